Background: an optimization exercise with open tools, aiming at small area. Do not read the settings as production practice. RTL that was checked went through simulation tests only; none was proved equivalent to the original. Order is by start time. A run may have started before the one above it ended, and the first run may already hold edits. Not every run is shown, and edits may drop behaviour that the tests do not exercise. No functional check of the RTL was part of runs 6, 13, 14, 18, 19, 24 and 28 to 30.

`design/flow/run.sh`:
```
#!/bin/bash
# synth_recipe.tcl (not shown) runs the flow's synth.tcl, then flattens the netlist and writes it again
# the make line also repeats each setting of config.mk as NAME=value (left out here)
make -C /OpenROAD-flow-scripts/flow DESIGN_CONFIG=/design/flow/config.mk WORK_HOME=/design/flow/orfs CLKGATE_MAP_FILE= SYNTH_SCRIPT=/design/flow/synth_recipe.tcl finish
```
`design/flow/constraint.sdc`:
```
create_clock -name core_clock -period 10.0 [get_ports {clk}]
set_input_delay 2.0000 -clock core_clock [delete_from_list [all_inputs] [get_ports {clk}]]
set_output_delay 2.0000 -clock core_clock [all_outputs]
set_load 0.01 [all_outputs]
```
`design/flow/config.mk`:
```
export PLATFORM = sky130hd
export DESIGN_NAME = lpf_cascade
export DESIGN_NICKNAME = lpf_cascade
export VERILOG_FILES = /design/flow/design.v
export SDC_FILE = /design/flow/constraint.sdc
export NUM_CORES = 4
export LEC_CHECK = 0
export CAP_MARGIN = 20
export CORE_MARGIN = 2
export CORE_UTILIZATION = 40
export PLACE_DENSITY = 0.6
export SLEW_MARGIN = 20
```
`design/flow/design.v`:
```
module Module_LowPassFilter	(	qzt_clk,
					clk_in,
					reset,
					k,
					Vin,
					Vout);
input		qzt_clk;
input		clk_in;
input		reset;
input	[3:0]	k;
input signed	[19:0]	Vin;
output signed	[19:0]	Vout;
reg signed	[19:0]	Vout;
reg signed	[19:0]	Vin_old;
reg		clk_in_old;
always @(posedge qzt_clk) begin
	if(clk_in & !clk_in_old)begin
		Vin_old <= Vin;
		Vout <= ((Vin + Vin_old) >>> (k+1)) + Vout - (Vout >>> k);
	end
	clk_in_old <= clk_in;
	if (reset) begin
		Vin_old <= 0;
		Vout <= 0;
		clk_in_old <= 0;
	end
end
endmodule
module lpf_cascade	(	clk,
				rst,
				sample_clk,
				k,
				vin,
				vout,
				vout_valid);
input		clk;
input		rst;
input		sample_clk;
input	[3:0]	k;
input	[13:0]	vin;
output	[19:0]	vout;
output		vout_valid;
reg		vout_valid;
reg		sample_clk_old;
wire	[19:0]	wb_Va_filtered_1;
wire	[19:0]	wb_Va_filtered_2;
wire	[19:0]	wb_Va_filtered_3;
wire	[19:0]	wb_Va_filtered_4;
wire	[19:0]	wb_Va_filtered_5;
assign vout = wb_Va_filtered_5;
always @(posedge clk) begin
	vout_valid <= sample_clk & !sample_clk_old & !rst;
	sample_clk_old <= sample_clk & !rst;
end
Module_LowPassFilter	LPF_1		(	.qzt_clk(clk),
						.clk_in(sample_clk),
						.reset(rst),
						.k(k),
						.Vin({vin[13:0], 6'b000000}),
						.Vout(wb_Va_filtered_1));
Module_LowPassFilter	LPF_2		(	.qzt_clk(clk),
						.clk_in(sample_clk),
						.reset(rst),
						.k(k),
						.Vin(wb_Va_filtered_1),
						.Vout(wb_Va_filtered_2));
Module_LowPassFilter	LPF_3		(	.qzt_clk(clk),
						.clk_in(sample_clk),
						.reset(rst),
						.k(k),
						.Vin(wb_Va_filtered_2),
						.Vout(wb_Va_filtered_3));
Module_LowPassFilter	LPF_4		(	.qzt_clk(clk),
						.clk_in(sample_clk),
						.reset(rst),
						.k(k),
						.Vin(wb_Va_filtered_3),
						.Vout(wb_Va_filtered_4));
Module_LowPassFilter	LPF_5		(	.qzt_clk(clk),
						.clk_in(sample_clk),
						.reset(rst),
						.k(k),
						.Vin(wb_Va_filtered_4),
						.Vout(wb_Va_filtered_5));
endmodule
```
==> reports/metrics.yaml, run 1 <==
clocking:
  cts.sinks: 197
  clkTransAtPathRegs_ps: 90
  numCtsBuffers: 17
  clockBufferDepth: 2
  tritoncts: "done"
  cts_root_buf: "clkbuf_16"
  hold_buffers: 0
  insertion_delay_ps: 540
  ctsResizeCount: 0
  cts_max_level: 4
  post_cts_buffers: 0
sta:
  whs_ps: 390
  hold_viol: 0
  rsz0062_at_grt: "no"
  skew_ps: 19.9
  setup_viol: 0
  maxSlewHeadroom_pct: 17.8
  fmax_mhz: 118
  maxSlewViolCount: 0
  fin_crit_sh_pct: 84.6
  timing.final.crit_period_ps: 8460
  worst_pin_slew_ps: 1230
  setup-tns-final_ps: 0
worst_setup_path:
  crit_arrival_ps: 8920
  path_buf_inv: 3
  ff2ff_path_depth: 26
  cp-end-kind: "flop"
  critical_path.slowest_cell: "nor2_1"
  cp_cell_sequence: "clkbuf_8 -> ha_2 -> inv_2 -> nor2_1 -> nand3_1 -> o211a_1 -> o221ai_1 -> nor2_1 -> o31ai_1 -> fa_1 -> inv_1 -> ha_1 -> a21o_1 -> a21o_1 -> a2111oi_0 -> nor3_1 -> nor3_1 -> o31ai_1 -> a31oi_1 -> xnor2_1 -> nand2_1 -> a21oi_1"
  required_ps: 10460
  cp_slowest_stage_delay_ps: 800
  crit_type: "input port to flop"
  critical-path-top-delay-family: "compound AO/OA/AOI/OAI gates"
  timing.rr.end: "LPF_2.Vout[18]$_SDFFE_PP0P_"
  r2r_slack_ps: 2990
  cp_max_fo: 104
  r2r-start: "LPF_1.Vout[0]$_SDFFE_PP0P_"
  critPathLaunchType: "input port"
floorplan:
  die-area_um2: 70000
  boundaryPins: 42
  rows: 95
  die-height_um: 264
  core_um2: 67200
  initial_core_util_pct: 40.4
  fp.dieW_um: 264
detailed_routing:
  drtIter0Drc: 2429
  vias_per_cell: 5.93
  wl_per_cell_um: 20.2
  drcViolationCount: 0
  dr.pass1.iters: 6
  ant_nets: 0
  wl_um: 91200
  via_count: 26800
grt:
  grt_pass1_vias: 24500
  grt_usage_pct: 25.8
  grt_overflow_total: 0
  antenna_found_initial: 2
  grt_pass1_wl_um: 142000
  grt_max_degree: 145
run_status:
  status: "complete, no violations"
cells_and_area:
  fillers: 6908
  antennaDiodeCount: 0
  nets: 3952
  areaGrowthSynthToFinish_pct: 6.05
  drive_gt1_share_pct: 6.08
place:
  port_buffers: 41
  dp_hpwl_um: 67500
  routabilityCongestion: 0.936
synthesis:
  synth_edf_count: 0
  ys_ff_latch: 197
  syn_inst: 3763
  syn_avg_cell_area_um2: 7.21
  synthesis.area_um2: 27100
  synth.distinct_cells: 94
  synth_top_flop_cell: "dfxtp_1"
  yosysSeqAreaShare_pct: 14.5
  ys_async_sr_fraction_pct: 0
  ys.warnings.count: 2
  synth_nets: 4074
run:
  drv_cap: 0
hold_path:
  min_to: "vout_valid$_DFF_P_"
  min_path_cells: 1
  hp-start: "sample_clk_old$_DFF_P_"
  min_path_type: "flop to flop"
[metrics by stage]
step                      std cells  utilization [%]  setup WS, ps  instance area (um2)
after floorplan                3763                -          2690                27100
after global placement         4494             41.9          1360                28200
after detailed placement       4495             41.9          1200                28200
after CTS                      4527             42.9          1760                28800
after global routing           4527             42.9          1140                28800
final                          4527             42.9          1540                28800
[state kept, by name, indices dropped and copies added, names as in the netlist]
register          count
LPF_1.Vout           20
LPF_2.Vin_old        20
LPF_2.Vout           20
LPF_3.Vin_old        20
LPF_3.Vout           20
LPF_4.Vin_old        20
LPF_4.Vout           20
LPF_5.Vin_old        20
LPF_5.Vout           20
LPF_1.Vin_old        14
LPF_5.clk_in_old      1
sample_clk_old        1
vout_valid            1
[area by class of cell]
type,instances,area [um2],share of cell area [%]
clock buffers,17,425,1.48
repair buffers,75,677,2.35
clock inverters,15,188,0.652
well taps,873,1090,3.79
inverters,337,1270,4.41
flip-flops and latches,197,3940,13.7
multi-input cells,3013,21200,73.6
[worst register-to-register path: stages (launching register included)]
cell,delay (ps)
dfxtp_1,400
ha_1,230
inv_1,70
fa_1,400
nor2b_1,120
o21ai_0,110
a21oi_1,280
o21a_1,370
o21a_1,330
xor2_1,310
nand2_1,150
a31o_2,310
a221oi_1,350
o211ai_1,220
fa_1,540
inv_1,60
fa_1,400
a21o_1,170
a21o_1,210
a2111oi_0,600
nor3_1,200
nor3_1,330
o31ai_1,170
a31oi_1,230
xnor2_1,140
nand2_1,70
a21oi_1,170
[synth_stat cells (23+ instances only)]
cell type / n / area [um2]
xor2_1: 38 / 333
nor2b_1: 23 / 144
nand3_1: 53 / 265
o211a_1: 24 / 240
nor2_1: 206 / 773
a21o_1: 68 / 510
a21oi_1: 407 / 2040
mux2_2: 36 / 405
xnor2_1: 125 / 1090
dfxtp_1: 197 / 3940
ha_1: 190 / 2380
clkbuf_1: 173 / 649
and3_1: 27 / 169
o211ai_1: 52 / 390
a31oi_1: 51 / 319
mux2i_1: 102 / 1020
nand2b_1: 46 / 288
o21bai_1: 24 / 180
o21ai_0: 193 / 966
nand2_1: 713 / 2680
inv_1: 336 / 1260
buf_1: 39 / 146
nor3_1: 58 / 290
fa_1: 100 / 2000
or3_1: 29 / 181
mux4_2: 56 / 1260
o21a_1: 58 / 435
a211oi_1: 59 / 443
[worst max path at each step]
stage	start	end	slack [ps]	depth (start not counted)
after floorplan	vin[1]	LPF_1.Vout[16]$_SDFFE_PP0P_	2690	24
after global placement	k[0]	LPF_2.Vout[18]$_SDFFE_PP0P_	1360	22
after detailed placement	k[0]	LPF_2.Vout[18]$_SDFFE_PP0P_	1200	22
after CTS	k[0]	LPF_2.Vout[18]$_SDFFE_PP0P_	1760	22
after global routing	k[0]	LPF_2.Vout[18]$_SDFFE_PP0P_	1140	22
final	k[0]	LPF_2.Vout[18]$_SDFFE_PP0P_	1540	22
[layout by cell type, fill, tap and decap left out, types with 9 or more instances in the layout]
cell type / synthesis / routed
and2_1: 19 / 19
xor2_1: 38 / 37
o21bai_1: 24 / 24
clkbuf_16: 0 / 17
or2_2: 13 / 13
o21a_1: 58 / 58
nand3_1: 53 / 53
mux4_2: 56 / 56
o211a_1: 24 / 24
o21ai_0: 193 / 193
a221oi_1: 11 / 11
clkdlybuf4s50_1: 0 / 36
a31oi_1: 51 / 51
nor2b_1: 23 / 22
a21oi_1: 407 / 407
o211ai_1: 52 / 52
a211oi_1: 59 / 59
a21o_1: 68 / 68
nor2_1: 206 / 203
buf_4: 0 / 34
inv_1: 336 / 333
o221ai_1: 12 / 12
nand2b_1: 46 / 45
or3_1: 29 / 29
o31ai_1: 17 / 17
nor3_1: 58 / 57
a211o_1: 19 / 19
mux2_2: 36 / 36
and3_1: 27 / 27
nand2_1: 713 / 713
nand3b_1: 9 / 9
fa_1: 100 / 100
o22ai_1: 14 / 14
ha_1: 190 / 189
dfxtp_1: 197 / 197
xnor2_1: 125 / 122
mux2i_1: 102 / 102
[cell families after synthesis]
| family | Yosys count | synth area share, % |
|---|---|---|
| muxes | 195 | 9.96 |
| adders and majority gates | 290 | 16.1 |
| AOI/OAI and AO/OA | 1133 | 26.8 |
| xor gates and xnor gates | 164 | 5.32 |
| DFF | 197 | 14.5 |
| and+or+nand+nor | 1231 | 19.5 |
| buffers and inverters | 553 | 7.69 |
[per-layer routing]
metal | global-route usage (%) | up-vias | routed length [um]
met4 | 9.14 | 4 | 2870
li1 | - | 12900 | -
met5 | 0 | - | 27
met2 | 39.2 | 978 | 39400
met3 | 5.29 | 171 | 7090
met1 | 36.0 | 12700 | 41900
Power of run 1 is not shown: the default activity estimate is doubtful for this run.
==> inputs of run 2 (changes only) <==
==> design/flow/design.v (replaced) <==
module lpf_stage_sub	(	in,
				w,
				v,
				k,
				d,
				b);
input	[19:0]	in;
input	[19:0]	w;
input	[19:0]	v;
input	[3:0]	k;
output	[20:0]	d;
output		b;
wire	[20:0]	cs;
wire	[19:0]	s;
wire	[20:0]	a;
wire	[20:0]	nv;
wire	[21:0]	cd;
assign cs[0] = 1'b0;
genvar j;
generate
	for (j = 0; j < 20; j = j + 1) begin : g_s
		assign s[j] = in[j] ^ w[j] ^ cs[j];
		assign cs[j+1] = (in[j] & w[j]) | (cs[j] & (in[j] ^ w[j]));
	end
endgenerate
assign a = {s[19], s[19], s[19:1]};
assign nv = ~{v[19], v};
assign cd[0] = 1'b1;
generate
	for (j = 0; j < 21; j = j + 1) begin : g_d
		assign d[j] = a[j] ^ nv[j] ^ cd[j];
		assign cd[j+1] = (a[j] & nv[j]) | (cd[j] & (a[j] ^ nv[j]));
	end
endgenerate
wire	[15:0]	cdk = cd[15:0];
assign b = ~cdk[k];
endmodule
module lpf_stage_acc	(	v,
				d,
				b,
				k,
				vn);
input	[19:0]	v;
input	[20:0]	d;
input		b;
input	[3:0]	k;
output	[19:0]	vn;
wire signed	[20:0]	ds = d;
wire	[20:0]	shf = ds >>> k;
wire	[19:0]	sh = shf[19:0];
wire	[20:0]	c;
assign c[0] = b;
genvar j;
generate
	for (j = 0; j < 20; j = j + 1) begin : g_v
		assign vn[j] = v[j] ^ sh[j] ^ c[j];
		assign c[j+1] = (v[j] & sh[j]) | (c[j] & (v[j] ^ sh[j]));
	end
endgenerate
endmodule
module lpf_cascade	(	clk,
				rst,
				sample_clk,
				k,
				vin,
				vout,
				vout_valid);
input		clk;
input		rst;
input		sample_clk;
input	[3:0]	k;
input	[13:0]	vin;
output	[19:0]	vout;
output		vout_valid;
reg		vout_valid;
reg		sample_clk_old;
reg	[13:0]	vin_h;
reg	[3:0]	k_h;
reg	[2:0]	ph;
reg		clr;
reg		pend;
reg		run;
reg		run2;
reg	[19:0]	V0, V1, V2, V3, V4;
reg	[19:0]	W0, W1, W2, W3, W4;
reg	[20:0]	d_r;
reg		b_r;
wire		sample = sample_clk & !sample_clk_old;
wire		ph4 = (ph == 3'd4);
wire		zero = rst | clr;
wire	[19:0]	in = ph4 ? {vin_h, 6'b000000} : V1;
wire	[20:0]	d;
wire		b;
wire	[19:0]	vn;
lpf_stage_sub	SUB	(	.in(in),
				.w(W0),
				.v(V0),
				.k(k_h),
				.d(d),
				.b(b));
lpf_stage_acc	ACC	(	.v(V4),
				.d(d_r),
				.b(b_r),
				.k(k_h),
				.vn(vn));
assign vout = V3;
always @(posedge clk) begin
	sample_clk_old <= sample_clk & !rst;
	if (sample) begin
		vin_h <= vin;
		k_h <= k;
	end
	if (rst) begin
		ph <= 3'd1;
		clr <= 1'b1;
		pend <= 1'b0;
		run <= 1'b0;
		run2 <= 1'b0;
		vout_valid <= 1'b0;
	end else begin
		ph <= ph4 ? 3'd0 : ph + 3'd1;
		if (ph4)
			clr <= 1'b0;
		if (ph4) begin
			run <= pend | sample;
			pend <= 1'b0;
		end else begin
			pend <= pend | sample;
		end
		run2 <= run;
		vout_valid <= run2 & (ph == 3'd1);
	end
	d_r <= run ? d : 21'd0;
	b_r <= run & b;
	V0 <= V1;
	V1 <= V2;
	V2 <= V3;
	V3 <= zero ? 20'd0 : vn;
	V4 <= V0;
	W0 <= W1;
	W1 <= W2;
	W2 <= W3;
	W3 <= W4;
	W4 <= zero ? 20'd0 : (run ? in : W0);
end
endmodule
==> reports/metrics.yaml, run 2 <==
cells_and_area:
  drive_gt1_share_pct: 19.8
  final_common_cell: "dfxtp_1"
  antennaDiodeCount: 0
  largest-register: "d_r"
  areaGrowthSynthToFinish_pct: 21.8
  nets: 814
  largest_register_ffs: 21
  layout_common_cells: "dfxtp_1 (231), inv_1 (64), fa_2 (41), clkdlybuf4s50_1 (41), and2_1 (40)"
detailed_routing:
  drtIter0Drc: 135
  wl_um: 16900
  drcViolationCount: 0
  vias_per_cell: 4.67
  wl_per_cell_um: 16.5
  dr.pass1.iters: 5
  ant_nets: 0
  via_count: 4796
synthesis:
  synth_nets: 740
  yosysMostFrequentCell: "dfxtp_1"
  yosysSeqAreaShare_pct: 60.0
  synthesis.area_um2: 8610
  synth_top_area_share_pct: 53.7
  ys_ff_latch: 249
  syn_inst: 659
  synthSimpleGateAreaFrac_pct: 7.73
  synth.area.top_cells: "dfxtp_1 (54%), fa_1 (13%), edfxtp_1 (6.3%)"
  synth_top_family_by_area: "adder cells"
  syn_avg_cell_area_um2: 13.1
  ys.warnings.count: 1
  synth_top_flop_cell: "dfxtp_1"
  synth.distinct_cells: 45
  synthMuxAreaShare_pct: 9.14
  synth_xor_area_share_pct: 0.407
  synth_edf_count: 18
  synth_top_area_cell: "dfxtp_1"
  ys_async_sr_fraction_pct: 0
  synth_common_cells: "dfxtp_1 (231), inv_1 (64), fa_1 (56), and2_1 (40), nor2_1 (39)"
  synth_fa_ha_area_share_pct: 13.6
  synth_compound_area_share_pct: 4.77
floorplan:
  initial_core_util_pct: 40.8
  die-area_um2: 22700
  fp.dieW_um: 151
  die-height_um: 151
  boundaryPins: 42
  core_um2: 21100
  rows: 53
grt:
  grt_pass1_wl_um: 27900
  grt_max_degree: 56
  grt_pass1_vias: 5182
  grt_usage_pct: 15.9
  antenna_found_initial: 0
  grt_overflow_total: 0
worst_setup_path:
  required_ps: 10420
  critical_path.slowest_cell: "fa_2"
  crit_top_cell: "fa_2"
  crit_arrival_ps: 10040
  cp_max_fo: 4
  critical-path-top-delay-family: "adder cells"
  critPathLaunchType: "flop"
  path_buf_inv: 4
  cp_slowest_stage_delay_ps: 530
  cp-end-kind: "flop"
  crit_type: "flop to flop"
clocking:
  cts_max_level: 1
  numCtsBuffers: 25
  clkTransAtPathRegs_ps: 60
  cts.sinks: 249
  insertion_delay_ps: 530
  tritoncts: "done"
  clockBufferDepth: 3
  cts_root_buf: "clkbuf_16"
sta:
  worst_pin_slew_ps: 1050
  fin_crit_sh_pct: 96.2
  maxSlewHeadroom_pct: 30.1
  setup_viol: 0
  skew_ps: 9.82
  maxSlewViolCount: 0
  fmax_mhz: 104
  timing.final.crit_period_ps: 9620
  hold_viol: 0
  setup-tns-final_ps: 0
place:
  dp_hpwl_um: 12100
  routabilityCongestion: 0.827
  port_buffers: 41
hold_path:
  min_path_type: "flop to flop"
run:
  drv_cap: 0
run_status:
  status: "complete, no violations"
==> run 2: layer usage <==
metal / share of wire (%) / vias to the layer above / wire length [um] / track usage, %
li1: - / 2307 / - / -
met1: 45 / 2360 / 7690 / 22.0
met2: 48 / 98 / 8090 / 25.7
met3: 4.5 / 31 / 764 / 2.73
met4: 2.1 / 0 / 359 / 4.63
met5: 0 / - / 0 / 0
==> run 2: final cells by class <==
class                           count  area, um2
Inverter                           64        240
Multi-Input combinational cell    316       3200
Tap cell                          275        344
Clock inverter                     16        153
Timing Repair Buffer               77        693
Fill cell                        1863      10600
Sequential cell                   249       5160
Clock buffer                       30        696
==> run 2: worst paths after layout <==
path / from / to / slack [ps] / cells after the start
max: ph[0]$_SDFF_PP1_ / d_r[19]$_SDFF_PN0_ / 380 / 29
min: W1[16]$_DFF_P_ / W0[16]$_DFF_P_ / 320 / 0
max reg2reg: ph[0]$_SDFF_PP1_ / d_r[19]$_SDFF_PN0_ / 380 / 29
min reg2reg: W1[16]$_DFF_P_ / W0[16]$_DFF_P_ / 320 / 0
==> run 2: kinds of logic after synthesis <==
group                      count (synthesis)
buffers and inverters                     94
adders and majority gates                 60
DFF                                      249
and+or+nand+nor                          135
muxes                                     55
xor gates and xnor gates                   4
AOI/OAI and AO/OA                         62
==> run 2: repair_timing <==
action	4_1_cts	5_1_grt
hold buffers	0	0
cloned	0	0
buffers inserted	2	1
hold endpoints to repair	0	0
setup endpoints to repair	4	4
resized for setup	16	14
pin swaps	6	8
==> run 2: metrics by stage <==
step | worst slack, ps | util (%) | cells | cell area, um2 | hold slack, ps
final | 377 | 49.7 | 1027 | 10500 | 323
after detailed placement | -506 | 45.2 | 978 | 9520 | 312
after global placement | -501 | 45.2 | 978 | 9520 | 310
after global routing | -0.262 | 49.7 | 1027 | 10500 | 329
after floorplan | 7.94 | - | 659 | 8670 | 310
after CTS | 9.86 | 49.5 | 1026 | 10400 | 324
Power of run 2 is not shown: the default activity estimate is doubtful for this run.
==> inputs of run 3 (changes only) <==
--- a/design/flow/config.mk
+++ b/design/flow/config.mk
@@ -6,7 +6,9 @@
 export NUM_CORES = 4
 export LEC_CHECK = 0
+export ABC_AREA = 1
 export CAP_MARGIN = 20
 export CORE_MARGIN = 2
 export CORE_UTILIZATION = 40
+export CTS_BUF_LIST = sky130_fd_sc_hd__clkbuf_4
 export PLACE_DENSITY = 0.6
 export SLEW_MARGIN = 20
==> reports/metrics.yaml, run 3 <==
run_status:
  status: "complete, no violations"
worst_setup_path:
  cp_max_fo: 3
  critical_path.slowest_cell: "fa_2"
  critPathLaunchType: "flop"
  cp-end-kind: "flop"
  crit_type: "flop to flop"
  crit_arrival_ps: 10180
  critical-path-top-delay-family: "adder cells"
  cp_slowest_stage_delay_ps: 530
  crit_top_cell: "fa_2"
  required_ps: 10580
  path_buf_inv: 6
cells_and_area:
  nets: 985
  layout_common_cells: "dfxtp_1 (230), nand2_1 (147), inv_1 (133)"
  multi_input_area_um2: 2800
  fillers: 1969
  final_area_um2: 10300
  areaGrowthSynthToFinish_pct: 21.5
  final_common_cell: "dfxtp_1"
  largest-register: "d_r"
  largest_register_ffs: 21
  drive_gt1_share_pct: 18.2
  ff_latch_area_um2: 5170
  fin_cells: 1232
place:
  routabilityCongestion: 0.886
  port_buffers: 41
  dp_hpwl_um: 11300
  dp_cells: 1115
  post_dp_cell_area_um2: 9430
detailed_routing:
  via_count: 5224
  dr.pass1.iters: 4
  ant_nets: 0
  wl_per_cell_um: 13.2
  wl_um: 16200
  vias_per_cell: 4.24
  drcViolationCount: 0
  drtIter0Drc: 202
sta:
  maxSlewViolCount: 0
  whs_ps: 312
  fin_crit_sh_pct: 96.0
  setup_viol: 0
  worst_pin_slew_ps: 845
  timing.final.crit_period_ps: 9600
  fmax_mhz: 104
  skew_ps: 34.5
  maxSlewHeadroom_pct: 43.6
  rsz0062_at_grt: "no"
  hold_viol: 0
clocking:
  clockBufferDepth: 3
  tritoncts: "done"
  hold_buffers: 0
  clkTransAtPathRegs_ps: 70
  cts_root_buf: "clkbuf_4"
  cts_max_level: 2
  numCtsBuffers: 61
  insertion_delay_ps: 660
  cts.sinks: 249
hold_path:
  min_path_type: "flop to flop"
floorplan:
  die-area_um2: 22400
  rows: 53
  initial_core_util_pct: 40.5
  die-height_um: 150
  boundaryPins: 42
  fp.dieW_um: 150
  core_um2: 21000
synthesis:
  yosysSeqAreaShare_pct: 60.8
  syn_inst: 793
  ys_ff_latch: 249
  synth_nets: 874
  synth_top_flop_cell: "dfxtp_1"
  synth.distinct_cells: 28
  ys.warnings.count: 1
  synth.area.top_cells: "dfxtp_1 (54%), fa_1 (13%), nand2_1 (6.5%)"
  synth_edf_count: 18
  synth_top_area_cell: "dfxtp_1"
  ys_async_sr_fraction_pct: 0
  synthesis.area_um2: 8500
  synth_top_area_share_pct: 54.4
  yosysMostFrequentCell: "dfxtp_1"
  syn_avg_cell_area_um2: 10.7
  synth_common_cells: "dfxtp_1 (231), nand2_1 (148), inv_1 (133), fa_1 (56), nor2_1 (48)"
grt:
  grtUsageMet3_pct: 3.66
  grt_usage_pct: 15.4
  antenna_found_initial: 1
  grt_overflow_total: 0
  top_usage_layer: "met2"
  grt_pass1_wl_um: 26600
  grt_max_degree: 60
  grt_pass1_vias: 5421
  met1_usage_pct: 21.2
  use_met2_pct: 23.9
run:
  drv_cap: 0
[run 3: cell count changes after synthesis, sizes merged, moves of 17 or more]
cell    before  now
mux4        17    0
a211oi      19    0
nand2       28  148
o21ai       10   49
o211ai       1   23
and2        41    3
inv         64  134
[run 3: final cells by class]
class                   count  share of cell area, %
multi-input cells         380                   27.1
inverters                 134                   4.87
diodes                      1                 0.0242
clock inverters            29                   1.62
flip-flops and latches    249                   50.1
clock buffers              86                   6.26
well taps                 275                   3.33
repair buffers             78                   6.67
[run 3: per-stage QoR]
| step | utilization (%) | setup TNS, ps | setup slack, ps |
|---|---|---|---|
| 2_1_floorplan | - | 0 | 35.2 |
| 3_3_place_gp | 45.0 | -273 | -174 |
| 3_5_place_dp | 45.0 | -467 | -252 |
| 4_1_cts | 49.0 | -23.3 | -23.3 |
| 5_1_grt | 49.2 | 0 | 0.535 |
| 6_report | 49.2 | 0 | 405 |
[run 3: repair_timing]
item / in CTS / in global routing
endpoints found under the hold margin: 0 / 0
pin swaps: 2 / 8
gates resized for setup: 9 / 16
buffers inserted: 0 / 1
endpoints found under the setup margin: 3 / 4
[run 3: per-layer routing]
metal	routed length (um)	share of wire, %
met3	746	4.6
met2	7280	45
met1	7890	49
met4	295	1.8
met5	0	0
[run 3: final timing paths]
check,start,endpoint,slack [ps],cells past startpoint
setup / recovery,ph[0]$_SDFF_PP1_,d_r[19]$_SDFF_PN0_,400,32
hold / removal,V2[6]$_DFF_P_,V1[6]$_DFF_P_,310,0
setup reg to reg,ph[0]$_SDFF_PP1_,d_r[19]$_SDFF_PN0_,400,32
hold reg to reg,V2[6]$_DFF_P_,V1[6]$_DFF_P_,310,0
[run 3: kinds of logic (layout without fill, tap and decap cells)]
family | Yosys count | after routing | synth area share [%]
DFF | 249 | 249 | 60.8
and+or+nand+nor | 219 | 219 | 10.1
buffers and inverters | 164 | 327 | 7.53
AOI/OAI and AO/OA | 81 | 81 | 5.52
adders and majority gates | 60 | 60 | 13.8
muxes | 16 | 16 | 1.89
xor gates and xnor gates | 4 | 4 | 0.412
other | 0 | 1 | 0
[run 3: worst register-to-register path, delay by kind of cell (launching register included)]
kind,cells,cell delay (ps)
simple gates,4,330
flops,1,330
buf+inv,6,390
fa+ha+maj,22,8480
Power of run 3 is not shown: the default activity estimate is doubtful for this run.
==> inputs of run 4 (changes only) <==
--- a/design/flow/config.mk
+++ b/design/flow/config.mk
@@ -9,6 +9,7 @@
 export CAP_MARGIN = 20
 export CORE_MARGIN = 2
-export CORE_UTILIZATION = 40
-export CTS_BUF_LIST = sky130_fd_sc_hd__clkbuf_4
-export PLACE_DENSITY = 0.6
+export CORE_UTILIZATION = 60
+export CTS_BUF_LIST = sky130_fd_sc_hd__clkbuf_2
+export CTS_CLUSTER_SIZE = 20
+export PLACE_DENSITY = 0.75
 export SLEW_MARGIN = 20
==> reports/metrics.yaml, run 4 <==
run_status:
  status: "complete, no violations"
worst_setup_path:
  path_buf_inv: 6
  cp_slowest_stage_delay_ps: 540
  required_ps: 10750
  crit_type: "flop to flop"
  critical-path-top-delay-family: "adder cells"
  crit_top_cell: "fa_2"
  cp_max_fo: 3
  cp-end-kind: "flop"
  crit_arrival_ps: 10410
  critPathLaunchType: "flop"
  critical_path.slowest_cell: "fa_2"
synthesis:
  synth.distinct_cells: 28
  syn_inst: 793
  ys_ff_latch: 249
  synth_top_area_share_pct: 54.4
  synth_edf_count: 18
  synth_common_cells: "dfxtp_1 (231), nand2_1 (148), inv_1 (133), fa_1 (56), nor2_1 (48)"
  synth_top_flop_cell: "dfxtp_1"
  ys_async_sr_fraction_pct: 0
  yosysMostFrequentCell: "dfxtp_1"
  synth_nets: 874
  yosysSeqAreaShare_pct: 60.8
  syn_avg_cell_area_um2: 10.7
  synthesis.area_um2: 8500
  synth.area.top_cells: "dfxtp_1 (54%), fa_1 (13%), nand2_1 (6.5%)"
  ys.warnings.count: 1
  synth_top_area_cell: "dfxtp_1"
grt:
  grt_overflow_total: 0
  antenna_found_initial: 1
  grt_max_degree: 60
  grt_pass1_vias: 5785
  grt_usage_pct: 24.5
  grt_pass1_wl_um: 28000
clocking:
  clockBufferDepth: 3
  cts_root_buf: "clkbuf_2"
  insertion_delay_ps: 840
  post_cts_buffers: 0
  tritoncts: "done"
  cts_max_level: 2
  hold_buffers: 0
  clkTransAtPathRegs_ps: 110
  numCtsBuffers: 57
  cts.sinks: 249
detailed_routing:
  wl_per_cell_um: 15.4
  drtIter0Drc: 323
  ant_nets: 0
  wl_um: 17200
  via_count: 5360
  vias_per_cell: 4.79
  drcViolationCount: 0
  dr.pass1.iters: 7
place:
  post_dp_cell_area_um2: 9250
  routabilityCongestion: 0.923
  dp_hpwl_um: 12400
  port_buffers: 41
cells_and_area:
  drive_gt1_share_pct: 17.8
  nets: 972
  layout_common_cells: "dfxtp_1 (230), nand2_1 (148), inv_1 (132)"
  largest-register: "d_r"
  largest_register_ffs: 21
  final_area_um2: 9850
  final_common_cell: "dfxtp_1"
  areaGrowthSynthToFinish_pct: 15.9
sta:
  setup-tns-final_ps: 0
  setup_viol: 0
  maxSlewViolCount: 0
  skew_ps: 46.6
  timing.final.crit_period_ps: 9660
  fmax_mhz: 103
  rsz0062_at_grt: "no"
  maxSlewHeadroom_pct: 42.9
  fin_crit_sh_pct: 96.6
  worst_pin_slew_ps: 855
  hold_viol: 0
floorplan:
  initial_core_util_pct: 61.2
  die-height_um: 123
  core_um2: 13900
  rows: 43
  boundaryPins: 42
  die-area_um2: 15100
  fp.dieW_um: 123
run:
  drv_cap: 0
hold_path:
  min_path_type: "flop to flop"
[run 4: cell types whose count changed in the layout (fill, tap and decap cells not counted), sizes merged]
cell	delta
clkbuf	+4
clkinvlp	+1
clkinv	-15
buf	-9
inv	+2
bufinv	-2
[run 4: cells by family (layout without fill, tap and decap cells)]
group | count (synthesis) | count (layout) | share of synthesized area (%)
DFF | 249 | 249 | 60.8
and+or+nand+nor | 219 | 219 | 10.1
buffers and inverters | 164 | 308 | 7.53
AOI/OAI and AO/OA | 81 | 81 | 5.52
adders and majority gates | 60 | 60 | 13.8
muxes | 16 | 16 | 1.89
xor gates and xnor gates | 4 | 4 | 0.412
other | 0 | 1 | 0
[run 4: cell type report]
type                    count  area [um2]
clock inverters            15        65.1
well taps                 180         225
fillers                  1025        4040
multi-input cells         380        2800
repair buffers             69         624
diodes                      1        2.50
flip-flops and latches    249        5170
clock buffers              90         450
inverters                 134         505
[run 4: path summary, 6_finish.rpt]
kind | startpoint | endpoint | slack (ps) | cells after the start
setup / recovery | ph[1]$_SDFF_PP0_ | d_r[19]$_SDFF_PN0_ | 340 | 31
hold / removal | W4[11]$_SDFF_PP0_ | W3[11]$_DFF_P_ | 320 | 0
hold reg to reg | W4[11]$_SDFF_PP0_ | W3[11]$_DFF_P_ | 320 | 0
setup reg to reg | ph[1]$_SDFF_PP0_ | d_r[19]$_SDFF_PN0_ | 340 | 31
[run 4: timing repair]
item	CTS	global route
endpoints found under the setup margin	4	4
pin swaps	4	7
resized for setup	19	9
[run 4: routing by layer]
metal | up-vias | global-route usage [%] | wire length, um
met5 | - | 0 | 0
met4 | 0 | 8.03 | 299
met3 | 31 | 5.72 | 756
met2 | 128 | 39.6 | 8200
met1 | 2558 | 32.8 | 7960
li1 | 2643 | - | -
[run 4: metrics by stage]
| stage | hold slack, ps | utilization (%) | cells | worst slack [ps] |
|---|---|---|---|---|
| 2_1_floorplan | 310 | - | 793 | 35.2 |
| 3_3_place_gp | 310 | 66.6 | 1011 | -111 |
| 3_5_place_dp | 312 | 66.6 | 1012 | -418 |
| 4_1_cts | 307 | 70.7 | 1117 | 30.0 |
| 5_1_grt | 310 | 70.9 | 1118 | 6.47 |
| 6_report | 318 | 70.9 | 1118 | 336 |
Power of run 4 is not shown: the default activity estimate is doubtful for this run.
==> inputs of run 5 (changes only) <==
==> design/flow/flow/run.sh (new file) <==
#!/bin/bash
# Standard ORFS layout with smaller port buffers and a leaner clock tree.
set -euo pipefail
export BUFFER_PORTS_ARGS="-buffer_cell sky130_fd_sc_hd__buf_1"
export CTS_ARGS="-sink_clustering_enable -repair_clock_nets -dont_use_dummy_load -buf_list {sky130_fd_sc_hd__clkbuf_4 sky130_fd_sc_hd__clkbuf_8} -sink_clustering_size 20 -sink_clustering_max_diameter 60"
bash standard.sh > standard.log 2>&1
==> design/flow/standard.sh (new file) <==
#!/bin/bash
# synth_recipe.tcl (not shown) runs the flow's synth.tcl, then flattens the netlist and writes it again
# the make line also repeats each setting of config.mk as NAME=value (left out here)
make -C /OpenROAD-flow-scripts/flow DESIGN_CONFIG=/design/flow/config.mk WORK_HOME=/design/flow/orfs CLKGATE_MAP_FILE= SYNTH_SCRIPT=/design/flow/synth_recipe.tcl "${@:-finish}"
--- a/design/flow/config.mk
+++ b/design/flow/config.mk
@@ -9,7 +9,5 @@
 export CAP_MARGIN = 20
 export CORE_MARGIN = 2
-export CORE_UTILIZATION = 60
-export CTS_BUF_LIST = sky130_fd_sc_hd__clkbuf_2
-export CTS_CLUSTER_SIZE = 20
-export PLACE_DENSITY = 0.75
+export CORE_UTILIZATION = 40
+export PLACE_DENSITY = 0.6
 export SLEW_MARGIN = 20
removed: design/flow/run.sh
==> reports/metrics.yaml, run 5 <==
synthesis:
  yosysMostFrequentCell: "dfxtp_1"
  syn_inst: 793
  synth_nets: 874
  ys_async_sr_fraction_pct: 0
  synth_edf_count: 18
  ys_ff_latch: 249
  synth_common_cells: "dfxtp_1 (231), nand2_1 (148), inv_1 (133), fa_1 (56), nor2_1 (48)"
  yosysSeqAreaShare_pct: 60.8
  synth_top_flop_cell: "dfxtp_1"
  synthesis.area_um2: 8500
  synth.area.top_cells: "dfxtp_1 (54%), fa_1 (13%), nand2_1 (6.5%)"
  synth_top_area_cell: "dfxtp_1"
  synth_top_area_share_pct: 54.4
  ys.warnings.count: 1
  synth.distinct_cells: 28
  syn_avg_cell_area_um2: 10.7
cells_and_area:
  drive_gt1_share_pct: 12.0
  final_common_cell: "dfxtp_1"
  areaGrowthSynthToFinish_pct: 11.8
  nets: 942
  largest_register_ffs: 21
  antennaDiodeCount: 0
  layout_common_cells: "dfxtp_1 (229), nand2_1 (147), inv_1 (132)"
  largest-register: "d_r"
  fillers: 1989
floorplan:
  core_um2: 21000
  boundaryPins: 42
  initial_core_util_pct: 40.5
  die-height_um: 150
  fp.dieW_um: 150
  die-area_um2: 22400
  rows: 53
sta:
  worst_pin_slew_ps: 897
  setup_viol: 0
  fmax_mhz: 104
  maxSlewHeadroom_pct: 40.1
  maxSlewViolCount: 0
  skew_ps: 56.6
  whs_ps: 307
  hold_viol: 0
  timing.final.crit_period_ps: 9630
  fin_crit_sh_pct: 96.3
  rsz0062_at_grt: "no"
  worst_slack_ps: 367
detailed_routing:
  via_count: 4959
  wl_per_cell_um: 14.0
  wl_um: 15900
  dr.pass1.iters: 6
  drtIter0Drc: 225
  ant_nets: 0
  vias_per_cell: 4.37
  drcViolationCount: 0
grt:
  grt_usage_pct: 15.1
  grt_pass1_vias: 5102
  grt_pass1_wl_um: 26100
  grt_overflow_total: 0
  antenna_found_initial: 0
  grt_max_degree: 59
run_status:
  status: "complete, no violations"
worst_setup_path:
  timing.rr.end: "d_r[19]$_SDFF_PN0_"
  cp_max_fo: 3
  crit_arrival_ps: 10110
  crit_type: "flop to flop"
  crit_top_cell: "fa_2"
  required_ps: 10470
  ff2ff_path_depth: 32
  r2r_slack_ps: 370
  r2r-start: "ph[0]$_SDFF_PP1_"
  cp_slowest_stage_delay_ps: 540
  cp-end-kind: "flop"
  critical_path.slowest_cell: "fa_2"
  critPathLaunchType: "flop"
place:
  dp_hpwl_um: 11800
  port_buffers: 41
  routabilityCongestion: 0.890
  place_ws_ps: -304
hold_path:
  hp-start: "W4[2]$_SDFF_PP0_"
  min_to: "W3[2]$_DFF_P_"
  min_path_cells: 0
  min_path_type: "flop to flop"
clocking:
  tritoncts: "done"
  clkTransAtPathRegs_ps: 120
  numCtsBuffers: 18
  cts_root_buf: "clkbuf_8"
  hold_buffers: 0
  clockBufferDepth: 3
  cts.sinks: 249
  insertion_delay_ps: 520
  cts_max_level: 1
run:
  drv_cap: 0
[run 5: logic make-up (layout without fill, tap and decap cells)]
logic type / after synthesis / in the layout / share of synthesized area, %
flip-flops: 249 / 249 / 60.8
AND/OR/NAND/NOR: 219 / 219 / 10.1
buffers and inverters: 164 / 230 / 7.53
AO/OA/AOI/OAI: 81 / 81 / 5.52
adder cells (fa/ha/maj): 60 / 60 / 13.8
multiplexers: 16 / 16 / 1.89
XOR/XNOR: 4 / 4 / 0.412
[run 5: routing by layer]
layer | share of wire, % | global-route usage [%]
met2 | 45 | 23.9
met4 | 2.4 | 4.62
met1 | 49 | 21.3
met3 | 4.1 | 2.41
met5 | 0 | 0
[run 5: critical path: cells and delay by family (launching register included)]
family	cells	cell delay, ps
fa+ha+maj	22	8560
buf+inv	6	380
flops	1	340
simple gates	4	330
[run 5: how the worst max path moves through the flow]
stage	startpoint	end	slack (ps)	depth (start not counted)
2_1_floorplan	ph[0]$_SDFF_PP1_	d_r[19]$_SDFF_PN0_	40	32
3_3_place_gp	ph[0]$_SDFF_PP1_	d_r[19]$_SDFF_PN0_	-160	30
3_5_place_dp	ph[1]$_SDFF_PP0_	d_r[19]$_SDFF_PN0_	-300	32
4_1_cts	k_h[0]$_DFFE_PP_	V3[19]$_SDFF_PP0_	10	32
5_1_grt	ph[0]$_SDFF_PP1_	d_r[19]$_SDFF_PN0_	6	32
6_report	ph[0]$_SDFF_PP1_	d_r[19]$_SDFF_PN0_	370	32
[run 5: repair_timing]
item	CTS	global route
setup buffers	0	1
pin swaps	2	6
endpoints found under the setup margin	3	4
gates resized for setup	12	19
[run 5: area by class of cell]
class / instances / area (um2) / area share (%)
flip-flops and latches: 249 / 5170 / 54.4
multi-input cells: 380 / 2800 / 29.5
inverters: 134 / 503 / 5.29
repair buffers: 78 / 435 / 4.58
well taps: 275 / 344 / 3.62
clock buffers: 18 / 248 / 2.61
[run 5: metrics by stage]
stage	instances	instance area, um2	utilization (%)	TNS (ps)
6_report	1134	9500	45.3	0
5_1_grt	1134	9500	45.3	0
4_1_cts	1133	9450	45.1	0
3_5_place_dp	1115	9170	43.8	-597
3_3_place_gp	1115	9170	43.8	-234
2_1_floorplan	793	8540	-	0
Power of run 5 is not shown: the default activity estimate is doubtful for this run.
==> inputs of run 6 (changes only) <==
==> design/flow/design.v (replaced) <==
module lpf_add_s	(	x,
			y,
			s);
input	[19:0]	x;
input	[19:0]	y;
output	[19:1]	s;
wire	[20:1]	c;
assign c[1] = x[0] | y[0];
genvar j;
generate
	for (j = 1; j < 20; j = j + 1) begin : g_s
		assign s[j] = x[j] ^ y[j] ^ c[j];
		assign c[j+1] = (x[j] & y[j]) | (c[j] & (x[j] ^ y[j]));
	end
endgenerate
endmodule
module lpf_add_d	(	x,
			y,
			s);
input	[20:0]	x;
input	[20:0]	y;
output	[20:0]	s;
wire	[21:0]	c;
assign c[0] = 1'b0;
genvar j;
generate
	for (j = 0; j < 21; j = j + 1) begin : g_d
		assign s[j] = x[j] ^ y[j] ^ c[j];
		assign c[j+1] = (x[j] & y[j]) | (c[j] & (x[j] ^ y[j]));
	end
endgenerate
endmodule
module lpf_add_v	(	x,
			y,
			s);
input	[19:0]	x;
input	[19:0]	y;
output	[19:0]	s;
wire	[20:0]	c;
assign c[0] = 1'b0;
genvar j;
generate
	for (j = 0; j < 20; j = j + 1) begin : g_v
		assign s[j] = x[j] ^ y[j] ^ c[j];
		assign c[j+1] = (x[j] & y[j]) | (c[j] & (x[j] ^ y[j]));
	end
endgenerate
endmodule
module lpf_cascade	(	clk,
				rst,
				sample_clk,
				k,
				vin,
				vout,
				vout_valid);
input		clk;
input		rst;
input		sample_clk;
input	[3:0]	k;
input	[13:0]	vin;
output	[19:0]	vout;
output		vout_valid;
reg		vout_valid;
reg		sample_clk_old;
reg	[13:0]	vin_h;
reg	[3:0]	k_h;
reg	[2:0]	ph;
reg	[1:0]	clr_n;
reg		pend;
reg		run;
reg		run2;
reg	[19:0]	V0, V1, V2, V3, V4;
reg	[19:0]	W0, W1, W2, W3, W4;
reg	[20:0]	d_r;
wire		sample = sample_clk & !sample_clk_old;
wire		ph4 = (ph == 3'd4);
wire		clr = (clr_n != 2'd0);
wire	[19:0]	in_n = ~((ph4 & !clr) ? {vin_h, 6'b000000} : V1);
wire	[14:0]	keep;
wire	[20:0]	vm;
wire	[19:1]	s_n;
wire	[20:0]	d_n;
wire signed	[20:0]	d_s = d_r;
wire	[20:0]	sh = d_s >>> k_h;
wire	[19:0]	vn;
genvar j;
generate
	for (j = 0; j < 15; j = j + 1) begin : g_m
		assign keep[j] = (k_h <= j);
	end
endgenerate
assign vm = {V0[19], V0[19:15], V0[14:0] & keep};
lpf_add_s	ADD_S	(	.x(in_n),
				.y(W0),
				.s(s_n));
lpf_add_d	ADD_D	(	.x({s_n[19], s_n[19], s_n[19:1]}),
				.y(vm),
				.s(d_n));
lpf_add_v	ADD_V	(	.x(V4),
				.y(sh[19:0]),
				.s(vn));
assign vout = V3;
always @(posedge clk) begin
	sample_clk_old <= sample_clk & !rst;
	if (sample) begin
		vin_h <= vin;
		k_h <= k;
	end
	if (rst) begin
		ph <= 3'd3;
		clr_n <= 2'd2;
		pend <= 1'b0;
		run <= 1'b0;
		run2 <= 1'b0;
		vout_valid <= 1'b0;
	end else begin
		ph <= ph4 ? 3'd0 : ph + 3'd1;
		if (ph4) begin
			if (clr)
				clr_n <= clr_n - 2'd1;
			run <= (pend | sample) & (clr_n[1] == 1'b0);
			pend <= (pend | sample) & clr_n[1];
		end else begin
			pend <= pend | sample;
		end
		run2 <= run;
		vout_valid <= run2 & (ph == 3'd1);
	end
	d_r <= ~(d_n | {21{!run}});
	V0 <= V1;
	V1 <= V2;
	V2 <= V3;
	V3 <= (rst | clr) ? 20'd0 : vn;
	V4 <= V0;
	W0 <= W1;
	W1 <= W2;
	W2 <= W3;
	W3 <= W4;
	W4 <= (run | clr) ? in_n : W0;
end
endmodule
--- a/design/flow/flow/run.sh
+++ b/design/flow/flow/run.sh
@@ -1,4 +1,6 @@
 #!/bin/bash
-# Standard ORFS layout with smaller port buffers and a leaner clock tree.
+# Standard ORFS layout (standard.sh) with a single small buffer on
+# each port and a clock tree built from small clock buffers without dummy
+# loads. Each tool's output goes to standard.log.
 set -euo pipefail
 export BUFFER_PORTS_ARGS="-buffer_cell sky130_fd_sc_hd__buf_1"
--- a/design/flow/config.mk
+++ b/design/flow/config.mk
@@ -6,5 +6,5 @@
 export NUM_CORES = 4
 export LEC_CHECK = 0
-export ABC_AREA = 1
+export ABC_AREA = 0
 export CAP_MARGIN = 20
 export CORE_MARGIN = 2
@@ -12,2 +12,4 @@
 export PLACE_DENSITY = 0.6
 export SLEW_MARGIN = 20
+export SYNTH_HIERARCHICAL = 1
+export SYNTH_MINIMUM_KEEP_SIZE = 0
==> reports/metrics.yaml, run 6 <==
run:
  drv_cap: 0
sta:
  worst_slack_ps: 278
  skew_ps: 64.2
  fin_crit_sh_pct: 97.2
  maxSlewHeadroom_pct: 40.0
  maxSlewViolCount: 0
  rsz0062_at_grt: "no"
  fmax_mhz: 103
  setup_viol: 0
  worst_pin_slew_ps: 896
  setup-tns-final_ps: 0
  timing.final.crit_period_ps: 9720
  hold_viol: 0
run_status:
  status: "complete, no violations"
synthesis:
  synth_top_flop_cell: "dfxtp_1"
  synth_common_cells: "dfxtp_1 (231), fa_1 (55), mux2_2 (28), nor2b_1 (28), mux2i_1 (26)"
  syn_inst: 584
  synth_nets: 666
  ys_ff_latch: 249
  syn_avg_cell_area_um2: 14.6
  synth_top_area_share_pct: 54.2
  yosysMostFrequentCell: "dfxtp_1"
  synth_edf_count: 18
  yosysSeqAreaShare_pct: 60.5
  synth.area.top_cells: "dfxtp_1 (54%), fa_1 (13%), edfxtp_1 (6.3%)"
  ys_async_sr_fraction_pct: 0
  synth.distinct_cells: 41
  synth_top_area_cell: "dfxtp_1"
  ys.warnings.count: 7
  synthesis.area_um2: 8540
place:
  dp_cells: 888
  post_dp_cell_area_um2: 9040
  dp_hpwl_um: 10800
  port_buffers: 41
  routabilityCongestion: 0.855
  place_ws_ps: -49.1
worst_setup_path:
  crit_arrival_ps: 10150
  cp-end-kind: "flop"
  required_ps: 10420
  cp_max_fo: 5
  critPathLaunchType: "flop"
  crit_type: "flop to flop"
cells_and_area:
  final_area_um2: 9340
  largest_register_ffs: 21
  nets: 719
  drive_gt1_share_pct: 17.0
  largest-register: "d_r"
  layout_common_cells: "dfxtp_1 (230), buf_1 (41), fa_1 (38)"
  antennaDiodeCount: 0
  fin_cells: 910
  areaGrowthSynthToFinish_pct: 9.35
  final_common_cell: "dfxtp_1"
detailed_routing:
  drtIter0Drc: 149
  dr.pass1.iters: 4
  vias_per_cell: 4.67
  wl_um: 15100
  wl_per_cell_um: 16.6
  drcViolationCount: 0
  ant_nets: 0
  via_count: 4246
grt:
  grt_pass1_wl_um: 24600
  met1_usage_pct: 19.5
  grt_max_degree: 27
  grtUsageMet3_pct: 2.48
  use_met2_pct: 22.9
  grt_pass1_vias: 4521
  grt_usage_pct: 14.0
  grt_overflow_total: 0
  antenna_found_initial: 0
  top_usage_layer: "met2"
floorplan:
  die-area_um2: 22500
  die-height_um: 150
  boundaryPins: 42
  rows: 53
  fp.dieW_um: 150
  initial_core_util_pct: 40.7
  core_um2: 21000
clocking:
  numCtsBuffers: 18
  cts_max_level: 1
  cts.sinks: 249
  tritoncts: "done"
  cts_root_buf: "clkbuf_8"
  clockBufferDepth: 3
  insertion_delay_ps: 520
  clkTransAtPathRegs_ps: 110
hold_path:
  min_path_type: "flop to flop"
==> run 6: cell count changes after synthesis, moves of 18 or more <==
cell      before  now
nand2_1      148   24
o211ai_1      23    1
mux2_2         0   28
inv_1        133    5
o21ai_1       20    0
mux4_2         0   18
nor2_1        48   22
nor2b_1        0   28
and2_1         2   23
==> run 6: through the flow <==
stage          utilization, %  hold slack, ps
2_1_floorplan               -             310
3_3_place_gp             43.1             310
3_5_place_dp             43.1             312
4_1_cts                  44.3             297
5_1_grt                  44.5             289
6_report                 44.5             289
==> run 6: cells by family (layout without fill, tap and decap cells) <==
logic type               count (synthesis)  count (layout)  share of synthesized area (%)
flip-flops                             249             249                           60.5
AND/OR/NAND/NOR                        115             115                           7.02
multiplexers                            76              76                           12.5
adder cells (fa/ha/maj)                 61              61                           13.8
AO/OA/AOI/OAI                           47              47                           3.46
buffers and inverters                   32              83                           1.85
XOR/XNOR                                 4               4                          0.938
==> run 6: final cells by class <==
type	instances	area (um2)
well taps	275	344
repair buffers	60	297
flip-flops and latches	249	5170
multi-input cells	303	3260
inverters	5	18.8
clock buffers	18	248
fillers	1938	11600
==> run 6: metal layers <==
metal	wire, um	up-vias
li1	-	2058
met1	7150	2107
met2	7110	59
met3	487	22
met4	307	0
met5	0	-
==> run 6: worst paths after layout <==
kind / startpoint / to / slack, ps / cells after the start
setup reg to reg: k_h[0]$_DFFE_PP_ / V3[19]$_SDFF_PP0_ / 280 / 26
hold reg to reg: V2[4]$_DFF_P_ / V1[4]$_DFF_P_ / 290 / 0
hold / removal: V2[4]$_DFF_P_ / V1[4]$_DFF_P_ / 290 / 0
setup / recovery: k_h[0]$_DFFE_PP_ / V3[19]$_SDFF_PP0_ / 280 / 26
==> run 6: modules after synthesis (local to each module, per instance) <==
module / flip-flops and latches / copies in the design
lpf_add_d: 0 / 1
lpf_add_s: 0 / 1
lpf_cascade: 249 / 1
lpf_add_v: 0 / 1
==> run 6: timing repair <==
item	CTS	global route
resized for setup	1	6
hold buffers	0	0
endpoints found under the setup margin	1	2
setup buffers	0	4
==> run 6: critical path, stage by stage (launching register included) <==
cell and delay, ps:
edfxtp_1 460, buf_4 150, mux4_2 550, mux2_2 310, nand2_1 70, o21ai_0 150
ha_1 250, fa_1 400, fa_1 400, fa_1 400, fa_1 390, fa_1 390
fa_1 410, fa_1 390, fa_1 400, fa_1 410, fa_1 380, fa_1 410
fa_1 390, fa_1 380, fa_1 390, fa_1 410, fa_1 420, fa_1 400
fa_1 400, xor3_1 360, and2_1 150
Power of run 6 is not shown: the default activity estimate is doubtful for this run.
==> inputs of run 7 (changes only) <==
==> design/flow/design.v (replaced) <==
module lpf_stage_sub	(	in_n,
				w_n,
				v,
				k,
				d_n);
input	[19:0]	in_n;
input	[19:0]	w_n;
input	[19:0]	v;
input	[3:0]	k;
output	[20:0]	d_n;
wire	[20:0]	cs;
wire	[19:0]	s_n;
wire	[20:0]	a_n;
wire	[14:0]	keep;
wire	[20:0]	vm;
wire	[21:0]	ce;
assign cs[0] = 1'b1;
genvar j;
generate
	for (j = 0; j < 20; j = j + 1) begin : g_s
		assign s_n[j] = in_n[j] ^ w_n[j] ^ cs[j];
		assign cs[j+1] = (in_n[j] & w_n[j]) | (cs[j] & (in_n[j] ^ w_n[j]));
	end
	for (j = 0; j < 15; j = j + 1) begin : g_m
		assign keep[j] = (k <= j);
	end
endgenerate
assign a_n = {s_n[19], s_n[19], s_n[19:1]};
assign vm = {v[19], v[19:15], v[14:0] & keep};
assign ce[0] = 1'b0;
generate
	for (j = 0; j < 21; j = j + 1) begin : g_d
		assign d_n[j] = a_n[j] ^ vm[j] ^ ce[j];
		assign ce[j+1] = (a_n[j] & vm[j]) | (ce[j] & (a_n[j] ^ vm[j]));
	end
endgenerate
endmodule
module lpf_stage_acc	(	v,
				d,
				k,
				vn);
input	[19:0]	v;
input	[20:0]	d;
input	[3:0]	k;
output	[19:0]	vn;
wire signed	[20:0]	ds = d;
wire	[20:0]	shf = ds >>> k;
wire	[19:0]	sh = shf[19:0];
wire	[20:0]	c;
assign c[0] = 1'b0;
genvar j;
generate
	for (j = 0; j < 20; j = j + 1) begin : g_v
		assign vn[j] = v[j] ^ sh[j] ^ c[j];
		assign c[j+1] = (v[j] & sh[j]) | (c[j] & (v[j] ^ sh[j]));
	end
endgenerate
endmodule
module lpf_cascade	(	clk,
				rst,
				sample_clk,
				k,
				vin,
				vout,
				vout_valid);
input		clk;
input		rst;
input		sample_clk;
input	[3:0]	k;
input	[13:0]	vin;
output	[19:0]	vout;
output		vout_valid;
reg		vout_valid;
reg		sample_clk_old;
reg	[13:0]	vin_h;
reg	[3:0]	k_h;
reg	[2:0]	ph;
reg	[1:0]	clr_n;
reg		pend;
reg		run;
reg		run2;
reg	[19:0]	V0, V1, V2, V3, V4;
reg	[19:0]	W0, W1, W2, W3, W4;
reg	[20:0]	d_r;
wire		sample = sample_clk & !sample_clk_old;
wire		ph4 = (ph == 3'd4);
wire		clr = (clr_n != 2'd0);
wire	[19:0]	in_n = ~((ph4 & !clr) ? {vin_h, 6'b000000} : V1);
wire	[20:0]	d_n;
wire	[19:0]	vn;
lpf_stage_sub	SUB	(	.in_n(in_n),
				.w_n(W0),
				.v(V0),
				.k(k_h),
				.d_n(d_n));
lpf_stage_acc	ACC	(	.v(V4),
				.d(d_r),
				.k(k_h),
				.vn(vn));
assign vout = V3;
always @(posedge clk) begin
	sample_clk_old <= sample_clk & !rst;
	if (sample) begin
		vin_h <= vin;
		k_h <= k;
	end
	if (rst) begin
		ph <= 3'd3;
		clr_n <= 2'd2;
		pend <= 1'b0;
		run <= 1'b0;
		run2 <= 1'b0;
		vout_valid <= 1'b0;
	end else begin
		ph <= ph4 ? 3'd0 : ph + 3'd1;
		if (ph4) begin
			if (clr)
				clr_n <= clr_n - 2'd1;
			run <= (pend | sample) & (clr_n[1] == 1'b0);
			pend <= (pend | sample) & clr_n[1];
		end else begin
			pend <= pend | sample;
		end
		run2 <= run;
		vout_valid <= run2 & (ph == 3'd1);
	end
	d_r <= ~(d_n | {21{!run}});
	V0 <= V1;
	V1 <= V2;
	V2 <= V3;
	V3 <= (rst | clr) ? 20'd0 : vn;
	V4 <= V0;
	W0 <= W1;
	W1 <= W2;
	W2 <= W3;
	W3 <= W4;
	W4 <= (run | clr) ? in_n : W0;
end
endmodule
--- a/design/flow/config.mk
+++ b/design/flow/config.mk
@@ -6,5 +6,5 @@
 export NUM_CORES = 4
 export LEC_CHECK = 0
-export ABC_AREA = 0
+export ABC_AREA = 1
 export CAP_MARGIN = 20
 export CORE_MARGIN = 2
@@ -12,4 +12,2 @@
 export PLACE_DENSITY = 0.6
 export SLEW_MARGIN = 20
-export SYNTH_HIERARCHICAL = 1
-export SYNTH_MINIMUM_KEEP_SIZE = 0
==> reports/metrics.yaml, run 7 <==
grt:
  grt_max_degree: 25
  antenna_found_initial: 0
  grt_overflow_total: 0
  grt_pass1_wl_um: 25300
  grt_usage_pct: 14.7
  grt_pass1_vias: 4827
cells_and_area:
  drive_gt1_share_pct: 7.38
  largest-register: "d_r"
  fin_cells: 1074
  final_area_um2: 9140
  nets: 884
  antennaDiodeCount: 0
  layout_common_cells: "dfxtp_1 (230), nand2_1 (170), inv_1 (75)"
  areaGrowthSynthToFinish_pct: 8.00
  final_common_cell: "dfxtp_1"
  largest_register_ffs: 21
worst_setup_path:
  required_ps: 10460
  cp_slowest_stage_delay_ps: 500
  critPathLaunch: "ph[0]$_SDFF_PP1_"
  crit_arrival_ps: 10010
  r2r_slack_ps: 450
  timing.rr.end: "d_r[19]$_DFF_P_"
  r2r-start: "ph[0]$_SDFF_PP1_"
  crit_path_end: "d_r[19]$_DFF_P_"
  cp_max_fo: 13
  critPathLaunchType: "flop"
  critical_path.slowest_cell: "fa_1"
  crit_top_cell: "fa_1"
  ff2ff_path_depth: 34
  cp-end-kind: "flop"
  crit_type: "flop to flop"
synthesis:
  synth_top_area_share_pct: 54.7
  ys_ff_latch: 249
  syn_inst: 751
  ys.warnings.count: 1
  synth_top_area_cell: "dfxtp_1"
  synth.area.top_cells: "dfxtp_1 (55%), fa_1 (13%), nand2_1 (7.5%)"
  yosysMostFrequentCell: "dfxtp_1"
  yosysSeqAreaShare_pct: 61.1
  ys_async_sr_fraction_pct: 0
  synth.distinct_cells: 41
  synthesis.area_um2: 8460
  synth_nets: 834
  syn_avg_cell_area_um2: 11.3
  synth_common_cells: "dfxtp_1 (231), nand2_1 (170), inv_1 (75), fa_1 (56), nor2_1 (54)"
  synth_top_flop_cell: "dfxtp_1"
  synth_edf_count: 18
sta:
  fmax_mhz: 105
  setup_viol: 0
  timing.final.crit_period_ps: 9550
  setup-tns-final_ps: 0
  hold_viol: 0
  rsz0062_at_grt: "no"
  maxSlewViolCount: 0
  skew_ps: 88.2
  worst_pin_slew_ps: 908
  maxSlewHeadroom_pct: 39.4
  fin_crit_sh_pct: 95.5
floorplan:
  rows: 53
  die-height_um: 149
  die-area_um2: 22300
  core_um2: 20900
  initial_core_util_pct: 40.5
  fp.dieW_um: 149
  boundaryPins: 42
run:
  drv_cap: 0
place:
  dp_cells: 1055
  port_buffers: 41
  routabilityCongestion: 0.844
  post_dp_cell_area_um2: 8860
  dp_hpwl_um: 10800
detailed_routing:
  drcViolationCount: 0
  wl_um: 15500
  drtIter0Drc: 229
  ant_nets: 0
  wl_per_cell_um: 14.4
  vias_per_cell: 4.50
  via_count: 4834
  dr.pass1.iters: 5
clocking:
  cts_root_buf: "clkbuf_8"
  insertion_delay_ps: 540
  clkTransAtPathRegs_ps: 100
  clockBufferDepth: 3
  cts_max_level: 1
  numCtsBuffers: 19
  cts.sinks: 249
  tritoncts: "done"
run_status:
  status: "complete, no violations"
hold_path:
  min_path_type: "flop to flop"
==> run 7: cell count changes after synthesis, moves of 6 or more <==
cell	change
o21ai_1	+14
mux2_2	-28
o21ai_2	+12
inv_1	+70
and3_1	-6
clkbuf_1	-15
and2_1	-22
nand3_1	+15
nor2b_1	-28
mux4_2	-18
inv_2	+6
nor2_1	+32
mux2i_1	-13
nand2_1	+146
==> run 7: how the worst min path moves through the flow <==
stage / endpoint / depth (start not counted) / from
final: W0[9]$_DFF_P_ / 0 / W1[9]$_DFF_P_
after floorplan: V1[0]$_DFF_P_ / 0 / V2[0]$_DFF_P_
after CTS: W0[9]$_DFF_P_ / 0 / W1[9]$_DFF_P_
after detailed placement: V1[15]$_DFF_P_ / 0 / V2[15]$_DFF_P_
after global routing: W0[9]$_DFF_P_ / 0 / W1[9]$_DFF_P_
after global placement: W0[8]$_DFF_P_ / 0 / W1[8]$_DFF_P_
==> run 7: critical path, delay by kind of cell (launching register included) <==
kind | cells | cell delay (ps)
buffers and inverters | 7 | 490
DFF | 1 | 360
and+or+nand+nor | 5 | 410
adders and majority gates | 22 | 8220
==> run 7: timing repair <==
item | CTS | global route
hold buffers | 0 | 0
buffers inserted | 0 | 0
endpoints found under the setup margin | 0 | 2
resized for setup | 0 | 6
==> run 7: kinds of logic (layout without fill, tap and decap cells) <==
kind of cell,count (synthesis),count (layout),share of synthesized area (%)
compound gates,68,68,5.10
xor+xnor,4,4,0.503
fa+ha+maj,62,62,14.1
buf+inv,104,152,5.71
flops,249,249,61.1
mux,13,13,1.54
simple gates,251,251,12.0
==> run 7: cell type report <==
| class | instances | area, um2 |
|---|---|---|
| fillers | 2028 | 11800 |
| clock buffers | 19 | 262 |
| multi-input cells | 398 | 2820 |
| flip-flops and latches | 249 | 5170 |
| repair buffers | 50 | 221 |
| inverters | 83 | 324 |
| well taps | 275 | 344 |
==> run 7: layer usage <==
metal  vias up  GRT usage (%)  share of wire (%)
met5         -              0                  0
met4         0           4.52                3.3
met3        35           2.62                4.8
met2       120           22.9                 44
met1      2280           20.9                 48
li1       2399              -                  -
==> run 7: stage by stage <==
step                setup WS, ps  hold slack [ps]  utilization (%)
CTS                         65.4              261             43.7
global route                12.9              260             43.7
global placement             137              310             42.4
floorplan                    743              310                -
detailed placement          83.3              312             42.4
finish                       452              255             43.7
Power of run 7 is not shown: the default activity estimate is doubtful for this run.
==> inputs of run 8 (changes only) <==
==> design/flow/flow/run.sh (replaced) <==
#!/bin/bash
# Standard ORFS layout (standard.sh) with a single small buffer on
# each port and a clock tree built from small clock buffers without dummy
# loads. Each tool's output goes to standard.log.
set -euo pipefail
export BUFFER_PORTS_ARGS="-buffer_cell sky130_fd_sc_hd__buf_1"
export CTS_ARGS="-sink_clustering_enable -repair_clock_nets -dont_use_dummy_load -buf_list {sky130_fd_sc_hd__clkbuf_16} -sink_clustering_size 30 -sink_clustering_max_diameter 80"
bash standard.sh > standard.log 2>&1
==> reports/metrics.yaml, run 8 <==
run_status:
  status: "complete, no violations"
detailed_routing:
  ant_nets: 0
  wl_per_cell_um: 14.4
  drcViolationCount: 0
  via_count: 4783
  dr.pass1.iters: 5
  vias_per_cell: 4.48
  drtIter0Drc: 246
  wl_um: 15400
sta:
  skew_ps: 67.2
  timing.final.crit_period_ps: 9540
  whs_ps: 273
  hold_viol: 0
  setup_viol: 0
  worst_pin_slew_ps: 885
  worst_slack_ps: 457
  setup-tns-final_ps: 0
  fmax_mhz: 105
  maxSlewHeadroom_pct: 40.9
  rsz0062_at_grt: "no"
  maxSlewViolCount: 0
  fin_crit_sh_pct: 95.4
clocking:
  cts.sinks: 249
  insertion_delay_ps: 500
  numCtsBuffers: 13
  post_cts_buffers: 0
  ctsResizeCount: 0
  clockBufferDepth: 3
  cts_root_buf: "clkbuf_16"
  tritoncts: "done"
  cts_max_level: 1
  hold_buffers: 0
  clkTransAtPathRegs_ps: 110
hold_path:
  min_path_type: "flop to flop"
  min_path_cells: 0
  min_to: "W2[14]$_DFF_P_"
  hp-start: "W3[14]$_DFF_P_"
floorplan:
  rows: 53
  die-area_um2: 22300
  boundaryPins: 42
  die-height_um: 149
  core_um2: 20900
  initial_core_util_pct: 40.5
  fp.dieW_um: 149
grt:
  grt_pass1_wl_um: 25200
  grt_pass1_vias: 4774
  antenna_found_initial: 0
  grt_usage_pct: 14.6
  grt_overflow_total: 0
  grt_max_degree: 31
worst_setup_path:
  ff2ff_path_depth: 34
  crit_top_cell: "fa_1"
  cp-end-kind: "flop"
  cp_slowest_stage_delay_ps: 500
  critPathLaunchType: "flop"
  critical_path.slowest_cell: "fa_1"
  path_buf_inv: 7
  cp_max_fo: 13
  crit_arrival_ps: 10000
  r2r_slack_ps: 460
  critical-path-top-delay-family: "adder cells"
  crit_type: "flop to flop"
  r2r-start: "ph[0]$_SDFF_PP1_"
  required_ps: 10450
  timing.rr.end: "d_r[19]$_DFF_P_"
place:
  routabilityCongestion: 0.844
  post_dp_cell_area_um2: 8860
  port_buffers: 41
  place_ws_ps: 83.3
  dp_hpwl_um: 10800
cells_and_area:
  antennaDiodeCount: 0
  final_common_cell: "dfxtp_1"
  largest_register_ffs: 21
  final_area_um2: 9200
  nets: 878
  largest-register: "d_r"
  drive_gt1_share_pct: 6.56
  layout_common_cells: "dfxtp_1 (231), nand2_1 (170), inv_1 (75)"
  areaGrowthSynthToFinish_pct: 8.74
synthesis:
  ys.warnings.count: 1
  ys_ff_latch: 249
  synth_edf_count: 18
  synthesis.area_um2: 8460
  synth_top_area_cell: "dfxtp_1"
  syn_inst: 751
  synth.distinct_cells: 41
  synth_nets: 834
  syn_avg_cell_area_um2: 11.3
  synth_common_cells: "dfxtp_1 (231), nand2_1 (170), inv_1 (75), fa_1 (56), nor2_1 (54)"
  yosysMostFrequentCell: "dfxtp_1"
  ys_async_sr_fraction_pct: 0
  synth_top_flop_cell: "dfxtp_1"
  synth.area.top_cells: "dfxtp_1 (55%), fa_1 (13%), nand2_1 (7.5%)"
  synth_top_area_share_pct: 54.7
  yosysSeqAreaShare_pct: 61.1
run:
  drv_cap: 0
==> run 8: cell counts after synthesis <==
Identical to the previous run, type by type.
==> run 8: kinds of logic after synthesis <==
kind of cell | after synthesis | synth area share, %
simple gates | 251 | 12.0
flops | 249 | 61.1
buf+inv | 104 | 5.71
compound gates | 68 | 5.10
fa+ha+maj | 62 | 14.1
mux | 13 | 1.54
xor+xnor | 4 | 0.503
==> run 8: area by class of cell <==
class / count / area (um2)
clock buffers: 13 / 325
flip-flops and latches: 249 / 5160
inverters: 83 / 324
multi-input cells: 398 / 2820
fillers: 2002 / 11700
repair buffers: 50 / 221
well taps: 275 / 344
==> run 8: worst max-delay path by stage <==
stage | from | endpoint | slack (ps) | cells after the start
5_1_grt | ph[0]$_SDFF_PP1_ | d_r[19]$_DFF_P_ | 30 | 34
3_3_place_gp | ph[0]$_SDFF_PP1_ | d_r[19]$_DFF_P_ | 140 | 34
3_5_place_dp | ph[0]$_SDFF_PP1_ | d_r[19]$_DFF_P_ | 80 | 34
2_1_floorplan | ph[0]$_SDFF_PP1_ | d_r[19]$_DFF_P_ | 740 | 35
4_1_cts | ph[0]$_SDFF_PP1_ | d_r[19]$_DFF_P_ | 120 | 34
6_report | ph[0]$_SDFF_PP1_ | d_r[19]$_DFF_P_ | 460 | 34
==> run 8: routing by layer <==
layer  part of all wire (%)  vias to the layer above  GRT usage [%]
li1                       -                     2386              -
met1                     48                     2266           20.7
met2                     45                      104           23.1
met3                    3.9                       27           2.35
met4                    2.9                        0           4.52
met5                      0                        -              0
==> run 8: worst reg2reg max path, delay by kind of cell, from the launching register on <==
family / cells / cell delay, ps
fa+ha+maj: 22 / 8270
buf+inv: 7 / 500
flops: 1 / 370
simple gates: 5 / 420
==> run 8: through the flow <==
stage          util [%]  instances
6_report           44.0       1068
5_1_grt            44.0       1068
4_1_cts            44.0       1068
3_5_place_dp       42.4       1055
3_3_place_gp       42.4       1055
2_1_floorplan         -        751
Power of run 8 is not shown: the default activity estimate is doubtful for this run.
==> inputs of run 9 (changes only) <==
==> design/flow/flow/run.sh (replaced) <==
#!/bin/bash
# Standard ORFS layout (standard.sh) with a single small buffer on
# each port and a clock tree built from small clock buffers without dummy
# loads. Each tool's output goes to standard.log.
set -euo pipefail
export BUFFER_PORTS_ARGS="-buffer_cell sky130_fd_sc_hd__buf_1"
export CTS_ARGS="-sink_clustering_enable -repair_clock_nets -dont_use_dummy_load -buf_list {sky130_fd_sc_hd__clkbuf_4} -sink_clustering_size 12 -sink_clustering_max_diameter 50"
bash standard.sh > standard.log 2>&1
==> reports/metrics.yaml, run 9 <==
run_status:
  status: "complete, no violations"
synthesis:
  synth_top_area_cell: "dfxtp_1"
  ys.warnings.count: 1
  synthesis.area_um2: 8460
  synth_top_flop_cell: "dfxtp_1"
  synth_edf_count: 18
  syn_avg_cell_area_um2: 11.3
  yosysSeqAreaShare_pct: 61.1
  synth_common_cells: "dfxtp_1 (231), nand2_1 (170), inv_1 (75), fa_1 (56), nor2_1 (54)"
  ys_async_sr_fraction_pct: 0
  synth_top_area_share_pct: 54.7
  synth.area.top_cells: "dfxtp_1 (55%), fa_1 (13%), nand2_1 (7.5%)"
  synth.distinct_cells: 41
  yosysMostFrequentCell: "dfxtp_1"
  syn_inst: 751
  synth_nets: 834
  ys_ff_latch: 249
worst_setup_path:
  required_ps: 10650
  cp_max_fo: 13
  critPathLaunchType: "flop"
  cp_slowest_stage_delay_ps: 500
  r2r-start: "clr_n[0]$_SDFFE_PP0P_"
  critical_path.slowest_cell: "fa_1"
  crit_top_cell: "fa_1"
  critPathLaunch: "clr_n[0]$_SDFFE_PP0P_"
  cp-end-kind: "flop"
  crit_arrival_ps: 10220
  crit_type: "flop to flop"
grt:
  grt_usage_pct: 14.8
  grt_max_degree: 25
  grt_pass1_wl_um: 25600
  grt_overflow_total: 0
  antenna_found_initial: 1
  grt_pass1_vias: 4913
detailed_routing:
  ant_nets: 0
  wl_um: 15600
  drtIter0Drc: 203
  drcViolationCount: 0
  dr.pass1.iters: 5
  wl_per_cell_um: 14.4
  vias_per_cell: 4.50
  via_count: 4881
sta:
  setup-tns-final_ps: 0
  maxSlewHeadroom_pct: 38.3
  worst_pin_slew_ps: 924
  rsz0062_at_grt: "no"
  setup_viol: 0
  timing.final.crit_period_ps: 9580
  whs_ps: 276
  maxSlewViolCount: 0
  skew_ps: 102
  fmax_mhz: 104
  fin_crit_sh_pct: 95.8
  worst_slack_ps: 423
  hold_viol: 0
cells_and_area:
  largest-register: "d_r"
  final_area_um2: 9090
  areaGrowthSynthToFinish_pct: 7.42
  nets: 893
  final_common_cell: "dfxtp_1"
  layout_common_cells: "dfxtp_1 (230), nand2_1 (170), inv_1 (75)"
  largest_register_ffs: 21
  drive_gt1_share_pct: 8.29
clocking:
  tritoncts: "done"
  clockBufferDepth: 3
  clkTransAtPathRegs_ps: 120
  hold_buffers: 0
  numCtsBuffers: 27
  cts_root_buf: "clkbuf_4"
  insertion_delay_ps: 690
  cts_max_level: 1
  cts.sinks: 249
place:
  port_buffers: 41
  post_dp_cell_area_um2: 8860
  routabilityCongestion: 0.844
  place_ws_ps: 83.3
  dp_hpwl_um: 10800
hold_path:
  min_path_type: "flop to flop"
  hp-start: "W3[0]$_DFF_P_"
floorplan:
  boundaryPins: 42
  rows: 53
  die-area_um2: 22300
  core_um2: 20900
  die-height_um: 149
  initial_core_util_pct: 40.5
  fp.dieW_um: 149
run:
  drv_cap: 0
==> run 9: cell counts after synthesis <==
Identical to the previous run, type by type.
==> run 9: area by class of cell <==
class	count	area (um2)
inverter	83	324
fill	2028	11800
multi-input combinational	398	2820
tap	275	344
antenna	2	5.00
sequential	249	5170
clock buffer	27	203
timing repair buffer	51	229
==> run 9: final timing paths <==
| path | cells after the start | to | slack [ps] |
|---|---|---|---|
| max reg2reg | 34 | d_r[19]$_DFF_P_ | 420 |
| min | 0 | W2[0]$_DFF_P_ | 280 |
| min reg2reg | 0 | W2[0]$_DFF_P_ | 280 |
| max | 34 | d_r[19]$_DFF_P_ | 420 |
==> run 9: what timing repair did <==
item	4_1_cts	5_1_grt
buffers inserted	0	1
resized for setup	0	5
setup endpoints to repair	0	2
==> run 9: metrics by stage <==
step                      std cells  utilization [%]
after floorplan                 751                -
after global placement         1055             42.4
after detailed placement       1055             42.4
after CTS                      1082             43.4
after global routing           1085             43.5
final                          1085             43.5
==> run 9: kinds of logic after synthesis <==
kind of cell	count (synthesis)	synth area share, %
AND/OR/NAND/NOR	251	12.0
adder cells (fa/ha/maj)	62	14.1
AO/OA/AOI/OAI	68	5.10
flip-flops	249	61.1
XOR/XNOR	4	0.503
buffers and inverters	104	5.71
multiplexers	13	1.54
==> run 9: critical path: cells and delay by family (launching register included) <==
family                     cells  cell delay, ps
adders and majority gates     22            8250
buffers and inverters          8             600
DFF                            1             370
and+or+nand+nor                4             290
==> run 9: metal layers <==
layer	vias to the layer above	wire (um)	GRT usage [%]
li1	2425	-	-
met4	0	542	5.52
met3	33	780	2.59
met5	-	0	0
met2	135	6820	23.1
met1	2288	7440	20.8
Power of run 9 is not shown: the default activity estimate is doubtful for this run.
==> inputs of run 10 (changes only) <==
==> design/flow/flow/run.sh (replaced) <==
#!/bin/bash
# Standard ORFS layout (standard.sh) with a single small buffer on
# each port and a clock tree built from small clock buffers without dummy
# loads. Each tool's output goes to standard.log.
set -euo pipefail
export BUFFER_PORTS_ARGS="-buffer_cell sky130_fd_sc_hd__buf_1"
export CTS_ARGS="-sink_clustering_enable -repair_clock_nets -dont_use_dummy_load -buf_list {sky130_fd_sc_hd__clkbuf_4 sky130_fd_sc_hd__clkbuf_8} -sink_clustering_size 20 -sink_clustering_max_diameter 60"
bash standard.sh > standard.log 2>&1
--- a/design/flow/config.mk
+++ b/design/flow/config.mk
@@ -9,5 +9,5 @@
 export CAP_MARGIN = 20
 export CORE_MARGIN = 2
-export CORE_UTILIZATION = 40
-export PLACE_DENSITY = 0.6
+export CORE_UTILIZATION = 65
+export PLACE_DENSITY = 0.8
 export SLEW_MARGIN = 20
==> reports/metrics.yaml, run 10 <==
run_status:
  status: "complete, no violations"
worst_setup_path:
  crit_type: "flop to flop"
  critPathLaunchType: "flop"
  required_ps: 10480
  crit_arrival_ps: 9970
  cp_slowest_stage_delay_ps: 500
  critical_path.slowest_cell: "fa_1"
  cp-end-kind: "flop"
  crit_top_cell: "fa_1"
  ff2ff_path_depth: 34
  cp_max_fo: 13
cells_and_area:
  ff_latch_area_um2: 5170
  layout_common_cells: "dfxtp_1 (228), nand2_1 (170), inv_1 (75)"
  drive_gt1_share_pct: 7.29
  areaGrowthSynthToFinish_pct: 6.08
  final_common_cell: "dfxtp_1"
  antennaDiodeCount: 0
  fillers: 952
  largest_register_ffs: 21
  multi_input_area_um2: 2820
  largest-register: "d_r"
  nets: 881
floorplan:
  die-height_um: 118
  boundaryPins: 42
  die-area_um2: 13900
  core_um2: 12700
  rows: 41
  initial_core_util_pct: 66.8
  fp.dieW_um: 118
place:
  routabilityCongestion: 0.952
  port_buffers: 41
  dp_hpwl_um: 11200
  place_ws_ps: 294
grt:
  grt_max_degree: 25
  grt_usage_pct: 23.0
  grt_overflow_total: 0
  grt_pass1_vias: 5086
  grt_pass1_wl_um: 25300
  antenna_found_initial: 0
sta:
  fmax_mhz: 105
  worst_pin_slew_ps: 798
  fin_crit_sh_pct: 94.9
  timing.final.crit_period_ps: 9490
  hold_viol: 0
  maxSlewViolCount: 0
  setup-tns-final_ps: 0
  setup_viol: 0
  skew_ps: 55.8
  maxSlewHeadroom_pct: 46.8
  rsz0062_at_grt: "no"
  worst_slack_ps: 512
detailed_routing:
  drcViolationCount: 0
  dr.pass1.iters: 5
  wl_per_cell_um: 15.6
  drtIter0Drc: 278
  vias_per_cell: 5.08
  ant_nets: 0
  wl_um: 15100
  via_count: 4914
hold_path:
  min_path_type: "flop to flop"
  min_path_cells: 0
clocking:
  cts.sinks: 249
  clockBufferDepth: 3
  cts_root_buf: "clkbuf_8"
  numCtsBuffers: 16
  clkTransAtPathRegs_ps: 120
  cts_max_level: 1
  tritoncts: "done"
  insertion_delay_ps: 530
synthesis:
  yosysMostFrequentCell: "dfxtp_1"
  syn_avg_cell_area_um2: 11.3
  synth_nets: 834
  ys_ff_latch: 249
  ys_async_sr_fraction_pct: 0
  synth_top_flop_cell: "dfxtp_1"
  synth_top_area_share_pct: 54.7
  synth_top_area_cell: "dfxtp_1"
  synth.area.top_cells: "dfxtp_1 (55%), fa_1 (13%), nand2_1 (7.5%)"
  synth.distinct_cells: 41
  synth_edf_count: 18
  ys.warnings.count: 1
  synth_common_cells: "dfxtp_1 (231), nand2_1 (170), inv_1 (75), fa_1 (56), nor2_1 (54)"
  syn_inst: 751
  synthesis.area_um2: 8460
  yosysSeqAreaShare_pct: 61.1
run:
  drv_cap: 0
run 10: cell counts after synthesis:
No cell type changed its count.
run 10: per-layer routing:
metal / vias up / wire length (um) / global-route usage (%)
li1: 2385 / - / -
met1: 2342 / 6530 / 30.8
met2: 149 / 7280 / 38.4
met3: 38 / 822 / 3.54
met4: 0 / 506 / 7.53
met5: - / 0 / 0
run 10: cells by family after synthesis:
logic type / synth area share (%)
compound gates: 5.10
xor+xnor: 0.503
fa+ha+maj: 14.1
buf+inv: 5.71
flops: 61.1
mux: 1.54
simple gates: 12.0
run 10: per-stage QoR:
step	instance area [um2]	utilization, %	cells	hold WS, ps
3_5_place_dp	8700	68.7	948	312
4_1_cts	8920	70.4	964	315
6_report	8970	70.8	968	310
3_3_place_gp	8700	68.7	948	310
5_1_grt	8970	70.8	968	335
2_1_floorplan	8460	-	751	310
run 10: final cells by class:
class / count / area share, %
Sequential cell: 249 / 57.6
Multi-Input combinational cell: 398 / 31.5
Inverter: 83 / 3.61
Timing Repair Buffer: 50 / 2.47
Clock buffer: 16 / 2.45
Tap cell: 172 / 2.40
run 10: path summary, 6_finish.rpt:
| path | start | to | slack (ps) |
|---|---|---|---|
| max | clr_n[0]$_SDFFE_PP0P_ | d_r[19]$_DFF_P_ | 510 |
| min | V2[6]$_DFF_P_ | V1[6]$_DFF_P_ | 310 |
| max reg2reg | clr_n[0]$_SDFFE_PP0P_ | d_r[19]$_DFF_P_ | 510 |
| min reg2reg | V2[6]$_DFF_P_ | V1[6]$_DFF_P_ | 310 |
run 10: critical path: cells and delay by family (launching register included):
kind | cells | cell delay (ps)
flip-flops | 1 | 360
AND/OR/NAND/NOR | 4 | 290
adder cells (fa/ha/maj) | 22 | 8160
buffers and inverters | 8 | 610
run 10: timing repair:
item	4_1_cts	5_1_grt
setup endpoints to repair	0	3
gates resized for setup	0	8
hold buffers	0	0
setup buffers	0	4
Power of run 10 is not shown: the default activity estimate is doubtful for this run.
==> inputs of run 11 (changes only) <==
==> design/flow/flow/run.sh (replaced) <==
#!/bin/bash
# Standard ORFS layout (standard.sh) with a single small buffer on
# each port and a clock tree built from small clock buffers without dummy
# loads. Each tool's output goes to standard.log.
set -euo pipefail
export BUFFER_PORTS_ARGS="-buffer_cell sky130_fd_sc_hd__buf_1"
export CTS_ARGS="-sink_clustering_enable -repair_clock_nets -dont_use_dummy_load -buf_list {sky130_fd_sc_hd__clkbuf_4} -sink_clustering_size 10 -sink_clustering_max_diameter 40"
bash standard.sh > standard.log 2>&1
==> reports/metrics.yaml, run 11 <==
floorplan:
  fp.dieW_um: 118
  die-area_um2: 13900
  boundaryPins: 42
  core_um2: 12700
  initial_core_util_pct: 66.8
  rows: 41
  die-height_um: 118
sta:
  maxSlewViolCount: 0
  rsz0062_at_grt: "no"
  setup_viol: 0
  worst_pin_slew_ps: 809
  timing.final.crit_period_ps: 9550
  hold_viol: 0
  maxSlewHeadroom_pct: 46.0
  fin_crit_sh_pct: 95.5
  fmax_mhz: 105
  skew_ps: 74.8
  setup-tns-final_ps: 0
cells_and_area:
  nets: 895
  antennaDiodeCount: 0
  largest_register_ffs: 21
  areaGrowthSynthToFinish_pct: 6.12
  final_common_cell: "dfxtp_1"
  largest-register: "d_r"
  layout_common_cells: "dfxtp_1 (229), nand2_1 (170), inv_1 (75)"
  drive_gt1_share_pct: 8.77
detailed_routing:
  via_count: 4983
  dr.pass1.iters: 5
  ant_nets: 0
  drcViolationCount: 0
  vias_per_cell: 5.07
  drtIter0Drc: 306
  wl_per_cell_um: 15.5
  wl_um: 15300
synthesis:
  yosysSeqAreaShare_pct: 61.1
  synth_top_area_share_pct: 54.7
  synth.area.top_cells: "dfxtp_1 (55%), fa_1 (13%), nand2_1 (7.5%)"
  synth_nets: 834
  synth_common_cells: "dfxtp_1 (231), nand2_1 (170), inv_1 (75), fa_1 (56), nor2_1 (54)"
  synthesis.area_um2: 8460
  yosysMostFrequentCell: "dfxtp_1"
  ys_ff_latch: 249
  ys_async_sr_fraction_pct: 0
  synth_top_area_cell: "dfxtp_1"
  syn_avg_cell_area_um2: 11.3
  ys.warnings.count: 1
  synth_edf_count: 18
  synth_top_flop_cell: "dfxtp_1"
  syn_inst: 751
  synth.distinct_cells: 41
worst_setup_path:
  critPathLaunchType: "flop"
  cp_slowest_stage_delay_ps: 500
  crit_top_cell: "fa_1"
  cp-end-kind: "flop"
  cp_max_fo: 13
  required_ps: 10600
  crit_arrival_ps: 10150
  critical_path.slowest_cell: "fa_1"
  r2r_slack_ps: 450
  crit_type: "flop to flop"
clocking:
  clockBufferDepth: 3
  clkTransAtPathRegs_ps: 100
  cts_max_level: 1
  cts_root_buf: "clkbuf_4"
  cts.sinks: 249
  numCtsBuffers: 30
  insertion_delay_ps: 660
  tritoncts: "done"
place:
  dp_hpwl_um: 11200
  routabilityCongestion: 0.952
  port_buffers: 41
grt:
  grt_max_degree: 25
  grt_pass1_vias: 5222
  grt_pass1_wl_um: 25700
  antenna_found_initial: 0
  grt_usage_pct: 23.3
  grt_overflow_total: 0
run:
  drv_cap: 0
hold_path:
  min_path_type: "flop to flop"
run_status:
  status: "complete, no violations"
run 11: cell types whose count changed in the layout (fill, tap and decap cells not counted), sizes merged:
cell	delta
clkbuf	+14
run 11: stage by stage:
step                      instance area, um2  std cells  util [%]  hold WS [ps]  worst slack, ps
after floorplan                         8460        751         -           310              743
after global routing                    8980        982      70.9           309             17.0
final                                   8980        982      70.9           303              453
after detailed placement                8700        948      68.7           312              294
after CTS                               8930        978      70.5           297              234
after global placement                  8700        948      68.7           310              548
run 11: cells by family after synthesis:
logic type	after synthesis	share of synthesized area (%)
xor gates and xnor gates	4	0.503
buffers and inverters	104	5.71
adders and majority gates	62	14.1
and+or+nand+nor	251	12.0
AOI/OAI and AO/OA	68	5.10
muxes	13	1.54
DFF	249	61.1
run 11: what timing repair did:
action,4_1_cts,5_1_grt
buffers inserted,0,4
hold buffers,0,0
endpoints found under the setup margin,0,3
gates resized for setup,0,7
run 11: routing by layer:
| layer | up-vias | wire [um] | track usage, % |
|---|---|---|---|
| met5 | - | 0 | 0 |
| li1 | 2424 | - | - |
| met2 | 151 | 7480 | 38.3 |
| met3 | 41 | 846 | 4.65 |
| met4 | 0 | 391 | 7.76 |
| met1 | 2367 | 6550 | 31.2 |
run 11: worst paths after layout:
path                endpoint              from  depth (start not counted)
min           W3[11]$_DFF_P_    W4[11]$_DFF_P_                          0
max reg2reg  d_r[19]$_DFF_P_  ph[0]$_SDFF_PP1_                         34
min reg2reg   W3[11]$_DFF_P_    W4[11]$_DFF_P_                          0
max          d_r[19]$_DFF_P_  ph[0]$_SDFF_PP1_                         34
run 11: cell type report:
type,instances,area [um2]
clock buffers,30,225
flip-flops and latches,249,5170
fillers,966,3690
repair buffers,50,221
well taps,172,215
multi-input cells,398,2820
inverters,83,324
run 11: worst max-delay path: cells and delay by family (launching register included):
family / cells / cell delay (ps)
fa+ha+maj: 22 / 8200
buf+inv: 7 / 490
simple gates: 5 / 420
flops: 1 / 370
Power of run 11 is not shown: the default activity estimate is doubtful for this run.
==> inputs of run 12 (changes only) <==
--- a/design/flow/design.v
+++ b/design/flow/design.v
@@ -101,8 +101,10 @@
 always @(posedge clk) begin
 	sample_clk_old <= sample_clk & !rst;
-	if (sample) begin
+	if (sample)
 		vin_h <= vin;
+	if (rst)
+		k_h <= 4'd0;
+	else if (sample)
 		k_h <= k;
-	end
 	if (rst) begin
 		ph <= 3'd3;
==> reports/metrics.yaml, run 12 <==
run_status:
  status: "complete, no violations"
worst_setup_path:
  crit_top_cell: "fa_1"
  timing.rr.end: "d_r[19]$_DFF_P_"
  critPathLaunchType: "flop"
  ff2ff_path_depth: 34
  required_ps: 10620
  r2r-start: "clr_n[1]$_SDFFE_PP1P_"
  cp-end-kind: "flop"
  crit_type: "flop to flop"
  crit_arrival_ps: 10230
  r2r_slack_ps: 390
  cp_slowest_stage_delay_ps: 500
  cp_max_fo: 13
  critical_path.slowest_cell: "fa_1"
clocking:
  clkTransAtPathRegs_ps: 110
  cts_max_level: 1
  post_cts_buffers: 0
  cts_root_buf: "clkbuf_4"
  clockBufferDepth: 3
  tritoncts: "done"
  insertion_delay_ps: 670
  hold_buffers: 0
  cts.sinks: 249
  numCtsBuffers: 31
  ctsResizeCount: 0
hold_path:
  hp-start: "W3[12]$_DFF_P_"
  min_path_cells: 0
  min_to: "W2[12]$_DFF_P_"
  min_path_type: "flop to flop"
run:
  drv_cap: 0
sta:
  fmax_mhz: 104
  timing.final.crit_period_ps: 9610
  maxSlewHeadroom_pct: 48.8
  setup-tns-final_ps: 0
  maxSlewViolCount: 0
  rsz0062_at_grt: "no"
  skew_ps: 83.2
  worst_pin_slew_ps: 767
  whs_ps: 307
  hold_viol: 0
  setup_viol: 0
  fin_crit_sh_pct: 96.1
cells_and_area:
  layout_common_cells: "dfxtp_1 (235), nand2_1 (170), inv_1 (76)"
  fillers: 959
  areaGrowthSynthToFinish_pct: 5.77
  final_area_um2: 8970
  drive_gt1_share_pct: 8.31
  nets: 903
  largest_register_ffs: 21
  final_common_cell: "dfxtp_1"
  multi_input_area_um2: 2870
  ff_latch_area_um2: 5120
  largest-register: "d_r"
  fin_cells: 990
  antennaDiodeCount: 0
synthesis:
  ys.warnings.count: 1
  synth_edf_count: 14
  ys_ff_latch: 249
  synth_nets: 844
  synth.area.top_cells: "dfxtp_1 (55%), fa_1 (13%), nand2_1 (7.5%)"
  synth_top_flop_cell: "dfxtp_1"
  synth_common_cells: "dfxtp_1 (235), nand2_1 (170), inv_1 (76), fa_1 (56), nor2_1 (54)"
  syn_avg_cell_area_um2: 11.1
  synthesis.area_um2: 8480
  yosysMostFrequentCell: "dfxtp_1"
  synth_top_area_cell: "dfxtp_1"
  ys_async_sr_fraction_pct: 0
  synth.distinct_cells: 43
  syn_inst: 761
  synth_top_area_share_pct: 55.5
  yosysSeqAreaShare_pct: 60.4
floorplan:
  initial_core_util_pct: 66.9
  core_um2: 12700
  die-height_um: 118
  die-area_um2: 14000
  boundaryPins: 42
  rows: 41
  fp.dieW_um: 118
place:
  dp_cells: 959
  dp_hpwl_um: 11500
  port_buffers: 41
  post_dp_cell_area_um2: 8730
  routabilityCongestion: 0.927
grt:
  grt_usage_pct: 23.9
  grt_pass1_vias: 5377
  grt_overflow_total: 0
  antenna_found_initial: 0
  grt_pass1_wl_um: 26400
  grt_max_degree: 25
detailed_routing:
  wl_um: 15700
  ant_nets: 0
  via_count: 4980
  dr.pass1.iters: 4
  drcViolationCount: 0
  drtIter0Drc: 225
  wl_per_cell_um: 15.8
  vias_per_cell: 5.03
[run 12: changes by cell type after synthesis, sizes merged]
cell,delta
a21oi,+3
and3,+1
buf,+1
dfxtp,+4
edfxtp,-4
inv,+1
o21ai,+4
[run 12: logic make-up (layout without fill, tap and decap cells)]
kind of cell,Yosys count,count (layout),synth area share [%]
buf+inv,106,163,5.81
fa+ha+maj,62,62,14.1
mux,13,13,1.53
flops,249,249,60.4
compound gates,75,75,5.62
simple gates,252,252,12.0
xor+xnor,4,4,0.502
[run 12: final cells by class]
type	count	share of cell area, %
Tap cell	172	2.40
Timing Repair Buffer	48	2.30
Clock buffer	31	2.59
Sequential cell	249	57.1
Multi-Input combinational cell	406	31.9
Inverter	84	3.63
[run 12: worst max-delay path, delay by kind of cell, from the launching register on]
kind	cells	cell delay [ps]
adders and majority gates	22	8250
buffers and inverters	8	640
DFF	1	410
and+or+nand+nor	4	300
[run 12: how the worst max path moves through the flow]
stage	slack, ps	from	depth (start not counted)	to
2_1_floorplan	740	ph[0]$_SDFF_PP1_	35	d_r[19]$_DFF_P_
3_3_place_gp	520	k_h[2]$_SDFFE_PP0P_	30	V3[19]$_SDFF_PP0_
3_5_place_dp	290	clr_n[1]$_SDFFE_PP1P_	34	d_r[19]$_DFF_P_
4_1_cts	280	clr_n[1]$_SDFFE_PP1P_	34	d_r[19]$_DFF_P_
5_1_grt	30	k_h[2]$_SDFFE_PP0P_	30	V3[19]$_SDFF_PP0_
6_report	390	clr_n[1]$_SDFFE_PP1P_	34	d_r[19]$_DFF_P_
[run 12: metal layers]
| layer | part of all wire [%] | global-route usage, % | wire length (um) |
|---|---|---|---|
| met1 | 42 | 30.9 | 6620 |
| met2 | 51 | 41.0 | 7930 |
| met3 | 4.9 | 4.49 | 764 |
| met4 | 2.4 | 7.08 | 371 |
| met5 | 0 | 0 | 0 |
[run 12: metrics by stage]
| step | setup slack, ps | utilization, % |
|---|---|---|
| floorplan | 743 | - |
| global placement | 517 | 68.9 |
| detailed placement | 289 | 68.9 |
| CTS | 278 | 70.8 |
| global route | 28.5 | 70.8 |
| finish | 388 | 70.8 |
Power of run 12 is not shown: the default activity estimate is doubtful for this run.
==> inputs of run 13 (changes only) <==
--- a/design/flow/design.v
+++ b/design/flow/design.v
@@ -1,24 +1,24 @@
-module lpf_stage_sub	(	in_n,
-				w_n,
+module lpf_stage_sub	(	in,
+				w,
 				v,
 				k,
-				d_n);
-input	[19:0]	in_n;
-input	[19:0]	w_n;
+				d);
+input	[19:0]	in;
+input	[19:0]	w;
 input	[19:0]	v;
 input	[3:0]	k;
-output	[20:0]	d_n;
+output	[20:0]	d;
 wire	[20:0]	cs;
-wire	[19:0]	s_n;
-wire	[20:0]	a_n;
+wire	[19:0]	s;
+wire	[20:0]	a;
 wire	[14:0]	keep;
-wire	[20:0]	vm;
-wire	[21:0]	ce;
-assign cs[0] = 1'b1;
+wire	[20:0]	nvm;
+wire	[21:0]	cd;
+assign cs[0] = 1'b0;
 genvar j;
 generate
 	for (j = 0; j < 20; j = j + 1) begin : g_s
-		assign s_n[j] = in_n[j] ^ w_n[j] ^ cs[j];
-		assign cs[j+1] = (in_n[j] & w_n[j]) | (cs[j] & (in_n[j] ^ w_n[j]));
+		assign s[j] = in[j] ^ w[j] ^ cs[j];
+		assign cs[j+1] = (in[j] & w[j]) | (cs[j] & (in[j] ^ w[j]));
 	end
 	for (j = 0; j < 15; j = j + 1) begin : g_m
@@ -26,11 +26,11 @@
 	end
 endgenerate
-assign a_n = {s_n[19], s_n[19], s_n[19:1]};
-assign vm = {v[19], v[19:15], v[14:0] & keep};
-assign ce[0] = 1'b0;
+assign a = {s[19], s[19], s[19:1]};
+assign nvm = ~{v[19], v[19:15], v[14:0] & keep};
+assign cd[0] = 1'b1;
 generate
 	for (j = 0; j < 21; j = j + 1) begin : g_d
-		assign d_n[j] = a_n[j] ^ vm[j] ^ ce[j];
-		assign ce[j+1] = (a_n[j] & vm[j]) | (ce[j] & (a_n[j] ^ vm[j]));
+		assign d[j] = a[j] ^ nvm[j] ^ cd[j];
+		assign cd[j+1] = (a[j] & nvm[j]) | (cd[j] & (a[j] ^ nvm[j]));
 	end
 endgenerate
@@ -86,12 +86,12 @@
 wire		ph4 = (ph == 3'd4);
 wire		clr = (clr_n != 2'd0);
-wire	[19:0]	in_n = ~((ph4 & !clr) ? {vin_h, 6'b000000} : V1);
-wire	[20:0]	d_n;
+wire	[19:0]	in = (ph4 & !clr) ? {vin_h, 6'b000000} : V1;
+wire	[20:0]	d;
 wire	[19:0]	vn;
-lpf_stage_sub	SUB	(	.in_n(in_n),
-				.w_n(W0),
+lpf_stage_sub	SUB	(	.in(in),
+				.w(W0),
 				.v(V0),
 				.k(k_h),
-				.d_n(d_n));
+				.d(d));
 lpf_stage_acc	ACC	(	.v(V4),
 				.d(d_r),
@@ -127,5 +127,5 @@
 		vout_valid <= run2 & (ph == 3'd1);
 	end
-	d_r <= ~(d_n | {21{!run}});
+	d_r <= d & {21{run}};
 	V0 <= V1;
 	V1 <= V2;
@@ -137,5 +137,5 @@
 	W2 <= W3;
 	W3 <= W4;
-	W4 <= (run | clr) ? in_n : W0;
+	W4 <= (run | clr) ? in : W0;
 end
 endmodule
==> reports/metrics.yaml, run 13 <==
clocking:
  post_cts_buffers: 0
  cts_max_level: 1
  insertion_delay_ps: 660
  clockBufferDepth: 3
  clkTransAtPathRegs_ps: 110
  cts_root_buf: "clkbuf_4"
  hold_buffers: 0
  cts.sinks: 249
  ctsResizeCount: 0
  numCtsBuffers: 29
  tritoncts: "done"
sta:
  fin_crit_sh_pct: 95.4
  fmax_mhz: 105
  rsz0062_at_grt: "no"
  maxSlewHeadroom_pct: 49.3
  setup_viol: 0
  maxSlewViolCount: 0
  worst_slack_ps: 461
  setup-tns-final_ps: 0
  timing.final.crit_period_ps: 9540
  hold_viol: 0
  skew_ps: 99.0
  worst_pin_slew_ps: 760
detailed_routing:
  via_count: 5016
  wl_per_cell_um: 16.0
  dr.pass1.iters: 5
  vias_per_cell: 5.08
  wl_um: 15800
  drtIter0Drc: 301
  ant_nets: 0
  drcViolationCount: 0
synthesis:
  ys_ff_latch: 249
  syn_inst: 760
  synth_common_cells: "dfxtp_1 (235), nand2_1 (167), inv_1 (73), fa_1 (55), nor2_1 (48)"
  ys.warnings.count: 1
  synth_top_area_share_pct: 55.8
  ys_async_sr_fraction_pct: 0
  synth.distinct_cells: 40
  synth_top_area_cell: "dfxtp_1"
  synth.area.top_cells: "dfxtp_1 (56%), fa_1 (13%), nand2_1 (7.4%)"
  syn_avg_cell_area_um2: 11.1
  yosysMostFrequentCell: "dfxtp_1"
  yosysSeqAreaShare_pct: 60.8
  synth_nets: 842
  synthesis.area_um2: 8430
  synth_edf_count: 14
  synth_top_flop_cell: "dfxtp_1"
worst_setup_path:
  crit_top_cell: "fa_1"
  cp-end-kind: "flop"
  cp_max_fo: 17
  r2r-start: "ph[0]$_SDFF_PP1_"
  crit_path_end: "d_r[19]$_DFF_P_"
  cp_slowest_stage_delay_ps: 510
  timing.rr.end: "d_r[19]$_DFF_P_"
  ff2ff_path_depth: 32
  critPathLaunchType: "flop"
  crit_type: "flop to flop"
  critical-path-top-delay-family: "adder cells"
  cp_num_cells: 32
  critical_path.slowest_cell: "fa_1"
  path_buf_inv: 6
  crit_arrival_ps: 10140
  critPathLaunch: "ph[0]$_SDFF_PP1_"
  r2r_slack_ps: 460
  required_ps: 10600
cells_and_area:
  drive_gt1_share_pct: 9.57
  areaGrowthSynthToFinish_pct: 5.91
  largest_register_ffs: 21
  layout_common_cells: "dfxtp_1 (235), nand2_1 (167), inv_1 (73)"
  final_area_um2: 8930
  largest-register: "d_r"
  antennaDiodeCount: 0
  nets: 899
  final_common_cell: "dfxtp_1"
  fin_cells: 987
floorplan:
  core_um2: 12600
  die-area_um2: 13900
  fp.dieW_um: 118
  rows: 41
  boundaryPins: 42
  initial_core_util_pct: 66.8
  die-height_um: 118
grt:
  grt_pass1_vias: 5297
  grt_pass1_wl_um: 26200
  antenna_found_initial: 0
  grt_overflow_total: 0
  grt_usage_pct: 24.0
  grt_max_degree: 24
place:
  place_ws_ps: 452
  dp_hpwl_um: 11800
  dp_cells: 958
  post_dp_cell_area_um2: 8710
  routabilityCongestion: 0.878
  port_buffers: 41
run:
  drv_cap: 0
run_status:
  status: "complete, no violations"
hold_path:
  min_path_type: "flop to flop"
[run 13: cell types whose count changed after synthesis, moves of 3 or more]
cell	change
o211ai_1	+5
nand2_1	-3
o21ai_1	-4
nand2_2	+5
inv_1	-3
mux2i_1	-8
o21ai_0	+6
a31oi_1	+4
nand3_2	+3
o21ai_2	+5
nor2_1	-6
clkbuf_1	+4
[run 13: layer usage]
metal / GRT usage (%) / wire length [um]
met4: 6.70 / 302
met5: 0 / 0
met2: 40.4 / 7580
met1: 32.3 / 7160
met3: 3.88 / 748
[run 13: area by class of cell]
type | instances | area, um2
clock buffers | 29 | 218
inverters | 83 | 319
repair buffers | 49 | 214
well taps | 172 | 215
multi-input cells | 405 | 2840
flip-flops and latches | 249 | 5120
fillers | 971 | 3690
[run 13: logic make-up (layout without fill, tap and decap cells)]
kind of cell | after synthesis | in the layout | synth area share (%)
buffers and inverters | 106 | 161 | 5.55
AO/OA/AOI/OAI | 86 | 86 | 6.50
flip-flops | 249 | 249 | 60.8
multiplexers | 5 | 5 | 0.594
XOR/XNOR | 4 | 4 | 0.416
AND/OR/NAND/NOR | 249 | 249 | 12.2
adder cells (fa/ha/maj) | 61 | 61 | 14.0
[run 13: worst min-delay path by stage]
stage | startpoint | to | cells past startpoint
after floorplan | V2[0]$_DFF_P_ | V1[0]$_DFF_P_ | 0
after global placement | W2[14]$_DFF_P_ | W1[14]$_DFF_P_ | 0
after detailed placement | W4[16]$_DFF_P_ | W3[16]$_DFF_P_ | 0
after CTS | V2[10]$_DFF_P_ | V1[10]$_DFF_P_ | 0
after global routing | V2[10]$_DFF_P_ | V1[10]$_DFF_P_ | 0
final | V2[10]$_DFF_P_ | V1[10]$_DFF_P_ | 0
[run 13: stage by stage]
| step | hold slack, ps | util, % |
|---|---|---|
| after floorplan | 310 | - |
| after global placement | 310 | 69.0 |
| after detailed placement | 312 | 69.0 |
| after CTS | 304 | 70.8 |
| after global routing | 309 | 70.8 |
| final | 299 | 70.8 |
[run 13: worst register-to-register path: cells and delay by family, from the launching register on]
kind                     cells  cell delay [ps]
adder cells (fa/ha/maj)     22             8100
AND/OR/NAND/NOR              4              370
buffers and inverters        6              610
flip-flops                   1              390
Power of run 13 is not shown: the default activity estimate is doubtful for this run.
==> inputs of run 14 (changes only) <==
--- a/design/flow/config.mk
+++ b/design/flow/config.mk
@@ -6,5 +6,5 @@
 export NUM_CORES = 4
 export LEC_CHECK = 0
-export ABC_AREA = 1
+export ABC_AREA = 0
 export CAP_MARGIN = 20
 export CORE_MARGIN = 2
==> reports/metrics.yaml, run 14 <==
run:
  drv_cap: 0
cells_and_area:
  largest_register_ffs: 21
  areaGrowthSynthToFinish_pct: 6.57
  layout_common_cells: "dfxtp_1 (234), nor2_1 (55), fa_1 (55)"
  drive_gt1_share_pct: 10.2
  final_common_cell: "dfxtp_1"
  fin_util_pct: 71.3
  fin_cells: 870
  fillers: 911
  antennaDiodeCount: 0
  nets: 782
  largest-register: "d_r"
clocking:
  hold_buffers: 0
  clockBufferDepth: 3
  insertion_delay_ps: 690
  cts.sinks: 249
  clkTransAtPathRegs_ps: 100
  numCtsBuffers: 31
  tritoncts: "done"
  cts_max_level: 1
  cts_root_buf: "clkbuf_4"
floorplan:
  initial_core_util_pct: 66.9
  rows: 41
  core_um2: 12700
  boundaryPins: 42
  die-area_um2: 14000
  die-height_um: 118
  fp.dieW_um: 118
sta:
  skew_ps: 91.8
  hold_viol: 0
  rsz0062_at_grt: "no"
  setup_viol: 0
  maxSlewHeadroom_pct: 29.5
  fmax_mhz: 106
  maxSlewViolCount: 0
  worst_slack_ps: 535
  timing.final.crit_period_ps: 9460
  worst_pin_slew_ps: 1060
  fin_crit_sh_pct: 94.6
  setup-tns-final_ps: 0
detailed_routing:
  wl_per_cell_um: 18.0
  drcViolationCount: 0
  via_count: 4696
  vias_per_cell: 5.40
  drtIter0Drc: 351
  wl_um: 15700
  ant_nets: 0
  dr.pass1.iters: 4
run_status:
  status: "complete, no violations"
place:
  dp_hpwl_um: 11300
  dp_cells: 839
  routabilityCongestion: 0.977
  place_ws_ps: 379
  port_buffers: 41
synthesis:
  synth_nets: 724
  synth.distinct_cells: 43
  yosysMostFrequentCell: "dfxtp_1"
  syn_avg_cell_area_um2: 13.2
  synth.area.top_cells: "dfxtp_1 (55%), fa_1 (13%), edfxtp_1 (5.0%)"
  ys.warnings.count: 1
  ys_ff_latch: 249
  yosysSeqAreaShare_pct: 60.4
  synth_top_flop_cell: "dfxtp_1"
  synthesis.area_um2: 8480
  syn_inst: 642
  synth_common_cells: "dfxtp_1 (235), fa_1 (55), nor2_1 (55), and2_1 (41), mux2i_1 (33)"
  synth_top_area_cell: "dfxtp_1"
  synth_top_area_share_pct: 55.5
  ys_async_sr_fraction_pct: 0
  synth_edf_count: 14
worst_setup_path:
  required_ps: 10560
  ff2ff_path_depth: 26
  critPathLaunchType: "flop"
  crit_arrival_ps: 10020
  crit_type: "flop to flop"
  cp_slowest_stage_delay_ps: 580
  critical_path.slowest_cell: "mux4_1"
  crit_top_cell: "fa_1"
  cp-end-kind: "flop"
  cp_max_fo: 14
grt:
  grt_pass1_vias: 4904
  grt_pass1_wl_um: 25600
  grt_overflow_total: 0
  grt_usage_pct: 23.4
  grt_max_degree: 26
  antenna_found_initial: 0
hold_path:
  min_path_type: "flop to flop"
  min_path_cells: 0
==> run 14: cell type report <==
| type | count | area (um2) | share of cell area, % |
|---|---|---|---|
| clock buffers | 31 | 233 | 2.58 |
| repair buffers | 53 | 244 | 2.70 |
| well taps | 172 | 215 | 2.38 |
| multi-input cells | 343 | 3140 | 34.7 |
| flip-flops and latches | 249 | 5130 | 56.7 |
| inverters | 22 | 82.6 | 0.914 |
==> run 14: per-stage QoR <==
stage,hold WS [ps],area [um2]
finish,302,9040
floorplan,310,8480
global route,292,9040
detailed placement,312,8800
global placement,310,8800
CTS,284,9030
==> run 14: cell families after synthesis <==
family	count (synthesis)	share of synthesized area [%]
simple gates	161	9.28
fa+ha+maj	61	13.9
xor+xnor	5	0.517
buf+inv	50	2.61
flops	249	60.4
mux	63	9.43
compound gates	53	3.85
==> run 14: final timing paths <==
check	from	to	slack, ps
hold reg to reg	W2[4]$_DFF_P_	W1[4]$_DFF_P_	300
setup / recovery	k_h[1]$_SDFFE_PP0P_	V3[19]$_SDFF_PP0_	540
setup reg to reg	k_h[1]$_SDFFE_PP0P_	V3[19]$_SDFF_PP0_	540
hold / removal	W2[4]$_DFF_P_	W1[4]$_DFF_P_	300
==> run 14: worst max-delay path, delay by kind of cell (launching register included) <==
family          cells  cell delay, ps
mux                 2             890
fa+ha+maj          18            7160
flops               1             380
simple gates        1             150
xor+xnor            2             310
compound gates      1             160
buf+inv             2             300
==> run 14: repair_timing <==
action | 4_1_cts | 5_1_grt
setup buffers | 0 | 0
endpoints found under the setup margin | 0 | 1
gates resized for setup | 0 | 1
==> run 14: layer usage <==
metal	routed length [um]	vias up	global-route usage (%)
li1	-	2205	-
met1	7330	2317	34.4
met2	7270	146	36.6
met3	787	28	3.67
met4	302	0	6.17
met5	0	-	0
Power of run 14 is not shown: the default activity estimate is doubtful for this run.
==> inputs of run 15 (changes only) <==
--- a/design/flow/design.v
+++ b/design/flow/design.v
@@ -79,5 +79,4 @@
 reg		pend;
 reg		run;
-reg		run2;
 reg	[19:0]	V0, V1, V2, V3, V4;
 reg	[19:0]	W0, W1, W2, W3, W4;
@@ -112,5 +111,4 @@
 		pend <= 1'b0;
 		run <= 1'b0;
-		run2 <= 1'b0;
 		vout_valid <= 1'b0;
 	end else begin
@@ -124,6 +122,5 @@
 			pend <= pend | sample;
 		end
-		run2 <= run;
-		vout_valid <= run2 & (ph == 3'd1);
+		vout_valid <= run & (ph == 3'd1);
 	end
 	d_r <= d & {21{run}};
--- a/design/flow/config.mk
+++ b/design/flow/config.mk
@@ -6,5 +6,5 @@
 export NUM_CORES = 4
 export LEC_CHECK = 0
-export ABC_AREA = 0
+export ABC_AREA = 1
 export CAP_MARGIN = 20
 export CORE_MARGIN = 2
==> reports/metrics.yaml, run 15 <==
run_status:
  status: "complete, no violations"
detailed_routing:
  wl_met2_um: 7900
  dr.pass1.iters: 5
  routed.top_layer: "met4"
  vias_per_cell: 5.13
  wl_per_cell_um: 16.4
  wl_met3_um: 624
  via_count: 5056
  drtIter0Drc: 239
  drcViolationCount: 0
  drt-met1-wl_um: 7050
  ant_nets: 0
  wl_um: 16200
sta:
  whs_ps: 313
  rsz0062_at_grt: "no"
  setup_viol: 0
  worst_pin_slew_ps: 828
  fin_crit_sh_pct: 94.6
  fmax_mhz: 106
  timing.final.crit_period_ps: 9460
  hold_viol: 0
  maxSlewHeadroom_pct: 44.7
  setup-tns-final_ps: 0
  maxSlewViolCount: 0
  skew_ps: 51.0
place:
  dp_hpwl_um: 11700
  port_buffers: 41
  routabilityCongestion: 0.896
  post_dp_cell_area_um2: 8590
cells_and_area:
  antennaDiodeCount: 0
  layout_common_cells: "dfxtp_1 (234), nand2_1 (168), inv_1 (75)"
  largest_register_ffs: 21
  drive_gt1_share_pct: 6.03
  fillers: 961
  nets: 897
  final_area_um2: 8810
  largest-register: "d_r"
  final_common_cell: "dfxtp_1"
  fin_util_pct: 70.4
  areaGrowthSynthToFinish_pct: 6.91
synthesis:
  ys_async_sr_fraction_pct: 0
  synth_common_cells: "dfxtp_1 (234), nand2_1 (168), inv_1 (75), fa_1 (55), nor2_1 (47)"
  synth_top_area_cell: "dfxtp_1"
  synth_nets: 835
  syn_inst: 753
  synth_top_area_share_pct: 56.8
  yosysMostFrequentCell: "dfxtp_1"
  syn_avg_cell_area_um2: 10.9
  synth_edf_count: 14
  synth.distinct_cells: 34
  yosysSeqAreaShare_pct: 61.9
  synthesis.area_um2: 8240
  synth.area.top_cells: "dfxtp_1 (57%), fa_1 (13%), nand2_1 (7.7%)"
  ys_ff_latch: 248
  synth_top_flop_cell: "dfxtp_1"
  ys.warnings.count: 1
grt:
  grt_usage_pct: 24.9
  antenna_found_initial: 0
  grt_max_degree: 24
  grt_pass1_wl_um: 25400
  grt_overflow_total: 0
  grt_pass1_vias: 5192
floorplan:
  rows: 41
  die-height_um: 117
  boundaryPins: 42
  initial_core_util_pct: 65.8
  die-area_um2: 13600
  core_um2: 12500
  fp.dieW_um: 117
clocking:
  cts_root_buf: "clkbuf_4"
  tritoncts: "done"
  cts.sinks: 248
  numCtsBuffers: 30
  ctsResizeCount: 0
  clockBufferDepth: 3
  hold_buffers: 0
  clkTransAtPathRegs_ps: 100
  post_cts_buffers: 0
  cts_max_level: 1
  insertion_delay_ps: 640
run:
  drv_cap: 0
worst_setup_path:
  cp-end-kind: "flop"
  crit_top_cell: "fa_1"
  critPathLaunchType: "flop"
  critical_path.slowest_cell: "fa_1"
  required_ps: 10550
  cp_slowest_stage_delay_ps: 460
  cp_max_fo: 23
  crit_arrival_ps: 10010
  crit_type: "flop to flop"
hold_path:
  min_path_type: "flop to flop"
-- run 15: worst max-delay path: cells and delay by family (launching register included) --
kind	cells	cell delay, ps
DFF	1	360
AOI/OAI and AO/OA	2	320
and+or+nand+nor	6	560
xor gates and xnor gates	1	230
buffers and inverters	3	420
adders and majority gates	19	7480
-- run 15: cells by family (layout without fill, tap and decap cells) --
| kind of cell | Yosys count | in the layout | synth area share [%] |
|---|---|---|---|
| fa+ha+maj | 61 | 61 | 14.3 |
| xor+xnor | 4 | 4 | 0.425 |
| compound gates | 88 | 88 | 5.95 |
| mux | 6 | 6 | 0.729 |
| simple gates | 243 | 243 | 11.6 |
| buf+inv | 103 | 163 | 5.04 |
| flops | 248 | 248 | 61.9 |
-- run 15: metrics by stage --
| stage | cells | setup WS [ps] |
|---|---|---|
| final | 985 | 536 |
| after global routing | 985 | 182 |
| after CTS | 985 | 474 |
| after detailed placement | 955 | 491 |
| after global placement | 955 | 555 |
| after floorplan | 753 | 1050 |
-- run 15: metal layers --
metal,track usage (%),vias up
met2,42.2,146
li1,-,2457
met1,31.8,2403
met3,4.72,50
met5,0,-
met4,9.88,0
-- run 15: cell type report --
type	instances	area [um2]	area share, %
repair buffers	53	244	2.77
flip-flops and latches	248	5100	57.9
multi-input cells	402	2720	30.9
inverters	80	300	3.41
well taps	172	215	2.44
clock buffers	30	225	2.56
-- run 15: worst paths after layout --
kind,start,endpoint,slack [ps],cells after the start
max,k_h[0]$_SDFFE_PP0P_,V3[19]$_SDFF_PP0_,540,31
min,W3[19]$_DFF_P_,W2[19]$_DFF_P_,310,0
max reg2reg,k_h[0]$_SDFFE_PP0P_,V3[19]$_SDFF_PP0_,540,31
min reg2reg,W3[19]$_DFF_P_,W2[19]$_DFF_P_,310,0
Power of run 15 is not shown: the default activity estimate is doubtful for this run.
==> inputs of run 16 (changes only) <==
==> design/flow/flow/run.sh (replaced) <==
#!/bin/bash
# The standard layout (standard.sh) with three changes:
#  - synthesis uses ORFS's own scripts unchanged except ABC's area script,
#    which maps for area only (amap) instead of map with buffering and
#    sizing for delay; registers are mapped exactly as the standard
#    synthesis maps them (dfflibmap runs before ABC);
#  - each port gets a single buf_1 buffer;
#  - the clock tree is built from clkbuf_4 cells without dummy loads.
# Each tool's output goes to its own log file in this folder.
set -euo pipefail
rm -rf scripts_local
cp -r "$FLOW_HOME/scripts" scripts_local
printf 'strash\\ndch -f\\namap\\ntopo\\n' > scripts_local/abc_area.script
SCRIPTS_DIR="$PWD/scripts_local" bash standard.sh synth > synth.log 2>&1
export BUFFER_PORTS_ARGS="-buffer_cell sky130_fd_sc_hd__buf_1"
export CTS_ARGS="-sink_clustering_enable -repair_clock_nets -dont_use_dummy_load -buf_list {sky130_fd_sc_hd__clkbuf_4} -sink_clustering_size 10 -sink_clustering_max_diameter 40"
bash standard.sh > standard.log 2>&1
==> reports/metrics.yaml, run 16 <==
run_status:
  status: "stopped before the end"
  lastStage: "synthesis"
  first-error: "ERROR: ABC script did not complete successfully"
synthesis:
  ys.warnings.count: 1
==> inputs of run 17 (changes only) <==
--- a/design/flow/flow/run.sh
+++ b/design/flow/flow/run.sh
@@ -11,5 +11,5 @@
 rm -rf scripts_local
 cp -r "$FLOW_HOME/scripts" scripts_local
-printf 'strash\\ndch -f\\namap\\ntopo\\n' > scripts_local/abc_area.script
+printf 'strash\ndch -f\namap\ntopo\n' > scripts_local/abc_area.script
 SCRIPTS_DIR="$PWD/scripts_local" bash standard.sh synth > synth.log 2>&1
 export BUFFER_PORTS_ARGS="-buffer_cell sky130_fd_sc_hd__buf_1"
==> reports/metrics.yaml, run 17 <==
detailed_routing:
  wl_per_cell_um: 19.1
  drtIter0Drc: 224
  ant_nets: 0
  dr.pass1.iters: 4
  wl_um: 15500
  via_count: 4547
  vias_per_cell: 5.60
  drcViolationCount: 0
run_status:
  status: "complete, no violations"
sta:
  maxSlewHeadroom_pct: 36.9
  setup_viol: 0
  maxSlewViolCount: 0
  fin_crit_sh_pct: 96.2
  worst_pin_slew_ps: 944
  fmax_mhz: 104
  skew_ps: 70.1
  timing.final.crit_period_ps: 9620
  setup-tns-final_ps: 0
  hold_viol: 0
worst_setup_path:
  crit_type: "flop to flop"
  crit_top_cell: "fa_1"
  critPathLaunchType: "flop"
  cp_max_fo: 14
  required_ps: 10520
  cp-end-kind: "flop"
  crit_arrival_ps: 10150
  critical_path.slowest_cell: "fa_1"
  cp_slowest_stage_delay_ps: 470
clocking:
  cts.sinks: 248
  insertion_delay_ps: 650
  cts_max_level: 1
  tritoncts: "done"
  clockBufferDepth: 3
  cts_root_buf: "clkbuf_4"
  hold_buffers: 0
  clkTransAtPathRegs_ps: 100
  numCtsBuffers: 30
cells_and_area:
  nets: 749
  ff_latch_area_um2: 5100
  areaGrowthSynthToFinish_pct: 9.07
  antennaDiodeCount: 0
  largest-register: "d_r"
  multi_input_area_um2: 2650
  largest_register_ffs: 21
  drive_gt1_share_pct: 7.82
  fin_cells: 812
  layout_common_cells: "dfxtp_1 (234), fa_1 (55), o22a_1 (46)"
  final_common_cell: "dfxtp_1"
  fin_util_pct: 71.9
  fillers: 817
grt:
  grt_pass1_vias: 4864
  grt_usage_pct: 25.3
  grt_pass1_wl_um: 25100
  grt_max_degree: 25
  grt_overflow_total: 0
  antenna_found_initial: 0
synthesis:
  yosysMostFrequentCell: "dfxtp_1"
  ys_async_sr_fraction_pct: 0
  synth_nets: 662
  synth_edf_count: 14
  synth_top_area_cell: "dfxtp_1"
  synth_common_cells: "dfxtp_1 (234), fa_1 (55), o22a_1 (46), nor2b_1 (38), nor2_1 (36)"
  ys_ff_latch: 248
  syn_avg_cell_area_um2: 13.5
  ys.warnings.count: 1
  syn_inst: 580
  synth.area.top_cells: "dfxtp_1 (60%), fa_1 (14%), edfxtp_1 (5.4%)"
  synthesis.area_um2: 7850
  yosysSeqAreaShare_pct: 65.0
  synth_top_flop_cell: "dfxtp_1"
  synth.distinct_cells: 26
  synth_top_area_share_pct: 59.7
floorplan:
  die-area_um2: 13000
  core_um2: 11900
  rows: 40
  fp.dieW_um: 114
  die-height_um: 114
  boundaryPins: 42
  initial_core_util_pct: 65.9
place:
  routabilityCongestion: 0.868
  dp_hpwl_um: 11200
  dp_cells: 781
  port_buffers: 41
hold_path:
  min_path_type: "flop to flop"
run:
  drv_cap: 0
==> run 17: worst max-delay path, delay by kind of cell, from the launching register on <==
kind	cells	cell delay (ps)
buf+inv	3	370
flops	1	420
fa+ha+maj	18	7310
simple gates	1	60
compound gates	6	1330
==> run 17: cells by family (layout without fill, tap and decap cells) <==
logic type               Yosys count  count (layout)  synth area share [%]
adder cells (fa/ha/maj)           61              61                  15.0
AND/OR/NAND/NOR                  103             103                  6.41
flip-flops                       248             248                  65.0
AO/OA/AOI/OAI                    134             134                  12.0
buffers and inverters             34             119                  1.63
==> run 17: through the flow <==
| stage | cell area (um2) | setup WS (ps) | hold slack, ps |
|---|---|---|---|
| floorplan | 7850 | 75.7 | 310 |
| global placement | 8290 | 1.44 | 310 |
| detailed placement | 8290 | -8.46 | 312 |
| CTS | 8510 | 145 | 286 |
| global route | 8560 | -0.507 | 280 |
| finish | 8560 | 375 | 282 |
==> run 17: path summary, 6_finish.rpt <==
check        cells after the start  slack (ps)           endpoint                start
min                              0         280      W0[5]$_DFF_P_        W1[5]$_DFF_P_
max reg2reg                     28         380  V3[19]$_SDFF_PP0_  k_h[0]$_SDFFE_PP0P_
min reg2reg                      0         280      W0[5]$_DFF_P_        W1[5]$_DFF_P_
max                             28         380  V3[19]$_SDFF_PP0_  k_h[0]$_SDFFE_PP0P_
==> run 17: what timing repair did <==
| item | in CTS | in global routing |
|---|---|---|
| pin swaps | 0 | 1 |
| setup buffers | 0 | 1 |
| endpoints found under the setup margin | 1 | 4 |
| resized for setup | 1 | 12 |
==> run 17: cell type report <==
| class | instances | share of cell area [%] |
|---|---|---|
| Clock buffer | 30 | 2.63 |
| Inverter | 34 | 1.56 |
| Multi-Input combinational cell | 298 | 30.9 |
| Sequential cell | 248 | 59.6 |
| Tap cell | 147 | 2.15 |
| Timing Repair Buffer | 55 | 3.16 |
==> run 17: per-layer routing <==
metal	global-route usage (%)	wire (um)	vias up	share of wire (%)
met5	0	0	-	0
met2	40.8	7340	131	47
met1	35.6	7160	2227	46
met3	5.79	869	15	5.6
li1	-	-	2174	-
met4	5.37	174	0	1.1
Power of run 17 is not shown: the default activity estimate is doubtful for this run.
==> inputs of run 18 (changes only) <==
--- a/design/flow/design.v
+++ b/design/flow/design.v
@@ -71,5 +71,4 @@
 output	[19:0]	vout;
 output		vout_valid;
-reg		vout_valid;
 reg		sample_clk_old;
 reg	[13:0]	vin_h;
@@ -98,4 +97,5 @@
 				.vn(vn));
 assign vout = V3;
+assign vout_valid = run & (ph == 3'd2);
 always @(posedge clk) begin
 	sample_clk_old <= sample_clk & !rst;
@@ -111,5 +111,4 @@
 		pend <= 1'b0;
 		run <= 1'b0;
-		vout_valid <= 1'b0;
 	end else begin
 		ph <= ph4 ? 3'd0 : ph + 3'd1;
@@ -122,5 +121,4 @@
 			pend <= pend | sample;
 		end
-		vout_valid <= run & (ph == 3'd1);
 	end
 	d_r <= d & {21{run}};
==> reports/metrics.yaml, run 18 <==
worst_setup_path:
  crit_arrival_ps: 10130
  critical_path.slowest_cell: "fa_1"
  critPathLaunchType: "flop"
  required_ps: 10500
  cp_max_fo: 4
  ff2ff_path_depth: 30
  crit_type: "flop to flop"
  crit_top_cell: "fa_1"
  cp_slowest_stage_delay_ps: 460
  cp-end-kind: "flop"
synthesis:
  yosysMostFrequentCell: "dfxtp_1"
  syn_inst: 579
  synth_top_area_share_pct: 59.6
  ys.warnings.count: 1
  synth_top_flop_cell: "dfxtp_1"
  syn_avg_cell_area_um2: 13.5
  synth_top_family_by_area: "adder cells"
  ys_async_sr_fraction_pct: 0
  yosysSeqAreaShare_pct: 64.9
  synth.distinct_cells: 26
  synth_common_cells: "dfxtp_1 (233), fa_1 (55), o22a_1 (46), nor2b_1 (38), nor2_1 (37)"
  synthMuxAreaShare_pct: 0
  ys_ff_latch: 247
  synthesis.area_um2: 7830
  synth.area.top_cells: "dfxtp_1 (60%), fa_1 (14%), edfxtp_1 (5.4%)"
  synth_fa_ha_area_share_pct: 15.0
  synthSimpleGateAreaFrac_pct: 6.41
  synth_edf_count: 14
  synth_nets: 661
  synth_xor_area_share_pct: 0
  synth_top_area_cell: "dfxtp_1"
  synth_compound_area_share_pct: 12.0
sta:
  fmax_mhz: 104
  worst_slack_ps: 372
  skew_ps: 47.9
  hold_viol: 0
  maxSlewHeadroom_pct: 32.8
  fin_crit_sh_pct: 96.3
  worst_pin_slew_ps: 1010
  timing.final.crit_period_ps: 9630
  setup_viol: 0
  maxSlewViolCount: 0
place:
  post_dp_cell_area_um2: 8270
  dp_cells: 780
  routabilityCongestion: 0.955
  dp_hpwl_um: 11300
  place_ws_ps: 151
  port_buffers: 41
clocking:
  hold_buffers: 0
  clockBufferDepth: 3
  cts.sinks: 247
  cts_max_level: 2
  insertion_delay_ps: 600
  tritoncts: "done"
  cts_root_buf: "clkbuf_4"
  numCtsBuffers: 34
  clkTransAtPathRegs_ps: 100
cells_and_area:
  multi_input_area_um2: 2640
  antennaDiodeCount: 0
  ff_latch_area_um2: 5090
  nets: 755
  layout_common_cells: "dfxtp_1 (232), fa_1 (55), o22a_1 (46)"
  largest_register_ffs: 21
  areaGrowthSynthToFinish_pct: 9.52
  final_common_cell: "dfxtp_1"
  fin_cells: 818
  drive_gt1_share_pct: 8.49
  final_area_um2: 8580
  fillers: 832
  largest-register: "d_r"
grt:
  grt_pass1_vias: 4838
  antenna_found_initial: 0
  grt_max_degree: 25
  grt_pass1_wl_um: 25200
  grt_usage_pct: 26.0
  grt_overflow_total: 0
floorplan:
  core_um2: 11900
  boundaryPins: 42
  rows: 40
  die-height_um: 114
  initial_core_util_pct: 66.0
  die-area_um2: 12900
  fp.dieW_um: 114
detailed_routing:
  ant_nets: 0
  via_count: 4583
  drtIter0Drc: 292
  vias_per_cell: 5.60
  drcViolationCount: 0
  wl_per_cell_um: 19.6
  wl_um: 16000
  dr.pass1.iters: 5
hold_path:
  min_path_type: "flop to flop"
  min_path_cells: 0
run:
  drv_cap: 0
run_status:
  status: "complete, no violations"
run 18: final timing paths:
path	start	endpoint	slack, ps
setup reg to reg	k_h[0]$_SDFFE_PP0P_	V3[19]$_SDFF_PP0_	370
setup / recovery	k_h[0]$_SDFFE_PP0P_	V3[19]$_SDFF_PP0_	370
hold / removal	W3[19]$_DFF_P_	W2[19]$_DFF_P_	270
hold reg to reg	W3[19]$_DFF_P_	W2[19]$_DFF_P_	270
run 18: final cells by class:
class	instances	area share (%)
flip-flops and latches	247	59.3
multi-input cells	298	30.8
repair buffers	57	3.24
clock buffers	34	2.98
well taps	147	2.14
inverters	34	1.53
repair inverters	1	0.0584
run 18: timing repair:
action | in CTS | in global routing
setup endpoints to repair | 0 | 4
buffers inserted | 0 | 3
gates resized for setup | 0 | 9
run 18: critical path, delay by kind of cell (launching register included):
family / cells / cell delay, ps
buffers and inverters: 3 / 360
adder cells (fa/ha/maj): 19 / 7510
AND/OR/NAND/NOR: 2 / 150
flip-flops: 1 / 400
AO/OA/AOI/OAI: 6 / 1100
run 18: logic make-up (layout without fill, tap and decap cells):
| kind of cell | Yosys count | after routing |
|---|---|---|
| flops | 247 | 247 |
| compound gates | 134 | 134 |
| simple gates | 103 | 103 |
| fa+ha+maj | 61 | 61 |
| buf+inv | 34 | 126 |
run 18: through the flow:
stage	TNS (ps)	util (%)	hold WS, ps
finish	0	72.3	266
global route	-6.14	72.3	262
CTS	0	71.8	263
detailed placement	0	69.7	313
global placement	0	69.7	310
floorplan	0	-	310
run 18: layer usage:
| layer | track usage (%) | part of all wire (%) |
|---|---|---|
| met3 | 5.37 | 5.7 |
| met5 | 0 | 0 |
| met4 | 8.94 | 1.8 |
| met2 | 41.1 | 47 |
| met1 | 36.6 | 45 |
Power of run 18 is not shown: the default activity estimate is doubtful for this run.
==> inputs of run 19 (changes only) <==
--- a/design/flow/config.mk
+++ b/design/flow/config.mk
@@ -7,7 +7,7 @@
 export LEC_CHECK = 0
 export ABC_AREA = 1
-export CAP_MARGIN = 20
+export CAP_MARGIN = 5
 export CORE_MARGIN = 2
 export CORE_UTILIZATION = 65
 export PLACE_DENSITY = 0.8
-export SLEW_MARGIN = 20
+export SLEW_MARGIN = 5
==> reports/metrics.yaml, run 19 <==
run_status:
  status: "complete, no violations"
detailed_routing:
  wl_um: 16000
  vias_per_cell: 5.60
  drtIter0Drc: 292
  dr.pass1.iters: 5
  drcViolationCount: 0
  via_count: 4583
  ant_nets: 0
  wl_per_cell_um: 19.6
synthesis:
  ys_ff_latch: 247
  synth_top_area_share_pct: 59.6
  syn_avg_cell_area_um2: 13.5
  synth.distinct_cells: 26
  synth.area.top_cells: "dfxtp_1 (60%), fa_1 (14%), edfxtp_1 (5.4%)"
  synth_common_cells: "dfxtp_1 (233), fa_1 (55), o22a_1 (46), nor2b_1 (38), nor2_1 (37)"
  syn_inst: 579
  synth_nets: 661
  ys.warnings.count: 1
  synth_top_area_cell: "dfxtp_1"
  synthesis.area_um2: 7830
  ys_async_sr_fraction_pct: 0
  synth_edf_count: 14
  synth_top_flop_cell: "dfxtp_1"
  yosysSeqAreaShare_pct: 64.9
  yosysMostFrequentCell: "dfxtp_1"
sta:
  skew_ps: 47.9
  setup_viol: 0
  maxSlewViolCount: 0
  hold_viol: 0
  fmax_mhz: 104
  maxSlewHeadroom_pct: 32.8
  timing.final.crit_period_ps: 9630
  worst_pin_slew_ps: 1010
  fin_crit_sh_pct: 96.3
floorplan:
  boundaryPins: 42
  rows: 40
  core_um2: 11900
  die-height_um: 114
  fp.dieW_um: 114
  initial_core_util_pct: 66.0
  die-area_um2: 12900
place:
  dp_hpwl_um: 11300
  routabilityCongestion: 0.955
  port_buffers: 41
  dp_cells: 780
cells_and_area:
  fin_cells: 818
  largest_register_ffs: 21
  layout_common_cells: "dfxtp_1 (232), fa_1 (55), o22a_1 (46)"
  nets: 755
  final_common_cell: "dfxtp_1"
  drive_gt1_share_pct: 8.49
  antennaDiodeCount: 0
  fillers: 832
  largest-register: "d_r"
  areaGrowthSynthToFinish_pct: 9.52
  fin_util_pct: 72.3
clocking:
  insertion_delay_ps: 600
  tritoncts: "done"
  cts_max_level: 2
  clkTransAtPathRegs_ps: 100
  hold_buffers: 0
  clockBufferDepth: 3
  cts_root_buf: "clkbuf_4"
  numCtsBuffers: 34
  cts.sinks: 247
worst_setup_path:
  critical-path-top-delay-family: "adder cells"
  critPathLaunchType: "flop"
  crit_type: "flop to flop"
  required_ps: 10500
  cp_slowest_stage_delay_ps: 460
  critical_path.slowest_cell: "fa_1"
  path_buf_inv: 3
  crit_arrival_ps: 10130
  cp_max_fo: 4
  cp-end-kind: "flop"
  crit_top_cell: "fa_1"
run:
  drv_cap: 0
grt:
  grt_overflow_total: 0
  grt_usage_pct: 26.0
  grt_pass1_vias: 4838
  grt_max_degree: 25
  antenna_found_initial: 0
  grt_pass1_wl_um: 25200
hold_path:
  min_path_type: "flop to flop"
## run 19: cell counts after synthesis
No cell type changed its count.
## run 19: per-layer routing
layer	routed length (um)	part of all wire, %	up-vias	GRT usage (%)
li1	-	-	2176	-
met1	7270	45	2228	36.6
met2	7540	47	150	41.1
met3	910	5.7	29	5.37
met4	292	1.8	0	8.94
met5	0	0	-	0
## run 19: cell type report
class                           instances  area (um2)  area share (%)
Timing Repair Buffer                   57         278            3.24
Inverter                               34         131            1.53
Sequential cell                       247        5090            59.3
Clock buffer                           34         255            2.98
Timing Repair inverter                  1        5.00          0.0584
Multi-Input combinational cell        298        2640            30.8
Tap cell                              147         184            2.14
## run 19: logic make-up (layout without fill, tap and decap cells)
logic type      after synthesis  in the layout  share of synthesized area [%]
flops                       247            247                           64.9
simple gates                103            103                           6.41
fa+ha+maj                    61             61                           15.0
buf+inv                      34            126                           1.63
compound gates              134            134                           12.0
## run 19: per-stage QoR
stage / TNS, ps / setup slack, ps / hold slack [ps] / instance area (um2)
floorplan: 0 / 77.0 / 310 / 7830
CTS: 0 / 76.9 / 263 / 8520
global placement: 0 / 156 / 310 / 8270
finish: 0 / 372 / 266 / 8580
global route: -6.14 / -6.14 / 262 / 8580
detailed placement: 0 / 151 / 313 / 8270
## run 19: final timing paths
path                                     endpoint  cells past startpoint                 from  slack (ps)
worst max-delay path            V3[19]$_SDFF_PP0_                     30  k_h[0]$_SDFFE_PP0P_         370
worst min-delay path               W2[19]$_DFF_P_                      0       W3[19]$_DFF_P_         270
worst max register to register  V3[19]$_SDFF_PP0_                     30  k_h[0]$_SDFFE_PP0P_         370
worst min register to register     W2[19]$_DFF_P_                      0       W3[19]$_DFF_P_         270
## run 19: timing repair
item / 4_1_cts / 5_1_grt
hold endpoints to repair: 0 / 0
setup endpoints to repair: 0 / 4
setup buffers: 0 / 3
resized for setup: 0 / 9
Power of run 19 is not shown: the default activity estimate is doubtful for this run.
==> inputs of run 20 (changes only) <==
--- a/design/flow/design.v
+++ b/design/flow/design.v
@@ -71,4 +71,5 @@
 output	[19:0]	vout;
 output		vout_valid;
+reg		vout_valid;
 reg		sample_clk_old;
 reg	[13:0]	vin_h;
@@ -97,5 +98,4 @@
 				.vn(vn));
 assign vout = V3;
-assign vout_valid = run & (ph == 3'd2);
 always @(posedge clk) begin
 	sample_clk_old <= sample_clk & !rst;
@@ -111,4 +111,5 @@
 		pend <= 1'b0;
 		run <= 1'b0;
+		vout_valid <= 1'b0;
 	end else begin
 		ph <= ph4 ? 3'd0 : ph + 3'd1;
@@ -121,4 +122,5 @@
 			pend <= pend | sample;
 		end
+		vout_valid <= run & (ph == 3'd1);
 	end
 	d_r <= d & {21{run}};
--- a/design/flow/flow/run.sh
+++ b/design/flow/flow/run.sh
@@ -14,4 +14,4 @@
 SCRIPTS_DIR="$PWD/scripts_local" bash standard.sh synth > synth.log 2>&1
 export BUFFER_PORTS_ARGS="-buffer_cell sky130_fd_sc_hd__buf_1"
-export CTS_ARGS="-sink_clustering_enable -repair_clock_nets -dont_use_dummy_load -buf_list {sky130_fd_sc_hd__clkbuf_4} -sink_clustering_size 10 -sink_clustering_max_diameter 40"
+export CTS_ARGS="-sink_clustering_enable -repair_clock_nets -dont_use_dummy_load -buf_list {sky130_fd_sc_hd__clkbuf_8} -sink_clustering_size 20 -sink_clustering_max_diameter 45"
 bash standard.sh > standard.log 2>&1
--- a/design/flow/config.mk
+++ b/design/flow/config.mk
@@ -7,7 +7,7 @@
 export LEC_CHECK = 0
 export ABC_AREA = 1
-export CAP_MARGIN = 5
+export CAP_MARGIN = 20
 export CORE_MARGIN = 2
 export CORE_UTILIZATION = 65
 export PLACE_DENSITY = 0.8
-export SLEW_MARGIN = 5
+export SLEW_MARGIN = 20
==> reports/metrics.yaml, run 20 <==
worst_setup_path:
  critPathLaunchType: "flop"
  crit_arrival_ps: 10040
  required_ps: 10390
  cp-end-kind: "flop"
  critPathLaunch: "k_h[0]$_SDFFE_PP0P_"
  critical_path.slowest_cell: "fa_1"
  ff2ff_path_depth: 28
  timing.rr.end: "V3[19]$_SDFF_PP0_"
  r2r-start: "k_h[0]$_SDFFE_PP0P_"
  r2r_slack_ps: 350
  cp_slowest_stage_delay_ps: 460
  crit_top_cell: "fa_1"
  crit_type: "flop to flop"
  cp_max_fo: 14
  crit_path_end: "V3[19]$_SDFF_PP0_"
cells_and_area:
  antennaDiodeCount: 0
  largest-register: "d_r"
  fin_util_pct: 72.1
  largest_register_ffs: 21
  final_common_cell: "dfxtp_1"
  layout_common_cells: "dfxtp_1 (234), fa_1 (55), o22a_1 (46)"
  drive_gt1_share_pct: 6.12
  areaGrowthSynthToFinish_pct: 9.40
  nets: 738
run:
  drv_cap: 0
floorplan:
  die-height_um: 114
  rows: 40
  boundaryPins: 42
  core_um2: 11900
  die-area_um2: 13000
  initial_core_util_pct: 65.9
  fp.dieW_um: 114
clocking:
  cts.sinks: 248
  cts_max_level: 1
  tritoncts: "done"
  clkTransAtPathRegs_ps: 110
  insertion_delay_ps: 530
  numCtsBuffers: 19
  clockBufferDepth: 3
  cts_root_buf: "clkbuf_8"
grt:
  grt_usage_pct: 25.2
  grt_overflow_total: 0
  grt_pass1_vias: 4773
  grt_pass1_wl_um: 25000
  grt_max_degree: 25
  antenna_found_initial: 0
sta:
  fmax_mhz: 104
  fin_crit_sh_pct: 96.5
  skew_ps: 74.1
  setup_viol: 0
  hold_viol: 0
  maxSlewHeadroom_pct: 37.0
  maxSlewViolCount: 0
  rsz0062_at_grt: "yes"
  timing.final.crit_period_ps: 9650
  worst_pin_slew_ps: 943
synthesis:
  syn_avg_cell_area_um2: 13.5
  synth_edf_count: 14
  yosysSeqAreaShare_pct: 65.0
  ys.warnings.count: 1
  synth_top_flop_cell: "dfxtp_1"
  yosysMostFrequentCell: "dfxtp_1"
  synth.distinct_cells: 26
  synth_top_area_cell: "dfxtp_1"
  synthesis.area_um2: 7850
  synth_nets: 662
  ys_async_sr_fraction_pct: 0
  ys_ff_latch: 248
  synth_top_area_share_pct: 59.7
  synth.area.top_cells: "dfxtp_1 (60%), fa_1 (14%), edfxtp_1 (5.4%)"
  synth_common_cells: "dfxtp_1 (234), fa_1 (55), o22a_1 (46), nor2b_1 (38), nor2_1 (36)"
  syn_inst: 580
detailed_routing:
  ant_nets: 0
  wl_um: 15500
  dr.pass1.iters: 4
  vias_per_cell: 5.57
  via_count: 4464
  wl_per_cell_um: 19.4
  drcViolationCount: 0
  drtIter0Drc: 253
place:
  dp_hpwl_um: 11200
  port_buffers: 41
  routabilityCongestion: 0.868
run_status:
  status: "complete, no violations"
hold_path:
  min_path_type: "flop to flop"
  min_path_cells: 0
==> run 20: changes by cell type in the layout (fill, tap and decap cells not counted), moves of 2 or more <==
cell	change
clkbuf_4	-34
clkbuf_8	+19
clkinv_1	-2
dfxtp_1	+2
buf_4	-3
==> run 20: worst min path at each step <==
stage / startpoint / endpoint / slack (ps)
floorplan: V2[0]$_DFF_P_ / V1[0]$_DFF_P_ / 310
global placement: W2[5]$_DFF_P_ / W1[5]$_DFF_P_ / 310
detailed placement: W2[17]$_DFF_P_ / W1[17]$_DFF_P_ / 310
CTS: W1[5]$_DFF_P_ / W0[5]$_DFF_P_ / 280
global route: W1[5]$_DFF_P_ / W0[5]$_DFF_P_ / 270
finish: W1[5]$_DFF_P_ / W0[5]$_DFF_P_ / 270
==> run 20: cells by family (layout without fill, tap and decap cells) <==
group | after synthesis | in the layout | synth area share [%]
flip-flops | 248 | 248 | 65.0
AO/OA/AOI/OAI | 134 | 134 | 12.0
buffers and inverters | 34 | 108 | 1.63
adder cells (fa/ha/maj) | 61 | 61 | 15.0
AND/OR/NAND/NOR | 103 | 103 | 6.41
==> run 20: stage by stage <==
stage	instances	instance area, um2	setup TNS (ps)	hold WS [ps]	setup WS [ps]
after floorplan	580	7850	0	310	75.7
after global placement	781	8290	0	310	1.44
after detailed placement	781	8290	-8.46	312	-8.46
after CTS	800	8550	0	275	110
after global routing	801	8590	-19.5	270	-19.5
final	801	8590	0	270	353
==> run 20: critical path, delay by kind of cell, from the launching register on <==
family          cells  cell delay (ps)
fa+ha+maj          18             7320
flops               1              420
compound gates      6             1330
simple gates        1               60
buf+inv             3              370
==> run 20: per-layer routing <==
| metal | track usage, % | share of wire (%) | wire length [um] | vias to the layer above |
|---|---|---|---|---|
| met5 | 0 | 0 | 0 | - |
| met4 | 6.26 | 2.1 | 319 | 0 |
| met3 | 4.73 | 5.8 | 909 | 25 |
| met2 | 40.1 | 47 | 7280 | 119 |
| met1 | 36.3 | 45 | 7040 | 2179 |
| li1 | - | - | - | 2141 |
==> run 20: area by class of cell <==
type | instances | area (um2)
repair buffers | 55 | 267
flip-flops and latches | 248 | 5100
well taps | 147 | 184
inverters | 34 | 134
multi-input cells | 298 | 2640
clock buffers | 19 | 262
fillers | 799 | 3320
==> run 20: what timing repair did <==
action	in CTS	in global routing
setup endpoints to repair	1	4
pin swaps	0	1
resized for setup	1	10
setup buffers	0	1
hold buffers	0	0
gates cloned	0	0
Power of run 20 is not shown: the default activity estimate is doubtful for this run.
==> inputs of run 21 (changes only) <==
--- a/design/flow/flow/run.sh
+++ b/design/flow/flow/run.sh
@@ -14,4 +14,4 @@
 SCRIPTS_DIR="$PWD/scripts_local" bash standard.sh synth > synth.log 2>&1
 export BUFFER_PORTS_ARGS="-buffer_cell sky130_fd_sc_hd__buf_1"
-export CTS_ARGS="-sink_clustering_enable -repair_clock_nets -dont_use_dummy_load -buf_list {sky130_fd_sc_hd__clkbuf_8} -sink_clustering_size 20 -sink_clustering_max_diameter 45"
+export CTS_ARGS="-sink_clustering_enable -repair_clock_nets -dont_use_dummy_load -buf_list {sky130_fd_sc_hd__clkbuf_16} -sink_clustering_size 40 -sink_clustering_max_diameter 60"
 bash standard.sh > standard.log 2>&1
==> reports/metrics.yaml, run 21 <==
run_status:
  status: "complete, no violations"
detailed_routing:
  dr.pass1.iters: 4
  wl_um: 15500
  vias_per_cell: 5.60
  wl_per_cell_um: 19.5
  via_count: 4466
  ant_nets: 0
  drtIter0Drc: 250
  drcViolationCount: 0
synthesis:
  ys_async_sr_fraction_pct: 0
  synth_top_area_cell: "dfxtp_1"
  synth.distinct_cells: 26
  synth.area.top_cells: "dfxtp_1 (60%), fa_1 (14%), edfxtp_1 (5.4%)"
  synth_edf_count: 14
  syn_inst: 580
  ys_ff_latch: 248
  synthSimpleGateAreaFrac_pct: 6.41
  yosysMostFrequentCell: "dfxtp_1"
  synth_nets: 662
  synthesis.area_um2: 7850
  synth_top_family_by_area: "adder cells"
  synth_common_cells: "dfxtp_1 (234), fa_1 (55), o22a_1 (46), nor2b_1 (38), nor2_1 (36)"
  ys.warnings.count: 1
  synthMuxAreaShare_pct: 0
  yosysSeqAreaShare_pct: 65.0
  synth_top_flop_cell: "dfxtp_1"
  synth_top_area_share_pct: 59.7
  synth_xor_area_share_pct: 0
  synth_compound_area_share_pct: 12.0
  syn_avg_cell_area_um2: 13.5
  synth_fa_ha_area_share_pct: 15.0
cells_and_area:
  nets: 734
  final_common_cell: "dfxtp_1"
  antennaDiodeCount: 0
  drive_gt1_share_pct: 5.85
  areaGrowthSynthToFinish_pct: 10.5
  largest_register_ffs: 21
  largest-register: "d_r"
  layout_common_cells: "dfxtp_1 (234), fa_1 (55), o22a_1 (46)"
sta:
  worst_pin_slew_ps: 952
  fmax_mhz: 104
  skew_ps: 44.3
  fin_crit_sh_pct: 96.6
  maxSlewHeadroom_pct: 36.4
  hold_viol: 0
  maxSlewViolCount: 0
  timing.final.crit_period_ps: 9660
  whs_ps: 315
  worst_slack_ps: 343
  setup_viol: 0
  rsz0062_at_grt: "no"
place:
  place_ws_ps: -8.46
  port_buffers: 41
  dp_hpwl_um: 11200
  routabilityCongestion: 0.868
worst_setup_path:
  crit_arrival_ps: 10010
  critPathLaunchType: "flop"
  critical_path.slowest_cell: "fa_1"
  required_ps: 10350
  cp_slowest_stage_delay_ps: 460
  critical-path-top-delay-family: "adder cells"
  crit_type: "flop to flop"
  cp_max_fo: 14
  cp-end-kind: "flop"
  path_buf_inv: 3
  crit_top_cell: "fa_1"
hold_path:
  min_path_type: "flop to flop"
grt:
  antenna_found_initial: 0
  grt_overflow_total: 0
  grt_pass1_vias: 4727
  grt_usage_pct: 25.2
  grt_max_degree: 33
  grt_pass1_wl_um: 25000
floorplan:
  rows: 40
  core_um2: 11900
  initial_core_util_pct: 65.9
  fp.dieW_um: 114
  die-area_um2: 13000
  boundaryPins: 42
  die-height_um: 114
clocking:
  numCtsBuffers: 13
  cts.sinks: 248
  cts_max_level: 1
  tritoncts: "done"
  clockBufferDepth: 3
  insertion_delay_ps: 480
  hold_buffers: 0
  clkTransAtPathRegs_ps: 100
  cts_root_buf: "clkbuf_16"
run:
  drv_cap: 0
==> run 21: cell counts after synthesis <==
Identical to the previous run, type by type.
==> run 21: kinds of logic (layout without fill, tap and decap cells) <==
group                    Yosys count  count (layout)
flip-flops                       248             248
AO/OA/AOI/OAI                    134             134
AND/OR/NAND/NOR                  103             103
adder cells (fa/ha/maj)           61              61
buffers and inverters             34             104
==> run 21: path summary, 6_finish.rpt <==
path                  startpoint                end  slack (ps)  cells after the start
max          k_h[0]$_SDFFE_PP0P_  V3[19]$_SDFF_PP0_         340                     28
max reg2reg  k_h[0]$_SDFFE_PP0P_  V3[19]$_SDFF_PP0_         340                     28
min reg2reg        W2[0]$_DFF_P_      W1[0]$_DFF_P_         310                      0
min                W2[0]$_DFF_P_      W1[0]$_DFF_P_         310                      0
==> run 21: worst register-to-register path: cells and delay by family, from the launching register on <==
family                     cells  cell delay [ps]
adders and majority gates     18             7320
and+or+nand+nor                1               60
AOI/OAI and AO/OA              6             1350
DFF                            1              420
buffers and inverters          3              380
==> run 21: final cells by class <==
class | instances | area, um2
Clock buffer | 13 | 325
Fill cell | 794 | 3230
Multi-Input combinational cell | 298 | 2650
Timing Repair Buffer | 57 | 285
Tap cell | 147 | 184
Sequential cell | 248 | 5100
Inverter | 34 | 134
==> run 21: per-layer routing <==
metal  share of wire [%]  routed length [um]  vias up  global-route usage, %
met5                   0                   0        -                      0
li1                    -                   -     2142                      -
met2                  46                7220      103                   40.2
met1                  47                7350     2198                   36.6
met3                 4.1                 635       23                   3.93
met4                 2.1                 332        0                   6.99
==> run 21: through the flow <==
stage	setup TNS, ps	area (um2)	cells	util [%]
final	0	8680	797	72.9
after global routing	0	8680	797	72.9
after CTS	0	8610	794	72.3
after detailed placement	-8.46	8290	781	69.6
after global placement	0	8290	781	69.6
after floorplan	0	7850	580	-
==> run 21: timing repair <==
action,in CTS,in global routing
pin swaps,0,3
setup buffers,0,3
resized for setup,1,13
endpoints found under the setup margin,1,4
Power of run 21 is not shown: the default activity estimate is doubtful for this run.
==> inputs of run 22 (changes only) <==
--- a/design/flow/flow/run.sh
+++ b/design/flow/flow/run.sh
@@ -14,4 +14,4 @@
 SCRIPTS_DIR="$PWD/scripts_local" bash standard.sh synth > synth.log 2>&1
 export BUFFER_PORTS_ARGS="-buffer_cell sky130_fd_sc_hd__buf_1"
-export CTS_ARGS="-sink_clustering_enable -repair_clock_nets -dont_use_dummy_load -buf_list {sky130_fd_sc_hd__clkbuf_16} -sink_clustering_size 40 -sink_clustering_max_diameter 60"
+export CTS_ARGS="-sink_clustering_enable -repair_clock_nets -dont_use_dummy_load -buf_list {sky130_fd_sc_hd__clkbuf_4} -sink_clustering_size 10 -sink_clustering_max_diameter 40"
 bash standard.sh > standard.log 2>&1
--- a/design/flow/config.mk
+++ b/design/flow/config.mk
@@ -10,4 +10,5 @@
 export CORE_MARGIN = 2
 export CORE_UTILIZATION = 65
+export GPL_TIMING_DRIVEN = 0
 export PLACE_DENSITY = 0.8
 export SLEW_MARGIN = 20
==> reports/metrics.yaml, run 22 <==
worst_setup_path:
  critPathLaunch: "ph[1]$_SDFF_PP1_"
  cp_max_fo: 17
  crit_top_cell: "fa_1"
  critPathLaunchType: "flop"
  critical_path.slowest_cell: "fa_1"
  r2r-start: "ph[1]$_SDFF_PP1_"
  crit_arrival_ps: 10170
  cp-end-kind: "flop"
  crit_type: "flop to flop"
  cp_slowest_stage_delay_ps: 460
  required_ps: 10510
clocking:
  cts_root_buf: "clkbuf_4"
  numCtsBuffers: 29
  cts_max_level: 1
  tritoncts: "done"
  cts.sinks: 248
  clockBufferDepth: 3
  hold_buffers: 0
  insertion_delay_ps: 640
  clkTransAtPathRegs_ps: 100
synthesis:
  synth_top_area_cell: "dfxtp_1"
  syn_inst: 580
  synth_top_area_share_pct: 59.7
  synth_top_flop_cell: "dfxtp_1"
  synth_edf_count: 14
  synthSimpleGateAreaFrac_pct: 6.41
  ys_ff_latch: 248
  synthMuxAreaShare_pct: 0
  ys.warnings.count: 1
  synth_compound_area_share_pct: 12.0
  ys_async_sr_fraction_pct: 0
  synth_common_cells: "dfxtp_1 (234), fa_1 (55), o22a_1 (46), nor2b_1 (38), nor2_1 (36)"
  synthesis.area_um2: 7850
  synth.distinct_cells: 26
  yosysSeqAreaShare_pct: 65.0
  synth_fa_ha_area_share_pct: 15.0
  synth_xor_area_share_pct: 0
  syn_avg_cell_area_um2: 13.5
  synth_nets: 662
  yosysMostFrequentCell: "dfxtp_1"
  synth_top_family_by_area: "adder cells"
  synth.area.top_cells: "dfxtp_1 (60%), fa_1 (14%), edfxtp_1 (5.4%)"
floorplan:
  rows: 40
  boundaryPins: 42
  core_um2: 11900
  initial_core_util_pct: 65.9
  die-height_um: 114
  fp.dieW_um: 114
  die-area_um2: 13000
grt:
  grt_usage_pct: 24.9
  grt_pass1_vias: 4953
  grt_overflow_total: 0
  antenna_found_initial: 0
  grt_max_degree: 27
  grt_pass1_wl_um: 25000
place:
  routabilityCongestion: 0.888
  port_buffers: 41
  dp_cells: 771
  place_ws_ps: -794
  dp_hpwl_um: 10400
sta:
  worst_pin_slew_ps: 872
  setup_viol: 0
  hold_viol: 0
  rsz0062_at_grt: "no"
  fmax_mhz: 103
  maxSlewHeadroom_pct: 41.7
  timing.final.crit_period_ps: 9660
  fin_crit_sh_pct: 96.6
  skew_ps: 30.2
  worst_slack_ps: 335
  whs_ps: 323
  maxSlewViolCount: 0
detailed_routing:
  wl_met2_um: 7130
  dr.pass1.iters: 5
  drcViolationCount: 0
  ant_nets: 0
  wl_per_cell_um: 19.1
  vias_per_cell: 5.71
  wl_met3_um: 716
  via_count: 4586
  drt-met1-wl_um: 7030
  routed.top_layer: "met4"
  wl_um: 15300
  drtIter0Drc: 264
cells_and_area:
  fin_util_pct: 71.8
  fillers: 819
  drive_gt1_share_pct: 8.69
  layout_common_cells: "dfxtp_1 (229), fa_1 (52), o22a_1 (46)"
  antennaDiodeCount: 0
  final_common_cell: "dfxtp_1"
  largest-register: "d_r"
  areaGrowthSynthToFinish_pct: 8.99
  nets: 740
  largest_register_ffs: 21
  fin_cells: 803
run_status:
  status: "complete, no violations"
hold_path:
  min_path_type: "flop to flop"
  hp-start: "V2[10]$_DFF_P_"
run:
  drv_cap: 0
[run 22: cell counts after synthesis]
Identical to the previous run, type by type.
[run 22: cells by family (layout without fill, tap and decap cells)]
logic type               count (synthesis)  in the layout
AO/OA/AOI/OAI                          134            134
adder cells (fa/ha/maj)                 61             61
buffers and inverters                   34            110
flip-flops                             248            248
AND/OR/NAND/NOR                        103            103
[run 22: metrics by stage]
step           cell area, um2  setup TNS (ps)
2_1_floorplan            7850               0
3_3_place_gp             8190           -9270
3_5_place_dp             8240           -3490
4_1_cts                  8490               0
5_1_grt                  8560               0
6_report                 8560               0
[run 22: layout make-up]
| class | instances | area (um2) | area share (%) |
|---|---|---|---|
| multi-input cells | 298 | 2660 | 31.1 |
| well taps | 147 | 184 | 2.15 |
| inverters | 34 | 158 | 1.84 |
| flip-flops and latches | 248 | 5120 | 59.8 |
| repair buffers | 47 | 223 | 2.60 |
| clock buffers | 29 | 218 | 2.54 |
[run 22: path summary, 6_finish.rpt]
| path | to | slack (ps) | cells after the start |
|---|---|---|---|
| worst max-delay path | d_r[19]$_DFF_P_ | 340 | 32 |
| worst max register to register | d_r[19]$_DFF_P_ | 340 | 32 |
| worst min register to register | V1[10]$_DFF_P_ | 320 | 0 |
| worst min-delay path | V1[10]$_DFF_P_ | 320 | 0 |
[run 22: metal layers]
metal,global-route usage [%],vias to the layer above
li1,-,2161
met1,34.5,2260
met2,39.5,127
met3,5.21,38
met4,8.94,0
met5,0,-
[run 22: repair_timing]
action	in CTS	in global routing
resized for setup	13	19
setup buffers	1	2
endpoints found under the setup margin	7	5
pin swaps	1	1
[run 22: worst max-delay path: cells and delay by family (launching register included)]
family / cells / cell delay [ps]
flip-flops: 1 / 360
buffers and inverters: 6 / 580
adder cells (fa/ha/maj): 22 / 8150
AND/OR/NAND/NOR: 4 / 440
Power of run 22 is not shown: the default activity estimate is doubtful for this run.
==> inputs of run 23 (changes only) <==
--- a/design/flow/config.mk
+++ b/design/flow/config.mk
@@ -9,6 +9,7 @@
 export CAP_MARGIN = 20
 export CORE_MARGIN = 2
-export CORE_UTILIZATION = 65
+export CORE_UTILIZATION = 55
+export GPL_ROUTABILITY_DRIVEN = 0
 export GPL_TIMING_DRIVEN = 0
-export PLACE_DENSITY = 0.8
+export PLACE_DENSITY = 0.7
 export SLEW_MARGIN = 20
==> reports/metrics.yaml, run 23 <==
worst_setup_path:
  r2r_slack_ps: 360
  cp_max_fo: 7
  cp-end-kind: "flop"
  crit_type: "flop to flop"
  timing.rr.end: "d_r[19]$_DFF_P_"
  ff2ff_path_depth: 33
  crit_path_end: "d_r[19]$_DFF_P_"
  required_ps: 10500
  critical-path-top-delay-family: "adder cells"
  critical_path.slowest_cell: "fa_1"
  crit_arrival_ps: 10140
  crit_top_cell: "fa_1"
  critPathLaunchType: "flop"
  cp_num_cells: 33
  path_buf_inv: 8
  cp_slowest_stage_delay_ps: 420
  critPathLaunch: "clr_n[0]$_SDFFE_PP0P_"
  r2r-start: "clr_n[0]$_SDFFE_PP0P_"
grt:
  grt_pass1_vias: 4679
  met1_usage_pct: 27.5
  grt_max_degree: 27
  grt_usage_pct: 19.9
  antenna_found_initial: 1
  grt_overflow_total: 0
  top_usage_layer: "met2"
  grtUsageMet3_pct: 3.78
  use_met2_pct: 31.8
  grt_pass1_wl_um: 23500
synthesis:
  yosysMostFrequentCell: "dfxtp_1"
  synth_top_area_share_pct: 59.7
  synth_nets: 662
  synth.distinct_cells: 26
  synthesis.area_um2: 7850
  yosysSeqAreaShare_pct: 65.0
  synth.area.top_cells: "dfxtp_1 (60%), fa_1 (14%), edfxtp_1 (5.4%)"
  ys.warnings.count: 1
  syn_inst: 580
  synth_common_cells: "dfxtp_1 (234), fa_1 (55), o22a_1 (46), nor2b_1 (38), nor2_1 (36)"
  ys_async_sr_fraction_pct: 0
  synth_top_area_cell: "dfxtp_1"
  ys_ff_latch: 248
  synth_top_flop_cell: "dfxtp_1"
  synth_edf_count: 14
  syn_avg_cell_area_um2: 13.5
sta:
  timing.final.crit_period_ps: 9640
  fmax_mhz: 104
  worst_pin_slew_ps: 882
  maxSlewViolCount: 0
  skew_ps: 22.6
  setup_viol: 0
  hold_viol: 0
  maxSlewHeadroom_pct: 41.1
  fin_crit_sh_pct: 96.4
clocking:
  cts_root_buf: "clkbuf_4"
  clkTransAtPathRegs_ps: 100
  numCtsBuffers: 29
  cts_max_level: 1
  hold_buffers: 0
  cts.sinks: 248
  insertion_delay_ps: 630
  tritoncts: "done"
  clockBufferDepth: 3
detailed_routing:
  dr.pass1.iters: 7
  drcViolationCount: 0
  via_count: 4541
  wl_um: 14300
  ant_nets: 0
  wl_per_cell_um: 17.1
  drtIter0Drc: 243
  vias_per_cell: 5.41
floorplan:
  fp.dieW_um: 123
  core_um2: 13900
  initial_core_util_pct: 56.4
  rows: 43
  boundaryPins: 42
  die-area_um2: 15200
  die-height_um: 123
cells_and_area:
  areaGrowthSynthToFinish_pct: 9.23
  drive_gt1_share_pct: 7.76
  final_common_cell: "dfxtp_1"
  layout_common_cells: "dfxtp_1 (231), fa_1 (55), o22a_1 (46)"
  largest_register_ffs: 21
  largest-register: "d_r"
  fin_util_pct: 61.6
  nets: 741
place:
  dp_hpwl_um: 9810
  port_buffers: 41
run:
  drv_cap: 0
hold_path:
  min_path_type: "flop to flop"
run_status:
  status: "complete, no violations"
==> run 23: cell counts after synthesis <==
Identical to the previous run, type by type.
==> run 23: kinds of logic after synthesis <==
group | share of synthesized area [%]
flops | 65.0
fa+ha+maj | 15.0
compound gates | 12.0
buf+inv | 1.63
simple gates | 6.41
==> run 23: routing by layer <==
layer / vias up / wire, um / share of wire, %
met4: 0 / 336 / 2.3
met3: 36 / 754 / 5.3
met2: 148 / 6610 / 46
li1: 2156 / - / -
met5: - / 0 / 0
met1: 2201 / 6610 / 46
==> run 23: layout make-up <==
type,instances,area (um2)
fillers,1106,5360
diodes,2,5.00
multi-input cells,298,2650
repair buffers,48,229
flip-flops and latches,248,5110
well taps,180,225
clock buffers,29,218
inverters,34,144
==> run 23: worst min path at each step <==
stage / start / to / slack (ps) / cells past startpoint
final: W1[8]$_DFF_P_ / W0[8]$_DFF_P_ / 320 / 0
after CTS: W1[5]$_DFF_P_ / W0[5]$_DFF_P_ / 330 / 0
after detailed placement: V2[8]$_DFF_P_ / V1[8]$_DFF_P_ / 310 / 0
after global placement: W1[10]$_DFF_P_ / W0[10]$_DFF_P_ / 310 / 0
after floorplan: V2[0]$_DFF_P_ / V1[0]$_DFF_P_ / 310 / 0
after global routing: W1[8]$_DFF_P_ / W0[8]$_DFF_P_ / 330 / 0
==> run 23: metrics by stage <==
stage	TNS [ps]	cell area (um2)	setup slack [ps]	instances	hold slack [ps]
6_report	0	8580	360	839	320
4_1_cts	-52.3	8520	-52.3	833	326
2_1_floorplan	0	7850	75.7	580	310
3_3_place_gp	-8830	8230	-1820	801	310
5_1_grt	-12.3	8570	-12.3	838	330
3_5_place_dp	-2910	8280	-729	804	312
==> run 23: repair_timing <==
action	4_1_cts	5_1_grt
pin swaps	0	1
gates resized for setup	9	10
buffers inserted	0	4
setup endpoints to repair	7	5
Power of run 23 is not shown: the default activity estimate is doubtful for this run.
==> inputs of run 24 (changes only) <==
--- a/design/flow/design.v
+++ b/design/flow/design.v
@@ -71,5 +71,4 @@
 output	[19:0]	vout;
 output		vout_valid;
-reg		vout_valid;
 reg		sample_clk_old;
 reg	[13:0]	vin_h;
@@ -98,4 +97,5 @@
 				.vn(vn));
 assign vout = V3;
+assign vout_valid = run & (ph == 3'd2);
 always @(posedge clk) begin
 	sample_clk_old <= sample_clk & !rst;
@@ -111,5 +111,4 @@
 		pend <= 1'b0;
 		run <= 1'b0;
-		vout_valid <= 1'b0;
 	end else begin
 		ph <= ph4 ? 3'd0 : ph + 3'd1;
@@ -122,5 +121,4 @@
 			pend <= pend | sample;
 		end
-		vout_valid <= run & (ph == 3'd1);
 	end
 	d_r <= d & {21{run}};
==> reports/metrics.yaml, run 24 <==
run_status:
  status: "complete, no violations"
floorplan:
  fp.dieW_um: 123
  initial_core_util_pct: 56.4
  core_um2: 13900
  die-area_um2: 15200
  die-height_um: 123
  boundaryPins: 42
  rows: 43
synthesis:
  ys_ff_latch: 247
  yosysSeqAreaShare_pct: 64.9
  syn_inst: 579
  syn_avg_cell_area_um2: 13.5
  synth_top_area_cell: "dfxtp_1"
  synth_nets: 661
  synth.distinct_cells: 26
  synth_top_flop_cell: "dfxtp_1"
  synthesis.area_um2: 7830
  synth_top_area_share_pct: 59.6
  ys_async_sr_fraction_pct: 0
  synth_common_cells: "dfxtp_1 (233), fa_1 (55), o22a_1 (46), nor2b_1 (38), nor2_1 (37)"
  ys.warnings.count: 1
  synth_edf_count: 14
  synth.area.top_cells: "dfxtp_1 (60%), fa_1 (14%), edfxtp_1 (5.4%)"
  yosysMostFrequentCell: "dfxtp_1"
cells_and_area:
  largest_register_ffs: 21
  areaGrowthSynthToFinish_pct: 9.63
  nets: 745
  largest-register: "d_r"
  drive_gt1_share_pct: 8.77
  layout_common_cells: "dfxtp_1 (230), fa_1 (54), o22a_1 (46)"
  fin_util_pct: 61.9
  final_common_cell: "dfxtp_1"
  antennaDiodeCount: 0
detailed_routing:
  vias_per_cell: 5.42
  drtIter0Drc: 257
  drcViolationCount: 0
  wl_um: 14200
  via_count: 4562
  wl_per_cell_um: 16.9
  dr.pass1.iters: 5
  ant_nets: 0
sta:
  setup_viol: 0
  maxSlewViolCount: 0
  setup-tns-final_ps: 0
  whs_ps: 301
  skew_ps: 54.0
  fmax_mhz: 104
  maxSlewHeadroom_pct: 43.8
  fin_crit_sh_pct: 96.3
  timing.final.crit_period_ps: 9630
  worst_pin_slew_ps: 841
  hold_viol: 0
clocking:
  cts_root_buf: "clkbuf_4"
  hold_buffers: 0
  clockBufferDepth: 3
  cts_max_level: 2
  insertion_delay_ps: 620
  cts.sinks: 247
  numCtsBuffers: 34
  tritoncts: "done"
  clkTransAtPathRegs_ps: 90
worst_setup_path:
  r2r-start: "ph[1]$_SDFF_PP1_"
  timing.rr.end: "d_r[19]$_DFF_P_"
  cp-end-kind: "flop"
  crit_top_cell: "fa_1"
  cp_slowest_stage_delay_ps: 420
  critPathLaunchType: "flop"
  crit_arrival_ps: 10110
  critical_path.slowest_cell: "fa_1"
  required_ps: 10480
  crit_path_end: "d_r[19]$_DFF_P_"
  crit_type: "flop to flop"
  critPathLaunch: "ph[1]$_SDFF_PP1_"
  ff2ff_path_depth: 33
  cp_max_fo: 8
  r2r_slack_ps: 370
grt:
  grt_usage_pct: 20.1
  grt_pass1_vias: 4590
  grt_overflow_total: 0
  antenna_found_initial: 0
  grt_max_degree: 27
  grt_pass1_wl_um: 23300
place:
  port_buffers: 41
  dp_hpwl_um: 9700
run:
  drv_cap: 0
hold_path:
  min_path_type: "flop to flop"
[run 24: worst max-delay path: cells and delay by family (launching register included)]
kind	cells	cell delay, ps
AND/OR/NAND/NOR	4	700
adder cells (fa/ha/maj)	22	7900
buffers and inverters	7	550
flip-flops	1	350
[run 24: logic make-up after synthesis]
logic type               count (synthesis)  synth area share, %
adder cells (fa/ha/maj)                 61                 15.0
AND/OR/NAND/NOR                        103                 6.41
flip-flops                             247                 64.9
buffers and inverters                   34                 1.63
AO/OA/AOI/OAI                          134                 12.0
[run 24: cell type report]
class	instances	area, um2
fill	1072	5300
sequential	247	5090
multi-input combinational	298	2650
clock buffer	34	255
timing repair buffer	48	225
tap	180	225
inverter	34	141
[run 24: worst min-delay path by stage]
stage | startpoint | to | slack [ps] | cells past startpoint
after global routing | W4[4]$_DFF_P_ | W3[4]$_DFF_P_ | 290 | 0
after detailed placement | W2[8]$_DFF_P_ | W1[8]$_DFF_P_ | 310 | 0
after CTS | W4[4]$_DFF_P_ | W3[4]$_DFF_P_ | 300 | 0
final | W4[4]$_DFF_P_ | W3[4]$_DFF_P_ | 300 | 0
after floorplan | V2[0]$_DFF_P_ | V1[0]$_DFF_P_ | 310 | 0
after global placement | W2[10]$_DFF_P_ | W1[10]$_DFF_P_ | 310 | 0
[run 24: what timing repair did]
action / CTS / global route
setup buffers: 0 / 4
pin swaps: 0 / 1
endpoints found under the setup margin: 6 / 5
resized for setup: 9 / 11
[run 24: metal layers]
layer	wire, um	GRT usage [%]	vias up	part of all wire [%]
met3	921	5.07	34	6.5
met1	6490	28.0	2207	46
met2	6500	31.1	161	46
met5	0	0	-	0
met4	320	6.68	0	2.2
li1	-	-	2160	-
[run 24: per-stage QoR]
step | std cells | cell area, um2 | setup WS [ps]
global placement | 800 | 8210 | -1810
global route | 841 | 8590 | -21.8
detailed placement | 803 | 8260 | -705
floorplan | 579 | 7830 | 77.0
CTS | 837 | 8530 | 14.6
finish | 841 | 8590 | 369
Power of run 24 is not shown: the default activity estimate is doubtful for this run.
==> inputs of run 25 (changes only) <==
--- a/design/flow/design.v
+++ b/design/flow/design.v
@@ -39,12 +39,14 @@
 				d,
 				k,
+				en,
 				vn);
 input	[19:0]	v;
 input	[20:0]	d;
 input	[3:0]	k;
+input		en;
 output	[19:0]	vn;
 wire signed	[20:0]	ds = d;
 wire	[20:0]	shf = ds >>> k;
-wire	[19:0]	sh = shf[19:0];
+wire	[19:0]	sh = shf[19:0] & {20{en}};
 wire	[20:0]	c;
 assign c[0] = 1'b0;
@@ -78,11 +80,14 @@
 reg		pend;
 reg		run;
+reg		run2;
 reg	[19:0]	V0, V1, V2, V3, V4;
 reg	[19:0]	W0, W1, W2, W3, W4;
-reg	[20:0]	d_r;
+reg		d20;
 wire		sample = sample_clk & !sample_clk_old;
 wire		ph4 = (ph == 3'd4);
 wire		clr = (clr_n != 2'd0);
-wire	[19:0]	in = (ph4 & !clr) ? {vin_h, 6'b000000} : V1;
+wire	[19:0]	x = {vin_h, 6'b000000};
+wire	[19:0]	in = ph4 ? x : V1;
+wire	[19:0]	in2 = (run2 & (ph == 3'd0)) ? x : V0;
 wire	[20:0]	d;
 wire	[19:0]	vn;
@@ -93,6 +98,7 @@
 				.d(d));
 lpf_stage_acc	ACC	(	.v(V4),
-				.d(d_r),
+				.d({d20, W4}),
 				.k(k_h),
+				.en(run2),
 				.vn(vn));
 assign vout = V3;
@@ -100,15 +106,14 @@
 always @(posedge clk) begin
 	sample_clk_old <= sample_clk & !rst;
-	if (sample)
+	if (sample) begin
 		vin_h <= vin;
-	if (rst)
-		k_h <= 4'd0;
-	else if (sample)
 		k_h <= k;
+	end
 	if (rst) begin
-		ph <= 3'd3;
+		ph <= 3'd2;
 		clr_n <= 2'd2;
 		pend <= 1'b0;
 		run <= 1'b0;
+		run2 <= 1'b0;
 	end else begin
 		ph <= ph4 ? 3'd0 : ph + 3'd1;
@@ -121,6 +126,7 @@
 			pend <= pend | sample;
 		end
+		run2 <= run;
 	end
-	d_r <= d & {21{run}};
+	d20 <= d[20];
 	V0 <= V1;
 	V1 <= V2;
@@ -131,6 +137,6 @@
 	W1 <= W2;
 	W2 <= W3;
-	W3 <= W4;
-	W4 <= (run | clr) ? in : W0;
+	W3 <= (run2 | clr) ? in2 : W4;
+	W4 <= run ? d[19:0] : W0;
 end
 endmodule
==> reports/metrics.yaml, run 25 <==
run:
  drv_cap: 0
detailed_routing:
  via_count: 5020
  vias_per_cell: 5.53
  wl_um: 16000
  wl_per_cell_um: 17.6
  drtIter0Drc: 332
  dr.pass1.iters: 7
  ant_nets: 0
  drcViolationCount: 0
hold_path:
  min_path_type: "flop to flop"
cells_and_area:
  fillers: 1111
  drive_gt1_share_pct: 7.29
  final_common_cell: "dfxtp_1"
  antennaDiodeCount: 0
  nets: 811
  fin_cells: 907
  final_area_um2: 8560
  multi_input_area_um2: 2910
  areaGrowthSynthToFinish_pct: 9.55
  ff_latch_area_um2: 4750
  layout_common_cells: "dfxtp_1 (209), nor2_1 (76), fa_1 (55)"
grt:
  grt_pass1_vias: 5102
  grt_overflow_total: 0
  grt_usage_pct: 22.2
  grt_max_degree: 36
  antenna_found_initial: 0
  grt_pass1_wl_um: 25800
synthesis:
  yosysMostFrequentCell: "dfxtp_1"
  ys_ff_latch: 228
  ys_async_sr_fraction_pct: 0
  synth.area.top_cells: "dfxtp_1 (54%), fa_1 (14%), edfxtp_1 (6.9%)"
  syn_avg_cell_area_um2: 12.1
  ys.warnings.count: 1
  synth.distinct_cells: 27
  synth_nets: 726
  synth_common_cells: "dfxtp_1 (210), nor2_1 (78), fa_1 (55), clkinv_1 (49), o22ai_1 (40)"
  syn_inst: 644
  synth_top_area_cell: "dfxtp_1"
  synth_edf_count: 18
  synth_top_flop_cell: "dfxtp_1"
  yosysSeqAreaShare_pct: 60.7
  synthesis.area_um2: 7810
  synth_top_area_share_pct: 53.8
place:
  place_ws_ps: -1440
  dp_hpwl_um: 10600
  dp_cells: 867
  port_buffers: 41
  post_dp_cell_area_um2: 8220
sta:
  maxSlewViolCount: 0
  timing.final.crit_period_ps: 9580
  hold_viol: 0
  fmax_mhz: 104
  fin_crit_sh_pct: 95.8
  maxSlewHeadroom_pct: 34.3
  skew_ps: 86.6
  worst_pin_slew_ps: 983
  rsz0062_at_grt: "no"
  setup_viol: 0
  worst_slack_ps: 423
worst_setup_path:
  critPathLaunchType: "flop"
  critical_path.slowest_cell: "fa_1"
  crit_top_cell: "fa_1"
  required_ps: 10520
  cp_max_fo: 9
  cp_slowest_stage_delay_ps: 500
  cp-end-kind: "flop"
  crit_type: "flop to flop"
  crit_arrival_ps: 10100
clocking:
  clockBufferDepth: 3
  cts_max_level: 1
  cts.sinks: 228
  cts_root_buf: "clkbuf_4"
  clkTransAtPathRegs_ps: 100
  tritoncts: "done"
  insertion_delay_ps: 670
  hold_buffers: 0
  numCtsBuffers: 29
floorplan:
  die-height_um: 123
  core_um2: 13900
  rows: 43
  fp.dieW_um: 123
  die-area_um2: 15200
  boundaryPins: 42
  initial_core_util_pct: 56.3
run_status:
  status: "complete, no violations"
-- run 25: cell count changes after synthesis, sizes merged, moves of 5 or more --
cell,before,now
o22ai,27,40
clkinv,34,49
nand2,19,35
o22a,46,22
or3,2,8
o21a,0,11
nor2,37,78
nor2b,38,26
a31oi,0,15
dfxtp,233,210
and3,0,5
o21ai,23,6
a21oi,18,26
a32o,1,6
-- run 25: path summary, 6_finish.rpt --
kind / from / endpoint / slack (ps) / cells after the start
worst max-delay path: ph[0]$_SDFF_PP0_ / W4[19]$_DFF_P_ / 420 / 32
worst min-delay path: W3[18]$_DFF_P_ / W2[18]$_DFF_P_ / 280 / 0
worst max register to register: ph[0]$_SDFF_PP0_ / W4[19]$_DFF_P_ / 420 / 32
worst min register to register: W3[18]$_DFF_P_ / W2[18]$_DFF_P_ / 280 / 0
-- run 25: cell type report --
type,count,area share [%]
inverter,49,2.33
sequential,228,55.5
clock buffer,29,2.54
multi-input combinational,368,34.0
tap,180,2.63
timing repair buffer,53,3.07
-- run 25: layer usage --
layer	part of all wire [%]	track usage, %	vias up
met2	48	36.5	182
met1	43	29.1	2405
met5	0	0	-
met3	5.7	4.47	52
li1	-	-	2381
met4	3.4	7.95	0
-- run 25: logic make-up after synthesis --
kind of cell	after synthesis	share of synthesized area, %
adders and majority gates	61	15.1
DFF	228	60.7
AOI/OAI and AO/OA	143	12.5
and+or+nand+nor	163	9.36
buffers and inverters	49	2.36
-- run 25: per-stage QoR --
step | setup TNS (ps) | hold slack, ps | utilization (%)
floorplan | 0 | 310 | -
global placement | -6200 | 310 | 59.0
detailed placement | -7010 | 312 | 59.2
CTS | 0 | 286 | 61.2
global route | 0 | 299 | 61.6
finish | 0 | 280 | 61.6
-- run 25: critical path, delay by kind of cell (launching register included) --
family,cells,cell delay [ps]
fa+ha+maj,22,8030
simple gates,2,250
buf+inv,7,630
flops,1,340
compound gates,1,160
-- run 25: what timing repair did --
item / CTS / global route
resized for setup: 6 / 7
setup buffers: 4 / 5
endpoints found under the setup margin: 9 / 4
pin swaps: 1 / 1
cloned: 1 / 0
Power of run 25 is not shown: the default activity estimate is doubtful for this run.
==> inputs of run 26 (changes only) <==
--- a/design/flow/config.mk
+++ b/design/flow/config.mk
@@ -9,7 +9,7 @@
 export CAP_MARGIN = 20
 export CORE_MARGIN = 2
-export CORE_UTILIZATION = 55
+export CORE_UTILIZATION = 65
 export GPL_ROUTABILITY_DRIVEN = 0
 export GPL_TIMING_DRIVEN = 0
-export PLACE_DENSITY = 0.7
+export PLACE_DENSITY = 0.8
 export SLEW_MARGIN = 20
==> reports/metrics.yaml, run 26 <==
place:
  dp_hpwl_um: 10500
  port_buffers: 41
floorplan:
  initial_core_util_pct: 65.8
  die-area_um2: 12900
  fp.dieW_um: 114
  die-height_um: 114
  core_um2: 11900
  rows: 40
  boundaryPins: 42
synthesis:
  synth_compound_area_share_pct: 12.5
  synth_nets: 726
  synth_xor_area_share_pct: 0
  ys.warnings.count: 1
  yosysSeqAreaShare_pct: 60.7
  synth_common_cells: "dfxtp_1 (210), nor2_1 (78), fa_1 (55), clkinv_1 (49), o22ai_1 (40)"
  synth_fa_ha_area_share_pct: 15.1
  synth_edf_count: 18
  synthesis.area_um2: 7810
  synth.area.top_cells: "dfxtp_1 (54%), fa_1 (14%), edfxtp_1 (6.9%)"
  synth_top_area_share_pct: 53.8
  synth_top_family_by_area: "adder cells"
  yosysMostFrequentCell: "dfxtp_1"
  synth.distinct_cells: 27
  ys_async_sr_fraction_pct: 0
  syn_inst: 644
  synth_top_area_cell: "dfxtp_1"
  synth_top_flop_cell: "dfxtp_1"
  syn_avg_cell_area_um2: 12.1
  synthSimpleGateAreaFrac_pct: 9.36
  synthMuxAreaShare_pct: 0
  ys_ff_latch: 228
sta:
  skew_ps: 37.4
  hold_viol: 0
  fmax_mhz: 103
  fin_crit_sh_pct: 97.0
  setup-tns-final_ps: 0
  worst_pin_slew_ps: 870
  rsz0062_at_grt: "no"
  maxSlewHeadroom_pct: 41.9
  timing.final.crit_period_ps: 9700
  setup_viol: 0
  maxSlewViolCount: 0
clocking:
  cts_max_level: 1
  insertion_delay_ps: 640
  cts_root_buf: "clkbuf_4"
  cts.sinks: 228
  hold_buffers: 0
  clkTransAtPathRegs_ps: 100
  tritoncts: "done"
  numCtsBuffers: 27
  clockBufferDepth: 3
worst_setup_path:
  crit_type: "flop to flop"
  cp_max_fo: 9
  required_ps: 10530
  critical_path.slowest_cell: "fa_1"
  crit_arrival_ps: 10230
  crit_top_cell: "fa_1"
  critPathLaunchType: "flop"
  cp_slowest_stage_delay_ps: 510
  cp-end-kind: "flop"
detailed_routing:
  vias_per_cell: 5.84
  drtIter0Drc: 491
  wl_um: 16100
  ant_nets: 0
  dr.pass1.iters: 5
  via_count: 5087
  drcViolationCount: 0
  wl_per_cell_um: 18.4
grt:
  grtUsageMet3_pct: 5.21
  grt_overflow_total: 0
  met1_usage_pct: 33.8
  use_met2_pct: 42.2
  grt_max_degree: 36
  antenna_found_initial: 0
  grt_pass1_vias: 5257
  grt_pass1_wl_um: 26000
  grt_usage_pct: 25.5
  top_usage_layer: "met2"
run:
  drv_cap: 0
cells_and_area:
  drive_gt1_share_pct: 6.91
  areaGrowthSynthToFinish_pct: 8.80
  final_common_cell: "dfxtp_1"
  antennaDiodeCount: 0
  nets: 808
  layout_common_cells: "dfxtp_1 (209), nor2_1 (76), fa_1 (55)"
run_status:
  status: "complete, no violations"
hold_path:
  min_path_type: "flop to flop"
run 26: cell counts after synthesis:
Identical to the previous run, type by type.
run 26: worst max-delay path, delay by kind of cell, from the launching register on:
kind / cells / cell delay (ps)
AO/OA/AOI/OAI: 1 / 160
adder cells (fa/ha/maj): 22 / 8050
buffers and inverters: 7 / 730
flip-flops: 1 / 330
AND/OR/NAND/NOR: 2 / 330
run 26: cell type report:
type / instances / area (um2)
repair buffers: 52 / 251
fillers: 854 / 3360
well taps: 147 / 184
inverters: 49 / 199
flip-flops and latches: 228 / 4750
clock buffers: 27 / 203
multi-input cells: 368 / 2910
run 26: repair_timing:
item / in CTS / in global routing
gates resized for setup: 6 / 7
setup buffers: 4 / 5
endpoints found under the hold margin: 0 / 0
setup endpoints to repair: 9 / 3
pin swaps: 1 / 0
gates cloned: 1 / 0
run 26: metal layers:
layer | up-vias | share of wire (%) | routed length (um)
met5 | - | 0 | 0
met4 | 0 | 3.7 | 593
met3 | 56 | 6.7 | 1080
met2 | 215 | 48 | 7720
met1 | 2440 | 42 | 6670
li1 | 2376 | - | -
run 26: final timing paths:
| path | cells after the start | from | slack (ps) | end |
|---|---|---|---|---|
| min | 0 | V2[12]$_DFF_P_ | 310 | V1[12]$_DFF_P_ |
| max | 32 | ph[0]$_SDFF_PP0_ | 300 | W4[19]$_DFF_P_ |
| max reg2reg | 32 | ph[0]$_SDFF_PP0_ | 300 | W4[19]$_DFF_P_ |
| min reg2reg | 0 | V2[12]$_DFF_P_ | 310 | V1[12]$_DFF_P_ |
run 26: logic make-up after synthesis:
| group | count (synthesis) |
|---|---|
| flip-flops | 228 |
| adder cells (fa/ha/maj) | 61 |
| AND/OR/NAND/NOR | 163 |
| AO/OA/AOI/OAI | 143 |
| buffers and inverters | 49 |
run 26: metrics by stage:
step	utilization [%]	instance area, um2	setup WS, ps	hold slack (ps)	instances
global route	71.6	8500	20.0	314	871
detailed placement	69.0	8180	-1530	312	834
finish	71.6	8500	301	312	871
floorplan	-	7810	250	310	644
CTS	71.1	8430	104	312	866
global placement	68.7	8150	-1210	309	832
Power of run 26 is not shown: the default activity estimate is doubtful for this run.
==> inputs of run 27 (changes only) <==
--- a/design/flow/flow/run.sh
+++ b/design/flow/flow/run.sh
@@ -11,5 +11,5 @@
 rm -rf scripts_local
 cp -r "$FLOW_HOME/scripts" scripts_local
-printf 'strash\ndch -f\namap\ntopo\n' > scripts_local/abc_area.script
+printf 'strash\ndch\namap -F 4 -A 8\ntopo\n' > scripts_local/abc_area.script
 SCRIPTS_DIR="$PWD/scripts_local" bash standard.sh synth > synth.log 2>&1
 export BUFFER_PORTS_ARGS="-buffer_cell sky130_fd_sc_hd__buf_1"
==> reports/metrics.yaml, run 27 <==
synthesis:
  ys_ff_latch: 228
  synth.distinct_cells: 25
  syn_avg_cell_area_um2: 12.4
  ys_async_sr_fraction_pct: 0
  synth_edf_count: 18
  synth_common_cells: "dfxtp_1 (210), o22ai_1 (67), fa_1 (55), clkinv_1 (53), nor2_1 (46)"
  yosysMostFrequentCell: "dfxtp_1"
  synth.area.top_cells: "dfxtp_1 (55%), fa_1 (14%), edfxtp_1 (7.0%)"
  yosysSeqAreaShare_pct: 61.6
  ys.warnings.count: 1
  synth_top_area_cell: "dfxtp_1"
  synth_nets: 704
  synthesis.area_um2: 7700
  syn_inst: 622
  synth_top_flop_cell: "dfxtp_1"
  synth_top_area_share_pct: 54.6
worst_setup_path:
  r2r_slack_ps: 340
  crit_arrival_ps: 10190
  r2r-start: "k_h[0]$_DFFE_PP_"
  crit_top_cell: "fa_1"
  critical_path.slowest_cell: "edfxtp_1"
  cp-end-kind: "flop"
  crit_type: "flop to flop"
  critPathLaunchType: "flop"
  ff2ff_path_depth: 28
  cp_max_fo: 10
  cp_slowest_stage_delay_ps: 540
  required_ps: 10530
  timing.rr.end: "V3[19]$_SDFF_PP0_"
floorplan:
  die-height_um: 113
  core_um2: 11500
  boundaryPins: 42
  fp.dieW_um: 113
  die-area_um2: 12700
  rows: 39
  initial_core_util_pct: 67.1
cells_and_area:
  fin_cells: 851
  drive_gt1_share_pct: 8.19
  final_common_cell: "dfxtp_1"
  nets: 792
  layout_common_cells: "dfxtp_1 (210), o22ai_1 (66), fa_1 (55)"
  antennaDiodeCount: 0
  areaGrowthSynthToFinish_pct: 9.33
  fillers: 785
place:
  port_buffers: 41
  place_ws_ps: -1370
  dp_hpwl_um: 10500
  dp_cells: 808
clocking:
  numCtsBuffers: 28
  insertion_delay_ps: 630
  cts.sinks: 228
  cts_max_level: 1
  clockBufferDepth: 3
  cts_root_buf: "clkbuf_4"
  tritoncts: "done"
  clkTransAtPathRegs_ps: 100
detailed_routing:
  drtIter0Drc: 715
  drcViolationCount: 0
  via_count: 5050
  ant_nets: 0
  wl_per_cell_um: 18.5
  vias_per_cell: 5.93
  dr.pass1.iters: 7
  wl_um: 15800
hold_path:
  min_path_cells: 0
  hp-start: "V2[13]$_DFF_P_"
  min_path_type: "flop to flop"
  min_to: "V1[13]$_DFF_P_"
sta:
  fin_crit_sh_pct: 96.6
  setup-tns-final_ps: 0
  hold_viol: 0
  maxSlewHeadroom_pct: 34.4
  timing.final.crit_period_ps: 9660
  skew_ps: 34.0
  worst_slack_ps: 341
  fmax_mhz: 104
  worst_pin_slew_ps: 978
  setup_viol: 0
  rsz0062_at_grt: "no"
  maxSlewViolCount: 0
grt:
  grt_pass1_vias: 5225
  grt_max_degree: 37
  antenna_found_initial: 0
  grt_usage_pct: 25.5
  grt_overflow_total: 0
  grt_pass1_wl_um: 25600
run:
  drv_cap: 0
run_status:
  status: "complete, no violations"
-- run 27: how the worst max path moves through the flow --
stage,cells past startpoint,slack [ps],endpoint,startpoint
after floorplan,33,250,W4[19]$_DFF_P_,ph[0]$_SDFF_PP0_
after global placement,33,-1170,W4[19]$_DFF_P_,ph[0]$_SDFF_PP0_
after detailed placement,33,-1370,W4[19]$_DFF_P_,ph[0]$_SDFF_PP0_
after CTS,29,50,V3[19]$_SDFF_PP0_,k_h[0]$_DFFE_PP_
after global routing,29,10,V3[19]$_SDFF_PP0_,k_h[0]$_DFFE_PP_
final,28,340,V3[19]$_SDFF_PP0_,k_h[0]$_DFFE_PP_
-- run 27: routing by layer --
layer	part of all wire, %	vias to the layer above	track usage (%)
met4	4.1	0	9.19
met1	41	2386	33.9
met2	47	255	42.8
met3	7.4	64	4.28
li1	-	2345	-
met5	0	-	0
-- run 27: through the flow --
step / util [%] / instance area (um2) / hold WS (ps)
final: 73.4 / 8410 / 313
after global routing: 73.4 / 8410 / 329
after CTS: 72.4 / 8300 / 320
after detailed placement: 70.3 / 8060 / 312
after global placement: 70.0 / 8030 / 310
after floorplan: - / 7700 / 310
-- run 27: kinds of logic after synthesis --
logic type | synth area share [%]
compound gates | 13.7
fa+ha+maj | 15.3
buf+inv | 2.58
flops | 61.6
simple gates | 6.75
-- run 27: worst max-delay path, delay by kind of cell (launching register included) --
family / cells / cell delay, ps
buffers and inverters: 1 / 260
AOI/OAI and AO/OA: 5 / 1080
adders and majority gates: 19 / 7420
and+or+nand+nor: 3 / 260
DFF: 1 / 540
-- run 27: what timing repair did --
action,CTS,global route
buffers inserted,2,11
resized for setup,5,9
endpoints found under the setup margin,8,4
pin swaps,1,0
gates cloned,1,1
hold buffers,0,0
-- run 27: area by class of cell --
type / count / area (um2) / area share, %
clock buffers: 28 / 210 / 2.50
inverters: 53 / 218 / 2.59
multi-input cells: 342 / 2790 / 33.1
flip-flops and latches: 228 / 4740 / 56.4
well taps: 143 / 179 / 2.13
repair buffers: 56 / 270 / 3.21
repair inverters: 1 / 5.00 / 0.0595
Power of run 27 is not shown: the default activity estimate is doubtful for this run.
==> inputs of run 28 (changes only) <==
==> design/flow/design.v (replaced) <==
module lpf_stage_sub	(	in_n,
				w_n,
				v,
				k,
				d_n);
input	[19:0]	in_n;
input	[19:0]	w_n;
input	[19:0]	v;
input	[3:0]	k;
output	[20:0]	d_n;
wire	[20:1]	cs;
wire	[19:1]	s_n;
wire	[20:0]	a_n;
wire	[14:0]	keep;
wire	[20:0]	vm;
wire	[21:0]	ce;
assign cs[1] = in_n[0] | w_n[0];
genvar j;
generate
	for (j = 1; j < 20; j = j + 1) begin : g_s
		assign s_n[j] = in_n[j] ^ w_n[j] ^ cs[j];
		assign cs[j+1] = (in_n[j] & w_n[j]) | (cs[j] & (in_n[j] ^ w_n[j]));
	end
	for (j = 0; j < 15; j = j + 1) begin : g_m
		assign keep[j] = (k <= j);
	end
endgenerate
assign a_n = {s_n[19], s_n[19], s_n[19:1]};
assign vm = {v[19], v[19:15], v[14:0] & keep};
assign ce[0] = 1'b0;
generate
	for (j = 0; j < 21; j = j + 1) begin : g_d
		assign d_n[j] = a_n[j] ^ vm[j] ^ ce[j];
		assign ce[j+1] = (a_n[j] & vm[j]) | (ce[j] & (a_n[j] ^ vm[j]));
	end
endgenerate
endmodule
module lpf_stage_acc	(	v,
				d_n,
				k,
				en,
				vn);
input	[19:0]	v;
input	[20:0]	d_n;
input	[3:0]	k;
input		en;
output	[19:0]	vn;
wire signed	[20:0]	ds_n = d_n;
wire	[20:0]	shf_n = ds_n >>> k;
wire	[19:0]	sh = ~(shf_n[19:0] | {20{!en}});
wire	[20:0]	c;
assign c[0] = 1'b0;
genvar j;
generate
	for (j = 0; j < 20; j = j + 1) begin : g_v
		assign vn[j] = v[j] ^ sh[j] ^ c[j];
		assign c[j+1] = (v[j] & sh[j]) | (c[j] & (v[j] ^ sh[j]));
	end
endgenerate
endmodule
module lpf_cascade	(	clk,
				rst,
				sample_clk,
				k,
				vin,
				vout,
				vout_valid);
input		clk;
input		rst;
input		sample_clk;
input	[3:0]	k;
input	[13:0]	vin;
output	[19:0]	vout;
output		vout_valid;
reg		sample_clk_old;
reg	[13:0]	vin_h;
reg	[3:0]	k_h;
reg	[2:0]	ph;
reg	[1:0]	clr_n;
reg		pend;
reg		run;
reg		run2;
reg	[19:0]	V0, V1, V2, V3, V4;
reg	[19:0]	W0, W1, W2, W3, W4;
reg		d20_n;
wire		sample = sample_clk & !sample_clk_old;
wire		ph4 = (ph == 3'd4);
wire		clr = (clr_n != 2'd0);
wire	[19:0]	x = {vin_h, 6'b000000};
wire	[19:0]	in_n = ~(ph4 ? x : V1);
wire	[19:0]	in2_n = ~((run2 & (ph == 3'd0)) ? x : V0);
wire	[20:0]	d_n;
wire	[19:0]	vn;
lpf_stage_sub	SUB	(	.in_n(in_n),
				.w_n(W0),
				.v(V0),
				.k(k_h),
				.d_n(d_n));
lpf_stage_acc	ACC	(	.v(V4),
				.d_n({d20_n, W4}),
				.k(k_h),
				.en(run2),
				.vn(vn));
assign vout = V3;
assign vout_valid = run & (ph == 3'd2);
always @(posedge clk) begin
	sample_clk_old <= sample_clk & !rst;
	if (sample) begin
		vin_h <= vin;
		k_h <= k;
	end
	if (rst) begin
		ph <= 3'd2;
		clr_n <= 2'd2;
		pend <= 1'b0;
		run <= 1'b0;
		run2 <= 1'b0;
	end else begin
		ph <= ph4 ? 3'd0 : ph + 3'd1;
		if (ph4) begin
			if (clr)
				clr_n <= clr_n - 2'd1;
			run <= (pend | sample) & (clr_n[1] == 1'b0);
			pend <= (pend | sample) & clr_n[1];
		end else begin
			pend <= pend | sample;
		end
		run2 <= run;
	end
	d20_n <= d_n[20];
	V0 <= V1;
	V1 <= V2;
	V2 <= V3;
	V3 <= (rst | clr) ? 20'd0 : vn;
	V4 <= V0;
	W0 <= W1;
	W1 <= W2;
	W2 <= W3;
	W3 <= (run2 | clr) ? in2_n : W4;
	W4 <= run ? d_n[19:0] : W0;
end
endmodule
==> reports/metrics.yaml, run 28 <==
clocking:
  clockBufferDepth: 3
  cts.sinks: 228
  tritoncts: "done"
  hold_buffers: 0
  cts_max_level: 1
  cts_root_buf: "clkbuf_4"
  insertion_delay_ps: 640
  numCtsBuffers: 27
  clkTransAtPathRegs_ps: 110
grt:
  grt_pass1_vias: 5320
  antenna_found_initial: 0
  grt_pass1_wl_um: 26000
  grt_overflow_total: 0
  grt_max_degree: 28
  grt_usage_pct: 25.7
floorplan:
  core_um2: 11500
  die-height_um: 113
  boundaryPins: 42
  rows: 39
  fp.dieW_um: 113
  initial_core_util_pct: 66.9
  die-area_um2: 12700
detailed_routing:
  vias_per_cell: 6.00
  ant_nets: 0
  wl_um: 15800
  drtIter0Drc: 410
  via_count: 4972
  drcViolationCount: 0
  dr.pass1.iters: 17
  wl_per_cell_um: 19.1
synthesis:
  synth_common_cells: "dfxtp_1 (210), fa_1 (56), clkinv_1 (54), o22ai_1 (53), nor2_1 (42)"
  yosysSeqAreaShare_pct: 61.5
  synth.distinct_cells: 24
  synth_top_area_share_pct: 54.5
  ys.warnings.count: 1
  ys_async_sr_fraction_pct: 0
  synth_nets: 684
  syn_avg_cell_area_um2: 12.8
  ys_ff_latch: 228
  yosysMostFrequentCell: "dfxtp_1"
  synth_top_flop_cell: "dfxtp_1"
  syn_inst: 601
  synth_top_area_cell: "dfxtp_1"
  synth_edf_count: 18
  synth.area.top_cells: "dfxtp_1 (55%), fa_1 (15%), edfxtp_1 (7.0%)"
  synthesis.area_um2: 7710
sta:
  hold_viol: 0
  maxSlewViolCount: 0
  maxSlewHeadroom_pct: 41.0
  worst_slack_ps: 325
  setup-tns-final_ps: 0
  worst_pin_slew_ps: 880
  skew_ps: 34.9
  fin_crit_sh_pct: 96.7
  rsz0062_at_grt: "no"
  timing.final.crit_period_ps: 9670
  fmax_mhz: 103
  setup_viol: 0
worst_setup_path:
  required_ps: 10480
  critPathLaunchType: "flop"
  cp_max_fo: 9
  r2r_slack_ps: 330
  critical_path.slowest_cell: "fa_1"
  critical-path-top-delay-family: "adder cells"
  cp_slowest_stage_delay_ps: 500
  cp-end-kind: "flop"
  path_buf_inv: 7
  crit_arrival_ps: 10160
  crit_top_cell: "fa_1"
  crit_type: "flop to flop"
cells_and_area:
  drive_gt1_share_pct: 8.89
  nets: 771
  final_area_um2: 8440
  layout_common_cells: "dfxtp_1 (208), o22ai_1 (53), fa_1 (53)"
  areaGrowthSynthToFinish_pct: 9.50
  final_common_cell: "dfxtp_1"
  antennaDiodeCount: 0
  fin_util_pct: 73.3
place:
  port_buffers: 41
  post_dp_cell_area_um2: 8070
  dp_hpwl_um: 10800
  place_ws_ps: -629
run_status:
  status: "complete, no violations"
hold_path:
  min_path_type: "flop to flop"
run:
  drv_cap: 0
-- run 28: cell types whose count changed after synthesis, moves of 9 or more --
cell	previous run	this run
o22a_1	8	19
o21ai_0	38	14
a22o_1	1	20
o21a_1	4	14
a22oi_1	10	0
o221ai_1	1	10
o22ai_1	67	53
-- run 28: metal layers --
| metal | up-vias | global-route usage [%] | wire length, um |
|---|---|---|---|
| li1 | 2272 | - | - |
| met1 | 2438 | 33.9 | 6540 |
| met2 | 211 | 43.3 | 7700 |
| met3 | 51 | 4.50 | 1030 |
| met4 | 0 | 9.76 | 565 |
| met5 | - | 0 | 0 |
-- run 28: cell families after synthesis --
| logic type | after synthesis | share of synthesized area [%] |
|---|---|---|
| AOI/OAI and AO/OA | 157 | 14.6 |
| DFF | 228 | 61.5 |
| buffers and inverters | 54 | 2.63 |
| and+or+nand+nor | 100 | 5.71 |
| adders and majority gates | 62 | 15.5 |
-- run 28: final timing paths --
path / depth (start not counted) / to / startpoint
worst max-delay path: 33 / W4[19]$_DFF_P_ / ph[0]$_SDFF_PP0_
worst min register to register: 0 / V1[11]$_DFF_P_ / V2[11]$_DFF_P_
worst min-delay path: 0 / V1[11]$_DFF_P_ / V2[11]$_DFF_P_
worst max register to register: 33 / W4[19]$_DFF_P_ / ph[0]$_SDFF_PP0_
-- run 28: per-stage QoR --
stage	instances	hold WS (ps)
2_1_floorplan	601	310
3_3_place_gp	785	310
3_5_place_dp	787	312
4_1_cts	817	334
5_1_grt	829	334
6_report	829	319
-- run 28: layout make-up --
class | count | area [um2]
Sequential cell | 228 | 4750
Fill cell | 807 | 3080
Multi-Input combinational cell | 319 | 2800
Timing Repair Buffer | 57 | 294
Inverter | 54 | 216
Clock buffer | 27 | 203
Tap cell | 143 | 179
Timing Repair inverter | 1 | 5.00
-- run 28: timing repair --
item | CTS | global route
endpoints found under the setup margin | 5 | 4
resized for setup | 7 | 11
setup buffers | 2 | 12
cloned | 1 | 0
pin swaps | 0 | 1
Power of run 28 is not shown: the default activity estimate is doubtful for this run.
==> inputs of run 29 (changes only) <==
--- a/design/flow/flow/run.sh
+++ b/design/flow/flow/run.sh
@@ -11,5 +11,5 @@
 rm -rf scripts_local
 cp -r "$FLOW_HOME/scripts" scripts_local
-printf 'strash\ndch\namap -F 4 -A 8\ntopo\n' > scripts_local/abc_area.script
+printf 'strash\ndch -f\namap\ntopo\n' > scripts_local/abc_area.script
 SCRIPTS_DIR="$PWD/scripts_local" bash standard.sh synth > synth.log 2>&1
 export BUFFER_PORTS_ARGS="-buffer_cell sky130_fd_sc_hd__buf_1"
--- a/design/flow/config.mk
+++ b/design/flow/config.mk
@@ -9,7 +9,7 @@
 export CAP_MARGIN = 20
 export CORE_MARGIN = 2
-export CORE_UTILIZATION = 65
+export CORE_UTILIZATION = 55
 export GPL_ROUTABILITY_DRIVEN = 0
 export GPL_TIMING_DRIVEN = 0
-export PLACE_DENSITY = 0.8
+export PLACE_DENSITY = 0.7
 export SLEW_MARGIN = 20
==> reports/metrics.yaml, run 29 <==
synthesis:
  synth_top_area_share_pct: 54.6
  syn_avg_cell_area_um2: 12.6
  ys_ff_latch: 228
  syn_inst: 611
  ys.warnings.count: 1
  synth_common_cells: "dfxtp_1 (210), nor2_1 (65), o22ai_1 (57), fa_1 (56), clkinv_1 (51)"
  yosysSeqAreaShare_pct: 61.6
  synth_top_flop_cell: "dfxtp_1"
  synth.distinct_cells: 25
  synthesis.area_um2: 7700
  synth_nets: 694
  ys_async_sr_fraction_pct: 0
  yosysMostFrequentCell: "dfxtp_1"
  synth_top_area_cell: "dfxtp_1"
  synth_edf_count: 18
  synth.area.top_cells: "dfxtp_1 (55%), fa_1 (15%), edfxtp_1 (7.0%)"
clocking:
  tritoncts: "done"
  cts.sinks: 228
  clkTransAtPathRegs_ps: 110
  cts_root_buf: "clkbuf_4"
  insertion_delay_ps: 660
  clockBufferDepth: 3
  numCtsBuffers: 29
  cts_max_level: 1
  hold_buffers: 0
detailed_routing:
  ant_nets: 0
  vias_per_cell: 5.73
  via_count: 5018
  dr.pass1.iters: 6
  wl_per_cell_um: 18.8
  drcViolationCount: 0
  drtIter0Drc: 577
  wl_um: 16400
worst_setup_path:
  critPathLaunchType: "flop"
  crit_arrival_ps: 10280
  cp_max_fo: 15
  cp-end-kind: "flop"
  required_ps: 10500
  crit_type: "flop to flop"
run_status:
  status: "complete, no violations"
grt:
  grt_max_degree: 29
  grt_pass1_vias: 5021
  grt_overflow_total: 0
  grt_pass1_wl_um: 26000
  grt_usage_pct: 22.6
  antenna_found_initial: 1
floorplan:
  rows: 43
  die-height_um: 122
  core_um2: 13800
  initial_core_util_pct: 55.9
  fp.dieW_um: 122
  die-area_um2: 15000
  boundaryPins: 42
sta:
  worst_slack_ps: 216
  fin_crit_sh_pct: 97.8
  worst_pin_slew_ps: 929
  maxSlewViolCount: 0
  timing.final.crit_period_ps: 9780
  fmax_mhz: 102
  hold_viol: 0
  skew_ps: 52.1
  maxSlewHeadroom_pct: 37.9
  rsz0062_at_grt: "no"
  setup_viol: 0
cells_and_area:
  nets: 780
  layout_common_cells: "dfxtp_1 (207), nor2_1 (63), o22ai_1 (57)"
  fillers: 1153
  drive_gt1_share_pct: 8.49
  final_common_cell: "dfxtp_1"
  fin_util_pct: 61.5
  areaGrowthSynthToFinish_pct: 9.91
place:
  dp_hpwl_um: 10800
  port_buffers: 41
  place_ws_ps: -450
hold_path:
  min_path_type: "flop to flop"
run:
  drv_cap: 0
[run 29: cell families after synthesis]
kind of cell / count (synthesis) / synth area share [%]
AOI/OAI and AO/OA: 148 / 13.5
adders and majority gates: 62 / 15.5
buffers and inverters: 51 / 2.49
DFF: 228 / 61.6
and+or+nand+nor: 122 / 6.89
[run 29: final cells by class]
type / count / area, um2 / area share, %
clock buffers: 29 / 218 / 2.57
diodes: 1 / 2.50 / 0.0296
flip-flops and latches: 228 / 4750 / 56.1
well taps: 180 / 225 / 2.66
inverters: 51 / 209 / 2.47
repair buffers: 52 / 254 / 3.00
multi-input cells: 332 / 2790 / 33.0
repair inverters: 3 / 15.0 / 0.177
[run 29: metal layers]
metal  vias up  global-route usage (%)  routed length (um)
met1      2459                    30.5                7010
li1       2297                       -                   -
met3        49                    3.76                 983
met5         -                       0                   0
met2       213                    37.0                7980
met4         0                    8.26                 468
[run 29: final timing paths]
check | start | slack (ps) | end | cells after the start
max | k_h[1]$_DFFE_PP_ | 220 | V3[19]$_SDFF_PP0_ | 26
min | W2[7]$_DFF_P_ | 290 | W1[7]$_DFF_P_ | 0
max reg2reg | k_h[1]$_DFFE_PP_ | 220 | V3[19]$_SDFF_PP0_ | 26
min reg2reg | W2[7]$_DFF_P_ | 290 | W1[7]$_DFF_P_ | 0
[run 29: stage by stage]
step	hold slack [ps]	instance area (um2)	cells	setup TNS (ps)
final	285	8460	876	0
after global routing	270	8460	876	0
after CTS	288	8360	864	0
after detailed placement	312	8120	835	-832
after global placement	310	8080	832	-3620
after floorplan	310	7700	611	0
[run 29: critical path: stages, from the launching register on]
cell	delay, ps
edfxtp_1	690
nor2_1	620
a222oi_1	190
o22ai_1	200
nor3_1	80
ha_1	200
fa_1	400
fa_1	410
fa_1	400
fa_1	390
fa_1	390
fa_1	390
fa_1	420
fa_1	390
fa_1	390
fa_1	380
fa_1	400
fa_1	390
fa_1	400
fa_1	430
fa_1	400
fa_1	380
fa_1	390
fa_1	390
a21oi_1	180
nor2_1	60
a211oi_1	310
[run 29: repair_timing]
action	4_1_cts	5_1_grt
hold endpoints to repair	0	0
pin swaps	0	0
endpoints found under the setup margin	4	4
gates cloned	0	3
buffers inserted	0	8
resized for setup	6	8
Power of run 29 is not shown: the default activity estimate is doubtful for this run.
==> inputs of run 30 (changes only) <==
--- a/design/flow/flow/run.sh
+++ b/design/flow/flow/run.sh
@@ -11,5 +11,5 @@
 rm -rf scripts_local
 cp -r "$FLOW_HOME/scripts" scripts_local
-printf 'strash\ndch -f\namap\ntopo\n' > scripts_local/abc_area.script
+printf 'strash\ndch\namap -F 4 -A 8\ntopo\n' > scripts_local/abc_area.script
 SCRIPTS_DIR="$PWD/scripts_local" bash standard.sh synth > synth.log 2>&1
 export BUFFER_PORTS_ARGS="-buffer_cell sky130_fd_sc_hd__buf_1"
==> reports/metrics.yaml, run 30 <==
detailed_routing:
  ant_nets: 0
  wl_um: 16500
  dr.pass1.iters: 5
  drtIter0Drc: 289
  via_count: 5016
  vias_per_cell: 5.78
  wl_per_cell_um: 19.1
  drcViolationCount: 0
grt:
  antenna_found_initial: 0
  grt_overflow_total: 0
  grt_max_degree: 28
  grt_pass1_vias: 5164
  grt_usage_pct: 23.1
  grt_pass1_wl_um: 26400
worst_setup_path:
  required_ps: 10530
  cp-end-kind: "flop"
  critPathLaunch: "ph[0]$_SDFF_PP0_"
  r2r-start: "ph[0]$_SDFF_PP0_"
  crit_type: "flop to flop"
  critical_path.slowest_cell: "fa_1"
  crit_path_end: "W4[19]$_DFF_P_"
  critPathLaunchType: "flop"
  timing.rr.end: "W4[19]$_DFF_P_"
  cp_slowest_stage_delay_ps: 490
  cp_max_fo: 8
  crit_arrival_ps: 10230
  r2r_slack_ps: 300
  ff2ff_path_depth: 33
  crit_top_cell: "fa_1"
clocking:
  clockBufferDepth: 3
  insertion_delay_ps: 660
  numCtsBuffers: 29
  cts.sinks: 228
  cts_max_level: 1
  tritoncts: "done"
  cts_root_buf: "clkbuf_4"
  clkTransAtPathRegs_ps: 100
run:
  drv_cap: 0
synthesis:
  syn_avg_cell_area_um2: 12.8
  synth_top_flop_cell: "dfxtp_1"
  ys_async_sr_fraction_pct: 0
  ys_ff_latch: 228
  synth_edf_count: 18
  synthesis.area_um2: 7710
  synth_nets: 684
  synth_top_area_share_pct: 54.5
  syn_inst: 601
  yosysSeqAreaShare_pct: 61.5
  synth_top_area_cell: "dfxtp_1"
  synth_common_cells: "dfxtp_1 (210), fa_1 (56), clkinv_1 (54), o22ai_1 (53), nor2_1 (42)"
  ys.warnings.count: 1
  synth.distinct_cells: 24
  synth.area.top_cells: "dfxtp_1 (55%), fa_1 (15%), edfxtp_1 (7.0%)"
  yosysMostFrequentCell: "dfxtp_1"
sta:
  setup_viol: 0
  maxSlewHeadroom_pct: 39.7
  fmax_mhz: 103
  maxSlewViolCount: 0
  worst_pin_slew_ps: 903
  fin_crit_sh_pct: 97.0
  hold_viol: 0
  skew_ps: 69.7
  worst_slack_ps: 301
  setup-tns-final_ps: 0
  timing.final.crit_period_ps: 9700
run_status:
  status: "complete, no violations"
floorplan:
  boundaryPins: 42
  fp.dieW_um: 122
  rows: 43
  initial_core_util_pct: 56.0
  die-area_um2: 15000
  core_um2: 13800
  die-height_um: 122
place:
  port_buffers: 41
  place_ws_ps: -583
  dp_hpwl_um: 11100
cells_and_area:
  areaGrowthSynthToFinish_pct: 10.1
  antennaDiodeCount: 0
  fillers: 1151
  final_common_cell: "dfxtp_1"
  nets: 773
  layout_common_cells: "dfxtp_1 (208), o22ai_1 (53), fa_1 (53)"
  drive_gt1_share_pct: 9.16
hold_path:
  min_path_type: "flop to flop"
  min_path_cells: 0
run 30: cell types whose count changed after synthesis, moves of 6 or more:
cell,delta
a21oi_1,-6
a22o_1,+20
nand2_1,+6
nor2_1,-23
o21a_1,+12
o22a_1,-23
run 30: kinds of logic (layout without fill, tap and decap cells):
logic type,count (synthesis),after routing,synth area share [%]
compound gates,157,157,14.6
fa+ha+maj,62,62,15.5
buf+inv,54,141,2.63
flops,228,228,61.5
simple gates,100,100,5.71
run 30: layout make-up:
class                   instances  area [um2]  area share [%]
repair inverters                1        5.00          0.0590
multi-input cells             319        2800            32.9
clock buffers                  29         218            2.56
repair buffers                 57         282            3.32
flip-flops and latches        228        4750            55.9
inverters                      54         216            2.55
well taps                     180         225            2.65
run 30: worst min path at each step:
stage	startpoint	to	slack [ps]
after CTS	W1[19]$_DFF_P_	W0[19]$_DFF_P_	280
after global placement	W2[15]$_DFF_P_	W1[15]$_DFF_P_	310
after global routing	W1[19]$_DFF_P_	W0[19]$_DFF_P_	290
after floorplan	V2[0]$_DFF_P_	V1[0]$_DFF_P_	310
final	W1[19]$_DFF_P_	W0[19]$_DFF_P_	280
after detailed placement	V2[18]$_DFF_P_	V1[18]$_DFF_P_	310
run 30: stage by stage:
stage | hold WS (ps) | instance area [um2] | std cells | utilization [%]
after CTS | 283 | 8380 | 856 | 60.8
final | 284 | 8490 | 868 | 61.6
after detailed placement | 312 | 8120 | 824 | 59.0
after global routing | 288 | 8490 | 868 | 61.6
after global placement | 310 | 8090 | 822 | 58.7
after floorplan | 310 | 7710 | 601 | -
run 30: critical path, delay by kind of cell (launching register included):
kind                       cells  cell delay, ps
adders and majority gates     22            8300
buffers and inverters          7             570
AOI/OAI and AO/OA              1              60
and+or+nand+nor                3             260
DFF                            1             350
run 30: what timing repair did:
action / CTS / global route
setup buffers: 2 / 12
endpoints found under the setup margin: 5 / 4
cloned: 1 / 0
gates resized for setup: 8 / 9
pin swaps: 0 / 1
hold buffers: 0 / 0
run 30: per-layer routing:
metal	GRT usage, %	vias up	wire [um]	share of wire (%)
li1	-	2281	-	-
met5	0	-	0	0
met4	9.27	0	544	3.3
met1	29.9	2475	6890	42
met2	38.1	212	8020	48
met3	4.69	48	1090	6.6
Power of run 30 is not shown: the default activity estimate is doubtful for this run.
==> inputs of run 31 (changes only) <==
==> design/flow/design.v: back to that of run 25 <==
==> reports/metrics.yaml, run 31 <==
sta:
  setup_viol: 0
  worst_slack_ps: 376
  worst_pin_slew_ps: 994
  fmax_mhz: 104
  timing.final.crit_period_ps: 9620
  maxSlewViolCount: 0
  hold_viol: 0
  rsz0062_at_grt: "no"
  maxSlewHeadroom_pct: 33.3
  fin_crit_sh_pct: 96.2
  skew_ps: 44.6
  whs_ps: 304
synthesis:
  synth_top_family_by_area: "adder cells"
  synth_compound_area_share_pct: 13.7
  synth_xor_area_share_pct: 0
  synth_top_flop_cell: "dfxtp_1"
  yosysMostFrequentCell: "dfxtp_1"
  yosysSeqAreaShare_pct: 61.6
  synth_top_area_share_pct: 54.6
  synthesis.area_um2: 7700
  synth.distinct_cells: 25
  synth.area.top_cells: "dfxtp_1 (55%), fa_1 (14%), edfxtp_1 (7.0%)"
  synth_fa_ha_area_share_pct: 15.3
  syn_inst: 622
  synth_top_area_cell: "dfxtp_1"
  syn_avg_cell_area_um2: 12.4
  synth_nets: 704
  ys_async_sr_fraction_pct: 0
  ys.warnings.count: 1
  synthMuxAreaShare_pct: 0
  synth_common_cells: "dfxtp_1 (210), o22ai_1 (67), fa_1 (55), clkinv_1 (53), nor2_1 (46)"
  synth_edf_count: 18
  ys_ff_latch: 228
  synthSimpleGateAreaFrac_pct: 6.75
cells_and_area:
  final_common_cell: "dfxtp_1"
  areaGrowthSynthToFinish_pct: 9.72
  drive_gt1_share_pct: 7.65
  final_area_um2: 8440
  layout_common_cells: "dfxtp_1 (210), o22ai_1 (66), fa_1 (55)"
  nets: 790
floorplan:
  boundaryPins: 42
  initial_core_util_pct: 55.9
  rows: 43
  core_um2: 13800
  die-area_um2: 15000
  die-height_um: 122
  fp.dieW_um: 122
run_status:
  status: "complete, no violations"
detailed_routing:
  drcViolationCount: 0
  dr.pass1.iters: 9
  wl_per_cell_um: 17.8
  wl_um: 15800
  via_count: 4982
  drtIter0Drc: 394
  vias_per_cell: 5.62
  ant_nets: 0
clocking:
  tritoncts: "done"
  cts.sinks: 228
  clkTransAtPathRegs_ps: 100
  hold_buffers: 0
  numCtsBuffers: 28
  cts_max_level: 1
  cts_root_buf: "clkbuf_4"
  insertion_delay_ps: 650
  clockBufferDepth: 3
worst_setup_path:
  crit_type: "flop to flop"
  crit_arrival_ps: 10120
  crit_top_cell: "fa_1"
  critical_path.slowest_cell: "fa_1"
  cp_max_fo: 19
  critPathLaunchType: "flop"
  cp-end-kind: "flop"
  cp_slowest_stage_delay_ps: 490
  required_ps: 10490
place:
  port_buffers: 41
  place_ws_ps: -1410
  post_dp_cell_area_um2: 8100
  dp_hpwl_um: 10500
run:
  drv_cap: 0
hold_path:
  min_path_type: "flop to flop"
grt:
  grt_usage_pct: 21.8
  grt_pass1_wl_um: 25400
  grt_max_degree: 37
  grt_pass1_vias: 5149
  grt_overflow_total: 0
  antenna_found_initial: 1
-- run 31: cells by family (layout without fill, tap and decap cells) --
family                     count (synthesis)  after routing
DFF                                      228            228
other                                      0              1
and+or+nand+nor                          116            117
adders and majority gates                 61             61
buffers and inverters                     53            136
AOI/OAI and AO/OA                        164            164
-- run 31: worst paths after layout --
kind	startpoint	to	slack, ps	depth (start not counted)
worst max-delay path	ph[0]$_SDFF_PP0_	W4[19]$_DFF_P_	380	33
worst min-delay path	W2[13]$_DFF_P_	W1[13]$_DFF_P_	300	0
worst max register to register	ph[0]$_SDFF_PP0_	W4[19]$_DFF_P_	380	33
worst min register to register	W2[13]$_DFF_P_	W1[13]$_DFF_P_	300	0
-- run 31: what timing repair did --
| action | in CTS | in global routing |
|---|---|---|
| pin swaps | 1 | 0 |
| setup buffers | 2 | 9 |
| gates resized for setup | 5 | 8 |
| gates cloned | 1 | 1 |
| setup endpoints to repair | 8 | 4 |
-- run 31: through the flow --
stage               TNS, ps  util [%]  std cells
global placement      -4990      58.6        843
detailed placement    -5820      58.8        845
CTS                       0      60.6        876
finish                    0      61.3        887
global route              0      61.3        887
floorplan                 0         -        622
-- run 31: area by class of cell --
class                           count  area [um2]
Timing Repair inverter              1        5.00
Tap cell                          180         225
Timing Repair Buffer               54         259
Multi-Input combinational cell    342        2780
Clock buffer                       28         210
Fill cell                        1136        5330
Antenna cell                        1        2.50
Inverter                           53         218
Sequential cell                   228        4740
-- run 31: per-layer routing --
metal	vias to the layer above	share of wire (%)	wire [um]	GRT usage [%]
li1	2341	-	-	-
met1	2411	44	6880	29.7
met2	186	48	7520	36.2
met3	44	6.2	976	3.44
met4	0	2.4	376	6.97
met5	-	0	0	0
-- run 31: worst max-delay path, delay by kind of cell, from the launching register on --
family,cells,cell delay [ps]
AOI/OAI and AO/OA,1,90
adders and majority gates,22,8040
buffers and inverters,7,560
DFF,1,350
and+or+nand+nor,3,460
Power of run 31 is not shown: the default activity estimate is doubtful for this run.
==> inputs of run 32 (changes only) <==
--- a/design/flow/design.v
+++ b/design/flow/design.v
@@ -76,5 +76,5 @@
 reg	[13:0]	vin_h;
 reg	[3:0]	k_h;
-reg	[2:0]	ph;
+reg	[4:0]	ph;
 reg	[1:0]	clr_n;
 reg		pend;
@@ -85,9 +85,9 @@
 reg		d20;
 wire		sample = sample_clk & !sample_clk_old;
-wire		ph4 = (ph == 3'd4);
+wire		ph4 = ph[4];
 wire		clr = (clr_n != 2'd0);
 wire	[19:0]	x = {vin_h, 6'b000000};
 wire	[19:0]	in = ph4 ? x : V1;
-wire	[19:0]	in2 = (run2 & (ph == 3'd0)) ? x : V0;
+wire	[19:0]	in2 = (run2 & ph[0]) ? x : V0;
 wire	[20:0]	d;
 wire	[19:0]	vn;
@@ -103,5 +103,5 @@
 				.vn(vn));
 assign vout = V3;
-assign vout_valid = run & (ph == 3'd2);
+assign vout_valid = run & ph[2];
 always @(posedge clk) begin
 	sample_clk_old <= sample_clk & !rst;
@@ -111,5 +111,5 @@
 	end
 	if (rst) begin
-		ph <= 3'd2;
+		ph <= 5'b00100;
 		clr_n <= 2'd2;
 		pend <= 1'b0;
@@ -117,5 +117,5 @@
 		run2 <= 1'b0;
 	end else begin
-		ph <= ph4 ? 3'd0 : ph + 3'd1;
+		ph <= {ph[3:0], ph[4]};
 		if (ph4) begin
 			if (clr)
==> reports/metrics.yaml, run 32 <==
run:
  drv_cap: 0
sta:
  worst_pin_slew_ps: 962
  maxSlewHeadroom_pct: 35.5
  maxSlewViolCount: 0
  whs_ps: 303
  fmax_mhz: 104
  rsz0062_at_grt: "yes"
  setup_viol: 0
  setup-tns-final_ps: 0
  fin_crit_sh_pct: 96.2
  hold_viol: 0
  skew_ps: 48.5
  timing.final.crit_period_ps: 9620
detailed_routing:
  wl_um: 15400
  wl_per_cell_um: 17.5
  drcViolationCount: 0
  drt-met1-wl_um: 6970
  ant_nets: 0
  wl_met3_um: 826
  wl_met2_um: 7330
  vias_per_cell: 5.57
  routed.top_layer: "met4"
  drtIter0Drc: 450
  dr.pass1.iters: 5
  via_count: 4899
synthesis:
  synth_top_area_cell: "dfxtp_1"
  yosysMostFrequentCell: "dfxtp_1"
  synth_top_area_share_pct: 54.8
  synth.distinct_cells: 27
  syn_avg_cell_area_um2: 12.3
  synth_top_flop_cell: "dfxtp_1"
  synthesis.area_um2: 7740
  ys.warnings.count: 1
  yosysSeqAreaShare_pct: 61.8
  synth_nets: 706
  synth_edf_count: 18
  synth_common_cells: "dfxtp_1 (212), clkinv_1 (59), fa_1 (55), nor2_1 (47)"
  ys_async_sr_fraction_pct: 0
  ys_ff_latch: 230
  synth.area.top_cells: "dfxtp_1 (55%), fa_1 (14%), edfxtp_1 (7.0%)"
  syn_inst: 627
cells_and_area:
  antennaDiodeCount: 0
  layout_common_cells: "dfxtp_1 (211), clkinv_1 (55), fa_1 (55)"
  nets: 781
  ff_latch_area_um2: 4790
  final_common_cell: "dfxtp_1"
  drive_gt1_share_pct: 5.86
  fin_cells: 880
  areaGrowthSynthToFinish_pct: 8.42
  multi_input_area_um2: 2750
  fillers: 1111
  final_area_um2: 8390
place:
  port_buffers: 41
  post_dp_cell_area_um2: 8130
  dp_hpwl_um: 10700
  dp_cells: 849
clocking:
  clkTransAtPathRegs_ps: 100
  cts_root_buf: "clkbuf_4"
  tritoncts: "done"
  numCtsBuffers: 29
  hold_buffers: 0
  cts_max_level: 1
  cts.sinks: 230
  insertion_delay_ps: 650
  clockBufferDepth: 3
floorplan:
  core_um2: 13800
  die-area_um2: 15000
  die-height_um: 123
  fp.dieW_um: 123
  rows: 43
  initial_core_util_pct: 56.0
  boundaryPins: 42
run_status:
  status: "complete, no violations"
hold_path:
  min_path_type: "flop to flop"
grt:
  grt_pass1_vias: 5036
  grt_usage_pct: 21.7
  grt_overflow_total: 0
  grt_max_degree: 37
  grt_pass1_wl_um: 25300
  antenna_found_initial: 0
worst_setup_path:
  cp_max_fo: 21
  crit_top_cell: "fa_1"
  crit_arrival_ps: 10160
  critical_path.slowest_cell: "edfxtp_1"
  critPathLaunchType: "flop"
  critical-path-top-delay-family: "adder cells"
  crit_type: "flop to flop"
  cp_slowest_stage_delay_ps: 460
  path_buf_inv: 3
  cp-end-kind: "flop"
  required_ps: 10550
-- run 32: cell count changes after synthesis, sizes merged, moves of 3 or more --
cell,change
ha,-3
o21ai,+5
a21oi,+4
a221o,+3
o22ai,-24
clkinv,+6
a22o,+12
-- run 32: layout make-up --
class	instances	share of cell area (%)
Sequential cell	230	57.1
Multi-Input combinational cell	338	32.7
Inverter	59	2.77
Tap cell	180	2.68
Clock buffer	29	2.59
Timing Repair Buffer	44	2.15
-- run 32: cells by family (layout without fill, tap and decap cells) --
logic type	after synthesis	after routing	synth area share [%]
simple gates	119	119	6.86
buf+inv	59	132	2.86
fa+ha+maj	58	58	14.7
flops	230	230	61.8
compound gates	161	161	13.7
-- run 32: worst register-to-register path, delay by kind of cell (launching register included) --
| family | cells | cell delay, ps |
|---|---|---|
| simple gates | 3 | 180 |
| buf+inv | 3 | 420 |
| fa+ha+maj | 19 | 7130 |
| compound gates | 6 | 1320 |
| flops | 1 | 460 |
-- run 32: per-layer routing --
metal  track usage (%)  vias to the layer above
met4              5.53                        0
met1              30.6                     2388
met3              4.23                       29
li1                  -                     2315
met5                 0                        -
met2              34.8                      167
-- run 32: what timing repair did --
action | 4_1_cts | 5_1_grt
buffers inserted | 1 | 1
endpoints found under the setup margin | 6 | 3
gates resized for setup | 5 | 5
endpoints found under the hold margin | 0 | 0
-- run 32: worst paths after layout --
| kind | from | endpoint | slack (ps) | depth (start not counted) |
|---|---|---|---|---|
| max | k_h[0]$_DFFE_PP_ | V3[19]$_SDFF_PP0_ | 380 | 31 |
| min | W1[2]$_DFF_P_ | W0[2]$_DFF_P_ | 300 | 0 |
| max reg2reg | k_h[0]$_DFFE_PP_ | V3[19]$_SDFF_PP0_ | 380 | 31 |
| min reg2reg | W1[2]$_DFF_P_ | W0[2]$_DFF_P_ | 300 | 0 |
-- run 32: per-stage QoR --
| step | setup slack [ps] | util, % |
|---|---|---|
| 6_report | 384 | 60.7 |
| 5_1_grt | -23.3 | 60.7 |
| 4_1_cts | 89.6 | 60.5 |
| 3_5_place_dp | -914 | 58.8 |
| 3_3_place_gp | -806 | 58.7 |
| 2_1_floorplan | 578 | - |
Power of run 32 is not shown: the default activity estimate is doubtful for this run.
==> inputs of run 33 (changes only) <==
==> design/flow/design.v (replaced) <==
module lpf_stage_sub	(	in_n,
				w_n,
				v,
				k,
				d_n);
input	[19:0]	in_n;
input	[19:0]	w_n;
input	[19:0]	v;
input	[3:0]	k;
output	[20:0]	d_n;
wire	[19:1]	s_n;
wire	[14:0]	keep;
wire	[20:0]	vm;
genvar j;
generate
	for (j = 0; j < 15; j = j + 1) begin : g_m
		assign keep[j] = (k <= j);
	end
endgenerate
assign vm = {v[19], v[19:15], v[14:0] & keep};
lpf_add_s	ADD_S	(	.x(in_n),
				.y(w_n),
				.s(s_n));
lpf_add_d	ADD_D	(	.x({s_n[19], s_n[19], s_n[19:1]}),
				.y(vm),
				.s(d_n));
endmodule
module lpf_stage_acc	(	v,
				d_n,
				k,
				en,
				vn);
input	[19:0]	v;
input	[20:0]	d_n;
input	[3:0]	k;
input		en;
output	[19:0]	vn;
wire signed	[20:0]	ds_n = d_n;
wire	[20:0]	shf_n = ds_n >>> k;
wire	[19:0]	sh = ~(shf_n[19:0] | {20{!en}});
lpf_add_v	ADD_V	(	.x(v),
				.y(sh),
				.s(vn));
endmodule
module lpf_add_s	(	x,
			y,
			s);
input	[19:0]	x;
input	[19:0]	y;
output	[19:1]	s;
wire	[20:1]	c;
assign c[1] = x[0] | y[0];
genvar j;
generate
	for (j = 1; j < 20; j = j + 1) begin : g_s
		assign s[j] = x[j] ^ y[j] ^ c[j];
		assign c[j+1] = (x[j] & y[j]) | (c[j] & (x[j] ^ y[j]));
	end
endgenerate
endmodule
module lpf_add_d	(	x,
			y,
			s);
input	[20:0]	x;
input	[20:0]	y;
output	[20:0]	s;
wire	[21:0]	c;
assign c[0] = 1'b0;
genvar j;
generate
	for (j = 0; j < 21; j = j + 1) begin : g_d
		assign s[j] = x[j] ^ y[j] ^ c[j];
		assign c[j+1] = (x[j] & y[j]) | (c[j] & (x[j] ^ y[j]));
	end
endgenerate
endmodule
module lpf_add_v	(	x,
			y,
			s);
input	[19:0]	x;
input	[19:0]	y;
output	[19:0]	s;
wire	[20:0]	c;
assign c[0] = 1'b0;
genvar j;
generate
	for (j = 0; j < 20; j = j + 1) begin : g_v
		assign s[j] = x[j] ^ y[j] ^ c[j];
		assign c[j+1] = (x[j] & y[j]) | (c[j] & (x[j] ^ y[j]));
	end
endgenerate
endmodule
module lpf_cascade	(	clk,
				rst,
				sample_clk,
				k,
				vin,
				vout,
				vout_valid);
input		clk;
input		rst;
input		sample_clk;
input	[3:0]	k;
input	[13:0]	vin;
output	[19:0]	vout;
output		vout_valid;
reg		sample_clk_old;
reg	[13:0]	vin_h;
reg	[3:0]	k_h;
reg	[4:0]	ph;
reg	[1:0]	clr_n;
reg		pend;
reg		run;
reg		run2;
reg	[19:0]	V0, V1, V2, V3, V4;
reg	[19:0]	W0, W1, W2, W3, W4;
reg		d20_n;
wire		sample = sample_clk & !sample_clk_old;
wire		ph4 = ph[4];
wire		clr = (clr_n != 2'd0);
wire	[19:0]	x = {vin_h, 6'b000000};
wire	[19:0]	in_n = ~(ph4 ? x : V1);
wire	[19:0]	in2_n = ~((run2 & ph[0]) ? x : V0);
wire	[20:0]	d_n;
wire	[19:0]	vn;
lpf_stage_sub	SUB	(	.in_n(in_n),
				.w_n(W0),
				.v(V0),
				.k(k_h),
				.d_n(d_n));
lpf_stage_acc	ACC	(	.v(V4),
				.d_n({d20_n, W4}),
				.k(k_h),
				.en(run2),
				.vn(vn));
assign vout = V3;
assign vout_valid = run & ph[2];
always @(posedge clk) begin
	sample_clk_old <= sample_clk & !rst;
	if (sample) begin
		vin_h <= vin;
		k_h <= k;
	end
	if (rst) begin
		ph <= 5'b00100;
		clr_n <= 2'd2;
		pend <= 1'b0;
		run <= 1'b0;
		run2 <= 1'b0;
	end else begin
		ph <= {ph[3:0], ph[4]};
		if (ph4) begin
			if (clr)
				clr_n <= clr_n - 2'd1;
			run <= (pend | sample) & (clr_n[1] == 1'b0);
			pend <= (pend | sample) & clr_n[1];
		end else begin
			pend <= pend | sample;
		end
		run2 <= run;
	end
	d20_n <= d_n[20];
	V0 <= V1;
	V1 <= V2;
	V2 <= V3;
	V3 <= (rst | clr) ? 20'd0 : vn;
	V4 <= V0;
	W0 <= W1;
	W1 <= W2;
	W2 <= W3;
	W3 <= (run2 | clr) ? in2_n : W4;
	W4 <= run ? d_n[19:0] : W0;
end
endmodule
--- a/design/flow/config.mk
+++ b/design/flow/config.mk
@@ -14,2 +14,4 @@
 export PLACE_DENSITY = 0.7
 export SLEW_MARGIN = 20
+export SYNTH_HIERARCHICAL = 1
+export SYNTH_MINIMUM_KEEP_SIZE = 0
==> reports/metrics.yaml, run 33 <==
run_status:
  status: "complete, no violations"
sta:
  fin_crit_sh_pct: 98.2
  maxSlewHeadroom_pct: 36.3
  worst_pin_slew_ps: 953
  timing.final.crit_period_ps: 9820
  hold_viol: 0
  setup_viol: 0
  maxSlewViolCount: 0
  rsz0062_at_grt: "no"
  skew_ps: 57.0
  fmax_mhz: 102
worst_setup_path:
  required_ps: 10540
  crit_top_cell: "fa_1"
  critical_path.slowest_cell: "fa_1"
  critPathLaunchType: "flop"
  crit_type: "flop to flop"
  path_buf_inv: 1
  crit_arrival_ps: 10360
  critical-path-top-delay-family: "adder cells"
  cp_slowest_stage_delay_ps: 520
  cp-end-kind: "flop"
  cp_max_fo: 23
detailed_routing:
  wl_per_cell_um: 19.6
  dr.pass1.iters: 5
  drcViolationCount: 0
  ant_nets: 0
  via_count: 4795
  vias_per_cell: 5.92
  wl_um: 15900
  drtIter0Drc: 333
clocking:
  cts_max_level: 1
  cts.sinks: 230
  hold_buffers: 0
  clockBufferDepth: 3
  numCtsBuffers: 28
  insertion_delay_ps: 640
  cts_root_buf: "clkbuf_4"
  clkTransAtPathRegs_ps: 100
  tritoncts: "done"
cells_and_area:
  ff_latch_area_um2: 4790
  nets: 711
  multi_input_area_um2: 2750
  final_area_um2: 8300
  areaGrowthSynthToFinish_pct: 8.97
  final_common_cell: "dfxtp_1"
  antennaDiodeCount: 0
  drive_gt1_share_pct: 6.98
  fillers: 1114
  layout_common_cells: "dfxtp_1 (211), o22ai_1 (59), fa_1 (54)"
synthesis:
  synth_top_flop_cell: "dfxtp_1"
  synth_top_area_share_pct: 55.7
  synth_common_cells: "dfxtp_1 (212), o22ai_1 (59), fa_1 (55), a22o_1 (34), clkinv_1 (26)"
  synthesis.area_um2: 7620
  yosysMostFrequentCell: "dfxtp_1"
  ys_ff_latch: 230
  synth.distinct_cells: 26
  syn_avg_cell_area_um2: 13.8
  synth_nets: 632
  ys.warnings.count: 7
  synth_top_area_cell: "dfxtp_1"
  ys_async_sr_fraction_pct: 0
  yosysSeqAreaShare_pct: 62.8
  syn_inst: 553
  synth.area.top_cells: "dfxtp_1 (56%), fa_1 (14%), edfxtp_1 (7.1%)"
  synth_edf_count: 18
hold_path:
  min_path_type: "flop to flop"
floorplan:
  die-area_um2: 14800
  boundaryPins: 42
  core_um2: 13700
  fp.dieW_um: 122
  initial_core_util_pct: 55.5
  rows: 43
  die-height_um: 122
place:
  dp_hpwl_um: 10500
  post_dp_cell_area_um2: 8020
  port_buffers: 41
run:
  drv_cap: 0
grt:
  grt_pass1_vias: 4820
  grt_usage_pct: 21.9
  antenna_found_initial: 0
  grt_overflow_total: 0
  grt_max_degree: 27
  grt_pass1_wl_um: 25000
## run 33: cell types whose count changed in the layout (fill, tap and decap cells not counted), sizes merged, moves of 5 or more
cell / delta
o221a: +5
a22oi: -7
a21oi: -6
nor2: -24
a22o: +21
o22ai: +16
o21ai: -36
o221ai: +8
o22a: +10
a222oi: -5
nand2: -22
clkinv: -35
o21a: +11
## run 33: path summary, 6_finish.rpt
| kind | cells past startpoint | endpoint | slack [ps] | startpoint |
|---|---|---|---|---|
| max | 25 | W4[19]$_DFF_P_ | 180 | ph[4]$_SDFF_PP0_ |
| min | 0 | W0[19]$_DFF_P_ | 300 | W1[19]$_DFF_P_ |
| max reg2reg | 25 | W4[19]$_DFF_P_ | 180 | ph[4]$_SDFF_PP0_ |
| min reg2reg | 0 | W0[19]$_DFF_P_ | 300 | W1[19]$_DFF_P_ |
## run 33: modules after synthesis, one instance, submodules excluded
module         times used  cell area [um2]
lpf_stage_acc           1              651
lpf_add_s               1              384
lpf_add_v               1              390
lpf_stage_sub           1              153
lpf_cascade             1             5630
lpf_add_d               1              410
## run 33: logic make-up (layout without fill, tap and decap cells)
family	Yosys count	in the layout	synth area share [%]
buffers and inverters	26	103	1.28
AOI/OAI and AO/OA	171	171	16.6
and+or+nand+nor	67	67	4.27
xor gates and xnor gates	1	1	0.115
DFF	230	230	62.8
adders and majority gates	58	58	14.9
## run 33: timing repair
item                                    CTS  global route
buffers inserted                          0             6
gates resized for setup                   3             7
cloned                                    0             1
endpoints found under the setup margin    5             4
## run 33: layout make-up
| class | count | area share (%) |
|---|---|---|
| repair inverters | 1 | 0.0603 |
| well taps | 180 | 2.71 |
| inverters | 26 | 1.37 |
| repair buffers | 48 | 2.53 |
| flip-flops and latches | 230 | 57.7 |
| clock buffers | 28 | 2.53 |
| multi-input cells | 297 | 33.1 |
## run 33: metal layers
metal	share of wire, %	global-route usage [%]	vias to the layer above	wire length (um)
met5	0	0	-	0
met4	2.9	6.68	0	461
met2	45	34.2	245	7200
met1	44	31.2	2325	6930
met3	8.1	4.73	49	1280
li1	-	-	2176	-
## run 33: stage by stage
stage                     std cells  worst slack (ps)  hold WS (ps)  util (%)  TNS (ps)
after global placement          774              -643           310      58.3     -1540
after global routing            810              26.3           302      60.5         0
after CTS                       803              2.68           293      60.0         0
after detailed placement        775              -656           312      58.4     -1970
final                           810               178           300      60.5         0
after floorplan                 553               478           310         -         0
## run 33: worst reg2reg max path, cell delays in order, from the launching register on
cell     delay (ps)
dfxtp_4         440
inv_8           190
nand2_1          70
or2_0           210
fa_1            380
fa_1            390
fa_1            400
fa_1            390
fa_1            400
fa_1            450
fa_1            520
fa_1            480
fa_1            430
fa_1            410
fa_1            390
fa_1            390
fa_1            380
fa_1            380
fa_1            380
fa_1            400
fa_1            390
fa_1            400
fa_1            410
fa_1            400
fa_1            440
a22o_1          230
Power of run 33 is not shown: the default activity estimate is doubtful for this run.
==> inputs of run 34 (changes only) <==
--- a/design/flow/design.v
+++ b/design/flow/design.v
@@ -27,18 +27,17 @@
 endmodule
 module lpf_stage_acc	(	v,
-				d_n,
+				d,
 				k,
 				en,
 				vn);
 input	[19:0]	v;
-input	[20:0]	d_n;
+input	[20:0]	d;
 input	[3:0]	k;
 input		en;
 output	[19:0]	vn;
-wire signed	[20:0]	ds_n = d_n;
-wire	[20:0]	shf_n = ds_n >>> k;
-wire	[19:0]	sh = ~(shf_n[19:0] | {20{!en}});
+wire signed	[20:0]	ds = d;
+wire	[20:0]	shf = ds >>> k;
 lpf_add_v	ADD_V	(	.x(v),
-				.y(sh),
+				.y(shf[19:0] & {20{en}}),
 				.s(vn));
 endmodule
@@ -115,5 +114,5 @@
 reg	[19:0]	V0, V1, V2, V3, V4;
 reg	[19:0]	W0, W1, W2, W3, W4;
-reg		d20_n;
+reg		d20;
 wire		sample = sample_clk & !sample_clk_old;
 wire		ph4 = ph[4];
@@ -130,5 +129,5 @@
 				.d_n(d_n));
 lpf_stage_acc	ACC	(	.v(V4),
-				.d_n({d20_n, W4}),
+				.d({d20, W4}),
 				.k(k_h),
 				.en(run2),
@@ -160,5 +159,5 @@
 		run2 <= run;
 	end
-	d20_n <= d_n[20];
+	d20 <= !d_n[20];
 	V0 <= V1;
 	V1 <= V2;
@@ -169,6 +168,6 @@
 	W1 <= W2;
 	W2 <= W3;
-	W3 <= (run2 | clr) ? in2_n : W4;
-	W4 <= run ? d_n[19:0] : W0;
+	W3 <= ~((run2 | clr) ? ~in2_n : W4);
+	W4 <= ~(run ? d_n[19:0] : W0);
 end
 endmodule
==> reports/metrics.yaml, run 34 <==
cells_and_area:
  drive_gt1_share_pct: 7.29
  areaGrowthSynthToFinish_pct: 9.36
  fillers: 1096
  layout_common_cells: "dfxtp_1 (211), o22ai_1 (78), fa_1 (54)"
  fin_cells: 822
  final_area_um2: 8290
  nets: 726
  final_common_cell: "dfxtp_1"
synthesis:
  synth.area.top_cells: "dfxtp_1 (56%), fa_1 (15%), edfxtp_1 (7.1%)"
  synth.distinct_cells: 24
  syn_inst: 565
  synthesis.area_um2: 7580
  synth_top_flop_cell: "dfxtp_1"
  synth_top_area_cell: "dfxtp_1"
  ys.warnings.count: 7
  synth_top_area_share_pct: 56.0
  synth_nets: 644
  synth_edf_count: 18
  yosysSeqAreaShare_pct: 63.1
  ys_async_sr_fraction_pct: 0
  yosysMostFrequentCell: "dfxtp_1"
  synth_common_cells: "dfxtp_1 (212), o22ai_1 (78), fa_1 (55), nor2_1 (39), nor2b_1 (25)"
  ys_ff_latch: 230
  syn_avg_cell_area_um2: 13.4
clocking:
  clockBufferDepth: 3
  hold_buffers: 0
  clkTransAtPathRegs_ps: 90
  cts_root_buf: "clkbuf_4"
  cts.sinks: 230
  cts_max_level: 1
  numCtsBuffers: 29
  insertion_delay_ps: 640
  tritoncts: "done"
sta:
  maxSlewViolCount: 0
  fmax_mhz: 102
  whs_ps: 317
  setup_viol: 0
  rsz0062_at_grt: "no"
  timing.final.crit_period_ps: 9810
  skew_ps: 38.8
  hold_viol: 0
  maxSlewHeadroom_pct: 36.8
  fin_crit_sh_pct: 98.1
  worst_pin_slew_ps: 946
worst_setup_path:
  crit_arrival_ps: 10310
  cp-end-kind: "flop"
  r2r-start: "ph[4]$_SDFF_PP0_"
  critical-path-top-delay-family: "adder cells"
  crit_top_cell: "fa_1"
  critPathLaunchType: "flop"
  cp_max_fo: 12
  crit_type: "flop to flop"
  critPathLaunch: "ph[4]$_SDFF_PP0_"
  required_ps: 10500
  critical_path.slowest_cell: "fa_2"
  path_buf_inv: 2
  cp_slowest_stage_delay_ps: 470
detailed_routing:
  vias_per_cell: 5.84
  ant_nets: 0
  dr.pass1.iters: 5
  drtIter0Drc: 362
  wl_per_cell_um: 19.5
  drcViolationCount: 0
  via_count: 4800
  wl_um: 16000
floorplan:
  rows: 42
  boundaryPins: 42
  die-height_um: 121
  fp.dieW_um: 121
  core_um2: 13300
  initial_core_util_pct: 56.8
  die-area_um2: 14700
hold_path:
  min_path_type: "flop to flop"
  hp-start: "W2[1]$_DFF_P_"
grt:
  antenna_found_initial: 1
  grt_overflow_total: 0
  grt_pass1_vias: 5073
  grt_usage_pct: 23.0
  grt_pass1_wl_um: 26300
  grt_max_degree: 25
run:
  drv_cap: 0
place:
  dp_hpwl_um: 10500
  dp_cells: 783
  post_dp_cell_area_um2: 7970
  port_buffers: 41
run_status:
  status: "complete, no violations"
==> run 34: what timing repair did <==
item,4_1_cts,5_1_grt
buffers inserted,1,7
endpoints found under the setup margin,6,4
gates resized for setup,6,3
gates cloned,0,1
==> run 34: per-stage QoR <==
stage,TNS [ps],utilization [%],setup slack (ps)
after floorplan,0,-,548
after global placement,-1790,59.6,-596
after detailed placement,-2810,59.7,-929
after CTS,0,61.5,30.9
after global routing,0,62.1,3.97
final,0,62.1,189
==> run 34: cells by family after synthesis <==
kind of cell | Yosys count | synth area share (%)
adders and majority gates | 58 | 15.0
buffers and inverters | 22 | 1.09
AOI/OAI and AO/OA | 168 | 15.5
and+or+nand+nor | 87 | 5.28
DFF | 230 | 63.1
==> run 34: layer usage <==
metal	share of wire, %	track usage, %	vias to the layer above	wire length, um
met5	0	0	-	0
met4	2.4	7.90	0	388
li1	-	-	2208	-
met2	47	36.7	210	7590
met1	44	31.6	2341	7020
met3	6.4	4.61	41	1020
==> run 34: worst reg2reg max path: stages (launching register included) <==
cell      delay (ps)
dfxtp_4          420
clkinv_8         110
nand2_1           70
or2_0            210
fa_1             400
fa_1             420
fa_2             470
fa_1             460
fa_1             410
fa_1             400
fa_1             410
fa_1             400
fa_1             420
fa_1             400
fa_1             390
fa_1             390
fa_1             390
fa_1             400
fa_1             420
fa_1             390
fa_1             400
fa_1             420
fa_1             410
fa_1             410
fa_1             410
a21oi_1          180
clkinv_1          90
==> run 34: Yosys stat by module, one instance, submodules excluded <==
module         cells inside  flops+latches
lpf_add_d                24              0
lpf_add_s                23              0
lpf_cascade             355            230
lpf_stage_acc           110              0
lpf_stage_sub            30              0
lpf_add_v                23              0
==> run 34: area by class of cell <==
class                           count  area, um2  share of cell area, %
Clock buffer                       29        218                   2.63
Timing Repair inverter              1       8.76                  0.106
Multi-Input combinational cell    313       2720                   32.9
Tap cell                          176        220                   2.66
Sequential cell                   230       4790                   57.8
Antenna cell                        1       2.50                 0.0302
Timing Repair Buffer               50        225                   2.72
Inverter                           22        101                   1.22
==> run 34: worst paths after layout <==
kind	to	slack, ps	cells after the start
max	d20$_DFF_P_	190	26
min	W1[1]$_DFF_P_	320	0
max reg2reg	d20$_DFF_P_	190	26
min reg2reg	W1[1]$_DFF_P_	320	0
Power of run 34 is not shown: the default activity estimate is doubtful for this run.
==> inputs of run 35 (changes only) <==
--- a/design/flow/config.mk
+++ b/design/flow/config.mk
@@ -9,8 +9,8 @@
 export CAP_MARGIN = 20
 export CORE_MARGIN = 2
-export CORE_UTILIZATION = 55
+export CORE_UTILIZATION = 65
 export GPL_ROUTABILITY_DRIVEN = 0
 export GPL_TIMING_DRIVEN = 0
-export PLACE_DENSITY = 0.7
+export PLACE_DENSITY = 0.8
 export SLEW_MARGIN = 20
 export SYNTH_HIERARCHICAL = 1
==> reports/metrics.yaml, run 35 <==
sta:
  setup_viol: 0
  fin_crit_sh_pct: 97.2
  fmax_mhz: 103
  skew_ps: 52.3
  maxSlewHeadroom_pct: 36.8
  maxSlewViolCount: 0
  timing.final.crit_period_ps: 9720
  rsz0062_at_grt: "no"
  worst_pin_slew_ps: 946
  whs_ps: 307
  hold_viol: 0
synthesis:
  synthesis.area_um2: 7580
  yosysMostFrequentCell: "dfxtp_1"
  synth_nets: 644
  ys_ff_latch: 230
  syn_avg_cell_area_um2: 13.4
  ys_async_sr_fraction_pct: 0
  synth_top_area_share_pct: 56.0
  ys.warnings.count: 7
  synth_top_flop_cell: "dfxtp_1"
  synth_common_cells: "dfxtp_1 (212), o22ai_1 (78), fa_1 (55), nor2_1 (39), nor2b_1 (25)"
  syn_inst: 565
  synth_top_area_cell: "dfxtp_1"
  yosysSeqAreaShare_pct: 63.1
  synth.area.top_cells: "dfxtp_1 (56%), fa_1 (15%), edfxtp_1 (7.1%)"
  synth.distinct_cells: 24
  synth_edf_count: 18
cells_and_area:
  ff_latch_area_um2: 4790
  antennaDiodeCount: 0
  final_area_um2: 8200
  nets: 721
  areaGrowthSynthToFinish_pct: 8.24
  layout_common_cells: "dfxtp_1 (211), o22ai_1 (78), fa_1 (55)"
  fin_cells: 783
  fillers: 815
  final_common_cell: "dfxtp_1"
  fin_util_pct: 71.8
  drive_gt1_share_pct: 6.41
  multi_input_area_um2: 2720
worst_setup_path:
  cp_max_fo: 23
  timing.rr.end: "d20$_DFF_P_"
  crit_arrival_ps: 10250
  critPathLaunchType: "flop"
  required_ps: 10520
  ff2ff_path_depth: 26
  cp-end-kind: "flop"
  r2r_slack_ps: 280
  crit_path_end: "d20$_DFF_P_"
  crit_type: "flop to flop"
  critPathLaunch: "ph[4]$_SDFF_PP0_"
  r2r-start: "ph[4]$_SDFF_PP0_"
clocking:
  clockBufferDepth: 3
  numCtsBuffers: 27
  tritoncts: "done"
  cts_max_level: 1
  hold_buffers: 0
  clkTransAtPathRegs_ps: 110
  insertion_delay_ps: 620
  cts.sinks: 230
  cts_root_buf: "clkbuf_4"
grt:
  use_met2_pct: 40.4
  grt_overflow_total: 0
  antenna_found_initial: 0
  grt_usage_pct: 25.5
  top_usage_layer: "met2"
  grtUsageMet3_pct: 5.33
  grt_max_degree: 25
  grt_pass1_vias: 5061
  grt_pass1_wl_um: 25300
  met1_usage_pct: 35.5
detailed_routing:
  drcViolationCount: 0
  wl_per_cell_um: 20.0
  via_count: 4788
  vias_per_cell: 6.11
  drtIter0Drc: 507
  ant_nets: 0
  wl_um: 15600
  dr.pass1.iters: 8
floorplan:
  initial_core_util_pct: 66.4
  boundaryPins: 42
  fp.dieW_um: 112
  die-area_um2: 12500
  rows: 39
  die-height_um: 112
  core_um2: 11400
run:
  drv_cap: 0
place:
  post_dp_cell_area_um2: 7930
  port_buffers: 41
  dp_hpwl_um: 10500
  dp_cells: 750
hold_path:
  hp-start: "W3[2]$_DFF_P_"
  min_path_type: "flop to flop"
run_status:
  status: "complete, no violations"
[run 35: cell counts after synthesis]
No cell type changed its count.
[run 35: worst min-delay path by stage]
stage | slack [ps] | end | depth (start not counted)
floorplan | 310 | V1[0]$_DFF_P_ | 0
global placement | 310 | W2[12]$_DFF_P_ | 0
detailed placement | 310 | W0[6]$_DFF_P_ | 0
CTS | 310 | W2[2]$_DFF_P_ | 0
global route | 300 | W2[2]$_DFF_P_ | 0
finish | 310 | W2[2]$_DFF_P_ | 0
[run 35: logic make-up after synthesis]
| family | Yosys count | synth area share (%) |
|---|---|---|
| adder cells (fa/ha/maj) | 58 | 15.0 |
| AO/OA/AOI/OAI | 168 | 15.5 |
| flip-flops | 230 | 63.1 |
| AND/OR/NAND/NOR | 87 | 5.28 |
| buffers and inverters | 22 | 1.09 |
[run 35: final cells by class]
class	count	share of cell area, %
Sequential cell	230	58.4
Multi-Input combinational cell	313	33.2
Timing Repair Buffer	48	2.56
Clock buffer	27	2.47
Tap cell	143	2.18
Inverter	22	1.24
[run 35: routing by layer]
layer,wire [um],part of all wire (%),vias up
met2,7350,47,242
li1,-,-,2199
met1,6640,42,2290
met5,0,0,-
met4,501,3.2,0
met3,1140,7.3,57
[run 35: modules after synthesis, one instance, submodules excluded]
module         times used  flip-flops and latches  area, um2  cells
lpf_add_d               1                       0        410     24
lpf_add_s               1                       0        384     23
lpf_add_v               1                       0        390     23
lpf_cascade             1                     230       5560    355
lpf_stage_acc           1                       0        681    110
lpf_stage_sub           1                       0        153     30
[run 35: metrics by stage]
step	setup TNS, ps	setup slack (ps)
floorplan	0	548
finish	0	275
CTS	0	57.0
global route	0	1.43
detailed placement	-2550	-782
global placement	-1620	-558
[run 35: critical path: stages (launching register included)]
cell	delay, ps
dfxtp_4	410
clkinv_8	130
nand2_1	60
or2_0	220
fa_1	390
fa_1	400
fa_1	400
fa_1	400
fa_1	400
fa_1	440
fa_1	510
fa_1	470
fa_1	410
fa_1	400
fa_1	400
fa_1	400
fa_1	390
fa_1	380
fa_1	380
fa_1	400
fa_1	390
fa_1	400
fa_1	400
fa_1	390
fa_1	410
a21oi_1	180
clkinv_1	70
[run 35: repair_timing]
item                                    CTS  global route
resized for setup                         5             4
endpoints found under the setup margin    5             4
setup buffers                             1             5
Power of run 35 is not shown: the default activity estimate is doubtful for this run.
==> inputs of run 36 (changes only) <==
--- a/design/flow/design.v
+++ b/design/flow/design.v
@@ -120,5 +120,7 @@
 wire	[19:0]	x = {vin_h, 6'b000000};
 wire	[19:0]	in_n = ~(ph4 ? x : V1);
-wire	[19:0]	in2_n = ~((run2 & ph[0]) ? x : V0);
+wire		w3_x = run2 & ph[0];
+wire		w3_v = (run2 & !ph[0]) | clr;
+wire		w3_w = !(run2 | clr);
 wire	[20:0]	d_n;
 wire	[19:0]	vn;
@@ -168,5 +170,5 @@
 	W1 <= W2;
 	W2 <= W3;
-	W3 <= ~((run2 | clr) ? ~in2_n : W4);
+	W3 <= ~(({20{w3_x}} & x) | ({20{w3_v}} & V0) | ({20{w3_w}} & W4));
 	W4 <= ~(run ? d_n[19:0] : W0);
 end
==> reports/metrics.yaml, run 36 <==
synthesis:
  syn_inst: 551
  ys.warnings.count: 7
  synthesis.area_um2: 7500
  synth_top_flop_cell: "dfxtp_1"
  synth_nets: 630
  yosysMostFrequentCell: "dfxtp_1"
  yosysSeqAreaShare_pct: 63.8
  synth.area.top_cells: "dfxtp_1 (57%), fa_1 (15%), edfxtp_1 (7.2%)"
  synth.distinct_cells: 26
  synth_top_area_cell: "dfxtp_1"
  synth_edf_count: 18
  syn_avg_cell_area_um2: 13.6
  synth_top_area_share_pct: 56.6
  ys_ff_latch: 230
  synth_common_cells: "dfxtp_1 (212), o22ai_1 (64), fa_1 (55), nor2_1 (41), nor2b_1 (25)"
  ys_async_sr_fraction_pct: 0
sta:
  rsz0062_at_grt: "no"
  setup-tns-final_ps: 0
  hold_viol: 0
  fmax_mhz: 102
  fin_crit_sh_pct: 97.7
  skew_ps: 68.2
  maxSlewViolCount: 0
  maxSlewHeadroom_pct: 35.3
  setup_viol: 0
  timing.final.crit_period_ps: 9770
  worst_pin_slew_ps: 969
  whs_ps: 318
cells_and_area:
  layout_common_cells: "dfxtp_1 (211), o22ai_1 (64), fa_1 (54)"
  nets: 711
  drive_gt1_share_pct: 7.62
  areaGrowthSynthToFinish_pct: 8.94
  fin_cells: 773
  antennaDiodeCount: 0
  final_common_cell: "dfxtp_1"
  fillers: 776
floorplan:
  initial_core_util_pct: 66.3
  fp.dieW_um: 111
  core_um2: 11300
  rows: 39
  die-height_um: 111
  boundaryPins: 42
  die-area_um2: 12400
clocking:
  clkTransAtPathRegs_ps: 100
  hold_buffers: 0
  cts_max_level: 1
  cts.sinks: 230
  insertion_delay_ps: 620
  tritoncts: "done"
  numCtsBuffers: 28
  cts_root_buf: "clkbuf_4"
  clockBufferDepth: 3
hold_path:
  min_path_cells: 0
  min_path_type: "flop to flop"
  min_to: "W0[12]$_DFF_P_"
  hp-start: "W1[12]$_DFF_P_"
grt:
  grt_pass1_vias: 4901
  grt_usage_pct: 25.5
  antenna_found_initial: 0
  grt_overflow_total: 0
  grt_pass1_wl_um: 25100
  grt_max_degree: 25
worst_setup_path:
  r2r-start: "ph[4]$_SDFF_PP0_"
  cp-end-kind: "flop"
  critPathLaunch: "ph[4]$_SDFF_PP0_"
  crit_arrival_ps: 10280
  r2r_slack_ps: 230
  cp_max_fo: 24
  timing.rr.end: "d20$_DFF_P_"
  crit_type: "flop to flop"
  ff2ff_path_depth: 26
  critPathLaunchType: "flop"
  required_ps: 10520
place:
  dp_cells: 738
  dp_hpwl_um: 10400
  port_buffers: 41
run_status:
  status: "complete, no violations"
detailed_routing:
  via_count: 4765
  wl_per_cell_um: 19.8
  drtIter0Drc: 570
  wl_um: 15300
  ant_nets: 0
  vias_per_cell: 6.16
  drcViolationCount: 0
  dr.pass1.iters: 6
run:
  drv_cap: 0
==> run 36: cell types whose count changed in the layout (fill, tap and decap cells not counted), moves of 2 or more <==
cell | before | now
a222oi_1 | 0 | 14
a22o_1 | 17 | 3
o22ai_1 | 78 | 64
clkinv_1 | 18 | 16
o221ai_1 | 7 | 1
nor2_1 | 38 | 40
a22oi_1 | 1 | 7
==> run 36: per-stage QoR <==
stage	utilization, %	setup WS, ps	instance area [um2]
3_5_place_dp	69.7	-696	7890
6_report	72.2	232	8170
3_3_place_gp	69.2	-601	7840
5_1_grt	72.2	31.8	8170
4_1_cts	71.7	36.2	8120
2_1_floorplan	-	556	7500
==> run 36: how the worst max path moves through the flow <==
stage / endpoint / slack (ps) / depth (start not counted)
after floorplan: d20$_DFF_P_ / 560 / 26
after global placement: d20$_DFF_P_ / -600 / 26
after detailed placement: d20$_DFF_P_ / -700 / 26
after CTS: d20$_DFF_P_ / 40 / 26
after global routing: V3[19]$_SDFF_PP0_ / 30 / 29
final: d20$_DFF_P_ / 230 / 26
==> run 36: area by class of cell <==
class | instances | area, um2 | area share, %
clock buffer | 28 | 210 | 2.57
tap | 143 | 179 | 2.19
timing repair buffer | 51 | 244 | 2.98
inverter | 20 | 95.1 | 1.16
sequential | 230 | 4790 | 58.6
multi-input combinational | 301 | 2660 | 32.5
==> run 36: cell families after synthesis <==
group	count (synthesis)	share of synthesized area, %
buffers and inverters	20	1.00
AOI/OAI and AO/OA	154	14.6
DFF	230	63.8
adders and majority gates	58	15.2
and+or+nand+nor	89	5.44
==> run 36: timing repair <==
| action | in CTS | in global routing |
|---|---|---|
| setup buffers | 1 | 6 |
| resized for setup | 6 | 4 |
| setup endpoints to repair | 5 | 4 |
==> run 36: metal layers <==
metal | share of wire (%) | GRT usage, % | vias to the layer above
met5 | 0 | 0 | -
met4 | 3.8 | 8.97 | 0
met3 | 6.9 | 5.17 | 68
met2 | 49 | 42.6 | 231
met1 | 40 | 33.7 | 2295
li1 | - | - | 2171
==> run 36: Yosys stat by module (local to each module, per instance) <==
module         copies in the design  cells  cell area, um2  flip-flops and latches
lpf_cascade                       1    341            5490                     230
lpf_stage_acc                     1    110             681                       0
lpf_add_d                         1     24             410                       0
lpf_add_v                         1     23             390                       0
lpf_add_s                         1     23             384                       0
lpf_stage_sub                     1     30             153                       0
==> run 36: worst max-delay path, stage by stage (launching register included) <==
cell and delay, ps:
dfxtp_4 390, clkinv_8 120, nand2_1 60, or2_0 210, fa_1 410, fa_1 410
fa_1 400, fa_1 410, fa_1 400, fa_1 390, fa_1 450, fa_2 480
fa_1 470, fa_1 400, fa_1 390, fa_1 390, fa_1 410, fa_1 390
fa_1 410, fa_1 430, fa_1 400, fa_1 390, fa_1 390, fa_1 390
fa_1 420, a21oi_1 190, clkinv_1 100
Power of run 36 is not shown: the default activity estimate is doubtful for this run.
==> inputs of run 37 (changes only) <==
--- a/design/flow/design.v
+++ b/design/flow/design.v
@@ -108,5 +108,5 @@
 reg	[3:0]	k_h;
 reg	[4:0]	ph;
-reg	[1:0]	clr_n;
+reg		clr;
 reg		pend;
 reg		run;
@@ -117,9 +117,8 @@
 wire		sample = sample_clk & !sample_clk_old;
 wire		ph4 = ph[4];
-wire		clr = (clr_n != 2'd0);
 wire	[19:0]	x = {vin_h, 6'b000000};
 wire	[19:0]	in_n = ~(ph4 ? x : V1);
 wire		w3_x = run2 & ph[0];
-wire		w3_v = (run2 & !ph[0]) | clr;
+wire		w3_v = run2 & !ph[0];
 wire		w3_w = !(run2 | clr);
 wire	[20:0]	d_n;
@@ -144,6 +143,6 @@
 	end
 	if (rst) begin
-		ph <= 5'b00100;
-		clr_n <= 2'd2;
+		ph <= 5'b00001;
+		clr <= 1'b1;
 		pend <= 1'b0;
 		run <= 1'b0;
@@ -152,8 +151,7 @@
 		ph <= {ph[3:0], ph[4]};
 		if (ph4) begin
-			if (clr)
-				clr_n <= clr_n - 2'd1;
-			run <= (pend | sample) & (clr_n[1] == 1'b0);
-			pend <= (pend | sample) & clr_n[1];
+			clr <= 1'b0;
+			run <= pend | sample;
+			pend <= 1'b0;
 		end else begin
 			pend <= pend | sample;
==> reports/metrics.yaml, run 37 <==
run_status:
  status: "complete, no violations"
synthesis:
  yosysMostFrequentCell: "dfxtp_1"
  ys_async_sr_fraction_pct: 0
  synth.area.top_cells: "dfxtp_1 (57%), fa_1 (15%), edfxtp_1 (7.3%)"
  ys.warnings.count: 7
  yosysSeqAreaShare_pct: 64.1
  synth_edf_count: 18
  synth_top_area_cell: "dfxtp_1"
  synth_common_cells: "dfxtp_1 (211), o22ai_1 (64), fa_1 (55), nor2_1 (42), nor2b_1 (24)"
  synth_nets: 620
  ys_ff_latch: 229
  synth_top_area_share_pct: 56.8
  synth_top_flop_cell: "dfxtp_1"
  syn_avg_cell_area_um2: 13.7
  syn_inst: 542
  synth.distinct_cells: 25
  synthesis.area_um2: 7440
clocking:
  cts.sinks: 229
  insertion_delay_ps: 630
  cts_max_level: 1
  numCtsBuffers: 27
  clockBufferDepth: 3
  tritoncts: "done"
  cts_root_buf: "clkbuf_4"
  hold_buffers: 0
  clkTransAtPathRegs_ps: 100
floorplan:
  die-area_um2: 12300
  boundaryPins: 42
  initial_core_util_pct: 66.0
  die-height_um: 111
  fp.dieW_um: 111
  core_um2: 11300
  rows: 39
sta:
  hold_viol: 0
  fmax_mhz: 102
  worst_slack_ps: 203
  worst_pin_slew_ps: 975
  maxSlewViolCount: 0
  timing.final.crit_period_ps: 9800
  rsz0062_at_grt: "no"
  setup-tns-final_ps: 0
  setup_viol: 0
  fin_crit_sh_pct: 98.0
  maxSlewHeadroom_pct: 34.9
  skew_ps: 68.9
detailed_routing:
  via_count: 4636
  wl_um: 15200
  ant_nets: 0
  wl_per_cell_um: 19.9
  vias_per_cell: 6.08
  drtIter0Drc: 530
  drcViolationCount: 0
  dr.pass1.iters: 8
cells_and_area:
  fillers: 778
  drive_gt1_share_pct: 7.43
  areaGrowthSynthToFinish_pct: 8.82
  nets: 699
  fin_util_pct: 71.8
  final_common_cell: "dfxtp_1"
  layout_common_cells: "dfxtp_1 (210), o22ai_1 (64), fa_1 (54)"
  final_area_um2: 8090
run:
  drv_cap: 0
worst_setup_path:
  cp-end-kind: "flop"
  cp_max_fo: 22
  required_ps: 10520
  crit_type: "flop to flop"
  critPathLaunchType: "flop"
  crit_arrival_ps: 10320
grt:
  grt_usage_pct: 25.3
  grt_pass1_vias: 4760
  grt_overflow_total: 0
  grt_max_degree: 25
  antenna_found_initial: 1
  grt_pass1_wl_um: 24600
hold_path:
  min_path_type: "flop to flop"
place:
  port_buffers: 41
  place_ws_ps: -753
  post_dp_cell_area_um2: 7820
  dp_hpwl_um: 10300
[run 37: area by class of cell]
class	instances	area, um2	share of cell area [%]
antenna	1	2.50	0.0309
timing repair buffer	50	236	2.92
clock buffer	27	203	2.50
tap	143	179	2.21
multi-input combinational	296	2620	32.4
inverter	17	82.6	1.02
sequential	229	4770	58.9
[run 37: layer usage]
metal	up-vias	GRT usage, %	wire length [um]
li1	2120	-	-
met1	2221	34.5	6200
met2	254	40.7	7220
met3	41	4.16	1250
met4	0	11.2	529
met5	-	0	0
[run 37: worst max-delay path, stage by stage, from the launching register on]
cell and delay, ps:
dfxtp_4 390, clkinv_8 120, nand2_1 60, or2_0 210
fa_1 400, fa_1 420, fa_1 400, fa_1 400
fa_1 390, fa_1 390, fa_1 450, fa_1 520
fa_1 470, fa_1 410, fa_1 390, fa_1 400
fa_1 400, fa_1 400, fa_1 440, fa_1 400
fa_1 390, fa_1 400, fa_1 400, fa_1 400
fa_1 390, a21oi_1 180, clkinv_1 80
[run 37: cell families after synthesis]
kind of cell,after synthesis,share of synthesized area (%)
DFF,229,64.1
AOI/OAI and AO/OA,150,14.4
and+or+nand+nor,88,5.43
adders and majority gates,57,15.1
buffers and inverters,17,0.858
xor gates and xnor gates,1,0.118
[run 37: worst paths after layout]
check	startpoint	to	slack [ps]	depth (start not counted)
worst min-delay path	W2[1]$_DFF_P_	W1[1]$_DFF_P_	290	0
worst max register to register	ph[4]$_SDFF_PP0_	d20$_DFF_P_	200	26
worst max-delay path	ph[4]$_SDFF_PP0_	d20$_DFF_P_	200	26
worst min register to register	W2[1]$_DFF_P_	W1[1]$_DFF_P_	290	0
[run 37: per-module statistics from Yosys (local to each module, per instance)]
| module | copies in the design | area (um2) | flops+latches | cells |
|---|---|---|---|---|
| lpf_add_d | 1 | 410 | 0 | 24 |
| lpf_add_s | 1 | 384 | 0 | 22 |
| lpf_add_v | 1 | 390 | 0 | 23 |
| lpf_cascade | 1 | 5420 | 229 | 333 |
| lpf_stage_acc | 1 | 681 | 0 | 110 |
| lpf_stage_sub | 1 | 153 | 0 | 30 |
[run 37: metrics by stage]
step,cells,hold slack [ps]
6_report,763,286
5_1_grt,763,291
4_1_cts,757,285
3_3_place_gp,726,310
2_1_floorplan,542,310
3_5_place_dp,729,312
[run 37: what timing repair did]
item	4_1_cts	5_1_grt
pin swaps	0	0
setup buffers	1	5
endpoints found under the setup margin	5	4
resized for setup	6	3
Power of run 37 is not shown: the default activity estimate is doubtful for this run.
==> inputs of run 38 (changes only) <==
--- a/design/flow/design.v
+++ b/design/flow/design.v
@@ -36,8 +36,18 @@
 input		en;
 output	[19:0]	vn;
-wire signed	[20:0]	ds = d;
-wire	[20:0]	shf = ds >>> k;
+wire		s8 = en & k[3];
+wire		s0 = en & !k[3];
+wire	[20:0]	t1, t2, t3, t4;
+genvar j;
+generate
+	for (j = 0; j < 21; j = j + 1) begin : g_sh
+		assign t1[j] = k[0] ? d[(j + 1 > 20) ? 20 : j + 1] : d[j];
+		assign t2[j] = k[1] ? t1[(j + 2 > 20) ? 20 : j + 2] : t1[j];
+		assign t3[j] = k[2] ? t2[(j + 4 > 20) ? 20 : j + 4] : t2[j];
+		assign t4[j] = (s8 & t3[(j + 8 > 20) ? 20 : j + 8]) | (s0 & t3[j]);
+	end
+endgenerate
 lpf_add_v	ADD_V	(	.x(v),
-				.y(shf[19:0] & {20{en}}),
+				.y(t4[19:0]),
 				.s(vn));
 endmodule
==> reports/metrics.yaml, run 38 <==
run_status:
  status: "complete, no violations"
worst_setup_path:
  cp_max_fo: 22
  cp-end-kind: "flop"
  ff2ff_path_depth: 26
  timing.rr.end: "d20$_DFF_P_"
  required_ps: 10530
  crit_arrival_ps: 10300
  crit_type: "flop to flop"
  r2r_slack_ps: 240
  critPathLaunchType: "flop"
  r2r-start: "ph[4]$_SDFF_PP0_"
sta:
  timing.final.crit_period_ps: 9760
  fmax_mhz: 102
  hold_viol: 0
  worst_pin_slew_ps: 986
  maxSlewHeadroom_pct: 34.2
  fin_crit_sh_pct: 97.6
  setup_viol: 0
  rsz0062_at_grt: "no"
  skew_ps: 47.3
  maxSlewViolCount: 0
synthesis:
  synth.distinct_cells: 24
  syn_inst: 532
  synth_top_flop_cell: "dfxtp_1"
  syn_avg_cell_area_um2: 13.9
  yosysMostFrequentCell: "dfxtp_1"
  synth.area.top_cells: "dfxtp_1 (57%), fa_1 (15%), edfxtp_1 (7.3%)"
  synthesis.area_um2: 7380
  synth_edf_count: 18
  ys.warnings.count: 7
  synth_nets: 610
  synth_top_area_cell: "dfxtp_1"
  ys_async_sr_fraction_pct: 0
  yosysSeqAreaShare_pct: 64.6
  synth_top_area_share_pct: 57.2
  synth_common_cells: "dfxtp_1 (211), o22ai_1 (63), fa_1 (55), nor2_1 (30), nor2b_1 (25)"
  ys_ff_latch: 229
place:
  port_buffers: 41
  dp_hpwl_um: 10400
  post_dp_cell_area_um2: 7750
floorplan:
  die-height_um: 111
  boundaryPins: 42
  die-area_um2: 12200
  rows: 38
  fp.dieW_um: 111
  core_um2: 11000
  initial_core_util_pct: 67.2
clocking:
  clkTransAtPathRegs_ps: 100
  numCtsBuffers: 27
  cts.sinks: 229
  clockBufferDepth: 3
  cts_max_level: 1
  hold_buffers: 0
  tritoncts: "done"
  cts_root_buf: "clkbuf_4"
  insertion_delay_ps: 640
cells_and_area:
  final_common_cell: "dfxtp_1"
  final_area_um2: 8020
  areaGrowthSynthToFinish_pct: 8.59
  drive_gt1_share_pct: 7.07
  nets: 688
  ff_latch_area_um2: 4770
  fillers: 743
  layout_common_cells: "dfxtp_1 (210), o22ai_1 (63), fa_1 (55)"
  multi_input_area_um2: 2550
hold_path:
  min_path_type: "flop to flop"
  min_to: "W1[4]$_DFF_P_"
  hp-start: "W2[4]$_DFF_P_"
  min_path_cells: 0
detailed_routing:
  drtIter0Drc: 479
  dr.pass1.iters: 6
  ant_nets: 0
  wl_um: 15200
  vias_per_cell: 6.17
  drcViolationCount: 0
  wl_per_cell_um: 20.3
  via_count: 4619
run:
  drv_cap: 0
grt:
  grt_pass1_wl_um: 24600
  grt_usage_pct: 25.3
  grt_max_degree: 27
  antenna_found_initial: 0
  grt_overflow_total: 0
  grt_pass1_vias: 4863
-- run 38: cell count changes in the layout (fill, tap and decap cells not counted), sizes merged, moves of 2 or more --
cell,before,now
o21ai,6,15
a21oi,20,15
o22a,19,23
a22o,3,0
nand2,17,15
o221a,5,0
o221ai,0,3
clkinv,16,19
nor2,42,30
-- run 38: final cells by class --
class                           count  share of cell area [%]
Timing Repair Buffer               49                    2.81
Tap cell                          140                    2.19
Inverter                           19                    1.08
Multi-Input combinational cell    284                    31.9
Antenna cell                        1                  0.0312
Sequential cell                   229                    59.5
Clock buffer                       27                    2.53
-- run 38: Yosys stat by module (local to each module, per instance) --
module         times used  cells
lpf_add_d               1     24
lpf_add_s               1     23
lpf_add_v               1     23
lpf_cascade             1    333
lpf_stage_acc           1     99
lpf_stage_sub           1     30
-- run 38: cell families (layout without fill, tap and decap cells) --
logic type / count (synthesis) / count (layout) / share of synthesized area [%]
other cells: 0 / 1 / 0
fa+ha+maj: 57 / 57 / 15.3
simple gates: 76 / 76 / 4.92
compound gates: 151 / 151 / 14.3
flops: 229 / 229 / 64.6
buf+inv: 19 / 95 / 0.966
-- run 38: routing by layer --
metal  vias up  GRT usage (%)  routed length (um)
met5         -              0                   0
met4         0           8.75                 524
met3        55           3.68                1060
met2       236           43.1                7570
met1      2250           33.6                6040
li1       2078              -                   -
-- run 38: worst max path at each step --
stage                startpoint     endpoint  slack, ps  depth (start not counted)
2_1_floorplan  ph[4]$_SDFF_PP0_  d20$_DFF_P_        600                         26
3_3_place_gp   ph[4]$_SDFF_PP0_  d20$_DFF_P_       -560                         26
3_5_place_dp   ph[4]$_SDFF_PP0_  d20$_DFF_P_       -760                         26
4_1_cts        ph[4]$_SDFF_PP0_  d20$_DFF_P_         40                         26
5_1_grt        ph[4]$_SDFF_PP0_  d20$_DFF_P_          8                         26
6_report       ph[4]$_SDFF_PP0_  d20$_DFF_P_        240                         26
-- run 38: metrics by stage --
stage,setup TNS (ps),setup slack [ps],hold WS [ps],instances,utilization (%)
3_3_place_gp,-1440,-558,310,713,70.2
4_1_cts,0,44.1,314,744,72.6
3_5_place_dp,-2260,-757,312,716,70.6
6_report,0,239,319,749,73.0
2_1_floorplan,0,597,310,532,-
5_1_grt,0,7.78,326,748,73.0
-- run 38: what timing repair did --
item	CTS	global route
setup endpoints to repair	5	4
hold endpoints to repair	0	0
gates resized for setup	5	3
buffers inserted	1	4
pin swaps	0	0
gates cloned	0	0
-- run 38: worst max-delay path: stages, from the launching register on --
cell      delay (ps)
dfxtp_4          410
clkinv_8         130
nand2_1           60
or2_0            220
fa_1             380
fa_1             400
fa_1             420
fa_1             410
fa_1             400
fa_1             410
fa_1             420
fa_1             400
fa_1             390
fa_1             390
fa_1             400
fa_1             400
fa_1             400
fa_1             400
fa_1             420
fa_1             400
fa_1             420
fa_1             490
fa_1             430
fa_1             430
fa_1             400
a21oi_1          170
clkinv_1          80
Power of run 38 is not shown: the default activity estimate is doubtful for this run.
==> inputs of run 39 (changes only) <==
--- a/design/flow/design.v
+++ b/design/flow/design.v
@@ -33,10 +33,10 @@
 input	[19:0]	v;
 input	[20:0]	d;
-input	[3:0]	k;
+input	[2:0]	k;
 input		en;
 output	[19:0]	vn;
-wire		s8 = en & k[3];
-wire		s0 = en & !k[3];
-wire	[20:0]	t1, t2, t3, t4;
+wire		s4 = en & k[2];
+wire		s0 = en & !k[2];
+wire	[20:0]	t1, t2, t3;
 genvar j;
 generate
@@ -44,10 +44,9 @@
 		assign t1[j] = k[0] ? d[(j + 1 > 20) ? 20 : j + 1] : d[j];
 		assign t2[j] = k[1] ? t1[(j + 2 > 20) ? 20 : j + 2] : t1[j];
-		assign t3[j] = k[2] ? t2[(j + 4 > 20) ? 20 : j + 4] : t2[j];
-		assign t4[j] = (s8 & t3[(j + 8 > 20) ? 20 : j + 8]) | (s0 & t3[j]);
+		assign t3[j] = (s4 & t2[(j + 4 > 20) ? 20 : j + 4]) | (s0 & t2[j]);
 	end
 endgenerate
 lpf_add_v	ADD_V	(	.x(v),
-				.y(t4[19:0]),
+				.y(t3[19:0]),
 				.s(vn));
 endmodule
@@ -134,4 +133,13 @@
 wire	[20:0]	d_n;
 wire	[19:0]	vn;
+wire	[19:0]	d_n8;
+wire		w4_8 = run & k_h[3];
+wire		w4_0 = run & !k_h[3];
+genvar j;
+generate
+	for (j = 0; j < 20; j = j + 1) begin : g_d8
+		assign d_n8[j] = d_n[(j + 8 > 20) ? 20 : j + 8];
+	end
+endgenerate
 lpf_stage_sub	SUB	(	.in_n(in_n),
 				.w_n(W0),
@@ -141,5 +149,5 @@
 lpf_stage_acc	ACC	(	.v(V4),
 				.d({d20, W4}),
-				.k(k_h),
+				.k(k_h[2:0]),
 				.en(run2),
 				.vn(vn));
@@ -179,5 +187,5 @@
 	W2 <= W3;
 	W3 <= ~(({20{w3_x}} & x) | ({20{w3_v}} & V0) | ({20{w3_w}} & W4));
-	W4 <= ~(run ? d_n[19:0] : W0);
+	W4 <= ~(({20{w4_8}} & d_n8) | ({20{w4_0}} & d_n[19:0]) | ({20{!run}} & W0));
 end
 endmodule
==> reports/metrics.yaml, run 39 <==
sta:
  worst_pin_slew_ps: 1030
  rsz0062_at_grt: "no"
  skew_ps: 38.5
  fmax_mhz: 102
  hold_viol: 0
  fin_crit_sh_pct: 97.8
  worst_slack_ps: 225
  timing.final.crit_period_ps: 9780
  maxSlewViolCount: 0
  maxSlewHeadroom_pct: 31.0
  setup_viol: 0
detailed_routing:
  via_count: 4572
  vias_per_cell: 6.38
  drtIter0Drc: 522
  wl_um: 15400
  drcViolationCount: 0
  ant_nets: 0
  dr.pass1.iters: 6
  wl_per_cell_um: 21.5
clocking:
  cts_max_level: 1
  tritoncts: "done"
  clkTransAtPathRegs_ps: 110
  numCtsBuffers: 27
  insertion_delay_ps: 640
  cts.sinks: 229
  clockBufferDepth: 3
  cts_root_buf: "clkbuf_4"
hold_path:
  min_path_cells: 0
  min_to: "W2[1]$_DFF_P_"
  min_path_type: "flop to flop"
  hp-start: "W3[1]$_DFF_P_"
synthesis:
  synthesis.area_um2: 7280
  synth_common_cells: "dfxtp_1 (211), fa_1 (55), o22ai_1 (48), a222oi_1 (34), nor2_1 (27)"
  ys_ff_latch: 229
  synth_top_flop_cell: "dfxtp_1"
  syn_avg_cell_area_um2: 14.5
  synth_edf_count: 18
  syn_inst: 502
  synth_top_area_cell: "dfxtp_1"
  synth.area.top_cells: "dfxtp_1 (58%), fa_1 (15%), edfxtp_1 (7.4%)"
  ys_async_sr_fraction_pct: 0
  ys.warnings.count: 7
  synth_top_area_share_pct: 58.0
  yosysSeqAreaShare_pct: 65.4
  synth.distinct_cells: 24
  yosysMostFrequentCell: "dfxtp_1"
  synth_nets: 580
worst_setup_path:
  r2r_slack_ps: 220
  crit_arrival_ps: 10260
  ff2ff_path_depth: 27
  critPathLaunchType: "flop"
  crit_type: "flop to flop"
  timing.rr.end: "W4[16]$_DFF_P_"
  required_ps: 10480
  cp_max_fo: 11
  r2r-start: "ph[4]$_SDFF_PP0_"
  cp-end-kind: "flop"
floorplan:
  boundaryPins: 42
  die-height_um: 110
  fp.dieW_um: 110
  initial_core_util_pct: 66.9
  rows: 38
  die-area_um2: 12100
  core_um2: 10900
grt:
  grt_usage_pct: 27.0
  grt_pass1_vias: 4758
  antenna_found_initial: 0
  grt_overflow_total: 0
  grt_pass1_wl_um: 24300
  grt_max_degree: 27
cells_and_area:
  fin_util_pct: 73.4
  antennaDiodeCount: 0
  areaGrowthSynthToFinish_pct: 9.64
  final_common_cell: "dfxtp_1"
  nets: 657
  drive_gt1_share_pct: 10.7
  fillers: 706
  layout_common_cells: "dfxtp_1 (210), o22ai_1 (48), buf_1 (41)"
place:
  place_ws_ps: -1420
  dp_hpwl_um: 10600
  port_buffers: 41
run:
  drv_cap: 0
run_status:
  status: "complete, no violations"
## run 39: changes by cell type after synthesis, moves of 4 or more
cell and change:
a21oi_1 -5, a222oi_1 +20, o22a_1 -7, o22ai_1 -15, clkinv_1 -5, o21ai_0 -7, o21a_1 -4
## run 39: worst max-delay path by stage
stage                          start             end  cells past startpoint
floorplan           ph[4]$_SDFF_PP0_  W4[12]$_DFF_P_                     26
global placement    ph[4]$_SDFF_PP0_  W4[19]$_DFF_P_                     26
detailed placement  ph[4]$_SDFF_PP0_  W4[15]$_DFF_P_                     26
CTS                 ph[4]$_SDFF_PP0_  W4[15]$_DFF_P_                     27
global route        ph[4]$_SDFF_PP0_  W4[16]$_DFF_P_                     27
finish              ph[4]$_SDFF_PP0_  W4[16]$_DFF_P_                     27
## run 39: cell type report
| cell class | instances | area (um2) | share of cell area, % |
|---|---|---|---|
| multi-input combinational | 259 | 2540 | 31.9 |
| sequential | 229 | 4770 | 59.7 |
| clock buffer | 27 | 203 | 2.54 |
| tap | 140 | 175 | 2.19 |
| inverter | 14 | 66.3 | 0.830 |
| timing repair buffer | 47 | 221 | 2.77 |
| timing repair inverter | 1 | 8.76 | 0.110 |
## run 39: modules after synthesis, one instance, submodules excluded
module	flip-flops and latches	cells inside	times used	area [um2]
lpf_add_s	0	23	1	384
lpf_stage_acc	0	67	1	443
lpf_add_d	0	24	1	410
lpf_cascade	229	335	1	5500
lpf_stage_sub	0	30	1	153
lpf_add_v	0	23	1	390
## run 39: cell families after synthesis
logic type,Yosys count,synth area share (%)
buffers and inverters,14,0.721
adder cells (fa/ha/maj),57,15.5
AND/OR/NAND/NOR,71,4.76
flip-flops,229,65.4
AO/OA/AOI/OAI,131,13.7
## run 39: what timing repair did
action                                  in CTS  in global routing
hold buffers                                 0                  0
hold endpoints to repair                     0                  0
resized for setup                           18                  9
buffers inserted                             1                  1
pin swaps                                    2                  4
endpoints found under the setup margin      13                 11
cloned                                       0                  1
## run 39: metal layers
layer	global-route usage, %	share of wire [%]
met3	4.09	8.6
met1	35.4	39
met5	0	0
met2	45.0	49
met4	11.0	3.8
## run 39: per-stage QoR
stage	setup TNS, ps	hold WS (ps)	cell area (um2)	std cells
3_3_place_gp	-11580	310	7610	683
2_1_floorplan	0	310	7280	502
6_report	0	308	7990	717
3_5_place_dp	-13960	312	7680	687
5_1_grt	0	299	7990	717
4_1_cts	0	306	7950	715
## run 39: worst max-delay path, stage by stage, from the launching register on
cell and delay [ps]:
dfxtp_4 400, clkinv_8 90, nand2_1 40, or2_0 220
fa_1 390, fa_1 400, fa_2 360, fa_1 400
fa_1 410, fa_2 360, fa_2 360, fa_2 440
fa_2 350, fa_1 390, fa_1 410, fa_2 370
fa_1 410, fa_1 470, fa_1 420, fa_1 390
fa_1 390, fa_2 360, fa_1 400, fa_2 360
fa_2 400, nor2_4 150, a21oi_4 80, a222oi_1 400
Power of run 39 is not shown: the default activity estimate is doubtful for this run.

==> afterwards: timing with drivers on the ports <==
In the flow no input, the clock included, has a driving cell. The finished layouts below were timed again as built, in two steps. Step 1 assumes that a clkbuf_16 drives the clock port and a buf_2 every other input. Step 2 also shifts input and output timing later by t, the mid clock arrival at the registers, as if the neighbouring blocks saw the same clock. Three values: ideal ports, drivers, drivers and shift; two values: the first two.
run	t (ns)	setup slack, ns	worst setup path after step 2	worst register clock-pin slew, ns
run 1	0.592	1.541 / 1.571 / 0.979	input to register	0.09 / 0.09
run 2	0.569	0.377 / 0.377 / 0.377	register to register	0.07 / 0.07
run 3	0.680	0.405 / 0.405 / 0.405	register to register	0.07 / 0.07
run 4	0.849	0.336 / 0.336 / 0.336	register to register	0.12 / 0.12
run 5	0.530	0.367 / 0.367 / 0.367	register to register	0.12 / 0.12
run 6	0.530	0.278 / 0.278 / 0.278	register to register	0.11 / 0.11
run 7	0.533	0.452 / 0.452 / 0.452	register to register	0.11 / 0.11
run 8	0.512	0.457 / 0.457 / 0.457	register to register	0.11 / 0.11
run 9	0.678	0.423 / 0.423 / 0.423	register to register	0.12 / 0.12
run 10	0.534	0.512 / 0.512 / 0.512	register to register	0.12 / 0.12
run 11	0.658	0.453 / 0.453 / 0.453	register to register	0.11 / 0.11
run 12	0.661	0.388 / 0.388 / 0.388	register to register	0.11 / 0.11
run 13	0.644	0.461 / 0.461 / 0.461	register to register	0.11 / 0.11
run 14	0.674	0.535 / 0.535 / 0.535	register to register	0.11 / 0.11
run 15	0.655	0.536 / 0.536 / 0.536	register to register	0.10 / 0.10
run 17	0.649	0.375 / 0.375 / 0.375	register to register	0.11 / 0.11
run 18	0.607	0.372 / 0.372 / 0.372	register to register	0.10 / 0.10
run 19	0.607	0.372 / 0.372 / 0.372	register to register	0.10 / 0.10
run 20	0.531	0.353 / 0.353 / 0.353	register to register	0.11 / 0.11
run 21	0.497	0.343 / 0.343 / 0.343	register to register	0.10 / 0.10
run 22	0.657	0.335 / 0.335 / 0.335	register to register	0.10 / 0.10
run 23	0.661	0.360 / 0.360 / 0.360	register to register	0.11 / 0.11
run 24	0.624	0.369 / 0.369 / 0.369	register to register	0.11 / 0.11
run 25	0.665	0.423 / 0.423 / 0.423	register to register	0.10 / 0.10
run 26	0.657	0.301 / 0.301 / 0.301	register to register	0.11 / 0.11
run 27	0.654	0.341 / 0.341 / 0.341	register to register	0.10 / 0.10
run 28	0.653	0.325 / 0.325 / 0.325	register to register	0.11 / 0.11
run 29	0.667	0.216 / 0.216 / 0.216	register to register	0.11 / 0.11
run 30	0.664	0.301 / 0.301 / 0.301	register to register	0.11 / 0.11
run 31	0.663	0.376 / 0.376 / 0.376	register to register	0.11 / 0.11
run 32	0.656	0.384 / 0.384 / 0.384	register to register	0.11 / 0.11
run 33	0.646	0.178 / 0.178 / 0.178	register to register	0.11 / 0.11
run 34	0.659	0.189 / 0.189 / 0.189	register to register	0.11 / 0.11
run 35	0.623	0.275 / 0.275 / 0.275	register to register	0.11 / 0.11
run 36	0.623	0.232 / 0.232 / 0.232	register to register	0.10 / 0.10
run 37	0.627	0.203 / 0.203 / 0.203	register to register	0.10 / 0.10
run 38	0.652	0.239 / 0.239 / 0.239	register to register	0.11 / 0.11
run 39	0.651	0.225 / 0.225 / 0.225	register to register	0.11 / 0.11
After both steps every run listed still meets setup and hold. For run 1, which loses most, drivers alone change the setup slack by +0.030 ns; drivers and shift together by -0.562 ns.
